From an optimization exercise on the open Yosys and OpenROAD flow, aimed at small area; shortcuts taken in it are not production practice.
At most, simulation tests tie the RTL to the original design; equivalence was not proved.
The runs stand in the order in which they began. Some may have run side by side, so a run need not build on the results above it, and the first need not be the original design.
Not every run is shown, and edits may drop behaviour that the tests do not exercise.
No functional check of the RTL was part of runs 3 and 4.

**design.v**
```verilog
`timescale 1ns / 1ps
module UART_BAUDRATE_GEN #(parameter BAUD_RATE = 9600)
(
    input I_sys_clk,  
    input I_rst,
    input I_enable,
    output reg O_BaudRate_generator_tick
);
localparam BAUD_RATE_DELIMITER = ((125_000_000/(BAUD_RATE*16))-1);
reg [$clog2(BAUD_RATE_DELIMITER) - 1:0] baud_counter_reg, baud_counter_reg_next;
reg                                     O_BaudRate_generator_tick_next;
always@(posedge I_sys_clk, posedge I_rst)
begin
    if(I_rst == 1)
    begin
    baud_counter_reg          <= 0;
    O_BaudRate_generator_tick <= 0;
    end
    else
    begin
    baud_counter_reg          <= baud_counter_reg_next;
    O_BaudRate_generator_tick <= O_BaudRate_generator_tick_next;
    end
end
always@(*)
begin
    baud_counter_reg_next          = baud_counter_reg;
    O_BaudRate_generator_tick_next = 0;
    if(I_enable == 1)
    begin
          if(baud_counter_reg >= BAUD_RATE_DELIMITER) 
          begin
            baud_counter_reg_next          = 0;
            O_BaudRate_generator_tick_next = 1;
            end
          else
          begin
            baud_counter_reg_next = baud_counter_reg+1;
          end
    end
end
endmodule
`timescale 1ns / 1ps
module UART_RX 
(
    input I_sys_clk,
    input I_rst,
    input I_rx_serial_data,
    input I_baud_tick,
    output [7:0] o_read_data,
    output o_read_data_valid
);
parameter STATE_IDLE             = 3'b001;
parameter STATE_DATA             = 3'b010;
parameter STATE_STOP             = 3'b100;
parameter SAMPLING_COUNTER_LIMIT = 16;
parameter DATA_WIDTH             = 8;
reg [2:0] bit_counter,bit_counter_next;
reg [3:0] sampling_counter,sampling_counter_next;
reg [7:0] recieved_byte,recieved_byte_next;
reg [2:0] current_state,current_state_next;
reg [1:0] I_rx_serial_data_sync2;
reg       read_data_valid,read_data_valid_next;
wire I_rx_serial_data_synced;
assign I_rx_serial_data_synced  = I_rx_serial_data_sync2[1];
assign o_read_data              = recieved_byte;
assign o_read_data_valid        = read_data_valid;
always@(posedge I_sys_clk, posedge I_rst)
begin
        if(I_rst == 1)
        begin
        bit_counter            <= 0;
        sampling_counter       <= 0;
        recieved_byte          <= 0;
        I_rx_serial_data_sync2 <= 0;
        read_data_valid        <= 0;
        current_state          <= STATE_IDLE;
        end
        else 
        begin
        bit_counter            <= bit_counter_next;
        sampling_counter       <= sampling_counter_next;
        recieved_byte          <= recieved_byte_next;
        current_state          <= current_state_next;
        read_data_valid        <= read_data_valid_next;
        I_rx_serial_data_sync2 <= {I_rx_serial_data_sync2[0],I_rx_serial_data};
        end
end
always@(*)
begin
    bit_counter_next      = bit_counter;
    sampling_counter_next = sampling_counter;
    recieved_byte_next    = recieved_byte;
    current_state_next    = current_state;
    read_data_valid_next  = 0;
    case(current_state)
    STATE_IDLE:  
    begin
        if(I_rx_serial_data_synced == 0)
        begin
            if(I_baud_tick == 1)
            begin
                if(sampling_counter <(SAMPLING_COUNTER_LIMIT/2))  
                begin
                    sampling_counter_next = sampling_counter+1;
                end
                if(sampling_counter ==(SAMPLING_COUNTER_LIMIT/2)-1)
                begin
                    sampling_counter_next = 0;
                    current_state_next    = STATE_DATA;
                end
                end
        end
    end 
    STATE_DATA:  
    begin
        if(I_baud_tick == 1)
        begin
             if(sampling_counter <SAMPLING_COUNTER_LIMIT)  
             begin
                sampling_counter_next = sampling_counter+1;  
             end
             if(sampling_counter == (SAMPLING_COUNTER_LIMIT)-1)
             begin
             sampling_counter_next = 0;
             recieved_byte_next    = {I_rx_serial_data_synced,recieved_byte[DATA_WIDTH-1:1]};
                if(bit_counter == DATA_WIDTH-1)
                begin
                    current_state_next      = STATE_STOP;  
                    read_data_valid_next    = 1;
                    bit_counter_next        = 0;
                end
                else
                begin
                    bit_counter_next = bit_counter+1;  
                end
             end
         end
    end   
    STATE_STOP:  
    begin
        if(I_baud_tick == 1)
        begin
             if(sampling_counter <SAMPLING_COUNTER_LIMIT)
             begin
                sampling_counter_next = sampling_counter+1;  
             end
             if(sampling_counter == (SAMPLING_COUNTER_LIMIT)-1)
             begin
                sampling_counter_next = 0;
                current_state_next    = STATE_IDLE;
             end
        end
    end
    default:
    begin 
        current_state_next = STATE_IDLE;
    end
    endcase
end   
endmodule
`timescale 1ns / 1ps
module Wrapper_UART #(parameter BAUD_RATE = 9600)
(
input        I_sys_clk,
input        I_rst,
input        I_enable,
input        I_rx_serial_data,
output [7:0] o_read_data,
output       o_read_data_valid
);
wire wire_tick;
wire baud_rate_gen_I_sys_clk;
wire baud_rate_gen_I_rst;
wire baud_rate_gen_I_enable;
wire baud_rate_gen_O_BaudRate_generator_tick;
UART_BAUDRATE_GEN  #(.BAUD_RATE(BAUD_RATE))
M1 (
    .I_sys_clk                (baud_rate_gen_I_sys_clk),
    .I_rst                    (baud_rate_gen_I_rst),
    .I_enable                 (baud_rate_gen_I_enable),
    .O_BaudRate_generator_tick(baud_rate_gen_O_BaudRate_generator_tick)
);
wire       rx_I_sys_clk;
wire       rx_I_rst;
wire       rx_I_rx_serial_data;
wire       rx_I_baud_tick;
wire [7:0] rx_o_read_data;
wire       rx_o_read_data_valid;
UART_RX M2
(
    .I_sys_clk        (rx_I_sys_clk),
    .I_rst            (rx_I_rst),
    .I_rx_serial_data (rx_I_rx_serial_data),
    .I_baud_tick      (rx_I_baud_tick),
    .o_read_data      (rx_o_read_data),
    .o_read_data_valid(rx_o_read_data_valid)
);
assign baud_rate_gen_I_sys_clk = I_sys_clk;
assign baud_rate_gen_I_rst     = I_rst;
assign baud_rate_gen_I_enable  = 1;
assign rx_I_sys_clk            = I_sys_clk;
assign rx_I_rst                = I_rst;
assign rx_I_rx_serial_data     = I_rx_serial_data;
assign rx_I_baud_tick          = baud_rate_gen_O_BaudRate_generator_tick;
assign o_read_data             = rx_o_read_data;
assign o_read_data_valid       = rx_o_read_data_valid;
endmodule
`timescale 1ns / 1ps
module UART_Check_data
(
    input            I_sys_clk,
    input            I_rst,
    input      [7:0] I_write_data,  
    input            I_read_data_valid,
    output reg [6:0] o_write_enable
);
parameter STATE_IDLE            = 8'b00000001;
parameter STATE_LEFT_MOVEMENT   = 8'b00000010;
parameter STATE_TOP_MOVEMENT    = 8'b00000100;
parameter STATE_BOTTOM_MOVEMENT = 8'b00001000;
parameter STATE_RIGHT_MOVEMENT  = 8'b00010000;
parameter STATE_SCANNER_START   = 8'b00100000;
parameter STATE_SCANNER_RST     = 8'b01000000;
parameter STATE_USER_RST        = 8'b10000000;
reg [6:0] o_write_enable_next;
reg [7:0] current_state,current_state_next;
always@(posedge I_sys_clk, posedge I_rst)
begin
        if(I_rst == 1)
        begin
        o_write_enable[0] <=0;  
        o_write_enable[1] <=0;  
        o_write_enable[2] <=0;  
        o_write_enable[3] <=0;  
        o_write_enable[4] <=0;  
        o_write_enable[5] <=0;  
        o_write_enable[6] <=0;  
        current_state     <= STATE_IDLE;
        end
        else
        begin
        o_write_enable[0] <= o_write_enable_next[0];
        o_write_enable[1] <= o_write_enable_next[1];
        o_write_enable[2] <= o_write_enable_next[2];
        o_write_enable[3] <= o_write_enable_next[3];
        o_write_enable[4] <= o_write_enable_next[4];
        o_write_enable[5] <= o_write_enable_next[5];
        o_write_enable[6] <= o_write_enable_next[6];
        current_state     <= current_state_next;
        end
end
always@(*)
begin
    o_write_enable_next[0]  = o_write_enable[0];
    o_write_enable_next[1]  = o_write_enable[1];
    o_write_enable_next[2]  = o_write_enable[2];
    o_write_enable_next[3]  = o_write_enable[3];
    o_write_enable_next[4]  = o_write_enable[4];
    o_write_enable_next[5]  = o_write_enable[5];
    o_write_enable_next[6]  = o_write_enable[6];
    current_state_next      = current_state;
    case (current_state)
    STATE_IDLE:  
    begin
        o_write_enable_next[0] =    0;
        o_write_enable_next[1] =    0;
        o_write_enable_next[2] =    0;
        o_write_enable_next[3] =    0;
        o_write_enable_next[4] =    0;
        o_write_enable_next[5] =    0;
        o_write_enable_next[6] =    0;
        if(I_read_data_valid == 1)
        begin
            if(I_write_data == 8'b01100001)
            begin
                current_state_next = STATE_LEFT_MOVEMENT;
            end
            else if (I_write_data == 8'b01110111)
            begin
                current_state_next = STATE_TOP_MOVEMENT;
            end
            else if (I_write_data == 8'b01110011)
            begin
                current_state_next = STATE_BOTTOM_MOVEMENT;
            end
            else if (I_write_data == 8'b01100100)
            begin
                current_state_next = STATE_RIGHT_MOVEMENT;
            end
            else if (I_write_data == 8'b01100010)
            begin
                current_state_next = STATE_SCANNER_START;
            end
            else if (I_write_data == 8'b01101110)
            begin
                current_state_next = STATE_SCANNER_RST;
            end
            else if (I_write_data == 8'b01101101)
            begin
                current_state_next = STATE_USER_RST;
            end
            else
            begin
                current_state_next = STATE_IDLE;
            end
        end
    end
    STATE_LEFT_MOVEMENT:  
    begin
        o_write_enable_next[0] = 1;
        current_state_next     = STATE_IDLE;
    end
    STATE_TOP_MOVEMENT:  
    begin
        o_write_enable_next[1] = 1;
        current_state_next     = STATE_IDLE;
    end
    STATE_BOTTOM_MOVEMENT:  
    begin
        o_write_enable_next[2] = 1;
        current_state_next     = STATE_IDLE;
    end
    STATE_RIGHT_MOVEMENT:  
    begin
        o_write_enable_next[3] = 1;
        current_state_next     = STATE_IDLE;
    end
    STATE_SCANNER_START:  
    begin
        o_write_enable_next[4] = 1;
        current_state_next     = STATE_IDLE;
    end
    STATE_SCANNER_RST:  
    begin
        o_write_enable_next[5] = 1;
        current_state_next     = STATE_IDLE;
    end
    STATE_USER_RST:  
    begin
        o_write_enable_next[6] = 1;
        current_state_next     = STATE_IDLE;
    end
    default:
    begin
       current_state_next = STATE_IDLE;
    end
    endcase
end
endmodule
`timescale 1ns / 1ps
module motor_logic #(parameter count_limit = 0)
(
    input       I_servo_pwm_EN,
    input [2:0] I_duty_cycle_selected,
    input       I_clk,
    input       I_rst,
    input       I_motor_tick,
    output reg  o_servo_output,
    output      movement_done
);
reg [8:0]  counter_pwm;
reg [13:0] counter_continous_signal;
reg        movement_done_reg;
wire       counter_trigger;
assign counter_trigger = (I_servo_pwm_EN)? 1 : 0;
assign movement_done   = movement_done_reg;
always@(posedge I_clk or posedge I_rst)
begin
  if(I_rst)
  begin
    counter_pwm              <= 0;
    counter_continous_signal <= 0;
    movement_done_reg        <= 0;
    o_servo_output           <= 0;
  end
  else if(I_motor_tick)
  begin
    if(counter_pwm >= I_duty_cycle_selected)
    begin
      counter_pwm          <= 0;
      o_servo_output       <= 0;
           if(counter_continous_signal >= count_limit)
           begin
                movement_done_reg         <= 1;
                counter_continous_signal  <= 0;
           end
      end
    else if (counter_trigger == 1 || counter_pwm > 0 )
    begin
      movement_done_reg    <= 0;
      counter_pwm          <= counter_pwm+1;
      o_servo_output       <= 1;
      end
    if(counter_continous_signal < count_limit)
    begin
    counter_continous_signal <= counter_continous_signal+1;
    end
  end
end
endmodule
`timescale 1ns / 1ps
module scanner #(parameter MOTOR_CLOCK_FREQUENCY = 2000)
(
    input       I_sys_clk, 
    input       I_rst,
    input       I_rst_button,
    input       I_start_button,
    input       direction1_movement_done,
    input       direction2_movement_done,
    input       direction3_movement_done,
    input       gripping1_movement_done,
    input       gripping2_movement_done,
    input       gripping3_movement_done,
    output      o_motor_clk,
    output      o_motor_tick,
    output reg  clk_posedge_detector,
    output reg  scanner_done,
    output reg  gripper1_orientation_indicator,
    output reg  gripper2_orientation_indicator,
    output reg  gripper3_orientation_indicator,
    output reg  directional1_orientation_indicator,
    output reg  directional2_orientation_indicator,
    output reg  directional3_orientation_indicator,
    output reg  o_servo1_directional,
    output reg  o_servo2_directional,
    output reg  o_servo3_directional,
    output reg  o_servo1_gripping,
    output reg  o_servo2_gripping,
    output reg  o_servo3_gripping
);
parameter COUNT_LIMIT                   = (125_000_000/(2*MOTOR_CLOCK_FREQUENCY))-1;
parameter SCANNING_IDLE                 = 8'b00000001;
parameter SCANNING_CUBE_1ST_FACE        = 8'b00000010;
parameter SCANNING_CUBE_2ND_FACE        = 8'b00000100;
parameter SCANNING_CUBE_3RD_FACE        = 8'b00001000;
parameter SCANNING_CUBE_4TH_FACE        = 8'b00010000;
parameter SCANNING_CUBE_5TH_FACE        = 8'b00100000;
parameter SCANNING_CUBE_6TH_FACE        = 8'b01000000;
parameter SCANNING_DONE                 = 8'b10000000;
reg [$clog2(COUNT_LIMIT) - 1:0] counter;
reg                             clk_divider;
reg [12:0] key;
reg [12:0] key_next;
reg [7:0]  cube_current_position;
reg [7:0]  cube_new_position;
reg        I_scanner_clk_sync;
reg        direction1_movement_done_reg;
reg        scanner_done_combinational;
reg       o_servo1_gripping_next;
reg       o_servo2_gripping_next;
reg       o_servo3_gripping_next;
reg       o_servo1_directional_next;
reg       o_servo2_directional_next;
reg       o_servo3_directional_next;
reg       gripper1_orientation_indicator_next;
reg       gripper2_orientation_indicator_next;
reg       gripper3_orientation_indicator_next;
reg       directional1_orientation_indicator_next;
reg       directional2_orientation_indicator_next;
reg       directional3_orientation_indicator_next;
always@(posedge I_sys_clk or posedge I_rst)  
begin
  if(I_rst)
  begin
    counter                 <= 0;
    clk_divider             <= 0;
    I_scanner_clk_sync      <= 0;
    clk_posedge_detector    <= 0;
  end
  else
  begin
    counter                 <= counter + 1;
    I_scanner_clk_sync      <= clk_divider;
    clk_posedge_detector    <= (clk_divider == 1 && I_scanner_clk_sync == 0);
        if(counter == COUNT_LIMIT)
        begin
            clk_divider     <=  ~clk_divider;
            counter         <=  0;
        end
  end
end
assign  o_motor_clk = clk_divider;
assign  o_motor_tick = (counter == COUNT_LIMIT) && (clk_divider == 0);  
always@(posedge I_sys_clk or posedge I_rst)
begin
    if(I_rst)
    begin
        cube_current_position              <= SCANNING_IDLE;
        o_servo1_gripping                  <= 0;
        o_servo2_gripping                  <= 0;
        o_servo3_gripping                  <= 0;
        o_servo1_directional               <= 0;
        o_servo2_directional               <= 0;
        o_servo3_directional               <= 0;
        gripper1_orientation_indicator     <= 0; 
        gripper2_orientation_indicator     <= 0; 
        gripper3_orientation_indicator     <= 0; 
        directional1_orientation_indicator <= 0;
        directional2_orientation_indicator <= 0;
        directional3_orientation_indicator <= 0;
        key[0]                             <= 0;
        key[1]                             <= 0;
        key[2]                             <= 0;
        key[3]                             <= 0;
        key[4]                             <= 0;
        key[5]                             <= 0;
        key[6]                             <= 0;
        key[7]                             <= 0;
        key[8]                             <= 0;
        key[9]                             <= 0;
        key[10]                            <= 0;
        key[11]                            <= 0;
        key[12]                            <= 0;
        scanner_done                       <= 1;
    end
    else if(I_rst_button)
    begin
        cube_current_position              <= SCANNING_IDLE;
        o_servo1_gripping                  <= 0;
        o_servo2_gripping                  <= 0;
        o_servo3_gripping                  <= 0;
        o_servo1_directional               <= 0;
        o_servo2_directional               <= 0;
        o_servo3_directional               <= 0;
        gripper1_orientation_indicator     <= 0; 
        gripper2_orientation_indicator     <= 0; 
        gripper3_orientation_indicator     <= 0; 
        directional1_orientation_indicator <= 0;
        directional2_orientation_indicator <= 0;
        directional3_orientation_indicator <= 0;
        key[0]                             <= 0;
        key[1]                             <= 0;
        key[2]                             <= 0;
        key[3]                             <= 0;
        key[4]                             <= 0;
        key[5]                             <= 0;
        key[6]                             <= 0;
        key[7]                             <= 0;
        key[8]                             <= 0;
        key[9]                             <= 0;
        key[10]                            <= 0;
        key[11]                            <= 0;
        key[12]                            <= 0;
        scanner_done                       <= 1;
    end
    else
    begin
        cube_current_position              <= cube_new_position;
        o_servo1_gripping                  <= o_servo1_gripping_next;
        o_servo2_gripping                  <= o_servo2_gripping_next;
        o_servo3_gripping                  <= o_servo3_gripping_next;
        o_servo1_directional               <= o_servo1_directional_next;
        o_servo2_directional               <= o_servo2_directional_next;
        o_servo3_directional               <= o_servo3_directional_next;
        gripper1_orientation_indicator     <= gripper1_orientation_indicator_next;
        gripper2_orientation_indicator     <= gripper2_orientation_indicator_next;
        gripper3_orientation_indicator     <= gripper3_orientation_indicator_next;
        directional1_orientation_indicator <= directional1_orientation_indicator_next;
        directional2_orientation_indicator <= directional2_orientation_indicator_next;
        directional3_orientation_indicator <= directional3_orientation_indicator_next;
        key[0]                             <= key_next[0];
        key[1]                             <= key_next[1];
        key[2]                             <= key_next[2];
        key[3]                             <= key_next[3];
        key[4]                             <= key_next[4];
        key[5]                             <= key_next[5];
        key[6]                             <= key_next[6];
        key[7]                             <= key_next[7];
        key[8]                             <= key_next[8];
        key[9]                             <= key_next[9];
        key[10]                            <= key_next[10];
        key[11]                            <= key_next[11];
        key[12]                            <= key_next[12];
        scanner_done                       <= scanner_done_combinational;
    end
end
always@(*)
begin
    cube_new_position                       = cube_current_position;
    o_servo1_gripping_next                  = o_servo1_gripping;
    o_servo2_gripping_next                  = o_servo2_gripping;
    o_servo3_gripping_next                  = o_servo3_gripping;
    o_servo1_directional_next               = o_servo1_directional;
    o_servo2_directional_next               = o_servo2_directional;
    o_servo3_directional_next               = o_servo3_directional;
    gripper1_orientation_indicator_next     = gripper1_orientation_indicator;
    gripper2_orientation_indicator_next     = gripper2_orientation_indicator;
    gripper3_orientation_indicator_next     = gripper3_orientation_indicator;
    directional1_orientation_indicator_next = directional1_orientation_indicator;
    directional2_orientation_indicator_next = directional2_orientation_indicator;
    directional3_orientation_indicator_next = directional3_orientation_indicator;
    scanner_done_combinational              = scanner_done;
    key_next[0]                             = key[0];
    key_next[1]                             = key[1];
    key_next[2]                             = key[2];
    key_next[3]                             = key[3];
    key_next[4]                             = key[4];
    key_next[5]                             = key[5];
    key_next[6]                             = key[6];
    key_next[7]                             = key[7];
    key_next[8]                             = key[8];
    key_next[9]                             = key[9];
    key_next[10]                            = key[10];
    key_next[11]                            = key[11];
    key_next[12]                            = key[12];
    case(cube_current_position)
    SCANNING_IDLE:  
    begin
           if(I_start_button == 1)
           begin
               cube_new_position          = SCANNING_CUBE_1ST_FACE;
               scanner_done_combinational = 0;
           end
           else
           begin
               cube_new_position          = SCANNING_IDLE;
               scanner_done_combinational = 1;
           end
    end
    SCANNING_CUBE_1ST_FACE:  
    begin
        if(clk_posedge_detector == 1)
        begin
             o_servo1_gripping_next                  = 0;  
             o_servo2_gripping_next                  = 0;  
             o_servo3_gripping_next                  = 0;  
             cube_new_position                       = SCANNING_CUBE_2ND_FACE;
             key_next[0]                             = 1;
             o_servo1_directional_next               = 1;  
             o_servo2_directional_next               = 1;  
             directional1_orientation_indicator_next = 1;
             directional2_orientation_indicator_next = 1;
        end
    end
    SCANNING_CUBE_2ND_FACE:  
    begin
        if(clk_posedge_detector == 1)
        begin
            if(direction1_movement_done == 1 & key[0] == 1)
            begin
                key_next[0]                         = 0;
                key_next[1]                         = 1;
                o_servo1_directional_next           = 0;
                o_servo2_directional_next           = 0;
                o_servo3_gripping_next              = 1; 
                gripper3_orientation_indicator_next = 1;
            end
            if(gripping3_movement_done == 1 & key[1] == 1)
            begin
                key_next[1]                         = 0;
                key_next[2]                         = 1;
                o_servo1_gripping_next              = 1;  
                gripper1_orientation_indicator_next = 1;
                o_servo2_gripping_next              = 1;  
                gripper2_orientation_indicator_next = 1;
                o_servo3_gripping_next              = 0;
            end
            if(gripping1_movement_done == 1 && gripping2_movement_done == 1 && key[2] == 1)
            begin
                key_next[2]                             = 0;
                o_servo1_gripping_next                  = 0;
                o_servo2_gripping_next                  = 0;
                o_servo1_directional_next               = 1;  
                directional1_orientation_indicator_next = 0;
                o_servo2_directional_next               = 1;  
                directional2_orientation_indicator_next = 0;
                key_next[3]                             = 1;
            end
            if(direction1_movement_done == 1 && gripping3_movement_done == 1 && key[3] == 1 )
            begin
                key_next[3]                         = 0;
                o_servo1_directional_next           = 0;
                o_servo2_directional_next           = 0;
                o_servo3_gripping_next              = 0;
                cube_new_position                   = SCANNING_CUBE_3RD_FACE;
                o_servo1_gripping_next              = 1;  
                gripper1_orientation_indicator_next = 0;
                o_servo2_gripping_next              = 1;  
                gripper2_orientation_indicator_next = 0;
                key_next[12]                        = 1;
            end
        end
    end
    SCANNING_CUBE_3RD_FACE:  
    begin
        if(clk_posedge_detector == 1)
        begin
            if(key[12] == 1)
            begin
                key_next[12]           = 0;
                key_next[2]            = 1;
            end
             if(gripping1_movement_done == 1 && key[2] == 1)
             begin
                key_next[2]                         = 0;
                o_servo1_gripping_next              = 0;
                o_servo2_gripping_next              = 0;
                o_servo3_gripping_next              = 1; 
                gripper3_orientation_indicator_next = 0;
                key_next[1]                         = 1;
             end
             if(key[1] == 1)
             begin
                key_next[1] = 0;
                key_next[0] = 1;
             end
             if(gripping3_movement_done == 1 && key[0] == 1)
             begin
                o_servo3_gripping_next                  = 0;
                o_servo1_directional_next               = 1;  
                directional1_orientation_indicator_next = 1;
                o_servo2_directional_next               = 1;  
                directional2_orientation_indicator_next = 1;
                key_next[10]                            = 1;
                key_next[0]                             = 0;
             end
             if(key[10] == 1)
             begin
                key_next[10] = 0;
                key_next[11] = 1;
             end
             if(direction1_movement_done == 1 && key[11] == 1)
             begin
                o_servo3_gripping_next              = 1; 
                gripper3_orientation_indicator_next = 1;
                o_servo1_directional_next           = 0;
                o_servo2_directional_next           = 0;
                key_next[11]                        = 0;
                key_next[3]                         = 1;
             end
             if(key[3] == 1)
             begin
                key_next[3] = 0;
                key_next[4] = 1;
             end
             if(gripping3_movement_done == 1 && key[4] == 1)
             begin
                o_servo1_gripping_next              = 1;  
                gripper1_orientation_indicator_next = 1;
                o_servo2_gripping_next              = 1;  
                gripper2_orientation_indicator_next = 1;
                o_servo3_gripping_next              = 0;
                key_next[4]                         = 0;
                key_next[5]                         = 1;
             end
            if(key[5] == 1)
             begin
                key_next[5] = 0;
                key_next[6] = 1;
             end
             if(gripping1_movement_done == 1 && key[6] == 1)
             begin
                o_servo1_gripping_next                  = 0;
                o_servo2_gripping_next                  = 0;
                o_servo1_directional_next               = 1;
                directional1_orientation_indicator_next = 0;
                o_servo2_directional_next               = 1;
                directional2_orientation_indicator_next = 0;
                key_next[6]                             = 0;
                key_next[7]                             = 1;
             end
             if(key[7] == 1)
             begin
                key_next[7] = 0;
                key_next[8] = 1;
             end
             if(direction1_movement_done == 1 && key[8] == 1)
             begin
                key_next[8]                         = 0;
                o_servo1_directional_next           = 0;
                o_servo2_directional_next           = 0;
                cube_new_position                   = SCANNING_CUBE_4TH_FACE;
                o_servo1_gripping_next              = 1;  
                gripper1_orientation_indicator_next = 0;
                o_servo2_gripping_next              = 1;  
                gripper2_orientation_indicator_next = 0;
                key_next[9]                         = 1;
             end
        end
    end
    SCANNING_CUBE_4TH_FACE:  
    begin
        if(clk_posedge_detector == 1)
        begin
            if(key[9] == 1)
            begin
                key_next[9] = 0;
                key_next[2] = 1;
            end
             if(gripping1_movement_done == 1 && key[2] == 1)
             begin
                key_next[2]                         = 0;
                o_servo1_gripping_next              = 0;
                o_servo2_gripping_next              = 0;
                o_servo3_gripping_next              = 1; 
                gripper3_orientation_indicator_next = 0;
                key_next[1]                         = 1;
             end
             if(key[1] == 1)
             begin
                key_next[1] = 0;
                key_next[0] = 1;
             end
             if(gripping3_movement_done == 1 && key[0] == 1)
             begin
                o_servo3_gripping_next                  = 0;
                o_servo1_directional_next               = 1;  
                directional1_orientation_indicator_next = 1;
                o_servo2_directional_next               = 1;  
                directional2_orientation_indicator_next = 1;
                key_next[12]                            = 1;
                key_next[0]                             = 0;
             end
             if(key[12] == 1)
             begin
                key_next[12]  = 0;
                key_next[11]  = 1;
             end
             if(direction1_movement_done == 1 && key[11] == 1)
             begin
                o_servo3_gripping_next              = 1; 
                gripper3_orientation_indicator_next = 1;
                o_servo1_directional_next           = 0;
                o_servo2_directional_next           = 0;
                key_next[11]                        = 0;
                key_next[3]                         = 1;
             end
             if(key[3] == 1)
             begin
                key_next[3] = 0;
                key_next[4] = 1;
             end
             if(gripping3_movement_done == 1 && key[4] == 1)
             begin
                o_servo1_gripping_next              = 1;  
                gripper1_orientation_indicator_next = 1;
                o_servo2_gripping_next              = 1;  
                gripper2_orientation_indicator_next = 1;
                o_servo3_gripping_next              = 0;
                key_next[4]                         = 0;
                key_next[5]                         = 1;
             end
            if(key[5] == 1)
             begin
                key_next[5] = 0;
                key_next[6] = 1;
             end
             if(gripping1_movement_done == 1 && key[6] == 1)
             begin
                o_servo1_gripping_next                  = 0;
                o_servo2_gripping_next                  = 0;
                o_servo1_directional_next               = 1;
                directional1_orientation_indicator_next = 0;
                o_servo2_directional_next               = 1;
                directional2_orientation_indicator_next = 0;
                key_next[6]                             = 0;
                key_next[7]                             = 1;
             end
             if(key[7] == 1)
             begin
                key_next[7] = 0;
                key_next[8] = 1;
             end
             if(direction1_movement_done == 1 && key[8] == 1)
             begin
                key_next[8]                             = 0;
                o_servo1_directional_next               = 0;
                o_servo2_directional_next               = 0;
                cube_new_position                       = SCANNING_CUBE_5TH_FACE;
                key_next[1]                             = 1;
                o_servo3_directional_next               = 1;  
                directional3_orientation_indicator_next = 1;
             end
        end
    end
    SCANNING_CUBE_5TH_FACE:  
    begin
        if(clk_posedge_detector == 1)
        begin
            if(key[1] == 1)
            begin
                key_next[0] = 1;
                key_next[1] = 0;
            end
            if(key[0] == 1)
            begin
                key_next[0]  = 0;
                key_next[11] = 1;
            end
            if(key[11] == 1)
            begin
                key_next[11] = 0;
                key_next[8]  = 1;
            end
            if(direction3_movement_done == 1 && key[8] == 1)
            begin
                key_next[8]                         = 0;
                o_servo3_directional_next           = 0;
                o_servo1_gripping_next              = 1;  
                gripper1_orientation_indicator_next = 0;
                o_servo2_gripping_next              = 1;  
                gripper2_orientation_indicator_next = 0;
                key_next[7]                         = 1;
            end
            if(key[7] == 1)
            begin
                key_next[7] = 0;
                key_next[6] = 1;
            end
            if(gripping1_movement_done == 1 && key[6] == 1)
            begin
                o_servo1_gripping_next              = 0;
                o_servo2_gripping_next              = 0;
                o_servo3_gripping_next              = 1;  
                gripper3_orientation_indicator_next = 0;
                key_next[6]                         = 0;
                key_next[5]                         = 1;
            end
            if(key[5] == 1)
            begin
                key_next[5] = 0;
                key_next[4] = 1;
            end
            if(gripping3_movement_done == 1 && key[4] == 1)
            begin
                o_servo3_gripping_next                  = 0;
                o_servo3_directional_next               = 1;  
                directional3_orientation_indicator_next = 0;
                key_next[4]                             = 0;
                key_next[3]                             = 1;
            end
            if(key[3] == 1)
            begin
                key_next[3] = 0;
                key_next[9] = 1;
            end
            if(key[9] == 1)
            begin
                key_next[9]  = 0;
                key_next[10] = 1;
            end
            if(key[10] == 1)
            begin
                key_next[10] = 0;
                key_next[2]  = 1;
            end
            if(direction3_movement_done == 1 && key[2] == 1)
            begin
                key_next[2]                         = 0;
                o_servo3_directional_next           = 0;
                cube_new_position                   = SCANNING_CUBE_6TH_FACE;
                key_next[1]                         = 1;
                o_servo3_gripping_next              = 1;  
                gripper3_orientation_indicator_next = 1;
            end
        end
    end
    SCANNING_CUBE_6TH_FACE:  
    begin
        if(clk_posedge_detector == 1)
        begin
            if(gripping3_movement_done == 1 && key[1] == 1)
            begin
                key_next[1]                         = 0;
                o_servo3_gripping_next              = 0;
                o_servo1_gripping_next              = 1;  
                gripper1_orientation_indicator_next = 1;
                o_servo2_gripping_next              = 1;  
                gripper2_orientation_indicator_next = 1;
                key_next[8]                         = 1;
            end
            if(key[8] == 1)
            begin
                key_next[8] = 0;
                key_next[7] = 1;
            end
            if(gripping1_movement_done == 1 && key[7] == 1)
            begin
                key_next[7]                             = 0;
                o_servo1_gripping_next                  = 0;
                o_servo2_gripping_next                  = 0;
                o_servo3_directional_next               = 1;  
                directional3_orientation_indicator_next = 1;
                key_next[6]                             = 1;
            end
            if(key[6] == 1)
            begin
                key_next[6] = 0;
                key_next[9] = 1;
            end
            if(key[9] == 1)
            begin
                key_next[9]  = 0;
                key_next[10] = 1;
            end
            if(key[10] == 1)
            begin
                key_next[10] = 0;
                key_next[5]  = 1;
            end
            if(direction3_movement_done == 1 && key[5] == 1)
            begin
                o_servo3_directional_next           = 0;
                key_next[5]                         = 0;
                cube_new_position                   = SCANNING_DONE;
                key_next[6]                         = 1;
                o_servo1_gripping_next              = 1;  
                gripper1_orientation_indicator_next = 0;
                o_servo2_gripping_next              = 1;  
                gripper2_orientation_indicator_next = 0;
            end
        end
    end
    SCANNING_DONE:  
    begin
        if(clk_posedge_detector == 1)
        begin
            if(gripping1_movement_done == 1 && key[6] == 1)
            begin
                o_servo1_gripping_next              = 0;
                o_servo2_gripping_next              = 0;
                o_servo3_gripping_next              = 1;
                gripper3_orientation_indicator_next = 0;
                key_next[6]                         = 0;
                key_next[8]                         = 1;
            end
            if(key[8] == 1)
            begin
                key_next[8] = 0;
                key_next[9] = 1;
            end
            if(key[9] == 1)
            begin
                key_next[9]  = 0;
                key_next[10] = 1;
            end
            if(key[10] == 1)
            begin
                key_next[10]             = 0;
                key_next[7]              = 1;
                o_servo3_gripping_next   = 0;
            end
            if(key[7] == 1)
            begin
                key_next[7]         = 0;
                cube_new_position   = SCANNING_IDLE;
            end
        end
    end
        default:
        begin
            cube_new_position = SCANNING_IDLE;
        end
        endcase
end   
endmodule
`timescale 1ns / 1ps
module user_controller
(
    input I_sys_clk,
    input I_rst,
    input I_motor_clk,
    input motor_clk_posedge,
    input I_scanner_done,
    input I_rst_user_button,
    input I_user_movement_leftRow,
    input I_user_movement_rightRow,
    input I_user_movement_topRow,
    input I_user_movement_bottomRow,
    input direction1_movement_done_controller,
    input direction2_movement_done_controller,
    input direction3_movement_done_controller,
    input direction4_movement_done_controller,
    input gripping1_movement_done_controller,
    input gripping2_movement_done_controller,
    input gripping3_movement_done_controller,
    input gripping4_movement_done_controller,
    output reg o_write_ready,
    output reg gripper1_orientation_indicator,
    output reg gripper2_orientation_indicator,
    output reg gripper3_orientation_indicator,
    output reg gripper4_orientation_indicator,
    output reg directional1_orientation_indicator,
    output reg directional2_orientation_indicator,
    output reg directional3_orientation_indicator,
    output reg directional4_orientation_indicator,
    output reg o_servo1_directional_controller,
    output reg o_servo2_directional_controller,
    output reg o_servo3_directional_controller,
    output reg o_servo4_directional_controller,
    output reg o_servo1_gripping_controller,
    output reg o_servo2_gripping_controller,
    output reg o_servo3_gripping_controller,
    output reg o_servo4_gripping_controller
);
parameter STATE_IDLE            = 5'b00001;
parameter STATE_LEFT_MOVEMENT   = 5'b00010;
parameter STATE_TOP_MOVEMENT    = 5'b00100;
parameter STATE_BOTTOM_MOVEMENT = 5'b01000;
parameter STATE_RIGHT_MOVEMENT  = 5'b10000;
wire leftRow;
wire rightRow;
wire topRow;
wire bottomRow;
wire mtr_clk;
wire scanner_done;
assign leftRow      = (I_user_movement_leftRow)   ? 1 : 0;
assign rightRow     = (I_user_movement_rightRow)  ? 1 : 0;
assign topRow       = (I_user_movement_topRow)    ? 1 : 0;
assign bottomRow    = (I_user_movement_bottomRow) ? 1 : 0;
assign mtr_clk      = I_motor_clk;
assign scanner_done = I_scanner_done;
reg [8:0] key;
reg [8:0] key_next;
reg [4:0] current_state,current_state_next;
reg       o_write_ready_next;
reg       gripper1_orientation_indicator_next;
reg       gripper2_orientation_indicator_next;
reg       gripper3_orientation_indicator_next;
reg       gripper4_orientation_indicator_next;
reg       directional1_orientation_indicator_next;
reg       directional2_orientation_indicator_next;
reg       directional3_orientation_indicator_next;
reg       directional4_orientation_indicator_next;
reg       o_servo1_gripping_controller_next;
reg       o_servo2_gripping_controller_next;
reg       o_servo3_gripping_controller_next;
reg       o_servo4_gripping_controller_next;
reg       o_servo1_directional_controller_next;
reg       o_servo2_directional_controller_next;
reg       o_servo3_directional_controller_next;
reg       o_servo4_directional_controller_next;
always@(posedge I_sys_clk or posedge I_rst)
begin
    if(I_rst)
    begin
        o_servo1_gripping_controller       <= 0;
        o_servo2_gripping_controller       <= 0;
        o_servo3_gripping_controller       <= 0;
        o_servo4_gripping_controller       <= 0;
        o_servo1_directional_controller    <= 0;
        o_servo2_directional_controller    <= 0;
        o_servo3_directional_controller    <= 0;
        o_servo4_directional_controller    <= 0;
        gripper1_orientation_indicator     <= 0;  
        gripper2_orientation_indicator     <= 0;  
        gripper3_orientation_indicator     <= 0;  
        gripper4_orientation_indicator     <= 0;  
        directional1_orientation_indicator <= 0;
        directional2_orientation_indicator <= 0;
        directional3_orientation_indicator <= 0;
        directional4_orientation_indicator <= 0;
        key[0]                             <= 0;
        key[1]                             <= 0;
        key[2]                             <= 0;
        key[3]                             <= 0;
        key[4]                             <= 0;
        key[5]                             <= 0;
        key[6]                             <= 0;
        key[7]                             <= 0;
        key[8]                             <= 0;
        o_write_ready                      <= 1;
        current_state                      <= STATE_IDLE;
    end
    else if(I_rst_user_button)
    begin
        o_servo1_gripping_controller       <= 0;
        o_servo2_gripping_controller       <= 0;
        o_servo3_gripping_controller       <= 0;
        o_servo4_gripping_controller       <= 0;
        o_servo1_directional_controller    <= 0;
        o_servo2_directional_controller    <= 0;
        o_servo3_directional_controller    <= 0;
        o_servo4_directional_controller    <= 0;
        gripper1_orientation_indicator     <= 0;  
        gripper2_orientation_indicator     <= 0;  
        gripper3_orientation_indicator     <= 0;  
        gripper4_orientation_indicator     <= 0;  
        directional1_orientation_indicator <= 0;
        directional2_orientation_indicator <= 0;
        directional3_orientation_indicator <= 0;
        directional4_orientation_indicator <= 0;
        key[0]                             <= 0;
        key[1]                             <= 0;
        key[2]                             <= 0;
        key[3]                             <= 0;
        key[4]                             <= 0;
        key[5]                             <= 0;
        key[6]                             <= 0;
        key[7]                             <= 0;
        key[8]                             <= 0;
        o_write_ready                      <= 1;
        current_state                      <= STATE_IDLE;
    end
    else
    begin
        o_servo1_gripping_controller           <= o_servo1_gripping_controller_next;
        o_servo2_gripping_controller           <= o_servo2_gripping_controller_next;
        o_servo3_gripping_controller           <= o_servo3_gripping_controller_next;
        o_servo4_gripping_controller           <= o_servo4_gripping_controller_next;
        o_servo1_directional_controller        <= o_servo1_directional_controller_next;
        o_servo2_directional_controller        <= o_servo2_directional_controller_next;
        o_servo3_directional_controller        <= o_servo3_directional_controller_next;
        o_servo4_directional_controller        <= o_servo4_directional_controller_next;
        gripper1_orientation_indicator         <= gripper1_orientation_indicator_next;
        gripper2_orientation_indicator         <= gripper2_orientation_indicator_next;
        gripper3_orientation_indicator         <= gripper3_orientation_indicator_next;
        gripper4_orientation_indicator         <= gripper4_orientation_indicator_next;
        directional1_orientation_indicator     <= directional1_orientation_indicator_next;
        directional2_orientation_indicator     <= directional2_orientation_indicator_next;
        directional3_orientation_indicator     <= directional3_orientation_indicator_next;
        directional4_orientation_indicator     <= directional4_orientation_indicator_next;
        key[0]                                 <= key_next[0];
        key[1]                                 <= key_next[1];
        key[2]                                 <= key_next[2];
        key[3]                                 <= key_next[3];
        key[4]                                 <= key_next[4];
        key[5]                                 <= key_next[5];
        key[6]                                 <= key_next[6];
        key[7]                                 <= key_next[7];
        key[8]                                 <= key_next[8];
        o_write_ready                          <= o_write_ready_next;
        current_state                          <= current_state_next;
    end
end
always@(*)
begin
    o_servo1_gripping_controller_next          = o_servo1_gripping_controller;
    o_servo2_gripping_controller_next          = o_servo2_gripping_controller;
    o_servo3_gripping_controller_next          = o_servo3_gripping_controller;
    o_servo4_gripping_controller_next          = o_servo4_gripping_controller;
    o_servo1_directional_controller_next       = o_servo1_directional_controller;
    o_servo2_directional_controller_next       = o_servo2_directional_controller;
    o_servo3_directional_controller_next       = o_servo3_directional_controller;
    o_servo4_directional_controller_next       = o_servo4_directional_controller;
    gripper1_orientation_indicator_next        = gripper1_orientation_indicator;
    gripper2_orientation_indicator_next        = gripper2_orientation_indicator;
    gripper3_orientation_indicator_next        = gripper3_orientation_indicator;
    gripper4_orientation_indicator_next        = gripper4_orientation_indicator;
    directional1_orientation_indicator_next    = directional1_orientation_indicator;
    directional2_orientation_indicator_next    = directional2_orientation_indicator;
    directional3_orientation_indicator_next    = directional3_orientation_indicator;
    directional4_orientation_indicator_next    = directional4_orientation_indicator;
    key_next[0]                                = key[0];
    key_next[1]                                = key[1];
    key_next[2]                                = key[2];
    key_next[3]                                = key[3];
    key_next[4]                                = key[4];
    key_next[5]                                = key[5];
    key_next[6]                                = key[6];
    key_next[7]                                = key[7];
    key_next[8]                                = key[8];
    o_write_ready_next                         = o_write_ready;
    current_state_next                         = current_state;
    case(current_state)
    STATE_IDLE:  
    begin
        if(scanner_done == 1)
        begin
            if(leftRow == 1)
            begin
                directional1_orientation_indicator_next    = 0;
                o_write_ready_next                         = 0;
                key_next[0]                                = 1;
                current_state_next                         = STATE_LEFT_MOVEMENT;
            end
            if(topRow == 1)
            begin
                directional3_orientation_indicator_next    = 0;
                o_write_ready_next                         = 0;
                key_next[0]                                = 1;
                current_state_next                         = STATE_TOP_MOVEMENT;
            end
            if(bottomRow == 1)
            begin
                directional4_orientation_indicator_next    = 0;
                o_write_ready_next                         = 0;
                key_next[0]                                = 1;
                current_state_next                         = STATE_BOTTOM_MOVEMENT;
            end
            if(rightRow == 1)
            begin
                directional2_orientation_indicator_next    = 0;
                o_write_ready_next                         = 0;
                key_next[0]                                = 1;
                current_state_next                         = STATE_RIGHT_MOVEMENT;
            end
        end
    end
    STATE_LEFT_MOVEMENT:  
    begin
        if(motor_clk_posedge == 1)
        begin
            if(key[0] == 1)
            begin
                o_write_ready_next                         = 0;
                o_servo1_gripping_controller_next          = 0;
                o_servo1_directional_controller_next       = 1;  
                directional1_orientation_indicator_next    = 1;
                key_next[0]                                = 0;
                key_next[1]                                = 1;
            end
            if(key[1] == 1)
            begin
                key_next[1] = 0;
                key_next[2] = 1;
            end
            if(direction1_movement_done_controller == 1 && key[2] == 1)
            begin
                o_servo1_directional_controller_next   = 0;
                o_servo1_gripping_controller_next      = 1;  
                gripper1_orientation_indicator_next    = 1;
                key_next[2]                            = 0;
                key_next[3]                            = 1;
            end
            if(key[3] == 1)
            begin
                key_next[3] = 0;
                key_next[4] = 1;
            end
            if(gripping1_movement_done_controller == 1 && key[4] == 1)
            begin
                o_servo1_gripping_controller_next         = 0;
                o_servo1_directional_controller_next      = 1; 
                directional1_orientation_indicator_next   = 0;
                key_next[4]                               = 0;
                key_next[5]                               = 1;
            end
            if(key[5] == 1)
            begin
                key_next[5] = 0;
                key_next[6] = 1;
            end
            if(direction1_movement_done_controller == 1 && key[6] == 1)
            begin
                o_servo1_directional_controller_next   = 0;
                o_servo1_gripping_controller_next      = 1;  
                gripper1_orientation_indicator_next    = 0;
                key_next[6]                            = 0;
                key_next[7]                            = 1;
            end
            if(key[7] == 1)
            begin
                key_next[7]   = 0;
                key_next[8] = 1;
            end
            if(gripping1_movement_done_controller == 1 && key[8] == 1)
            begin
                o_servo1_gripping_controller_next   = 0;
                key_next[8]                         = 0;
                o_write_ready_next                  = 1;
                current_state_next                  = STATE_IDLE;
            end
       end
      end
    STATE_TOP_MOVEMENT:  
    begin
        if(motor_clk_posedge == 1)
        begin
            if(key[0] == 1)
            begin
                o_write_ready_next                      = 0;
                o_servo3_gripping_controller_next       = 1;  
                gripper3_orientation_indicator_next     = 1;
                o_servo3_directional_controller_next    = 0;
                key_next[0]                             = 0;
                key_next[1]                             = 1;
            end
            if(key[1] == 1)
            begin
                key_next[1] = 0;
                key_next[2] = 1;
            end
            if(gripping3_movement_done_controller == 1 && key[2] == 1)
            begin
                o_servo3_directional_controller_next      = 1; 
                directional3_orientation_indicator_next   = 1;
                o_servo3_gripping_controller_next         = 0;
                key_next[2]                               = 0;
                key_next[3]                               = 1;
            end
            if(key[3] == 1)
            begin
                key_next[3] = 0;
                key_next[4] = 1;
            end
            if(direction3_movement_done_controller == 1 && key[4] == 1)
            begin
                o_servo3_directional_controller_next   = 0;
                o_servo3_gripping_controller_next      = 1; 
                gripper3_orientation_indicator_next    = 0;
                key_next[4]                            = 0;
                key_next[5]                            = 1;
            end
            if(key[5] == 1)
            begin
                key_next[5] = 0;
                key_next[6] = 1;
            end
            if(gripping3_movement_done_controller == 1 && key[6] == 1)
            begin
                o_servo3_directional_controller_next      = 1;  
                directional3_orientation_indicator_next   = 0;
                o_servo3_gripping_controller_next         = 0;
                key_next[6]                               = 0;
                key_next[7]                               = 1;
            end
            if(key[7] == 1)
            begin
                key_next[7] = 0;
                key_next[8] = 1;
            end
            if(direction3_movement_done_controller == 1 && key[8] == 1)
            begin
                o_servo3_directional_controller_next   = 0;
                key_next[8]                            = 0;
                o_write_ready_next                     = 1;
                current_state_next                     = STATE_IDLE;
            end
        end
    end
    STATE_BOTTOM_MOVEMENT:  
    begin
        if(motor_clk_posedge == 1)
        begin
            if(key[0] == 1)
            begin
                o_write_ready_next                         = 0;
                o_servo4_gripping_controller_next          = 0;
                o_servo4_directional_controller_next       = 1;  
                directional4_orientation_indicator_next    = 1;
                key_next[0]                                = 0;
                key_next[1]                                = 1;
            end
            if(key[1] == 1)
            begin
                key_next[1] = 0;
                key_next[2] = 1;
            end
            if(direction4_movement_done_controller == 1 && key[2] == 1)
            begin
                o_servo4_directional_controller_next   = 0;
                o_servo4_gripping_controller_next      = 1;  
                gripper4_orientation_indicator_next    = 1;
                key_next[2]                            = 0;
                key_next[3]                            = 1;
            end
            if(key[3] == 1)
            begin
                key_next[3] = 0;
                key_next[4] = 1;
            end
            if(gripping4_movement_done_controller == 1 && key[4] == 1)
            begin
                o_servo4_gripping_controller_next         = 0;
                o_servo4_directional_controller_next      = 1; 
                directional4_orientation_indicator_next   = 0;
                key_next[4]                               = 0;
                key_next[5]                               = 1;
            end
            if(key[5] == 1)
            begin
                key_next[5] = 0;
                key_next[6] = 1;
            end
            if(direction4_movement_done_controller == 1 && key[6] == 1)
            begin
                o_servo4_directional_controller_next   = 0;
                o_servo4_gripping_controller_next      = 1;  
                gripper4_orientation_indicator_next    = 0;
                key_next[6]                            = 0;
                key_next[7]                            = 1;
            end
            if(key[7] == 1)
            begin
                key_next[7] = 0;
                key_next[8] = 1;
            end
            if(gripping4_movement_done_controller == 1 && key[8] == 1)
            begin
                o_servo4_gripping_controller_next      = 0;
                key_next[8]                            = 0;
                o_write_ready_next                     = 1;
                current_state_next                     = STATE_IDLE;
            end
        end
    end
    STATE_RIGHT_MOVEMENT:  
    begin
        if(motor_clk_posedge == 1)
        begin
            if(key[0] == 1)
            begin
                o_write_ready_next                         = 0;
                o_servo2_gripping_controller_next          = 0;
                o_servo2_directional_controller_next       = 1;  
                directional2_orientation_indicator_next    = 1;
                key_next[0]                                = 0;
                key_next[1]                                = 1;
            end
            if(key[1] == 1)
            begin
                key_next[1] = 0;
                key_next[2] = 1;
            end
            if(direction2_movement_done_controller == 1 && key[2] == 1)
            begin
                o_servo2_directional_controller_next   = 0;
                o_servo2_gripping_controller_next      = 1;  
                gripper2_orientation_indicator_next    = 1;
                key_next[2]                            = 0;
                key_next[3]                            = 1;
            end
            if(key[3] == 1)
            begin
                key_next[3] = 0;
                key_next[4] = 1;
            end
            if(gripping2_movement_done_controller == 1 && key[4] == 1)
            begin
                o_servo2_gripping_controller_next         = 0;
                o_servo2_directional_controller_next      = 1; 
                directional2_orientation_indicator_next   = 0;
                key_next[4]                               = 0;
                key_next[5]                               = 1;
            end
            if(key[5] == 1)
            begin
                key_next[5] = 0;
                key_next[6] = 1;
            end
            if(direction2_movement_done_controller == 1 && key[6] == 1)
            begin
                o_servo2_directional_controller_next   = 0;
                o_servo2_gripping_controller_next      = 1;  
                gripper2_orientation_indicator_next    = 0;
                key_next[6]                            = 0;
                key_next[7]                            = 1;
            end
            if(key[7] == 1)
            begin
                key_next[7] = 0;
                key_next[8] = 1;
            end
            if(gripping2_movement_done_controller == 1 && key[8] == 1)
            begin
                o_servo2_gripping_controller_next      = 0;
                key_next[8]                            = 0;
                o_write_ready_next                     = 1;
                current_state_next                     = STATE_IDLE;
            end
        end
    end
    default:
    begin
        current_state_next = STATE_IDLE;
    end
    endcase
end
endmodule
`timescale 1ns / 1ps
module Top_level
#(
    parameter BAUD_RATE             = 781250,   
    parameter MOTOR_CLOCK_FREQUENCY = 3906250,  
    parameter SERVO_COUNT_LIMIT     = 40        
)
(
    input           I_sys_clk_top,
    input           I_on_board_reset_n,
    input           I_rx_serial_data,
    output          o_servo1_directional_output_top,
    output          o_servo2_directional_output_top,
    output          o_servo3_directional_output_top,
    output          o_servo4_directional_output_top,
    output          o_servo1_gripping_output_top,
    output          o_servo2_gripping_output_top,
    output          o_servo3_gripping_output_top,
    output          o_servo4_gripping_output_top
);
wire        uart_sys_clk;
wire        uart_rst;
wire        uart_enable;
wire        uart_rx_serial_data;
wire [7:0]  uart_read_data;
wire        uart_read_data_valid;
Wrapper_UART #(.BAUD_RATE(BAUD_RATE))
uart
(
    .I_sys_clk        (uart_sys_clk),
    .I_rst            (uart_rst),
    .I_enable         (uart_enable),
    .I_rx_serial_data (uart_rx_serial_data),
    .o_read_data      (uart_read_data),
    .o_read_data_valid(uart_read_data_valid)
);
wire        uart_check_sys_clk;
wire        uart_check_rst;
wire [7:0]  uart_check_write_data;
wire        uart_check_read_valid;
wire [6:0]  uart_check_write_enable;
UART_Check_data uart_check
(
    .I_sys_clk        (uart_check_sys_clk),
    .I_rst            (uart_check_rst),
    .I_write_data     (uart_check_write_data),
    .I_read_data_valid(uart_check_read_valid),
    .o_write_enable   (uart_check_write_enable)
);
wire    cube_scanner_sys_clk;
wire    cube_scanner_rst_button;
wire    cube_scanner_start_button;
wire    cube_scanner_direction1_movement_done;
wire    cube_scanner_direction2_movement_done;
wire    cube_scanner_direction3_movement_done;
wire    cube_scanner_direction4_movement_done;
wire    cube_scanner_gripping1_movement_done;
wire    cube_scanner_gripping2_movement_done;
wire    cube_scanner_gripping3_movement_done;
wire    cube_scanner_gripping4_movement_done;
wire    cube_scanner_gripper1_orientation_indicator;
wire    cube_scanner_gripper2_orientation_indicator;
wire    cube_scanner_gripper3_orientation_indicator;
wire    cube_scanner_directional1_orientation_indicator;
wire    cube_scanner_directional2_orientation_indicator;
wire    cube_scanner_directional3_orientation_indicator;
wire    cube_scanner_servo1_directional;
wire    cube_scanner_servo2_directional;
wire    cube_scanner_servo3_directional;
wire    cube_scanner_servo1_gripping;
wire    cube_scanner_servo2_gripping;
wire    cube_scanner_servo3_gripping;
wire    cube_scanner_motor_clk;
wire    cube_scanner_motor_tick;
wire    cube_scanner_clk_posedge_detector;
wire    cube_scanner_scanner_done;
scanner #(.MOTOR_CLOCK_FREQUENCY(MOTOR_CLOCK_FREQUENCY))
cube_scanner
(
    .I_sys_clk                         (cube_scanner_sys_clk),
    .I_rst                             (I_on_board_reset_n),
    .I_rst_button                      (cube_scanner_rst_button),
    .I_start_button                    (cube_scanner_start_button),
    .direction1_movement_done          (cube_scanner_direction1_movement_done),
    .direction2_movement_done          (cube_scanner_direction2_movement_done),
    .direction3_movement_done          (cube_scanner_direction3_movement_done),
    .gripping1_movement_done           (cube_scanner_gripping1_movement_done),
    .gripping2_movement_done           (cube_scanner_gripping2_movement_done),
    .gripping3_movement_done           (cube_scanner_gripping3_movement_done),
    .gripper1_orientation_indicator    (cube_scanner_gripper1_orientation_indicator),
    .gripper2_orientation_indicator    (cube_scanner_gripper2_orientation_indicator),
    .gripper3_orientation_indicator    (cube_scanner_gripper3_orientation_indicator),
    .directional1_orientation_indicator(cube_scanner_directional1_orientation_indicator),
    .directional2_orientation_indicator(cube_scanner_directional2_orientation_indicator),
    .directional3_orientation_indicator(cube_scanner_directional3_orientation_indicator),
    .o_servo1_directional              (cube_scanner_servo1_directional),
    .o_servo2_directional              (cube_scanner_servo2_directional),
    .o_servo3_directional              (cube_scanner_servo3_directional),
    .o_servo1_gripping                 (cube_scanner_servo1_gripping),
    .o_servo2_gripping                 (cube_scanner_servo2_gripping),
    .o_servo3_gripping                 (cube_scanner_servo3_gripping),
    .o_motor_clk                       (cube_scanner_motor_clk),
    .o_motor_tick                      (cube_scanner_motor_tick),
    .clk_posedge_detector              (cube_scanner_clk_posedge_detector),
    .scanner_done                      (cube_scanner_scanner_done)
);
wire user_controller_I_sys_clk;
wire user_controller_cube_scanner_motor_clk;
wire user_controller_cube_scanner_clk_posedge_detector;
wire user_controller_scanner_done;
wire user_controller_I_rst_user_button;
wire user_controller_I_user_movement_leftRow;
wire user_controller_I_user_movement_rightRow;
wire user_controller_I_user_movement_topRow;
wire user_controller_I_user_movement_bottomRow;
wire user_controller_direction1_movement_done;
wire user_controller_direction2_movement_done;
wire user_controller_direction3_movement_done;
wire user_controller_direction4_movement_done;
wire user_controller_gripping1_movement_done;
wire user_controller_gripping2_movement_done;
wire user_controller_gripping3_movement_done;
wire user_controller_gripping4_movement_done;
wire user_controller_write_ready;
wire user_controller_gripper1_orientation_indicator;
wire user_controller_gripper2_orientation_indicator;
wire user_controller_gripper3_orientation_indicator;
wire user_controller_gripper4_orientation_indicator;
wire user_controller_directional1_orientation_indicator;
wire user_controller_directional2_orientation_indicator;
wire user_controller_directional3_orientation_indicator;
wire user_controller_directional4_orientation_indicator;
wire user_controller_o_servo1_directional;
wire user_controller_o_servo2_directional;
wire user_controller_o_servo3_directional;
wire user_controller_o_servo4_directional;
wire user_controller_o_servo1_gripping;
wire user_controller_o_servo2_gripping;
wire user_controller_o_servo3_gripping;
wire user_controller_o_servo4_gripping;
user_controller user_controller
(
    .I_sys_clk                          (user_controller_I_sys_clk),
    .I_rst                              (I_on_board_reset_n),
    .I_motor_clk                        (user_controller_cube_scanner_motor_clk),
    .motor_clk_posedge                  (user_controller_cube_scanner_clk_posedge_detector),
    .I_scanner_done                     (user_controller_scanner_done),
    .I_rst_user_button                  (user_controller_I_rst_user_button),
    .I_user_movement_leftRow            (user_controller_I_user_movement_leftRow),
    .I_user_movement_rightRow           (user_controller_I_user_movement_rightRow),
    .I_user_movement_topRow             (user_controller_I_user_movement_topRow),
    .I_user_movement_bottomRow          (user_controller_I_user_movement_bottomRow),
    .direction1_movement_done_controller(user_controller_direction1_movement_done),
    .direction2_movement_done_controller(user_controller_direction2_movement_done),
    .direction3_movement_done_controller(user_controller_direction3_movement_done),
    .direction4_movement_done_controller(user_controller_direction4_movement_done),
    .gripping1_movement_done_controller (user_controller_gripping1_movement_done),
    .gripping2_movement_done_controller (user_controller_gripping2_movement_done),
    .gripping3_movement_done_controller (user_controller_gripping3_movement_done),
    .gripping4_movement_done_controller (user_controller_gripping4_movement_done),
    .o_write_ready                      (user_controller_write_ready),
    .gripper1_orientation_indicator     (user_controller_gripper1_orientation_indicator),
    .gripper2_orientation_indicator     (user_controller_gripper2_orientation_indicator),
    .gripper3_orientation_indicator     (user_controller_gripper3_orientation_indicator),
    .gripper4_orientation_indicator     (user_controller_gripper4_orientation_indicator),
    .directional1_orientation_indicator (user_controller_directional1_orientation_indicator),
    .directional2_orientation_indicator (user_controller_directional2_orientation_indicator),
    .directional3_orientation_indicator (user_controller_directional3_orientation_indicator),
    .directional4_orientation_indicator (user_controller_directional4_orientation_indicator),
    .o_servo1_directional_controller    (user_controller_o_servo1_directional),
    .o_servo2_directional_controller    (user_controller_o_servo2_directional),
    .o_servo3_directional_controller    (user_controller_o_servo3_directional),
    .o_servo4_directional_controller    (user_controller_o_servo4_directional),
    .o_servo1_gripping_controller       (user_controller_o_servo1_gripping),
    .o_servo2_gripping_controller       (user_controller_o_servo2_gripping),
    .o_servo3_gripping_controller       (user_controller_o_servo3_gripping),
    .o_servo4_gripping_controller       (user_controller_o_servo4_gripping)
);
wire       motor_logic_direction1_movement_done;
wire       motor_logic_direction2_movement_done;
wire       motor_logic_direction3_movement_done;
wire       motor_logic_direction4_movement_done;
wire       motor_logic_gripping1_movement_done;
wire       motor_logic_gripping2_movement_done;
wire       motor_logic_gripping3_movement_done;
wire       motor_logic_gripping4_movement_done;
wire       motor_logic_directional1_duty_select;
wire       motor_logic_directional2_duty_select;
wire       motor_logic_directional3_duty_select;
wire       motor_logic_directional4_duty_select;
wire       motor_logic_grip1_duty_select;
wire       motor_logic_grip2_duty_select;
wire       motor_logic_grip3_duty_select;
wire       motor_logic_grip4_duty_select;
wire [2:0] motor_logic_directional1_duty_cycle_selected;
wire [2:0] motor_logic_directional2_duty_cycle_selected;
wire [2:0] motor_logic_directional3_duty_cycle_selected;
wire [2:0] motor_logic_directional4_duty_cycle_selected;
wire [2:0] motor_logic_grip1_duty_cycle_selected;
wire [2:0] motor_logic_grip2_duty_cycle_selected;
wire [2:0] motor_logic_grip3_duty_cycle_selected;
wire [2:0] motor_logic_grip4_duty_cycle_selected;
wire       motor_logic_o_servo1_directional_top;
wire       motor_logic_o_servo2_directional_top;
wire       motor_logic_o_servo3_directional_top;
wire       motor_logic_o_servo4_directional_top;
wire       motor_logic_o_servo1_gripping_top;
wire       motor_logic_o_servo2_gripping_top;
wire       motor_logic_o_servo3_gripping_top;
wire       motor_logic_o_servo4_gripping_top;
motor_logic #(.count_limit(SERVO_COUNT_LIMIT))
S_directional_1
(
    .I_servo_pwm_EN         (motor_logic_o_servo1_directional_top),
    .I_clk                  (I_sys_clk_top),
    .I_rst                  (I_on_board_reset_n),
    .I_motor_tick           (cube_scanner_motor_tick),
    .I_duty_cycle_selected  (motor_logic_directional1_duty_cycle_selected),
    .o_servo_output         (o_servo1_directional_output_top),
    .movement_done          (motor_logic_direction1_movement_done)
);
motor_logic #(.count_limit(SERVO_COUNT_LIMIT))
S_directional_2
(
    .I_servo_pwm_EN         (motor_logic_o_servo2_directional_top),
    .I_clk                  (I_sys_clk_top),
    .I_rst                  (I_on_board_reset_n),
    .I_motor_tick           (cube_scanner_motor_tick),
    .I_duty_cycle_selected  (motor_logic_directional2_duty_cycle_selected),
    .o_servo_output         (o_servo2_directional_output_top),
    .movement_done          (motor_logic_direction2_movement_done)
);
motor_logic #(.count_limit(SERVO_COUNT_LIMIT))
S_directional_3
(
    .I_servo_pwm_EN         (motor_logic_o_servo3_directional_top),
    .I_clk                  (I_sys_clk_top),
    .I_rst                  (I_on_board_reset_n),
    .I_motor_tick           (cube_scanner_motor_tick),
    .I_duty_cycle_selected  (motor_logic_directional3_duty_cycle_selected),
    .o_servo_output         (o_servo3_directional_output_top),
    .movement_done          (motor_logic_direction3_movement_done)
);
motor_logic #(.count_limit(SERVO_COUNT_LIMIT))
S_directional_4
(
    .I_servo_pwm_EN         (motor_logic_o_servo4_directional_top),
    .I_clk                  (I_sys_clk_top),
    .I_rst                  (I_on_board_reset_n),
    .I_motor_tick           (cube_scanner_motor_tick),
    .I_duty_cycle_selected  (motor_logic_directional4_duty_cycle_selected),
    .o_servo_output         (o_servo4_directional_output_top),
    .movement_done          (motor_logic_direction4_movement_done)
);
motor_logic #(.count_limit(SERVO_COUNT_LIMIT))
S_gripping_1
(
    .I_servo_pwm_EN         (motor_logic_o_servo1_gripping_top),
    .I_clk                  (I_sys_clk_top),
    .I_rst                  (I_on_board_reset_n),
    .I_motor_tick           (cube_scanner_motor_tick),
    .I_duty_cycle_selected  (motor_logic_grip1_duty_cycle_selected),
    .o_servo_output         (o_servo1_gripping_output_top),
    .movement_done          (motor_logic_gripping1_movement_done)
);
motor_logic #(.count_limit(SERVO_COUNT_LIMIT))
S_gripping_2
(
    .I_servo_pwm_EN         (motor_logic_o_servo2_gripping_top),
    .I_clk                  (I_sys_clk_top),
    .I_rst                  (I_on_board_reset_n),
    .I_motor_tick           (cube_scanner_motor_tick),
    .I_duty_cycle_selected  (motor_logic_grip2_duty_cycle_selected),
    .o_servo_output         (o_servo2_gripping_output_top),
    .movement_done          (motor_logic_gripping2_movement_done)
);
motor_logic #(.count_limit(SERVO_COUNT_LIMIT))
S_gripping_3
(
    .I_servo_pwm_EN         (motor_logic_o_servo3_gripping_top),
    .I_clk                  (I_sys_clk_top),
    .I_rst                  (I_on_board_reset_n),
    .I_motor_tick           (cube_scanner_motor_tick),
    .I_duty_cycle_selected  (motor_logic_grip3_duty_cycle_selected),
    .o_servo_output         (o_servo3_gripping_output_top),
    .movement_done          (motor_logic_gripping3_movement_done)
);
motor_logic #(.count_limit(SERVO_COUNT_LIMIT))
S_gripping_4
(
    .I_servo_pwm_EN         (motor_logic_o_servo4_gripping_top),
    .I_clk                  (I_sys_clk_top),
    .I_rst                  (I_on_board_reset_n),
    .I_motor_tick           (cube_scanner_motor_tick),
    .I_duty_cycle_selected  (motor_logic_grip4_duty_cycle_selected),
    .o_servo_output         (o_servo4_gripping_output_top),
    .movement_done          (motor_logic_gripping4_movement_done)
);
assign uart_sys_clk                             = I_sys_clk_top;
assign uart_rst                                 = I_on_board_reset_n;
assign uart_enable                              = user_controller_write_ready;
assign uart_rx_serial_data                      = I_rx_serial_data;
assign uart_check_sys_clk                       = I_sys_clk_top;
assign uart_check_rst                           = I_on_board_reset_n;
assign uart_check_write_data                    = uart_read_data;
assign uart_check_read_valid                    = uart_read_data_valid;
assign I_user_movement_leftRow_top              = uart_check_write_enable[0];
assign I_user_movement_topRow_top               = uart_check_write_enable[1];
assign I_user_movement_bottomRow_top            = uart_check_write_enable[2];
assign I_user_movement_rightRow_top             = uart_check_write_enable[3];
assign I_start_button_top                       = uart_check_write_enable[4];
assign I_rst_button_top                         = uart_check_write_enable[5];
assign I_rst_user_button_top                    = uart_check_write_enable[6];
wire I_user_movement_leftRow_top;
wire I_user_movement_topRow_top;
wire I_user_movement_bottomRow_top;
wire I_user_movement_rightRow_top;
wire I_start_button_top;
wire I_rst_button_top;
wire I_rst_user_button_top;
wire mux_select;
assign mux_select                = cube_scanner_scanner_done;
assign cube_scanner_sys_clk      = I_sys_clk_top;
assign cube_scanner_rst_button   = I_rst_button_top;
assign cube_scanner_start_button = I_start_button_top;
assign user_controller_I_sys_clk                         = I_sys_clk_top;
assign user_controller_cube_scanner_motor_clk            = cube_scanner_motor_clk;
assign user_controller_cube_scanner_clk_posedge_detector = cube_scanner_clk_posedge_detector;
assign user_controller_scanner_done                      = cube_scanner_scanner_done;
assign user_controller_I_rst_user_button                 = I_rst_user_button_top;
assign user_controller_I_user_movement_leftRow           = I_user_movement_leftRow_top;
assign user_controller_I_user_movement_rightRow          = I_user_movement_rightRow_top;
assign user_controller_I_user_movement_topRow            = I_user_movement_topRow_top;
assign user_controller_I_user_movement_bottomRow         = I_user_movement_bottomRow_top;
assign motor_logic_o_servo1_directional_top              = (mux_select) ? user_controller_o_servo1_directional                  : cube_scanner_servo1_directional;
assign motor_logic_o_servo2_directional_top              = (mux_select) ? user_controller_o_servo2_directional                  : cube_scanner_servo2_directional;
assign motor_logic_o_servo3_directional_top              = (mux_select) ? user_controller_o_servo3_directional                  : cube_scanner_servo3_directional;
assign motor_logic_o_servo4_directional_top              = (mux_select) ? user_controller_o_servo4_directional                  : 0;
assign motor_logic_o_servo1_gripping_top                 = (mux_select) ? user_controller_o_servo1_gripping                     : cube_scanner_servo1_gripping;
assign motor_logic_o_servo2_gripping_top                 = (mux_select) ? user_controller_o_servo2_gripping                     : cube_scanner_servo2_gripping;
assign motor_logic_o_servo3_gripping_top                 = (mux_select) ? user_controller_o_servo3_gripping                     : cube_scanner_servo3_gripping;
assign motor_logic_o_servo4_gripping_top                 = (mux_select) ? user_controller_o_servo4_gripping                     : 0;
assign motor_logic_directional1_duty_select              = (mux_select) ? user_controller_directional1_orientation_indicator    : cube_scanner_directional1_orientation_indicator;
assign motor_logic_directional2_duty_select              = (mux_select) ? user_controller_directional2_orientation_indicator    : cube_scanner_directional2_orientation_indicator;
assign motor_logic_directional3_duty_select              = (mux_select) ? user_controller_directional3_orientation_indicator    : cube_scanner_directional3_orientation_indicator;
assign motor_logic_directional4_duty_select              = (mux_select) ? user_controller_directional4_orientation_indicator    : 0;
assign motor_logic_grip1_duty_select                     = (mux_select) ? user_controller_gripper1_orientation_indicator        : cube_scanner_gripper1_orientation_indicator;
assign motor_logic_grip2_duty_select                     = (mux_select) ? user_controller_gripper2_orientation_indicator        : cube_scanner_gripper2_orientation_indicator;
assign motor_logic_grip3_duty_select                     = (mux_select) ? user_controller_gripper3_orientation_indicator        : cube_scanner_gripper3_orientation_indicator;
assign motor_logic_grip4_duty_select                     = (mux_select) ? user_controller_gripper4_orientation_indicator        : 0;
assign motor_logic_directional1_duty_cycle_selected      = (motor_logic_directional1_duty_select == 0) ? 'd3   : 'd1;
assign motor_logic_directional2_duty_cycle_selected      = (motor_logic_directional2_duty_select == 0) ? 'd3   : 'd1;
assign motor_logic_directional3_duty_cycle_selected      = (motor_logic_directional3_duty_select == 0) ? 'd3   : 'd1;
assign motor_logic_directional4_duty_cycle_selected      = (motor_logic_directional4_duty_select == 0) ? 'd3   : 'd1;
assign motor_logic_grip1_duty_cycle_selected             = (motor_logic_grip1_duty_select == 0)        ? 'd1   : 'd2;
assign motor_logic_grip2_duty_cycle_selected             = (motor_logic_grip2_duty_select == 0)        ? 'd1   : 'd2;
assign motor_logic_grip3_duty_cycle_selected             = (motor_logic_grip3_duty_select == 0)        ? 'd2   : 'd1;
assign motor_logic_grip4_duty_cycle_selected             = (motor_logic_grip4_duty_select == 0)        ? 'd1   : 'd2;
assign cube_scanner_direction1_movement_done            = (mux_select==0) ? motor_logic_direction1_movement_done : 0;
assign cube_scanner_direction2_movement_done            = (mux_select==0) ? motor_logic_direction2_movement_done : 0;
assign cube_scanner_direction3_movement_done            = (mux_select==0) ? motor_logic_direction3_movement_done : 0;
assign cube_scanner_direction4_movement_done            = (mux_select==0) ? motor_logic_direction4_movement_done : 0;
assign user_controller_direction1_movement_done         = (mux_select==1) ? motor_logic_direction1_movement_done : 0;
assign user_controller_direction2_movement_done         = (mux_select==1) ? motor_logic_direction2_movement_done : 0;
assign user_controller_direction3_movement_done         = (mux_select==1) ? motor_logic_direction3_movement_done : 0;
assign user_controller_direction4_movement_done         = (mux_select==1) ? motor_logic_direction4_movement_done : 0;
assign cube_scanner_gripping1_movement_done             = (mux_select==0) ? motor_logic_gripping1_movement_done  : 0;
assign cube_scanner_gripping2_movement_done             = (mux_select==0) ? motor_logic_gripping2_movement_done  : 0;
assign cube_scanner_gripping3_movement_done             = (mux_select==0) ? motor_logic_gripping3_movement_done  : 0;
assign cube_scanner_gripping4_movement_done             = (mux_select==0) ? motor_logic_gripping4_movement_done  : 0;
assign user_controller_gripping1_movement_done          = (mux_select==1) ? motor_logic_gripping1_movement_done  : 0;
assign user_controller_gripping2_movement_done          = (mux_select==1) ? motor_logic_gripping2_movement_done  : 0;
assign user_controller_gripping3_movement_done          = (mux_select==1) ? motor_logic_gripping3_movement_done  : 0;
assign user_controller_gripping4_movement_done          = (mux_select==1) ? motor_logic_gripping4_movement_done  : 0;
endmodule
```
**constraint.sdc**
```tcl
create_clock -name core_clock -period 8.0 [get_ports {I_sys_clk_top}]
set_input_delay 1.6000 -clock core_clock [delete_from_list [all_inputs] [get_ports {I_sys_clk_top}]]
set_output_delay 1.6000 -clock core_clock [all_outputs]
set_load 0.01 [all_outputs]
```
**config.mk**
```make
export PLATFORM = sky130hd
export DESIGN_NAME = Top_level
export DESIGN_NICKNAME = Top_level
export VERILOG_FILES = /design/flow/design.v
export SDC_FILE = /design/flow/constraint.sdc
export NUM_CORES = 4
export LEC_CHECK = 0
export CAP_MARGIN = 20
export CORE_MARGIN = 2
export CORE_UTILIZATION = 40
export SLEW_MARGIN = 20
```
**run.sh**
```bash
#!/bin/bash
# synth_recipe.tcl (not shown) runs the flow's synth.tcl, then flattens the netlist and writes it again
# the make line also repeats each setting of config.mk as NAME=value (left out here)
make -C /OpenROAD-flow-scripts/flow DESIGN_CONFIG=/design/flow/config.mk WORK_HOME=/design/flow/orfs CLKGATE_MAP_FILE= SYNTH_SCRIPT=/design/flow/synth_recipe.tcl finish
```
==> impl_metrics.ini, run 1 <==
[worst_setup_path]
r2r-start = cube_scanner.scanner_done$_DFFE_PP1P_
path_cells = buf_4 > nand2_1 > ha_1 > or4_1 > a211oi_1 > a211oi_1 > nand3_1 > xor2_1 > nor2_1
cp.arrival_ns = 3.82
start_kind = register
cp.required_ns = 8.42
crit_type = reg -> reg
end_kind = register
cp_num_buf_inv = 1
path_delay_family = compound AO/OA/AOI/OAI gates
max_stage_delay_ns = 0.67
slowest_stage = a211oi_1
cp_common_cell = a211oi_1
cp_num_cells = 9
critPathMaxFanout = 60
r2r-end = S_gripping_4.counter_continous_signal[4]$_DFFE_PP0P_
r2r_cells = 9
ff2ff_setup_slack_ns = 4.59

[logic_synthesis]
syn_inst = 1694
synth-seq-area-share = 0.4874
synth_top_cell_area_share = 0.4791
yosys-top-cells-area = dfrtp_1, nor2_1, ha_1
synth_top_area_cell = dfrtp_1
synth_edf_count = 0
synth.most_common_cell = dfrtp_1
ys_ff_latch = 310
avgSynthCellArea_um2 = 9.403
synthArstFlopShare = 1.000
yosys_warnings = 6
synth_ff_type = dfrtp_1
synth_commonest_cells = dfrtp_1, nor2_1, a21oi_1
syn_nets = 1748
synthesis.area_um2 = 15930
yosysUniqueCellTypes = 81

[global_route]
grt_pass1_wl_um = 63710
met1_usage = 0.2598
grt_use_total = 0.1865
grt_max_degree = 151
gr-total-overflow = 0
met2_usage = 0.2910
antenna_found_initial = 0
grt.met3_usage = 0.03899
grt_pass1_vias = 12360
top_usage_layer = met2

[route]
drt-total-wl_um = 37810
antenna_left = 0
first_pass_iters = 5
wire_per_inst_um = 16.90
drtIter0Drc = 901
vias_per_cell = 5.648
vias = 12640
remaining_drc_errors = 0

[final_layout]
syn2layout_area_growth_pct = 11.63
fillers = 3774
multiInputGateArea_um2 = 7579
num_antenna_cells = 0
drive_gt1_frac = 0.07239
finalNetCount = 1740
regArea_um2 = 7764
fin_util = 0.4496

[clock_tree]
cts-resized-gates = 0
cts_buffer_depth = 3
cts.sinks = 310
clock_latency_ns = 0.55
tritoncts = built
cts-root-buf = clkbuf_16
cts_buffers = 36
cts_setup_buffers = 0
cts_hold_buffers = 0
clkTransAtPathRegs_ns = 0.06
htree_num_levels = 2

[sta]
min_period_over_period = 0.4258
worst_slack_ns = 4.594
report.final.slew_viol_count = 0
max_freq_mhz = 293.6
setup_tns_ns = 0
slew_headroom = 0.3745
setup_viol = 0
tightest_slew_ns = 0.9284
period_needed_ns = 3.406
hold_viol_final = 0
holdWs_ns = 0.3514
rsz0062_at_grt = no
clock_skew_ns = 0.02161

[floorplan]
start_util = 0.4028
die_h_um = 203.6
num_rows = 73
coreArea_um2 = 39550
dieArea_um2 = 41430
fp.dieW_um = 203.6
io-pin-count = 11

[hold_path]
hold_path.class = reg -> reg
hold_start = uart.M2.I_rx_serial_data_sync2[0]$_DFF_PP0_
min_path_cells = 0
min_to = uart.M2.I_rx_serial_data_sync2[1]$_DFF_PP0_

[placement]
pre_cts_ws_ns = 4.617
hpwlAfterDp_um = 25320
portBuffers = 10
place_congestion = 0.8971

[job]
cap_violations = 0

[outcome]
outcome = complete, no violations
==> area by class of cell <==
type | instances | area share
Clock buffer | 53 | 0.06171
Clock inverter | 12 | 0.007811
Inverter | 79 | 0.01689
Multi-Input combinational cell | 1233 | 0.4262
Sequential cell | 310 | 0.4366
Tap cell | 525 | 0.03694
Timing Repair Buffer | 26 | 0.01379
==> layer usage <==
layer  routed length, µm  vias to the layer above  part of all wire
met2               16970                      323              0.45
li1                    -                     6120                 -
met4                 971                        0             0.026
met5                   0                        -                 0
met3                2228                       80             0.059
met1               17640                     6117              0.47
==> kinds of logic (layout without fill, tap and decap cells) <==
logic type / Yosys count / after routing / share of synthesized area
xor gates and xnor gates: 26 / 26 / 0.01430
DFF: 310 / 310 / 0.4874
buffers and inverters: 151 / 170 / 0.03731
AOI/OAI and AO/OA: 407 / 407 / 0.1656
adders and majority gates: 51 / 51 / 0.04006
muxes: 40 / 40 / 0.02851
and+or+nand+nor: 709 / 709 / 0.2268
==> metrics by stage <==
step / cell area [µm²] / std cells
6_report: 17780 / 2238
5_1_grt: 17780 / 2238
4_1_cts: 17770 / 2238
3_5_place_dp: 16540 / 2173
3_3_place_gp: 16540 / 2173
2_1_floorplan: 15930 / 1694
==> worst max path at each step <==
stage | endpoint | startpoint | slack (ns)
CTS | S_gripping_4.counter_continous_signal[4]$_DFFE_PP0P_ | cube_scanner.scanner_done$_DFFE_PP1P_ | 4.64
detailed placement | S_gripping_4.counter_continous_signal[4]$_DFFE_PP0P_ | cube_scanner.scanner_done$_DFFE_PP1P_ | 4.62
floorplan | S_directional_1.counter_continous_signal[0]$_DFFE_PP0P_ | I_on_board_reset_n | 2.28
finish | S_gripping_4.counter_continous_signal[4]$_DFFE_PP0P_ | cube_scanner.scanner_done$_DFFE_PP1P_ | 4.59
global placement | S_gripping_4.counter_continous_signal[4]$_DFFE_PP0P_ | cube_scanner.scanner_done$_DFFE_PP1P_ | 4.70
global route | S_directional_2.counter_pwm[8]$_DFFE_PP0P_ | cube_scanner.scanner_done$_DFFE_PP1P_ | 4.27
==> worst register-to-register path, cell delays in order, from the launching register on <==
cell and delay [ns]:
dfstp_2 0.51, buf_4 0.48, nand2_1 0.24, ha_1 0.23, or4_1 0.39, a211oi_1 0.67, a211oi_1 0.35, nand3_1 0.21
xor2_1 0.16, nor2_1 0.05
==> cells in the final DEF (no fill, tap or decap), types with 41 or more instances in the layout <==
master     n
a31oi_1   47
and3_1    41
inv_1     78
ha_1      51
nand3_1   58
nor3_1    53
nor2_1   229
o21ai_0   99
and2_1    52
nand2_1  102
dfrtp_1  305
a21oi_1  104
Power of run 1 is not shown: the default activity estimate is doubtful for this run.
==> run 2, diff against run 1 <==
==> design.v (replaced) <==
module UART_BAUDRATE_GEN
(
    input  I_sys_clk,
    input  I_rst,
    output O_tick,
    output O_phase3      
);
reg [3:0] b;
always @(posedge I_sys_clk or posedge I_rst)
begin
    if (I_rst)
        b <= 4'd10;
    else begin
        b[0] <= ~b[0];
        b[1] <= (b[1] ^ b[0]) & ~b[3];
        b[2] <= b[2] ^ (b[1] & b[0]);
        b[3] <= (b[2] & b[1] & b[0]) | (b[3] & ~b[1] & ~b[0]);
    end
end
assign O_tick   = (b == 4'd0);
assign O_phase3 = (b == 4'd3);
endmodule
module UART_RX
(
    input        I_sys_clk,
    input        I_rst,
    input        I_rx_serial_data,
    input        I_baud_tick,
    output [2:0] o_code,
    output       o_stop_start    
);
reg [1:0] sync;
reg [3:0] u;
reg [3:0] sp;
reg [2:0] S;
wire line = sync[1];
wire idle = u[3] & u[0];
always @(posedge I_sys_clk or posedge I_rst)
begin
    if (I_rst) begin
        sync <= 2'b00;
        u    <= 4'd9;
        sp   <= 4'd0;
        S    <= 3'd0;
    end else begin
        sync <= {sync[0], I_rx_serial_data};
        if (I_baud_tick) begin
            if (idle) begin
                if (!line) begin
                    if (sp[2:0] == 3'd7) begin
                        u  <= 4'd0;
                        sp <= 4'd0;
                    end else
                        sp <= sp + 4'd1;
                end
            end else begin
                {u, sp} <= {u, sp} + 8'd1;
                if (!u[3] && sp == 4'd15) begin
                    case (u[2:0])
                    3'd0, 3'd1, 3'd2: S <= {line, S[2:1]};
                    3'd3: if (line != (S[2] & (S[0] ^ S[1]))) S <= 3'd0;
                    3'd4: if (line != (S[0] & S[1]))           S <= 3'd0;
                    3'd5, 3'd6: if (!line)                     S <= 3'd0;
                    default:    if (line)                      S <= 3'd0;
                    endcase
                end
            end
        end
    end
end
assign o_code       = S;
assign o_stop_start = u[3] & ~u[0] & (sp == 4'd0);
endmodule
module Wrapper_UART
(
    input        I_sys_clk,
    input        I_rst,
    input        I_rx_serial_data,
    output [7:0] o_cmd
);
wire       tick, phase3, stop_start;
wire [2:0] code;
UART_BAUDRATE_GEN M1 (.I_sys_clk(I_sys_clk), .I_rst(I_rst), .O_tick(tick), .O_phase3(phase3));
UART_RX M2 (.I_sys_clk(I_sys_clk), .I_rst(I_rst), .I_rx_serial_data(I_rx_serial_data),
            .I_baud_tick(tick), .o_code(code), .o_stop_start(stop_start));
UART_Check_data M3 (.I_code(code), .I_valid2(stop_start & phase3), .o_write_enable(o_cmd[6:0]));
assign o_cmd[7] = 1'b0;
endmodule
module UART_Check_data
(
    input  [2:0] I_code,
    input        I_valid2,
    output [6:0] o_write_enable
);
assign o_write_enable[0] = I_valid2 & (I_code == 3'b001);  
assign o_write_enable[1] = I_valid2 & (I_code == 3'b111);  
assign o_write_enable[2] = I_valid2 & (I_code == 3'b011);  
assign o_write_enable[3] = I_valid2 & (I_code == 3'b100);  
assign o_write_enable[4] = I_valid2 & (I_code == 3'b010);  
assign o_write_enable[5] = I_valid2 & (I_code == 3'b110);  
assign o_write_enable[6] = I_valid2 & (I_code == 3'b101);  
endmodule
module motor_logic #(parameter count_limit = 40, parameter KIND = 0)
(
    input   I_clk,
    input   I_rst,
    input   I_motor_tick,
    input   I_servo_pwm_EN,
    input   I_ind,             
    output  o_servo_output,
    output  movement_done
);
localparam CW = $clog2(count_limit + 1);
reg [1:0]    pwm;
reg [CW-1:0] cnt;
reg          dn;
wire sat = ((cnt & count_limit) == count_limit);
wire hi  = |pwm;
wire pend = (KIND == 0) ? (I_ind ? hi      : &pwm)    :    
            (KIND == 1) ? (I_ind ? pwm[1]  : hi)      :    
                          (I_ind ? hi      : pwm[1]);      
always @(posedge I_clk or posedge I_rst)
begin
    if (I_rst) begin
        pwm <= 2'd0;
        cnt <= {CW{1'b0}};
        dn  <= 1'b0;
    end else if (I_motor_tick) begin
        if (pend) begin
            pwm <= 2'd0;
            if (sat) begin
                dn  <= 1'b1;
                cnt <= {CW{1'b0}};
            end
        end else if (I_servo_pwm_EN || hi) begin
            dn  <= 1'b0;
            pwm <= pwm + 2'd1;
        end
        if (!sat)
            cnt <= cnt + 1'b1;
    end
end
assign o_servo_output = hi;
assign movement_done  = dn;
endmodule
module scanner
(
    input        I_sys_clk,
    input        I_rst,
    input        I_rst_button,
    input        I_start_button,
    input        det,
    input        D1,
    input        D3,
    input        G1,
    input        G2,
    input        G3,
    output       scanner_done,
    output [7:0] outs           
);
reg  [5:0] s;
reg        di3;
wire       cond;
wire [6:0] tab;
wire       di3_set, di3_clr;
scanner_table table_i (.s(s), .D1(D1), .D3(D3), .G1(G1), .G2(G2), .G3(G3),
                       .cond(cond), .outs(tab), .di3_set(di3_set), .di3_clr(di3_clr));
wire idle  = (s == 6'd0) | (s == 6'd63);
wire adv   = det & cond;
always @(posedge I_sys_clk or posedge I_rst)
begin
    if (I_rst) begin
        s   <= 6'd0;
        di3 <= 1'b0;
    end else if (I_rst_button) begin
        s   <= 6'd0;
        di3 <= 1'b0;
    end else begin
        if (idle) begin
            if (I_start_button) s <= 6'd10;
            else                s <= 6'd0;
        end else if (adv) begin
            s <= s + 6'd1;
            if (di3_set) di3 <= 1'b1;
            if (di3_clr) di3 <= 1'b0;
        end
    end
end
assign scanner_done = (s == 6'd0);
assign outs = {di3, tab};
endmodule
module scanner_table(input [5:0] s, input D1, input D3, input G1, input G2, input G3,
    output reg cond, output reg [6:0] outs, output di3_set, output di3_clr);
always @(*) begin
    case (s)
    6'd10: begin cond = 1'b1; outs = 7'b0000000; end  
    6'd11: begin cond = D1; outs = 7'b0001100; end  
    6'd12: begin cond = G3; outs = 7'b0111000; end  
    6'd13: begin cond = G1 & G2; outs = 7'b0101011; end  
    6'd14: begin cond = D1 & G3; outs = 7'b0100110; end  
    6'd15: begin cond = 1'b1; outs = 7'b0100001; end  
    6'd16: begin cond = G1; outs = 7'b0100001; end  
    6'd17: begin cond = 1'b1; outs = 7'b0010000; end  
    6'd18: begin cond = G3; outs = 7'b0010000; end  
    6'd19: begin cond = 1'b1; outs = 7'b0001100; end  
    6'd20: begin cond = D1; outs = 7'b0001100; end  
    6'd21: begin cond = 1'b1; outs = 7'b0111000; end  
    6'd22: begin cond = G3; outs = 7'b0111000; end  
    6'd23: begin cond = 1'b1; outs = 7'b0101011; end  
    6'd24: begin cond = G1; outs = 7'b0101011; end  
    6'd25: begin cond = 1'b1; outs = 7'b0100110; end  
    6'd26: begin cond = D1; outs = 7'b0100110; end  
    6'd27: begin cond = 1'b1; outs = 7'b0100001; end  
    6'd28: begin cond = G1; outs = 7'b0100001; end  
    6'd29: begin cond = 1'b1; outs = 7'b0010000; end  
    6'd30: begin cond = G3; outs = 7'b0010000; end  
    6'd31: begin cond = 1'b1; outs = 7'b0001100; end  
    6'd32: begin cond = D1; outs = 7'b0001100; end  
    6'd33: begin cond = 1'b1; outs = 7'b0111000; end  
    6'd34: begin cond = G3; outs = 7'b0111000; end  
    6'd35: begin cond = 1'b1; outs = 7'b0101011; end  
    6'd36: begin cond = G1; outs = 7'b0101011; end  
    6'd37: begin cond = 1'b1; outs = 7'b0100110; end  
    6'd38: begin cond = D1; outs = 7'b0100110; end  
    6'd39: begin cond = 1'b1; outs = 7'b1100010; end  
    6'd40: begin cond = 1'b1; outs = 7'b1100010; end  
    6'd41: begin cond = 1'b1; outs = 7'b1100010; end  
    6'd42: begin cond = D3; outs = 7'b1100010; end  
    6'd43: begin cond = 1'b1; outs = 7'b0100001; end  
    6'd44: begin cond = G1; outs = 7'b0100001; end  
    6'd45: begin cond = 1'b1; outs = 7'b0010000; end  
    6'd46: begin cond = G3; outs = 7'b0010000; end  
    6'd47: begin cond = 1'b1; outs = 7'b1000000; end  
    6'd48: begin cond = 1'b1; outs = 7'b1000000; end  
    6'd49: begin cond = 1'b1; outs = 7'b1000000; end  
    6'd50: begin cond = D3; outs = 7'b1000000; end  
    6'd51: begin cond = G3; outs = 7'b0110000; end  
    6'd52: begin cond = 1'b1; outs = 7'b0100011; end  
    6'd53: begin cond = G1; outs = 7'b0100011; end  
    6'd54: begin cond = 1'b1; outs = 7'b1100010; end  
    6'd55: begin cond = 1'b1; outs = 7'b1100010; end  
    6'd56: begin cond = 1'b1; outs = 7'b1100010; end  
    6'd57: begin cond = D3; outs = 7'b1100010; end  
    6'd58: begin cond = G1; outs = 7'b0100001; end  
    6'd59: begin cond = 1'b1; outs = 7'b0010000; end  
    6'd60: begin cond = 1'b1; outs = 7'b0010000; end  
    6'd61: begin cond = 1'b1; outs = 7'b0010000; end  
    6'd62: begin cond = 1'b1; outs = 7'b0000000; end  
    default: begin cond = 1'b1; outs = 7'b0000000; end
    endcase
end
assign di3_set = (s == 6'd38) | (s == 6'd53);
assign di3_clr = (s == 6'd46);
endmodule
module user_controller
(
    input        I_sys_clk,
    input        I_rst,
    input        I_rst_user_button,
    input  [3:0] I_move,         
    input        det,
    input        scanner_done,
    input  [7:0] done,           
    output [3:0] o_d,
    output [3:0] o_g,
    output [3:0] o_di,
    output [3:0] o_gi
);
reg [3:0] st;
reg [1:0] arm;    
wire idle = (st == 4'd0);
wire top  = (arm == 2'd2);
wire dA   = scanner_done & done[arm];
wire gA   = scanner_done & done[{1'b1, arm}];
wire cond = (top ^ st[1]) ? gA : dA;
always @(posedge I_sys_clk or posedge I_rst)
begin
    if (I_rst) begin
        st  <= 4'd0;
        arm <= 2'd0;
    end else if (I_rst_user_button) begin
        st  <= 4'd0;
        arm <= 2'd0;
    end else if (idle) begin
        if (scanner_done & (|I_move)) begin
            st  <= 4'b0111;
            arm <= {I_move[1] | I_move[2], I_move[3] | I_move[2]};
        end
    end else if (det & (~st[3] | ~st[0] | cond)) begin
        st <= st + 4'd1;
    end
end
wire act = st[3];
wire p1  = st[2];
wire p0  = st[1];
wire gv  = top ? ~p0 : p0;
wire dv  = ~gv;
wire giv = top ? ~p1 : (p1 ^ p0);
wire div = top ? (p1 ^ p0) : ~p1;
genvar i;
generate
for (i = 0; i < 4; i = i + 1) begin : arms
    wire sel = act & (arm == i);
    assign o_g[i]  = sel & gv;
    assign o_d[i]  = sel & dv;
    assign o_gi[i] = sel & giv;
    assign o_di[i] = sel & div;
end
endgenerate
endmodule
module Top_level
#(
    parameter BAUD_RATE             = 781250,   
    parameter MOTOR_CLOCK_FREQUENCY = 3906250,  
    parameter SERVO_COUNT_LIMIT     = 40        
)
(
    input           I_sys_clk_top,
    input           I_on_board_reset_n,
    input           I_rx_serial_data,
    output          o_servo1_directional_output_top,
    output          o_servo2_directional_output_top,
    output          o_servo3_directional_output_top,
    output          o_servo4_directional_output_top,
    output          o_servo1_gripping_output_top,
    output          o_servo2_gripping_output_top,
    output          o_servo3_gripping_output_top,
    output          o_servo4_gripping_output_top
);
wire clk = I_sys_clk_top;
wire rst = I_on_board_reset_n;
reg  [4:0] mc;
always @(posedge clk or posedge rst)
    if (rst) mc <= 5'd0;
    else     mc <= mc + 5'd1;
wire motor_tick = (mc == 5'd15);
wire motor_det  = (mc == 5'd17);
wire [7:0] cmd;
Wrapper_UART uart
(
    .I_sys_clk        (clk),
    .I_rst            (rst),
    .I_rx_serial_data (I_rx_serial_data),
    .o_cmd            (cmd)
);
wire       sc_done;
wire [7:0] sc_outs;    
wire [7:0] done;       
scanner cube_scanner
(
    .I_sys_clk  (clk),
    .I_rst      (rst),
    .I_rst_button(cmd[5]),
    .I_start_button(cmd[4]),
    .det        (motor_det),
    .D1         (done[0]),
    .D3         (done[2]),
    .G1         (done[4]),
    .G2         (done[5]),
    .G3         (done[6]),
    .scanner_done(sc_done),
    .outs       (sc_outs)
);
wire [3:0] u_d, u_g, u_di, u_gi;
user_controller user_ctrl
(
    .I_sys_clk  (clk),
    .I_rst      (rst),
    .I_rst_user_button(cmd[6]),
    .I_move     (cmd[3:0]),
    .det        (motor_det),
    .scanner_done(sc_done),
    .done       (done),
    .o_d        (u_d),
    .o_g        (u_g),
    .o_di       (u_di),
    .o_gi       (u_gi)
);
wire [3:0] en_d  = sc_done ? u_d  : {1'b0, sc_outs[6], sc_outs[2], sc_outs[2]};
wire [3:0] en_g  = sc_done ? u_g  : {1'b0, sc_outs[4], sc_outs[0], sc_outs[0]};
wire [3:0] ind_d = sc_done ? u_di : {1'b0, sc_outs[7], sc_outs[3], sc_outs[3]};
wire [3:0] ind_g = sc_done ? u_gi : {1'b0, sc_outs[5], sc_outs[1], sc_outs[1]};
wire [7:0] pwm_out;
genvar i;
generate
for (i = 0; i < 4; i = i + 1) begin : servo
    motor_logic #(.count_limit(SERVO_COUNT_LIMIT), .KIND(0)) S_directional
    (
        .I_clk(clk), .I_rst(rst), .I_motor_tick(motor_tick),
        .I_servo_pwm_EN(en_d[i]), .I_ind(ind_d[i]),
        .o_servo_output(pwm_out[i]), .movement_done(done[i])
    );
    motor_logic #(.count_limit(SERVO_COUNT_LIMIT), .KIND(i == 2 ? 2 : 1)) S_gripping
    (
        .I_clk(clk), .I_rst(rst), .I_motor_tick(motor_tick),
        .I_servo_pwm_EN(en_g[i]), .I_ind(ind_g[i]),
        .o_servo_output(pwm_out[4+i]), .movement_done(done[4+i])
    );
end
endgenerate
assign o_servo1_directional_output_top = pwm_out[0];
assign o_servo2_directional_output_top = pwm_out[1];
assign o_servo3_directional_output_top = pwm_out[2];
assign o_servo4_directional_output_top = pwm_out[3];
assign o_servo1_gripping_output_top    = pwm_out[4];
assign o_servo2_gripping_output_top    = pwm_out[5];
assign o_servo3_gripping_output_top    = pwm_out[6];
assign o_servo4_gripping_output_top    = pwm_out[7];
endmodule
==> run 2 against run 1 <==
Against the previous run:
- worst setup slack got worse by 0.052 ns
- utilization fell by 1.7 points
- area after synthesis decreased by 55%
- design area fell by 57%
- synthesized cell count is 52% lower
- critical path depth is the same
- critical endpoint is now servo[2].S_gripping.cnt[4]$_DFFE_PP0P_
==> impl_metrics.ini, run 2 <==
[outcome]
outcome = complete, no violations

[placement]
portBuffers = 10
place_area_um2 = 7436
place_congestion = 0.8759
dp.cells = 1023
hpwlAfterDp_um = 11450

[floorplan]
dieArea_um2 = 19100
io-pin-count = 11
die_h_um = 138.2
fp.dieW_um = 138.2
coreArea_um2 = 17840
start_util = 0.4037
num_rows = 49

[sta]
slew_headroom = 0.3548
min_period_over_period = 0.4322
tightest_slew_ns = 0.9678
report.final.slew_viol_count = 0
setup_viol = 0
hold_viol_final = 0
rsz0062_at_grt = no
setup_tns_ns = 0
period_needed_ns = 3.458
clock_skew_ns = 0.006897
max_freq_mhz = 289.2

[logic_synthesis]
synthesis.area_um2 = 7203
yosys-top-cells-area = dfrtp_1, ha_1, nand2_1
synth_top_area_cell = dfrtp_1
yosysUniqueCellTypes = 86
ys_ff_latch = 107
synth_edf_count = 0
synth-seq-area-share = 0.3724
syn_nets = 861
avgSynthCellArea_um2 = 8.806
synth_commonest_cells = dfrtp_1, nand2_1, inv_1
synth_ff_type = dfrtp_1
synth.most_common_cell = dfrtp_1
syn_inst = 818
synthArstFlopShare = 1.000
yosys_warnings = 9
synth_top_cell_area_share = 0.3578

[route]
first_pass_iters = 5
remaining_drc_errors = 0
vias = 6009
vias_per_cell = 5.783
drtIter0Drc = 677
drt-total-wl_um = 16580
wire_per_inst_um = 15.96
antenna_left = 0

[global_route]
gr-total-overflow = 0
grt_max_degree = 83
grt_pass1_wl_um = 27940
grt_pass1_vias = 5508
grt_use_total = 0.1753
antenna_found_initial = 0

[job]
cap_violations = 0

[clock_tree]
cts-resized-gates = 0
cts_buffers = 9
cts_setup_buffers = 0
cts.sinks = 107
clock_latency_ns = 0.37
clkTransAtPathRegs_ns = 0.08
tritoncts = built
cts_buffer_depth = 2
cts-root-buf = clkbuf_16
htree_num_levels = 3
cts_hold_buffers = 0

[final_layout]
syn2layout_area_growth_pct = 7.191
largestRegisters = servo.S_directional.cnt: 24 flops, servo.S_gripping.cnt: 24 flops
finalNetCount = 848
num_antenna_cells = 0
multiInputGateArea_um2 = 4079
instances_no_fill = 1039
final_cell_mix = dfrtp_1, nand2_1, inv_1
fillers = 1747
drive_gt1_frac = 0.07778
layout_commonest_cell = dfrtp_1
design_area_um2 = 7721
regArea_um2 = 2683

[hold_path]
hold_start = uart.M2.sync[0]$_DFF_PP0_
hold_path.class = reg -> reg

[worst_setup_path]
end_kind = register
r2r-start = mc[0]$_DFF_PP0_
crit_type = reg -> reg
cp.arrival_ns = 3.74
cp.required_ns = 8.28
start_kind = register
critPathMaxFanout = 82
cp-startpoint = mc[0]$_DFF_PP0_
-- run 2: cells by family after synthesis --
logic type / after synthesis / synth area share
xor gates and xnor gates: 10 / 0.01216
adders and majority gates: 40 / 0.06948
DFF: 107 / 0.3724
muxes: 24 / 0.03387
and+or+nand+nor: 277 / 0.2001
AOI/OAI and AO/OA: 253 / 0.2503
buffers and inverters: 107 / 0.06166
-- run 2: per-stage QoR --
stage / utilization / setup WS (ns) / hold slack (ns)
after global placement: 0.4168 / 4.600 / 0.3365
after CTS: 0.4328 / 4.535 / 0.3571
after detailed placement: 0.4168 / 4.524 / 0.3394
after global routing: 0.4328 / 4.251 / 0.3659
after floorplan: - / 3.589 / 0.3312
final: 0.4328 / 4.542 / 0.3559
-- run 2: layout make-up --
cell class                 count  share of cell area
multi-input combinational    604              0.5283
sequential                   107              0.3474
tap                          229             0.03711
inverter                      70             0.03435
clock buffer                   9             0.02917
timing repair buffer          13             0.01588
clock inverter                 7            0.007778
-- run 2: worst paths after layout --
kind / slack (ns) / cells after the start / endpoint
max: 4.54 / 9 / servo[2].S_gripping.cnt[4]$_DFFE_PP0P_
min reg2reg: 0.36 / 0 / uart.M2.sync[1]$_DFF_PP0_
min: 0.36 / 0 / uart.M2.sync[1]$_DFF_PP0_
max in group asynchronous: 5.11 / 3 / servo[2].S_directional.dn$_DFFE_PP0P_
min in group asynchronous: 1.69 / 2 / uart.M2.sync[0]$_DFF_PP0_
max reg2reg: 4.54 / 9 / servo[2].S_gripping.cnt[4]$_DFFE_PP0P_
-- run 2: critical path, stage by stage (launching register included) --
cell,delay (ns)
dfrtp_1,0.39
ha_1,0.20
and3_1,0.16
ha_2,0.16
buf_4,0.60
clkinv_1,0.80
a21oi_1,0.53
nand4_1,0.16
xor2_1,0.16
a41oi_1,0.16
-- run 2: per-layer routing --
layer,GRT usage,up-vias,routed length (µm)
met5,0,-,0
met4,0.05478,0,286
met3,0.02979,21,671
met2,0.2637,139,7275
met1,0.2585,2860,8347
li1,-,2989,-
Power of run 2 is not shown: the default activity estimate is doubtful for this run.
==> run 3, diff against run 2 <==
--- a/design.v
+++ b/design.v
@@ -2,7 +2,7 @@
 (
     input  I_sys_clk,
     input  I_rst,
-    output O_tick,
+    output O_tick,       
     output O_phase3      
 );
 reg [3:0] b;
@@ -17,7 +17,7 @@
         b[3] <= (b[2] & b[1] & b[0]) | (b[3] & ~b[1] & ~b[0]);
     end
 end
-assign O_tick   = (b == 4'd0);
+assign O_tick   = b[3] & ~b[1] & ~b[0];    
 assign O_phase3 = (b == 4'd3);
 endmodule
 module UART_RX
@@ -29,21 +29,18 @@
     output [2:0] o_code,
     output       o_stop_start    
 );
-reg [1:0] sync;
 reg [3:0] u;
 reg [3:0] sp;
 reg [2:0] S;
-wire line = sync[1];
+wire line = I_rx_serial_data;    
 wire idle = u[3] & u[0];
 always @(posedge I_sys_clk or posedge I_rst)
 begin
     if (I_rst) begin
-        sync <= 2'b00;
         u    <= 4'd9;
         sp   <= 4'd0;
         S    <= 3'd0;
     end else begin
-        sync <= {sync[0], I_rx_serial_data};
         if (I_baud_tick) begin
             if (idle) begin
                 if (!line) begin
@@ -100,49 +97,78 @@
 assign o_write_enable[5] = I_valid2 & (I_code == 3'b110);  
 assign o_write_enable[6] = I_valid2 & (I_code == 3'b101);  
 endmodule
-module motor_logic #(parameter count_limit = 40, parameter KIND = 0)
+module motor_logic #(parameter count_limit = 40)
 (
     input   I_clk,
     input   I_rst,
     input   I_motor_tick,
     input   I_servo_pwm_EN,
-    input   I_ind,             
+    input   I_ind,
     output  o_servo_output,
     output  movement_done
 );
 localparam CW = $clog2(count_limit + 1);
 reg [1:0]    pwm;
-reg [CW-1:0] cnt;
 reg          dn;
-wire sat = ((cnt & count_limit) == count_limit);
-wire hi  = |pwm;
-wire pend = (KIND == 0) ? (I_ind ? hi      : &pwm)    :    
-            (KIND == 1) ? (I_ind ? pwm[1]  : hi)      :    
-                          (I_ind ? hi      : pwm[1]);      
+reg [CW-1:0] cnt;
+wire T    = I_motor_tick;
+wire sat  = ((cnt & count_limit) == count_limit);
+wire hi   = |pwm;
+wire pend = I_ind ? hi : &pwm;
+wire stop = T & pend;                     
+wire step = T & ~pend & (I_servo_pwm_EN | hi);
+wire clr  = stop & sat;
+wire [CW-1:0] cnt_inc = cnt + {{(CW-1){1'b0}}, T & ~sat};
 always @(posedge I_clk or posedge I_rst)
 begin
     if (I_rst) begin
         pwm <= 2'd0;
-        cnt <= {CW{1'b0}};
         dn  <= 1'b0;
-    end else if (I_motor_tick) begin
-        if (pend) begin
-            pwm <= 2'd0;
-            if (sat) begin
-                dn  <= 1'b1;
-                cnt <= {CW{1'b0}};
-            end
-        end else if (I_servo_pwm_EN || hi) begin
-            dn  <= 1'b0;
-            pwm <= pwm + 2'd1;
-        end
-        if (!sat)
-            cnt <= cnt + 1'b1;
+        cnt <= {CW{1'b0}};
+    end else begin
+        pwm <= stop ? 2'd0 : pwm + {1'b0, step};
+        dn  <= clr | (dn & ~step);
+        cnt <= cnt_inc & ~({CW{clr}} & count_limit);
     end
 end
 assign o_servo_output = hi;
 assign movement_done  = dn;
 endmodule
+module motor_logic_grip #(parameter count_limit = 40, parameter REV = 0)
+(
+    input   I_clk,
+    input   I_rst,
+    input   I_motor_tick,
+    input   I_servo_pwm_EN,
+    input   I_ind,
+    output  o_servo_output,
+    output  movement_done
+);
+localparam CW = $clog2(count_limit + 1);
+reg [1:0]    q;
+reg [CW-1:0] cnt;
+wire T    = I_motor_tick;
+wire sat  = ((cnt & count_limit) == count_limit);
+wire two  = REV ? ~I_ind : I_ind;         
+wire pend = q[1] & (q[0] | ~two);
+wire stop = T & pend;
+wire step = T & ~pend & (I_servo_pwm_EN | q[1]);
+wire clr  = stop & sat;
+wire [CW-1:0] cnt_inc = cnt + {{(CW-1){1'b0}}, T & ~sat};
+always @(posedge I_clk or posedge I_rst)
+begin
+    if (I_rst) begin
+        q   <= 2'b00;
+        cnt <= {CW{1'b0}};
+    end else begin
+        if (stop)      q <= {1'b0, sat};
+        else if (step) q <= {1'b1, q[1]};
+        cnt <= cnt_inc & ~({CW{clr}} & count_limit);
+    end
+end
+assign o_servo_output = q[1];
+assign movement_done  = ~q[1] & q[0];
+endmodule
 module scanner
 (
     input        I_sys_clk,
@@ -187,7 +213,7 @@
     end
 end
 assign scanner_done = (s == 6'd0);
-assign outs = {di3, tab};
+assign outs = {di3 & ~scanner_done, tab};    
 endmodule
 module scanner_table(input [5:0] s, input D1, input D3, input G1, input G2, input G3,
     output reg cond, output reg [6:0] outs, output di3_set, output di3_clr);
@@ -300,7 +326,7 @@
 genvar i;
 generate
 for (i = 0; i < 4; i = i + 1) begin : arms
-    wire sel = act & (arm == i);
+    wire sel = act & scanner_done & (arm == i);
     assign o_g[i]  = sel & gv;
     assign o_d[i]  = sel & dv;
     assign o_gi[i] = sel & giv;
@@ -376,21 +402,21 @@
     .o_di       (u_di),
     .o_gi       (u_gi)
 );
-wire [3:0] en_d  = sc_done ? u_d  : {1'b0, sc_outs[6], sc_outs[2], sc_outs[2]};
-wire [3:0] en_g  = sc_done ? u_g  : {1'b0, sc_outs[4], sc_outs[0], sc_outs[0]};
-wire [3:0] ind_d = sc_done ? u_di : {1'b0, sc_outs[7], sc_outs[3], sc_outs[3]};
-wire [3:0] ind_g = sc_done ? u_gi : {1'b0, sc_outs[5], sc_outs[1], sc_outs[1]};
+wire [3:0] en_d  = u_d  | {1'b0, sc_outs[6], sc_outs[2], sc_outs[2]};
+wire [3:0] en_g  = u_g  | {1'b0, sc_outs[4], sc_outs[0], sc_outs[0]};
+wire [3:0] ind_d = u_di | {1'b0, sc_outs[7], sc_outs[3], sc_outs[3]};
+wire [3:0] ind_g = u_gi | {1'b0, sc_outs[5], sc_outs[1], sc_outs[1]};
 wire [7:0] pwm_out;
 genvar i;
 generate
 for (i = 0; i < 4; i = i + 1) begin : servo
-    motor_logic #(.count_limit(SERVO_COUNT_LIMIT), .KIND(0)) S_directional
+    motor_logic #(.count_limit(SERVO_COUNT_LIMIT)) S_directional
     (
         .I_clk(clk), .I_rst(rst), .I_motor_tick(motor_tick),
         .I_servo_pwm_EN(en_d[i]), .I_ind(ind_d[i]),
         .o_servo_output(pwm_out[i]), .movement_done(done[i])
     );
-    motor_logic #(.count_limit(SERVO_COUNT_LIMIT), .KIND(i == 2 ? 2 : 1)) S_gripping
+    motor_logic_grip #(.count_limit(SERVO_COUNT_LIMIT), .REV(i == 2)) S_gripping
     (
         .I_clk(clk), .I_rst(rst), .I_motor_tick(motor_tick),
         .I_servo_pwm_EN(en_g[i]), .I_ind(ind_g[i]),
--- a/config.mk
+++ b/config.mk
@@ -5,7 +5,9 @@
 export SDC_FILE = /design/flow/constraint.sdc
 export NUM_CORES = 4
 export LEC_CHECK = 0
+export ABC_AREA = 1
 export CAP_MARGIN = 20
 export CORE_MARGIN = 2
-export CORE_UTILIZATION = 40
+export CORE_UTILIZATION = 70
+export PLACE_DENSITY = 0.85
 export SLEW_MARGIN = 20
==> run 3 against run 2 <==
Against the previous run:
- maximum frequency grew 10%
- via count shrank 15%
- non-clock buffer count shrank 2
- sequential share of layout area grew 4.8 points
- synthesized cell count shrank 6.0%
- register-to-register slack gained 0.39 ns
- utilization grew 34 points
- critical path type is now reg -> out
==> impl_metrics.ini, run 3 <==
[logic_synthesis]
synth.most_common_cell = nand2_1
yosys-top-cells-area = dfrtp_1, nand2_1, ha_1
synthArstFlopShare = 1.000
synthesis.area_um2 = 6012
synth_edf_count = 0
synth_commonest_cells = nand2_1, inv_1, dfrtp_1
synth_ff_type = dfrtp_1
syn_nets = 810
synth_top_cell_area_share = 0.4037
synth_top_area_cell = dfrtp_1
syn_inst = 769
ys_ff_latch = 101
avgSynthCellArea_um2 = 7.818
yosysUniqueCellTypes = 43
synth-seq-area-share = 0.4212
yosys_warnings = 9

[route]
vias = 5091
first_pass_iters = 5
drtIter0Drc = 347
drt-total-wl_um = 13130
remaining_drc_errors = 0
wire_per_inst_um = 14.76
antenna_left = 0
vias_per_cell = 5.720

[worst_setup_path]
start_kind = register
cp.required_ns = 6.40
critPathMaxFanout = 5
r2r_cells = 12
cp.arrival_ns = 1.53
crit_type = reg -> out
end_kind = output pin

[placement]
place_congestion = 0.8820
portBuffers = 10
hpwlAfterDp_um = 9872

[global_route]
grt_max_degree = 84
grt_use_total = 0.2940
gr-total-overflow = 0
grt_pass1_wl_um = 22850
grt_pass1_vias = 5159
antenna_found_initial = 0

[final_layout]
drive_gt1_frac = 0.05223
largestRegisters = servo.S_directional.cnt: 24 flops, servo.S_gripping.cnt: 24 flops
fillers = 598
regArea_um2 = 2532
syn2layout_area_growth_pct = 6.410
final_cell_mix = nand2_1, inv_1, dfrtp_1
num_antenna_cells = 0
multiInputGateArea_um2 = 2943
layout_commonest_cell = nand2_1
finalNetCount = 821

[floorplan]
fp.dieW_um = 96.68
start_util = 0.7280
num_rows = 33
coreArea_um2 = 8258
dieArea_um2 = 9346
io-pin-count = 11
die_h_um = 96.68

[clock_tree]
clkTransAtPathRegs_ns = 0.11
cts_buffer_depth = 2
clock_latency_ns = 0.38
cts_setup_buffers = 0
cts_hold_buffers = 0
cts_buffers = 9
tritoncts = built
cts.sinks = 101
cts-resized-gates = 0
cts-root-buf = clkbuf_8
htree_num_levels = 3

[sta]
period_needed_ns = 3.134
hold_viol_final = 0
report.final.slew_viol_count = 0
setup_tns_ns = 0
tightest_slew_ns = 0.7379
min_period_over_period = 0.3917
slew_headroom = 0.5080
clock_skew_ns = 0.01620
setup_viol = 0
max_freq_mhz = 319.1
rsz0062_at_grt = no

[hold_path]
min_path_cells = 1
hold_path.class = reg -> reg

[job]
cap_violations = 0

[outcome]
outcome = complete, no violations
[run 3: kinds of logic (layout without fill, tap and decap cells)]
| family | count (synthesis) | count (layout) | synth area share |
|---|---|---|---|
| AOI/OAI and AO/OA | 78 | 78 | 0.07763 |
| xor gates and xnor gates | 39 | 39 | 0.05682 |
| DFF | 101 | 101 | 0.4212 |
| and+or+nand+nor | 374 | 374 | 0.2760 |
| adders and majority gates | 38 | 38 | 0.07908 |
| buffers and inverters | 139 | 155 | 0.08928 |
[run 3: final cells by class]
class | count | share of cell area
clock buffer | 10 | 0.01995
clock inverter | 6 | 0.01076
inverter | 128 | 0.07549
multi-input combinational | 529 | 0.4600
sequential | 101 | 0.3959
tap | 105 | 0.02054
timing repair buffer | 11 | 0.01741
[run 3: worst paths after layout]
kind | from | end | slack, ns
max in group asynchronous | I_on_board_reset_n | servo[0].S_gripping.cnt[5]$_DFF_PP0_ | 5.51
min reg2reg | uart.M1.b[0]$_DFF_PP0_ | uart.M1.b[0]$_DFF_PP0_ | 0.47
max | servo[0].S_directional.pwm[1]$_DFF_PP0_ | o_servo1_directional_output_top | 4.87
min in group asynchronous | I_on_board_reset_n | uart.M1.b[0]$_DFF_PP0_ | 1.49
min | uart.M1.b[0]$_DFF_PP0_ | uart.M1.b[0]$_DFF_PP0_ | 0.47
max reg2reg | mc[0]$_DFF_PP0_ | servo[2].S_directional.cnt[5]$_DFF_PP0_ | 4.93
[run 3: worst max-delay path: stages, from the launching register on]
cell	delay (ns)
dfrtp_1	0.38
inv_1	0.06
nand2_1	0.16
clkdlybuf4s50_1	0.57
[run 3: through the flow]
step | util | instances | area (µm²) | hold slack, ns | worst slack [ns]
finish | 0.7747 | 890 | 6397 | 0.4725 | 4.866
global route | 0.7747 | 890 | 6397 | 0.4927 | 4.610
CTS | 0.7742 | 890 | 6394 | 0.4761 | 4.854
detailed placement | 0.7505 | 874 | 6197 | 0.4597 | 4.696
global placement | 0.7505 | 874 | 6197 | 0.4393 | 4.804
floorplan | - | 769 | 6012 | 0.4271 | 3.759
[run 3: metal layers]
layer	part of all wire	vias up	track usage
met4	0.019	0	0.09642
met1	0.42	2441	0.3583
met3	0.049	27	0.05853
met5	0	-	0
li1	-	2493	-
met2	0.51	130	0.5235
Power of run 3 is not shown: the default activity estimate is doubtful for this run.
==> run 4, diff against run 3 <==
--- a/config.mk
+++ b/config.mk
@@ -8,6 +8,5 @@
 export ABC_AREA = 1
 export CAP_MARGIN = 20
 export CORE_MARGIN = 2
-export CORE_UTILIZATION = 70
-export PLACE_DENSITY = 0.85
+export CORE_UTILIZATION = 55
 export SLEW_MARGIN = 20
==> run 4 against run 3 <==
Against the previous run:
- still clean on timing, DRC and antenna
- worst hold slack worse by 0.0043 ns
- global-route usage is 5.9 points lower
- clock skew decreased by 0.0039 ns
- utilization shrank 18 points
- register-to-register slack improved by 0.12 ns
- sequential share of layout area shrank 0.22 points
- critical path type unchanged
==> impl_metrics.ini, run 4 <==
[global_route]
grt_pass1_wl_um = 21720
grt_max_degree = 67
gr-total-overflow = 0
grt_use_total = 0.2353
grt_pass1_vias = 4752
antenna_found_initial = 0

[logic_synthesis]
synth_commonest_cells = nand2_1, inv_1, dfrtp_1
synthesis.area_um2 = 6012
syn_inst = 769
yosys_warnings = 9
synth.most_common_cell = nand2_1
synth_edf_count = 0
synthArstFlopShare = 1.000
synth_top_cell_area_share = 0.4037
avgSynthCellArea_um2 = 7.818
synth_ff_type = dfrtp_1
synth-seq-area-share = 0.4212
ys_ff_latch = 101
yosysUniqueCellTypes = 43
yosys-top-cells-area = dfrtp_1, nand2_1, ha_1
synth_top_area_cell = dfrtp_1
syn_nets = 810

[route]
drtIter0Drc = 374
vias_per_cell = 5.306
drt-total-wl_um = 12520
vias = 4908
remaining_drc_errors = 0
first_pass_iters = 5
antenna_left = 0
wire_per_inst_um = 13.54

[final_layout]
drive_gt1_frac = 0.05223
fillers = 993
syn2layout_area_growth_pct = 6.993
layout_commonest_cell = nand2_1
multiInputGateArea_um2 = 2943
finalNetCount = 821
final_cell_mix = nand2_1, inv_1, dfrtp_1
regArea_um2 = 2532
largestRegisters = servo.S_directional.cnt: 24 flops, servo.S_gripping.cnt: 24 flops
num_antenna_cells = 0

[placement]
place_congestion = 0.9310
hpwlAfterDp_um = 9267
portBuffers = 10

[floorplan]
fp.dieW_um = 108.6
coreArea_um2 = 10750
num_rows = 38
dieArea_um2 = 11780
start_util = 0.5595
io-pin-count = 11
die_h_um = 108.6

[clock_tree]
cts-root-buf = clkbuf_8
cts_buffers = 9
cts_setup_buffers = 0
htree_num_levels = 3
tritoncts = built
cts.sinks = 101
cts-resized-gates = 0
clkTransAtPathRegs_ns = 0.09
cts_buffer_depth = 2
clock_latency_ns = 0.38
cts_hold_buffers = 0

[sta]
setup_tns_ns = 0
rsz0062_at_grt = no
hold_viol_final = 0
slew_headroom = 0.4537
tightest_slew_ns = 0.8194
clock_skew_ns = 0.01230
period_needed_ns = 3.128
max_freq_mhz = 319.7
setup_viol = 0
min_period_over_period = 0.3910
report.final.slew_viol_count = 0

[hold_path]
hold_start = uart.M1.b[0]$_DFF_PP0_
min_path_cells = 1
min_to = uart.M1.b[0]$_DFF_PP0_
hold_path.class = reg -> reg

[worst_setup_path]
crit_type = reg -> out
start_kind = register
cp.arrival_ns = 1.53
r2r-start = mc[0]$_DFF_PP0_
critPathMaxFanout = 5
ff2ff_setup_slack_ns = 5.05
r2r-end = servo[2].S_directional.cnt[5]$_DFF_PP0_
cp.required_ns = 6.40
end_kind = output pin
r2r_cells = 12

[outcome]
outcome = complete, no violations

[job]
cap_violations = 0
## run 4: how the worst max path moves through the flow
stage                                                  startpoint                                       to  slack, ns  cells after the start
after floorplan                                I_on_board_reset_n             cube_scanner.di3$_DFFE_PP0P_       3.76                      1
after global placement                         I_on_board_reset_n     servo[0].S_gripping.cnt[1]$_DFF_PP0_       4.78                      3
after detailed placement                         I_rx_serial_data                 uart.M2.u[2]$_DFFE_PP0P_       4.66                      7
after CTS                 servo[1].S_directional.pwm[0]$_DFF_PP0_          o_servo2_directional_output_top       4.84                      3
after global routing                              mc[0]$_DFF_PP0_  servo[2].S_directional.cnt[5]$_DFF_PP0_       4.64                     12
final                     servo[1].S_directional.pwm[0]$_DFF_PP0_          o_servo2_directional_output_top       4.87                      3
## run 4: layer usage
metal  up-vias  GRT usage  share of wire
met4         0    0.08974          0.019
met1      2310     0.3216           0.48
met5         -          0              0
met3        22    0.03496          0.035
li1       2491          -              -
met2        85     0.3790           0.46
## run 4: cell families (layout without fill, tap and decap cells)
| family | Yosys count | after routing | synth area share |
|---|---|---|---|
| fa+ha+maj | 38 | 38 | 0.07908 |
| xor+xnor | 39 | 39 | 0.05682 |
| compound gates | 78 | 78 | 0.07763 |
| simple gates | 374 | 374 | 0.2760 |
| buf+inv | 139 | 155 | 0.08928 |
| flops | 101 | 101 | 0.4212 |
## run 4: worst max-delay path: stages, from the launching register on
cell and delay (ns):
dfrtp_1 0.36, inv_1 0.07, nand2_1 0.16, clkdlybuf4s50_1 0.56
## run 4: layout make-up
type / instances / share of cell area
Timing Repair Buffer: 11 / 0.01673
Tap cell: 140 / 0.02723
Inverter: 128 / 0.07508
Multi-Input combinational cell: 529 / 0.4575
Clock buffer: 10 / 0.01984
Sequential cell: 101 / 0.3937
Clock inverter: 6 / 0.009920
## run 4: metrics by stage
step | hold slack, ns | util | instance area, µm² | cells | worst slack, ns
6_report | 0.4682 | 0.5986 | 6432 | 925 | 4.872
5_1_grt | 0.4835 | 0.5986 | 6432 | 925 | 4.642
4_1_cts | 0.4690 | 0.5986 | 6432 | 925 | 4.843
3_5_place_dp | 0.4486 | 0.5808 | 6241 | 909 | 4.656
3_3_place_gp | 0.4390 | 0.5808 | 6241 | 909 | 4.776
2_1_floorplan | 0.4271 | - | 6012 | 769 | 3.759
Power of run 4 is not shown: the default activity estimate is doubtful for this run.
==> run 5, diff against run 4 <==
--- a/design.v
+++ b/design.v
@@ -184,6 +184,9 @@
     output       scanner_done,
     output [7:0] outs           
 );
+localparam [5:0] IDLE0 = 6'd8;
+localparam [5:0] IDLE1 = 6'd9;
+localparam [5:0] FIRST = 6'd19;
 reg  [5:0] s;
 reg        di3;
 wire       cond;
@@ -191,92 +194,89 @@
 wire       di3_set, di3_clr;
 scanner_table table_i (.s(s), .D1(D1), .D3(D3), .G1(G1), .G2(G2), .G3(G3),
                        .cond(cond), .outs(tab), .di3_set(di3_set), .di3_clr(di3_clr));
-wire idle  = (s == 6'd0) | (s == 6'd63);
-wire adv   = det & cond;
+wire i0   = (s == IDLE0);
+wire i1   = (s == IDLE1);
+wire adv  = i0 | (~i1 & det & cond);
 always @(posedge I_sys_clk or posedge I_rst)
 begin
     if (I_rst) begin
-        s   <= 6'd0;
+        s   <= IDLE1;
         di3 <= 1'b0;
     end else if (I_rst_button) begin
-        s   <= 6'd0;
+        s   <= IDLE1;
         di3 <= 1'b0;
     end else begin
-        if (idle) begin
-            if (I_start_button) s <= 6'd10;
-            else                s <= 6'd0;
-        end else if (adv) begin
-            s <= s + 6'd1;
-            if (di3_set) di3 <= 1'b1;
-            if (di3_clr) di3 <= 1'b0;
-        end
+        if ((i0 | i1) & I_start_button) s <= FIRST;
+        else                            s <= s + {5'd0, adv};
+        if (adv & di3_set) di3 <= 1'b1;
+        if (adv & di3_clr) di3 <= 1'b0;
     end
 end
-assign scanner_done = (s == 6'd0);
-assign outs = {di3 & ~scanner_done, tab};    
+assign scanner_done = i1;
+assign outs = {di3 & ~i1, tab};    
 endmodule
 module scanner_table(input [5:0] s, input D1, input D3, input G1, input G2, input G3,
     output reg cond, output reg [6:0] outs, output di3_set, output di3_clr);
 always @(*) begin
     case (s)
-    6'd10: begin cond = 1'b1; outs = 7'b0000000; end  
-    6'd11: begin cond = D1; outs = 7'b0001100; end  
-    6'd12: begin cond = G3; outs = 7'b0111000; end  
-    6'd13: begin cond = G1 & G2; outs = 7'b0101011; end  
-    6'd14: begin cond = D1 & G3; outs = 7'b0100110; end  
-    6'd15: begin cond = 1'b1; outs = 7'b0100001; end  
-    6'd16: begin cond = G1; outs = 7'b0100001; end  
-    6'd17: begin cond = 1'b1; outs = 7'b0010000; end  
-    6'd18: begin cond = G3; outs = 7'b0010000; end  
-    6'd19: begin cond = 1'b1; outs = 7'b0001100; end  
+    6'd19: begin cond = 1'b1; outs = 7'b0000000; end  
     6'd20: begin cond = D1; outs = 7'b0001100; end  
-    6'd21: begin cond = 1'b1; outs = 7'b0111000; end  
-    6'd22: begin cond = G3; outs = 7'b0111000; end  
-    6'd23: begin cond = 1'b1; outs = 7'b0101011; end  
-    6'd24: begin cond = G1; outs = 7'b0101011; end  
-    6'd25: begin cond = 1'b1; outs = 7'b0100110; end  
-    6'd26: begin cond = D1; outs = 7'b0100110; end  
-    6'd27: begin cond = 1'b1; outs = 7'b0100001; end  
-    6'd28: begin cond = G1; outs = 7'b0100001; end  
-    6'd29: begin cond = 1'b1; outs = 7'b0010000; end  
-    6'd30: begin cond = G3; outs = 7'b0010000; end  
-    6'd31: begin cond = 1'b1; outs = 7'b0001100; end  
-    6'd32: begin cond = D1; outs = 7'b0001100; end  
-    6'd33: begin cond = 1'b1; outs = 7'b0111000; end  
-    6'd34: begin cond = G3; outs = 7'b0111000; end  
-    6'd35: begin cond = 1'b1; outs = 7'b0101011; end  
-    6'd36: begin cond = G1; outs = 7'b0101011; end  
-    6'd37: begin cond = 1'b1; outs = 7'b0100110; end  
-    6'd38: begin cond = D1; outs = 7'b0100110; end  
-    6'd39: begin cond = 1'b1; outs = 7'b1100010; end  
-    6'd40: begin cond = 1'b1; outs = 7'b1100010; end  
-    6'd41: begin cond = 1'b1; outs = 7'b1100010; end  
-    6'd42: begin cond = D3; outs = 7'b1100010; end  
-    6'd43: begin cond = 1'b1; outs = 7'b0100001; end  
-    6'd44: begin cond = G1; outs = 7'b0100001; end  
-    6'd45: begin cond = 1'b1; outs = 7'b0010000; end  
-    6'd46: begin cond = G3; outs = 7'b0010000; end  
-    6'd47: begin cond = 1'b1; outs = 7'b1000000; end  
-    6'd48: begin cond = 1'b1; outs = 7'b1000000; end  
-    6'd49: begin cond = 1'b1; outs = 7'b1000000; end  
-    6'd50: begin cond = D3; outs = 7'b1000000; end  
-    6'd51: begin cond = G3; outs = 7'b0110000; end  
-    6'd52: begin cond = 1'b1; outs = 7'b0100011; end  
-    6'd53: begin cond = G1; outs = 7'b0100011; end  
-    6'd54: begin cond = 1'b1; outs = 7'b1100010; end  
-    6'd55: begin cond = 1'b1; outs = 7'b1100010; end  
-    6'd56: begin cond = 1'b1; outs = 7'b1100010; end  
-    6'd57: begin cond = D3; outs = 7'b1100010; end  
-    6'd58: begin cond = G1; outs = 7'b0100001; end  
-    6'd59: begin cond = 1'b1; outs = 7'b0010000; end  
-    6'd60: begin cond = 1'b1; outs = 7'b0010000; end  
-    6'd61: begin cond = 1'b1; outs = 7'b0010000; end  
-    6'd62: begin cond = 1'b1; outs = 7'b0000000; end  
+    6'd21: begin cond = G3; outs = 7'b0111000; end  
+    6'd22: begin cond = G1 & G2; outs = 7'b0101011; end  
+    6'd23: begin cond = D1 & G3; outs = 7'b0100110; end  
+    6'd24: begin cond = 1'b1; outs = 7'b0100001; end  
+    6'd25: begin cond = G1; outs = 7'b0100001; end  
+    6'd26: begin cond = 1'b1; outs = 7'b0010000; end  
+    6'd27: begin cond = G3; outs = 7'b0010000; end  
+    6'd28: begin cond = 1'b1; outs = 7'b0001100; end  
+    6'd29: begin cond = D1; outs = 7'b0001100; end  
+    6'd30: begin cond = 1'b1; outs = 7'b0111000; end  
+    6'd31: begin cond = G3; outs = 7'b0111000; end  
+    6'd32: begin cond = 1'b1; outs = 7'b0101011; end  
+    6'd33: begin cond = G1; outs = 7'b0101011; end  
+    6'd34: begin cond = 1'b1; outs = 7'b0100110; end  
+    6'd35: begin cond = D1; outs = 7'b0100110; end  
+    6'd36: begin cond = 1'b1; outs = 7'b0100001; end  
+    6'd37: begin cond = G1; outs = 7'b0100001; end  
+    6'd38: begin cond = 1'b1; outs = 7'b0010000; end  
+    6'd39: begin cond = G3; outs = 7'b0010000; end  
+    6'd40: begin cond = 1'b1; outs = 7'b0001100; end  
+    6'd41: begin cond = D1; outs = 7'b0001100; end  
+    6'd42: begin cond = 1'b1; outs = 7'b0111000; end  
+    6'd43: begin cond = G3; outs = 7'b0111000; end  
+    6'd44: begin cond = 1'b1; outs = 7'b0101011; end  
+    6'd45: begin cond = G1; outs = 7'b0101011; end  
+    6'd46: begin cond = 1'b1; outs = 7'b0100110; end  
+    6'd47: begin cond = D1; outs = 7'b0100110; end  
+    6'd48: begin cond = 1'b1; outs = 7'b1100010; end  
+    6'd49: begin cond = 1'b1; outs = 7'b1100010; end  
+    6'd50: begin cond = 1'b1; outs = 7'b1100010; end  
+    6'd51: begin cond = D3; outs = 7'b1100010; end  
+    6'd52: begin cond = 1'b1; outs = 7'b0100001; end  
+    6'd53: begin cond = G1; outs = 7'b0100001; end  
+    6'd54: begin cond = 1'b1; outs = 7'b0010000; end  
+    6'd55: begin cond = G3; outs = 7'b0010000; end  
+    6'd56: begin cond = 1'b1; outs = 7'b1000000; end  
+    6'd57: begin cond = 1'b1; outs = 7'b1000000; end  
+    6'd58: begin cond = 1'b1; outs = 7'b1000000; end  
+    6'd59: begin cond = D3; outs = 7'b1000000; end  
+    6'd60: begin cond = G3; outs = 7'b0110000; end  
+    6'd61: begin cond = 1'b1; outs = 7'b0100011; end  
+    6'd62: begin cond = G1; outs = 7'b0100011; end  
+    6'd63: begin cond = 1'b1; outs = 7'b1100010; end  
+    6'd0: begin cond = 1'b1; outs = 7'b1100010; end  
+    6'd1: begin cond = 1'b1; outs = 7'b1100010; end  
+    6'd2: begin cond = D3; outs = 7'b1100010; end  
+    6'd3: begin cond = G1; outs = 7'b0100001; end  
+    6'd4: begin cond = 1'b1; outs = 7'b0010000; end  
+    6'd5: begin cond = 1'b1; outs = 7'b0010000; end  
+    6'd6: begin cond = 1'b1; outs = 7'b0010000; end  
+    6'd7: begin cond = 1'b1; outs = 7'b0000000; end  
     default: begin cond = 1'b1; outs = 7'b0000000; end
     endcase
 end
-assign di3_set = (s == 6'd38) | (s == 6'd53);
-assign di3_clr = (s == 6'd46);
+assign di3_set = (s == 6'd47) | (s == 6'd62);
+assign di3_clr = (s == 6'd55);
 endmodule
 module user_controller
 (
==> flow/run.sh (new file) <==
#!/bin/bash
# Layout flow: the standard flow (standard.sh), with the synthesis's final
# technology mapping done by an area-oriented abc script (flow/area.script)
# instead of ORFS's, and without ORFS's adder extraction. Everything before the
# mapping, and so every register, is as in the standard synthesis.
set -euo pipefail
HERE=$(pwd)
sed "s|^  log_cmd abc {\*}\$abc_args|  log_cmd abc -script $HERE/flow/area.script {*}[lrange \$abc_args 2 end]|" \
    "$FLOW_HOME/scripts/synth.tcl" > "$HERE/synth_area.tcl"
grep -q "flow/area.script" "$HERE/synth_area.tcl"
sed "s|^source \$::env(SCRIPTS_DIR)/synth.tcl|source $HERE/synth_area.tcl|" \
    "$HERE/synth_recipe.tcl" > "$HERE/synth_top.tcl"
grep -q "synth_area.tcl" "$HERE/synth_top.tcl"
bash "$HERE/standard.sh" SYNTH_SCRIPT="$HERE/synth_top.tcl" ADDER_MAP_FILE= finish > "$HERE/flow_make.log" 2>&1
==> flow/area.script (new file) <==
strash
&get -n
&st
&synch2
&dch -f
&nf -a
&put
mfs2
strash
dch -f
amap
==> standard.sh (new file) <==
#!/bin/bash
# synth_recipe.tcl (not shown) runs the flow's synth.tcl, then flattens the netlist and writes it again
# the make line also repeats each setting of config.mk as NAME=value (left out here)
make -C /OpenROAD-flow-scripts/flow DESIGN_CONFIG=/design/flow/config.mk WORK_HOME=/design/flow/orfs CLKGATE_MAP_FILE= SYNTH_SCRIPT=/design/flow/synth_recipe.tcl "${@:-finish}"
--- a/config.mk
+++ b/config.mk
@@ -8,5 +8,6 @@
 export ABC_AREA = 1
 export CAP_MARGIN = 20
 export CORE_MARGIN = 2
-export CORE_UTILIZATION = 55
+export CORE_UTILIZATION = 65
+export PLACE_DENSITY = 0.8
 export SLEW_MARGIN = 20
removed: run.sh
==> run 5 against run 4 <==
Against the previous run:
- flip-flop and latch count is the same
- worst setup slack got worse by 0.44 ns
- die area is 28% lower
- critical path depth grew 6
- wire length shrank 14%
==> impl_metrics.ini, run 5 <==
[worst_setup_path]
cp.arrival_ns = 3.85
cp.required_ns = 8.29
crit_type = in -> reg
end_kind = register
start_kind = input pin
critPathMaxFanout = 6

[final_layout]
layout_commonest_cell = nor2_1
num_antenna_cells = 0
final_cell_mix = nor2_1, dfrtp_1, clkinv_1
largestRegisters = servo.S_directional.cnt: 24 flops, servo.S_gripping.cnt: 24 flops
drive_gt1_frac = 0.03692
finalNetCount = 648
syn2layout_area_growth_pct = 9.230

[logic_synthesis]
synth_edf_count = 0
ys_ff_latch = 101
synth.most_common_cell = nor2_1
yosys-top-cells-area = dfrtp_1, nor2_1, clkinv_1
synth_commonest_cells = nor2_1, dfrtp_1, clkinv_1
syn_nets = 625
syn_inst = 622
yosys_warnings = 9
yosysUniqueCellTypes = 36
synth_ff_type = dfrtp_1
synthArstFlopShare = 1.000
synth-seq-area-share = 0.5014
synth_top_cell_area_share = 0.4702
synthesis.area_um2 = 5056
avgSynthCellArea_um2 = 8.129
synth_top_area_cell = dfrtp_1

[global_route]
gr-total-overflow = 0
grt_max_degree = 66
grt_pass1_vias = 4256
grt_pass1_wl_um = 18770
antenna_found_initial = 0
grt_use_total = 0.2771

[sta]
max_freq_mhz = 280.5
period_needed_ns = 3.565
clock_skew_ns = 0.009810
tightest_slew_ns = 0.9792
hold_viol_final = 0
rsz0062_at_grt = no
setup_tns_ns = 0
worst_slack_ns = 4.435
setup_viol = 0
min_period_over_period = 0.4457
report.final.slew_viol_count = 0
slew_headroom = 0.3303

[placement]
pre_cts_ws_ns = 4.087
hpwlAfterDp_um = 7897
portBuffers = 10
place_congestion = 0.9419

[route]
drtIter0Drc = 333
drt-total-wl_um = 10820
first_pass_iters = 5
wire_per_inst_um = 14.39
vias_per_cell = 5.891
remaining_drc_errors = 0
vias = 4430
antenna_left = 0

[floorplan]
coreArea_um2 = 7647
die_h_um = 92.20
start_util = 0.6612
num_rows = 32
fp.dieW_um = 92.20
dieArea_um2 = 8500
io-pin-count = 11

[clock_tree]
tritoncts = built
cts_buffers = 9
cts_buffer_depth = 2
htree_num_levels = 3
cts_setup_buffers = 0
cts-root-buf = clkbuf_8
clock_latency_ns = 0.36
cts-resized-gates = 0
clkTransAtPathRegs_ns = 0.10
cts_hold_buffers = 0
cts.sinks = 101

[job]
cap_violations = 0

[hold_path]
hold_path.class = reg -> reg

[outcome]
outcome = complete, no violations
[run 5: changes by cell type in the layout (fill, tap and decap cells not counted), moves of 25 or more]
cell      before  now
nand2_1      166   46
nor2_1        73  158
nand3_1       74   13
clkinv_1       0   89
inv_1        122    0
xor2_1        25    0
ha_1          38    0
[run 5: stage by stage]
stage                     std cells  hold slack (ns)  area (µm²)  utilization
final                           752           0.4797        5523       0.7222
after global routing            752           0.5000        5523       0.7222
after CTS                       752           0.4791        5523       0.7222
after detailed placement        736           0.4577        5301       0.6932
after global placement          736           0.4548        5301       0.6932
after floorplan                 622           0.4399        5056            -
[run 5: critical path: stages]
cell,delay [ns]
clkdlybuf4s50_1,0.46
a31oi_1,0.25
and3_1,0.24
nand2_1,0.08
nor3_1,0.34
o21ai_0,0.17
a221oi_1,0.50
nand3_1,0.12
o21ai_0,0.09
[run 5: final cells by class]
type | count | area [µm²]
flip-flops and latches | 101 | 2535
multi-input cells | 431 | 2183
fillers | 587 | 2125
inverters | 90 | 340.3
clock buffers | 10 | 127.6
well taps | 102 | 127.6
repair buffers | 12 | 115.1
clock inverters | 6 | 93.84
[run 5: kinds of logic after synthesis]
family	after synthesis	synth area share
flip-flops	101	0.5014
AO/OA/AOI/OAI	151	0.1943
buffers and inverters	90	0.06681
AND/OR/NAND/NOR	280	0.2376
[run 5: path summary, 6_finish.rpt]
check | depth (start not counted) | slack (ns) | to | from
worst min-delay path | 1 | 0.48 | servo[0].S_gripping.cnt[4]$_DFF_PP0_ | servo[0].S_gripping.cnt[4]$_DFF_PP0_
max in group asynchronous | 3 | 5.27 | cube_scanner.s[2]$_DFF_PP0_ | I_on_board_reset_n
worst max-delay path | 9 | 4.43 | uart.M2.S[1]$_DFFE_PP0P_ | I_rx_serial_data
worst min register to register | 1 | 0.48 | servo[0].S_gripping.cnt[4]$_DFF_PP0_ | servo[0].S_gripping.cnt[4]$_DFF_PP0_
min in group asynchronous | 2 | 1.59 | uart.M2.u[2]$_DFFE_PP0P_ | I_on_board_reset_n
worst max register to register | 12 | 4.44 | servo[3].S_directional.cnt[5]$_DFF_PP0_ | cube_scanner.s[3]$_DFF_PP1_
[run 5: routing by layer]
metal	GRT usage	wire [µm]
met3	0.03780	522
met1	0.3583	4802
met4	0.1132	257
met5	0	0
met2	0.4737	5237
Power of run 5 is not shown: the default activity estimate is doubtful for this run.
==> run 6, diff against run 5 <==
==> flow/area.script (replaced) <==
strash
&get -n
&st
&deepsyn -T 60
&st
&dch -f
&nf -a
&put
mfs2
strash
&get -n
&st
&deepsyn -T 60
&st
&dch -f
&nf -a
&put
mfs2
strash
dch -f
amap
==> run 6 against run 5 <==
Against the previous run:
- critical endpoint is now cube_scanner.s[5]$_DFF_PP0_
- critical path depth is 11 higher
- non-clock buffer count unchanged
- first-iteration DRC count is 9.0% lower
- flip-flop and latch count is the same
- synthesized cell count decreased by 11%
- still clean on timing, DRC and antenna
- register-to-register slack got worse by 0.20 ns
- clock-buffer cell count rose by 1
- area after synthesis down 6.0%
- worst setup slack worse by 0.20 ns
- via count decreased by 12%
- utilization about the same
==> impl_metrics.ini, run 6 <==
[sta]
min_period_over_period = 0.4702
max_freq_mhz = 265.9
tightest_slew_ns = 0.9213
setup_tns_ns = 0
period_needed_ns = 3.761
setup_viol = 0
slew_headroom = 0.3843
clock_skew_ns = 0.009057
report.final.slew_viol_count = 0
hold_viol_final = 0
rsz0062_at_grt = no
worst_slack_ns = 4.239

[final_layout]
num_antenna_cells = 0
fillers = 560
finalNetCount = 581
largestRegisters = servo.S_directional.cnt: 24 flops, servo.S_gripping.cnt: 24 flops
regArea_um2 = 2535
drive_gt1_frac = 0.03945
multiInputGateArea_um2 = 1941
final_cell_mix = nor2_1, dfrtp_1, clkinv_1
syn2layout_area_growth_pct = 9.110
fin_util = 0.7226
instances_no_fill = 682
layout_commonest_cell = nor2_1

[logic_synthesis]
avgSynthCellArea_um2 = 8.562
synth_top_area_cell = dfrtp_1
muxShareOfSynthArea = 0
yosys_warnings = 9
synth_commonest_cells = nor2_1, dfrtp_1, clkinv_1
synth_fa_ha_area_frac = 0
synth_compound_area_frac = 0.1893
synthSimpleGateAreaFrac = 0.2188
synth_ff_type = dfrtp_1
yosys-top-cells-area = dfrtp_1, nor2_1, clkinv_1
synth-seq-area-share = 0.5334
synthesis.area_um2 = 4752
synth_top_family_by_area = simple AND/OR/NAND/NOR gates
yosysUniqueCellTypes = 39
synth.most_common_cell = nor2_1
syn_nets = 558
synth_edf_count = 0
synth-xor-area-share = 0
syn_inst = 555
synth_top_cell_area_share = 0.5003
ys_ff_latch = 101
synthArstFlopShare = 1.000

[clock_tree]
cts.sinks = 101
cts_buffers = 9
clock_latency_ns = 0.37
cts_setup_buffers = 0
clkTransAtPathRegs_ns = 0.09
tritoncts = built
cts-resized-gates = 0
cts_hold_buffers = 0
htree_num_levels = 3
cts-root-buf = clkbuf_8
cts_buffer_depth = 2

[worst_setup_path]
crit_type = reg -> reg
start_kind = register
slowest_stage = dfrtp_1
max_stage_delay_ns = 0.44
cp-startpoint = cube_scanner.s[2]$_DFF_PP0_
path_cells = clkinv_1 > nor2_1 > clkinv_1 > nor2_1 > nand2_1 > nand3_1 > o32ai_1 > a41o_1 > nor2_1 > o21ai_0 > nor3_1 > a2111oi_0 > nor2_1 > clkinv_1 > nor2_1 > clkinv_1 > o32ai_1 > clkinv_1 > o22ai_1 > o22ai_1
r2r_cells = 20
end_kind = register
cp.arrival_ns = 4.00
critPathMaxFanout = 5
r2r-end = cube_scanner.s[5]$_DFF_PP0_
r2r-start = cube_scanner.s[2]$_DFF_PP0_
ff2ff_setup_slack_ns = 4.24
cp.required_ns = 8.24

[placement]
hpwlAfterDp_um = 7096
pre_cts_ws_ns = 4.370
place_congestion = 0.8840
portBuffers = 10
dp.cells = 666

[hold_path]
min_to = servo[1].S_directional.cnt[4]$_DFF_PP0_
min_path_cells = 1
hold_start = servo[1].S_directional.cnt[4]$_DFF_PP0_
hold_path.class = reg -> reg

[floorplan]
fp.dieW_um = 89.51
dieArea_um2 = 8011
io-pin-count = 11
coreArea_um2 = 7176
start_util = 0.6622
num_rows = 31
die_h_um = 89.51

[job]
cap_violations = 0

[route]
first_pass_iters = 5
remaining_drc_errors = 0
vias_per_cell = 5.710
wire_per_inst_um = 14.02
vias = 3894
drt-total-wl_um = 9560
drtIter0Drc = 303
antenna_left = 0

[global_route]
grt_pass1_vias = 3585
grt_use_total = 0.2572
gr-total-overflow = 0
grt_max_degree = 75
antenna_found_initial = 0
grt_pass1_wl_um = 15740

[outcome]
outcome = complete, no violations
[run 6: changes by cell type after synthesis, sizes merged, moves of 3 or more]
cell / previous run / this run
and2: 6 / 9
a221oi: 5 / 1
clkinv: 90 / 74
o32ai: 8 / 5
or3: 5 / 8
nand2: 46 / 42
nor4: 5 / 2
o22ai: 16 / 13
or2: 6 / 3
nand3: 13 / 6
nor2: 158 / 130
[run 6: cells by family (layout without fill, tap and decap cells)]
kind of cell / count (synthesis) / in the layout
and+or+nand+nor: 240 / 240
AOI/OAI and AO/OA: 140 / 140
DFF: 101 / 101
buffers and inverters: 74 / 102
[run 6: worst max path at each step]
stage,cells past startpoint,slack [ns],end
after floorplan,1,4.69,cube_scanner.di3$_DFFE_PP0P_
after global placement,20,4.47,cube_scanner.s[5]$_DFF_PP0_
final,20,4.24,cube_scanner.s[5]$_DFF_PP0_
after detailed placement,20,4.37,cube_scanner.s[5]$_DFF_PP0_
after global routing,20,3.76,cube_scanner.s[5]$_DFF_PP0_
after CTS,20,4.29,cube_scanner.s[5]$_DFF_PP0_
[run 6: area by class of cell]
class | instances | area share
flip-flops and latches | 101 | 0.4889
multi-input cells | 380 | 0.3743
inverters | 74 | 0.05405
clock buffers | 11 | 0.02534
well taps | 99 | 0.02389
repair buffers | 12 | 0.02220
clock inverters | 5 | 0.01134
[run 6: stage by stage]
| stage | cell area (µm²) | hold slack, ns |
|---|---|---|
| after floorplan | 4752 | 0.4399 |
| after global placement | 4994 | 0.4505 |
| after detailed placement | 4995 | 0.4575 |
| after CTS | 5185 | 0.4739 |
| after global routing | 5185 | 0.4928 |
| final | 5185 | 0.4713 |
[run 6: worst max-delay path: cells and delay by family, from the launching register on]
family,cells,cell delay (ns)
flip-flops,1,0.44
buffers and inverters,5,0.68
AND/OR/NAND/NOR,8,1.26
AO/OA/AOI/OAI,7,1.25
[run 6: layer usage]
| metal | track usage | vias to the layer above | wire length (µm) |
|---|---|---|---|
| met3 | 0.05355 | 19 | 415 |
| met4 | 0.09634 | 0 | 191 |
| met5 | 0 | - | 0 |
| met1 | 0.3263 | 1813 | 4182 |
| met2 | 0.4357 | 104 | 4770 |
| li1 | - | 1958 | - |
Power of run 6 is not shown: the default activity estimate is doubtful for this run.
==> run 7, diff against run 6 <==
--- a/design.v
+++ b/design.v
@@ -184,9 +184,9 @@
     output       scanner_done,
     output [7:0] outs           
 );
-localparam [5:0] IDLE0 = 6'd8;
-localparam [5:0] IDLE1 = 6'd9;
-localparam [5:0] FIRST = 6'd19;
+localparam [5:0] IDLE0 = 6'd24;
+localparam [5:0] IDLE1 = 6'd25;
+localparam [5:0] FIRST = 6'd27;
 reg  [5:0] s;
 reg        di3;
 wire       cond;
@@ -197,6 +197,7 @@
 wire i0   = (s == IDLE0);
 wire i1   = (s == IDLE1);
 wire adv  = i0 | (~i1 & det & cond);
+wire wrap = s[5] & (s[3:0] == 4'd11);    
 always @(posedge I_sys_clk or posedge I_rst)
 begin
     if (I_rst) begin
@@ -207,6 +208,7 @@
         di3 <= 1'b0;
     end else begin
         if ((i0 | i1) & I_start_button) s <= FIRST;
+        else if (adv & wrap)            s <= {~s[4], ~s[4], 4'd0};
         else                            s <= s + {5'd0, adv};
         if (adv & di3_set) di3 <= 1'b1;
         if (adv & di3_clr) di3 <= 1'b0;
@@ -219,64 +221,64 @@
     output reg cond, output reg [6:0] outs, output di3_set, output di3_clr);
 always @(*) begin
     case (s)
-    6'd19: begin cond = 1'b1; outs = 7'b0000000; end  
-    6'd20: begin cond = D1; outs = 7'b0001100; end  
-    6'd21: begin cond = G3; outs = 7'b0111000; end  
-    6'd22: begin cond = G1 & G2; outs = 7'b0101011; end  
-    6'd23: begin cond = D1 & G3; outs = 7'b0100110; end  
-    6'd24: begin cond = 1'b1; outs = 7'b0100001; end  
-    6'd25: begin cond = G1; outs = 7'b0100001; end  
-    6'd26: begin cond = 1'b1; outs = 7'b0010000; end  
-    6'd27: begin cond = G3; outs = 7'b0010000; end  
-    6'd28: begin cond = 1'b1; outs = 7'b0001100; end  
-    6'd29: begin cond = D1; outs = 7'b0001100; end  
-    6'd30: begin cond = 1'b1; outs = 7'b0111000; end  
-    6'd31: begin cond = G3; outs = 7'b0111000; end  
-    6'd32: begin cond = 1'b1; outs = 7'b0101011; end  
-    6'd33: begin cond = G1; outs = 7'b0101011; end  
-    6'd34: begin cond = 1'b1; outs = 7'b0100110; end  
-    6'd35: begin cond = D1; outs = 7'b0100110; end  
-    6'd36: begin cond = 1'b1; outs = 7'b0100001; end  
-    6'd37: begin cond = G1; outs = 7'b0100001; end  
-    6'd38: begin cond = 1'b1; outs = 7'b0010000; end  
-    6'd39: begin cond = G3; outs = 7'b0010000; end  
-    6'd40: begin cond = 1'b1; outs = 7'b0001100; end  
-    6'd41: begin cond = D1; outs = 7'b0001100; end  
-    6'd42: begin cond = 1'b1; outs = 7'b0111000; end  
-    6'd43: begin cond = G3; outs = 7'b0111000; end  
-    6'd44: begin cond = 1'b1; outs = 7'b0101011; end  
-    6'd45: begin cond = G1; outs = 7'b0101011; end  
-    6'd46: begin cond = 1'b1; outs = 7'b0100110; end  
-    6'd47: begin cond = D1; outs = 7'b0100110; end  
-    6'd48: begin cond = 1'b1; outs = 7'b1100010; end  
-    6'd49: begin cond = 1'b1; outs = 7'b1100010; end  
-    6'd50: begin cond = 1'b1; outs = 7'b1100010; end  
-    6'd51: begin cond = D3; outs = 7'b1100010; end  
-    6'd52: begin cond = 1'b1; outs = 7'b0100001; end  
-    6'd53: begin cond = G1; outs = 7'b0100001; end  
-    6'd54: begin cond = 1'b1; outs = 7'b0010000; end  
-    6'd55: begin cond = G3; outs = 7'b0010000; end  
-    6'd56: begin cond = 1'b1; outs = 7'b1000000; end  
-    6'd57: begin cond = 1'b1; outs = 7'b1000000; end  
-    6'd58: begin cond = 1'b1; outs = 7'b1000000; end  
-    6'd59: begin cond = D3; outs = 7'b1000000; end  
-    6'd60: begin cond = G3; outs = 7'b0110000; end  
-    6'd61: begin cond = 1'b1; outs = 7'b0100011; end  
-    6'd62: begin cond = G1; outs = 7'b0100011; end  
-    6'd63: begin cond = 1'b1; outs = 7'b1100010; end  
+    6'd27: begin cond = 1'b1; outs = 7'b0000000; end  
+    6'd28: begin cond = D1; outs = 7'b0001100; end  
+    6'd29: begin cond = G3; outs = 7'b0111000; end  
+    6'd30: begin cond = G1 & G2; outs = 7'b0101011; end  
+    6'd31: begin cond = D1 & G3; outs = 7'b0100110; end  
+    6'd32: begin cond = 1'b1; outs = 7'b0100001; end  
+    6'd33: begin cond = G1; outs = 7'b0100001; end  
+    6'd34: begin cond = 1'b1; outs = 7'b0010000; end  
+    6'd35: begin cond = G3; outs = 7'b0010000; end  
+    6'd36: begin cond = 1'b1; outs = 7'b0001100; end  
+    6'd37: begin cond = D1; outs = 7'b0001100; end  
+    6'd38: begin cond = 1'b1; outs = 7'b0111000; end  
+    6'd39: begin cond = G3; outs = 7'b0111000; end  
+    6'd40: begin cond = 1'b1; outs = 7'b0101011; end  
+    6'd41: begin cond = G1; outs = 7'b0101011; end  
+    6'd42: begin cond = 1'b1; outs = 7'b0100110; end  
+    6'd43: begin cond = D1; outs = 7'b0100110; end  
+    6'd48: begin cond = 1'b1; outs = 7'b0100001; end  
+    6'd49: begin cond = G1; outs = 7'b0100001; end  
+    6'd50: begin cond = 1'b1; outs = 7'b0010000; end  
+    6'd51: begin cond = G3; outs = 7'b0010000; end  
+    6'd52: begin cond = 1'b1; outs = 7'b0001100; end  
+    6'd53: begin cond = D1; outs = 7'b0001100; end  
+    6'd54: begin cond = 1'b1; outs = 7'b0111000; end  
+    6'd55: begin cond = G3; outs = 7'b0111000; end  
+    6'd56: begin cond = 1'b1; outs = 7'b0101011; end  
+    6'd57: begin cond = G1; outs = 7'b0101011; end  
+    6'd58: begin cond = 1'b1; outs = 7'b0100110; end  
+    6'd59: begin cond = D1; outs = 7'b0100110; end  
     6'd0: begin cond = 1'b1; outs = 7'b1100010; end  
     6'd1: begin cond = 1'b1; outs = 7'b1100010; end  
-    6'd2: begin cond = D3; outs = 7'b1100010; end  
-    6'd3: begin cond = G1; outs = 7'b0100001; end  
-    6'd4: begin cond = 1'b1; outs = 7'b0010000; end  
-    6'd5: begin cond = 1'b1; outs = 7'b0010000; end  
+    6'd2: begin cond = 1'b1; outs = 7'b1100010; end  
+    6'd3: begin cond = D3; outs = 7'b1100010; end  
+    6'd4: begin cond = 1'b1; outs = 7'b0100001; end  
+    6'd5: begin cond = G1; outs = 7'b0100001; end  
     6'd6: begin cond = 1'b1; outs = 7'b0010000; end  
-    6'd7: begin cond = 1'b1; outs = 7'b0000000; end  
+    6'd7: begin cond = G3; outs = 7'b0010000; end  
+    6'd8: begin cond = 1'b1; outs = 7'b1000000; end  
+    6'd9: begin cond = 1'b1; outs = 7'b1000000; end  
+    6'd10: begin cond = 1'b1; outs = 7'b1000000; end  
+    6'd11: begin cond = D3; outs = 7'b1000000; end  
+    6'd12: begin cond = G3; outs = 7'b0110000; end  
+    6'd13: begin cond = 1'b1; outs = 7'b0100011; end  
+    6'd14: begin cond = G1; outs = 7'b0100011; end  
+    6'd15: begin cond = 1'b1; outs = 7'b1100010; end  
+    6'd16: begin cond = 1'b1; outs = 7'b1100010; end  
+    6'd17: begin cond = 1'b1; outs = 7'b1100010; end  
+    6'd18: begin cond = D3; outs = 7'b1100010; end  
+    6'd19: begin cond = G1; outs = 7'b0100001; end  
+    6'd20: begin cond = 1'b1; outs = 7'b0010000; end  
+    6'd21: begin cond = 1'b1; outs = 7'b0010000; end  
+    6'd22: begin cond = 1'b1; outs = 7'b0010000; end  
+    6'd23: begin cond = 1'b1; outs = 7'b0000000; end  
     default: begin cond = 1'b1; outs = 7'b0000000; end
     endcase
 end
-assign di3_set = (s == 6'd47) | (s == 6'd62);
-assign di3_clr = (s == 6'd55);
+assign di3_set = (s == 6'd59) | (s == 6'd14);
+assign di3_clr = (s == 6'd7);
 endmodule
 module user_controller
 (
--- a/flow/run.sh
+++ b/flow/run.sh
@@ -11,4 +11,4 @@
 sed "s|^source \$::env(SCRIPTS_DIR)/synth.tcl|source $HERE/synth_area.tcl|" \
     "$HERE/synth_recipe.tcl" > "$HERE/synth_top.tcl"
 grep -q "synth_area.tcl" "$HERE/synth_top.tcl"
-bash "$HERE/standard.sh" SYNTH_SCRIPT="$HERE/synth_top.tcl" ADDER_MAP_FILE= finish > "$HERE/flow_make.log" 2>&1
+bash "$HERE/standard.sh" SYNTH_SCRIPT="$HERE/synth_top.tcl" ADDER_MAP_FILE= BUFFER_PORTS_ARGS="-buffer_cell sky130_fd_sc_hd__buf_1" finish > "$HERE/flow_make.log" 2>&1
--- a/config.mk
+++ b/config.mk
@@ -8,6 +8,8 @@
 export ABC_AREA = 1
 export CAP_MARGIN = 20
 export CORE_MARGIN = 2
-export CORE_UTILIZATION = 65
-export PLACE_DENSITY = 0.8
+export CORE_UTILIZATION = 75
+export CTS_CLUSTER_DIAMETER = 100
+export CTS_CLUSTER_SIZE = 40
+export PLACE_DENSITY = 0.85
 export SLEW_MARGIN = 20
==> run 7 against run 6 <==
Against the previous run:
- clock-buffer cell count is 1 lower
- area after synthesis grew 0.61%
- worst setup slack improved by 0.28 ns
- die area shrank 12%
- critical endpoint is now servo[3].S_gripping.cnt[3]$_DFF_PP0_
- largest cell class unchanged
==> impl_metrics.ini, run 7 <==
[outcome]
outcome = complete, no violations

[hold_path]
hold_start = servo[0].S_gripping.cnt[4]$_DFF_PP0_
hold_path.class = reg -> reg

[logic_synthesis]
synth_top_cell_area_share = 0.4920
synthArstFlopShare = 1.000
avgSynthCellArea_um2 = 8.417
yosys-top-cells-area = dfrtp_1, nor2_1, clkinv_1
synth_ff_type = dfrtp_1
synth_commonest_cells = nor2_1, dfrtp_1, clkinv_1
syn_nets = 571
synth-seq-area-share = 0.5305
synthesis.area_um2 = 4781
yosys_warnings = 9
syn_inst = 568
yosysUniqueCellTypes = 36
ys_ff_latch = 101
synth_top_area_cell = dfrtp_1
synth.most_common_cell = nor2_1
synth_edf_count = 0

[global_route]
grt_pass1_wl_um = 18310
antenna_found_initial = 0
grt_pass1_vias = 4079
grt_use_total = 0.3255
grt_max_degree = 63
gr-total-overflow = 0

[worst_setup_path]
r2r-start = cube_scanner.s[3]$_DFF_PP1_
cp-startpoint = cube_scanner.s[3]$_DFF_PP1_
r2r-end = servo[3].S_gripping.cnt[3]$_DFF_PP0_
cp.arrival_ns = 3.77
critPathMaxFanout = 8
cp.required_ns = 8.29
end_kind = register
ff2ff_setup_slack_ns = 4.52
start_kind = register
crit_type = reg -> reg
r2r_cells = 10
endpoint = servo[3].S_gripping.cnt[3]$_DFF_PP0_

[sta]
max_freq_mhz = 287.2
slew_headroom = 0.4597
tightest_slew_ns = 0.8003
rsz0062_at_grt = no
report.final.slew_viol_count = 0
setup_tns_ns = 0
hold_viol_final = 0
clock_skew_ns = 0.007506
worst_slack_ns = 4.518
min_period_over_period = 0.4352
period_needed_ns = 3.482
holdWs_ns = 0.4772
setup_viol = 0

[route]
vias_per_cell = 6.159
wire_per_inst_um = 15.61
drt-met1-wl_um = 4476
vias = 4151
drt-total-wl_um = 10520
remaining_drc_errors = 0
dr_wl_met3_um = 610
first_pass_iters = 5
met2_wirelength_um = 5174
drtIter0Drc = 378
top_layer = met4
antenna_left = 0

[floorplan]
die_h_um = 83.84
coreArea_um2 = 6241
dieArea_um2 = 7029
start_util = 0.7660
num_rows = 29
fp.dieW_um = 83.84
io-pin-count = 11

[clock_tree]
cts_setup_buffers = 0
cts-root-buf = clkbuf_8
clock_latency_ns = 0.37
cts_buffers = 9
htree_num_levels = 3
clkTransAtPathRegs_ns = 0.10
cts.sinks = 101
cts-resized-gates = 0
tritoncts = built
cts_buffer_depth = 2
cts_hold_buffers = 0

[final_layout]
syn2layout_area_growth_pct = 7.825
drive_gt1_frac = 0.04523
finalNetCount = 595
layout_commonest_cell = nor2_1
num_antenna_cells = 0
instances_no_fill = 674
largestRegisters = servo.S_directional.cnt: 24 flops, servo.S_gripping.cnt: 24 flops
final_cell_mix = nor2_1, dfrtp_1, clkinv_1

[job]
cap_violations = 0

[placement]
dp.cells = 658
portBuffers = 10
hpwlAfterDp_um = 7768
pre_cts_ws_ns = 4.696
place_congestion = 0.9764
## run 7: layout make-up
class / count / area (µm²)
Sequential cell: 101 / 2536
Multi-Input combinational cell: 383 / 1929
Fill cell: 372 / 1086
Inverter: 84 / 317.8
Clock buffer: 10 / 137.6
Tap cell: 77 / 96.34
Clock inverter: 6 / 77.57
Timing Repair Buffer: 13 / 60.06
## run 7: how the worst min path moves through the flow
stage                                               to  depth (start not counted)
2_1_floorplan  servo[1].S_directional.cnt[4]$_DFF_PP0_                          1
3_3_place_gp                    uart.M1.b[0]$_DFF_PP0_                          1
3_5_place_dp                    uart.M1.b[0]$_DFF_PP0_                          1
4_1_cts           servo[0].S_gripping.cnt[4]$_DFF_PP0_                          1
5_1_grt           servo[0].S_gripping.cnt[4]$_DFF_PP0_                          1
6_report          servo[0].S_gripping.cnt[4]$_DFF_PP0_                          1
## run 7: cells by family after synthesis
logic type             synth area share
flip-flops                       0.5305
AO/OA/AOI/OAI                    0.1782
buffers and inverters           0.06595
AND/OR/NAND/NOR                  0.2253
## run 7: metal layers
metal / up-vias / track usage
met5: - / 0
met4: 0 / 0.1202
met3: 36 / 0.07517
met2: 154 / 0.5389
met1: 1976 / 0.4238
li1: 1985 / -
## run 7: through the flow
stage	area, µm²	util
2_1_floorplan	4781	-
3_3_place_gp	4940	0.7915
3_5_place_dp	4940	0.7915
4_1_cts	5155	0.8260
5_1_grt	5155	0.8260
6_report	5155	0.8260
## run 7: critical path: stages (launching register included)
cell	delay, ns
dfstp_2	0.63
clkinv_1	0.16
nor3_1	0.24
nand2_1	0.18
nor2_1	0.33
clkinv_1	0.20
nor3_1	0.43
clkinv_1	0.16
o311ai_0	0.70
nor2_1	0.08
o32ai_1	0.28
Power of run 7 is not shown: the default activity estimate is doubtful for this run.
==> run 8, diff against run 7 <==
--- a/config.mk
+++ b/config.mk
@@ -9,7 +9,5 @@
 export CAP_MARGIN = 20
 export CORE_MARGIN = 2
 export CORE_UTILIZATION = 75
-export CTS_CLUSTER_DIAMETER = 100
-export CTS_CLUSTER_SIZE = 40
 export PLACE_DENSITY = 0.85
 export SLEW_MARGIN = 20
==> run 8 against run 7 <==
Against the previous run:
- largest cell class unchanged
- still clean
- first-iteration DRC count is the same
- flip-flop and latch count is the same
- worst hold slack is the same
- critical endpoint unchanged
==> impl_metrics.ini, run 8 <==
[worst_setup_path]
end_kind = register
cp.arrival_ns = 3.77
start_kind = register
cp.required_ns = 8.29
crit_type = reg -> reg
critPathMaxFanout = 8

[floorplan]
num_rows = 29
die_h_um = 83.84
io-pin-count = 11
start_util = 0.7660
fp.dieW_um = 83.84
coreArea_um2 = 6241
dieArea_um2 = 7029

[final_layout]
final_cell_mix = nor2_1, dfrtp_1, clkinv_1
num_antenna_cells = 0
drive_gt1_frac = 0.04523
largestRegisters = servo.S_directional.cnt: 24 flops, servo.S_gripping.cnt: 24 flops
syn2layout_area_growth_pct = 7.825
layout_commonest_cell = nor2_1
finalNetCount = 595

[route]
remaining_drc_errors = 0
wire_per_inst_um = 15.61
vias_per_cell = 6.159
first_pass_iters = 5
antenna_left = 0
vias = 4151
drt-total-wl_um = 10520
drtIter0Drc = 378

[sta]
report.final.slew_viol_count = 0
slew_headroom = 0.4597
setup_tns_ns = 0
setup_viol = 0
period_needed_ns = 3.482
max_freq_mhz = 287.2
rsz0062_at_grt = no
min_period_over_period = 0.4352
clock_skew_ns = 0.007506
hold_viol_final = 0
tightest_slew_ns = 0.8003

[global_route]
gr-total-overflow = 0
grt_pass1_vias = 4079
grt_use_total = 0.3255
grt_max_degree = 63
antenna_found_initial = 0
grt_pass1_wl_um = 18310

[logic_synthesis]
synth_ff_type = dfrtp_1
yosysUniqueCellTypes = 36
syn_inst = 568
synth.most_common_cell = nor2_1
synth-seq-area-share = 0.5305
yosys_warnings = 9
synthesis.area_um2 = 4781
syn_nets = 571
synth_commonest_cells = nor2_1, dfrtp_1, clkinv_1
avgSynthCellArea_um2 = 8.417
yosys-top-cells-area = dfrtp_1, nor2_1, clkinv_1
synth_edf_count = 0
synth_top_cell_area_share = 0.4920
synthArstFlopShare = 1.000
ys_ff_latch = 101
synth_top_area_cell = dfrtp_1

[clock_tree]
cts_hold_buffers = 0
cts_setup_buffers = 0
cts-resized-gates = 0
tritoncts = built
cts-root-buf = clkbuf_8
cts_buffer_depth = 2
cts.sinks = 101
htree_num_levels = 3
clkTransAtPathRegs_ns = 0.10
clock_latency_ns = 0.37
cts_buffers = 9

[placement]
portBuffers = 10
place_congestion = 0.9764
hpwlAfterDp_um = 7768

[job]
cap_violations = 0

[hold_path]
hold_path.class = reg -> reg

[outcome]
outcome = complete, no violations
[run 8: cell counts in the layout (fill, tap and decap cells not counted)]
Identical to the previous run, type by type.
[run 8: worst paths after layout]
kind	endpoint	depth (start not counted)	slack, ns	start
worst max register to register	servo[3].S_gripping.cnt[3]$_DFF_PP0_	10	4.52	cube_scanner.s[3]$_DFF_PP1_
worst min-delay path	servo[0].S_gripping.cnt[4]$_DFF_PP0_	1	0.48	servo[0].S_gripping.cnt[4]$_DFF_PP0_
worst min register to register	servo[0].S_gripping.cnt[4]$_DFF_PP0_	1	0.48	servo[0].S_gripping.cnt[4]$_DFF_PP0_
worst max-delay path	servo[3].S_gripping.cnt[3]$_DFF_PP0_	10	4.52	cube_scanner.s[3]$_DFF_PP1_
min in group asynchronous	servo[1].S_gripping.cnt[4]$_DFF_PP0_	2	1.23	I_on_board_reset_n
max in group asynchronous	servo[0].S_gripping.cnt[3]$_DFF_PP0_	3	5.62	I_on_board_reset_n
[run 8: metrics by stage]
step	area (µm²)	hold WS [ns]	cells	setup slack [ns]	util
global placement	4940	0.4528	658	4.787	0.7915
CTS	5155	0.4801	674	4.605	0.8260
detailed placement	4940	0.4638	658	4.696	0.7915
finish	5155	0.4772	674	4.518	0.8260
global route	5155	0.5003	674	4.112	0.8260
floorplan	4781	0.4399	568	4.690	-
[run 8: kinds of logic after synthesis]
group / Yosys count / synth area share
buffers and inverters: 84 / 0.06595
AND/OR/NAND/NOR: 252 / 0.2253
flip-flops: 101 / 0.5305
AO/OA/AOI/OAI: 131 / 0.1782
[run 8: layout make-up]
class	count	area, µm²
flip-flops and latches	101	2536
multi-input cells	383	1929
fillers	372	1086
inverters	84	317.8
clock buffers	10	137.6
well taps	77	96.34
clock inverters	6	77.57
repair buffers	13	60.06
[run 8: critical path, cell delays in order, from the launching register on]
cell      delay, ns
dfstp_2        0.63
clkinv_1       0.16
nor3_1         0.24
nand2_1        0.18
nor2_1         0.33
clkinv_1       0.20
nor3_1         0.43
clkinv_1       0.16
o311ai_0       0.70
nor2_1         0.08
o32ai_1        0.28
[run 8: per-layer routing]
metal / vias to the layer above / track usage / wire [µm]
li1: 1985 / - / -
met1: 1976 / 0.4238 / 4476
met2: 154 / 0.5389 / 5174
met3: 36 / 0.07517 / 610
met4: 0 / 0.1202 / 262
met5: - / 0 / 0
Power of run 8 is not shown: the default activity estimate is doubtful for this run.
==> run 9, diff against run 8 <==
==> flow/run.sh (replaced) <==
#!/bin/bash
# Layout flow: the standard flow (standard.sh), with the synthesis's final
# technology mapping done by an area-oriented abc script (flow/area.script)
# instead of ORFS's, and without ORFS's adder extraction. Everything before the
# mapping, and so every register, is as in the standard synthesis.
set -euo pipefail
CTS_ARGS_OVERRIDE="-sink_clustering_enable -repair_clock_nets -dont_use_dummy_load -buf_list {sky130_fd_sc_hd__clkbuf_4 sky130_fd_sc_hd__clkbuf_8}"
HERE=$(pwd)
sed "s|^  log_cmd abc {\*}\$abc_args|  log_cmd abc -script $HERE/flow/area.script {*}[lrange \$abc_args 2 end]|" \
    "$FLOW_HOME/scripts/synth.tcl" > "$HERE/synth_area.tcl"
grep -q "flow/area.script" "$HERE/synth_area.tcl"
sed "s|^source \$::env(SCRIPTS_DIR)/synth.tcl|source $HERE/synth_area.tcl|" \
    "$HERE/synth_recipe.tcl" > "$HERE/synth_top.tcl"
grep -q "synth_area.tcl" "$HERE/synth_top.tcl"
bash "$HERE/standard.sh" SYNTH_SCRIPT="$HERE/synth_top.tcl" ADDER_MAP_FILE= BUFFER_PORTS_ARGS="-buffer_cell sky130_fd_sc_hd__buf_1" CTS_ARGS="${CTS_ARGS_OVERRIDE:--sink_clustering_enable -repair_clock_nets -dont_use_dummy_load}" finish > "$HERE/flow_make.log" 2>&1
==> run 9 against run 8 <==
Against the previous run:
- synthesized cell count shrank 1.4%
- clock-buffer cell count fell by 1
- clock skew rose by 0.026 ns
- highest routed layer unchanged
- non-clock buffer count unchanged
- first-iteration DRC count is 9.8% lower
- area after synthesis is 0.29% higher
- largest cell class unchanged
- worst setup slack worse by 0.27 ns
- global-route usage is 0.49 points lower
- flip-flop and latch count stayed put
==> impl_metrics.ini, run 9 <==
[route]
vias = 4012
vias_per_cell = 6.088
first_pass_iters = 8
remaining_drc_errors = 0
drtIter0Drc = 341
drt-total-wl_um = 10610
antenna_left = 0
wire_per_inst_um = 16.10

[logic_synthesis]
yosysUniqueCellTypes = 36
syn_nets = 563
avgSynthCellArea_um2 = 8.562
synth_edf_count = 0
yosys-top-cells-area = dfrtp_1, nor2_1, clkinv_1
synth_top_area_cell = dfrtp_1
synth-seq-area-share = 0.5290
syn_inst = 560
yosys_warnings = 9
ys_ff_latch = 101
synth.most_common_cell = nor2_1
synth_commonest_cells = nor2_1, dfrtp_1, clkinv_1
synth_ff_type = dfrtp_1
synthArstFlopShare = 1.000
synthesis.area_um2 = 4795
synth_top_cell_area_share = 0.4906

[floorplan]
io-pin-count = 11
die_h_um = 83.96
start_util = 0.7638
coreArea_um2 = 6277
dieArea_um2 = 7048
num_rows = 29
fp.dieW_um = 83.96

[worst_setup_path]
critPathMaxFanout = 7
crit_type = reg -> reg
start_kind = register
r2r-end = cube_scanner.s[5]$_DFF_PP0_
r2r-start = cube_scanner.s[0]$_DFF_PP1_
cp.required_ns = 8.25
end_kind = register
cp.arrival_ns = 4.00
ff2ff_setup_slack_ns = 4.25
r2r_cells = 18

[placement]
portBuffers = 10
hpwlAfterDp_um = 7786
place_congestion = 0.8452

[sta]
tightest_slew_ns = 0.7419
clock_skew_ns = 0.03391
slew_headroom = 0.4991
setup_tns_ns = 0
min_period_over_period = 0.4686
report.final.slew_viol_count = 0
max_freq_mhz = 266.8
setup_viol = 0
period_needed_ns = 3.749
hold_viol_final = 0
rsz0062_at_grt = no

[clock_tree]
cts.sinks = 101
clock_latency_ns = 0.37
cts_hold_buffers = 0
cts_setup_buffers = 0
htree_num_levels = 3
cts-resized-gates = 0
cts_buffers = 9
tritoncts = built
cts-root-buf = clkbuf_8
cts_buffer_depth = 2
clkTransAtPathRegs_ns = 0.08

[global_route]
antenna_found_initial = 0
gr-total-overflow = 0
grt_max_degree = 54
grt_use_total = 0.3206
grt_pass1_wl_um = 18070
grt_pass1_vias = 3991

[final_layout]
finalNetCount = 587
layout_commonest_cell = nor2_1
drive_gt1_frac = 0.03436
final_cell_mix = nor2_1, dfrtp_1, clkinv_1
num_antenna_cells = 0
largestRegisters = servo.S_directional.cnt: 24 flops, servo.S_gripping.cnt: 24 flops
syn2layout_area_growth_pct = 5.898

[hold_path]
hold_start = servo[1].S_directional.cnt[4]$_DFF_PP0_
hold_path.class = reg -> reg
min_path_cells = 1
min_to = servo[1].S_directional.cnt[4]$_DFF_PP0_

[outcome]
outcome = complete, no violations

[job]
cap_violations = 0
## run 9: per-stage QoR
| stage | hold WS, ns | instances | area, µm² | util | setup WS (ns) |
|---|---|---|---|---|---|
| finish | 0.4723 | 659 | 5077 | 0.8089 | 4.251 |
| global route | 0.4909 | 659 | 5077 | 0.8089 | 3.904 |
| CTS | 0.4708 | 659 | 5077 | 0.8089 | 4.345 |
| detailed placement | 0.4602 | 650 | 4954 | 0.7891 | 4.384 |
| global placement | 0.4539 | 650 | 4954 | 0.7891 | 4.390 |
| floorplan | 0.4399 | 560 | 4795 | - | 4.690 |
## run 9: layout make-up
type	instances	area, µm²
clock buffers	9	123.9
fillers	417	1200
inverters	70	265.3
multi-input cells	389	1996
flip-flops and latches	101	2536
well taps	77	96.34
repair buffers	13	60.06
## run 9: worst max path at each step
stage | endpoint | depth (start not counted) | start | slack (ns)
6_report | cube_scanner.s[5]$_DFF_PP0_ | 18 | cube_scanner.s[0]$_DFF_PP1_ | 4.25
3_5_place_dp | cube_scanner.s[5]$_DFF_PP0_ | 18 | cube_scanner.s[0]$_DFF_PP1_ | 4.38
4_1_cts | cube_scanner.s[5]$_DFF_PP0_ | 18 | cube_scanner.s[0]$_DFF_PP1_ | 4.34
5_1_grt | cube_scanner.s[5]$_DFF_PP0_ | 18 | cube_scanner.s[0]$_DFF_PP1_ | 3.90
3_3_place_gp | cube_scanner.s[5]$_DFF_PP0_ | 18 | cube_scanner.s[0]$_DFF_PP1_ | 4.39
2_1_floorplan | cube_scanner.di3$_DFFE_PP0P_ | 1 | I_on_board_reset_n | 4.69
## run 9: kinds of logic after synthesis
family | after synthesis | share of synthesized area
AND/OR/NAND/NOR | 258 | 0.2377
buffers and inverters | 70 | 0.05480
flip-flops | 101 | 0.5290
AO/OA/AOI/OAI | 131 | 0.1785
## run 9: worst max-delay path, cell delays in order (launching register included)
cell and delay, ns:
dfstp_2 0.61, clkinv_1 0.21, o21a_1 0.25, nor2_1 0.14, nor2_1 0.07, o22ai_1 0.15
a21oi_1 0.11, o211ai_1 0.16, a21oi_1 0.06, a2111oi_0 0.64, o31ai_1 0.16, a21oi_1 0.22
nor2_1 0.10, nand2_1 0.12, clkinv_1 0.08, o21ai_0 0.18, nor2_1 0.14, a21oi_1 0.17
nor2_1 0.05
## run 9: routing by layer
metal	track usage	vias to the layer above	routed length, µm	share of wire
met1	0.3874	1901	4438	0.42
met5	0	-	0	0
li1	-	1951	-	-
met2	0.5709	126	5469	0.52
met4	0.1085	0	249	0.023
met3	0.06825	34	454	0.043
Power of run 9 is not shown: the default activity estimate is doubtful for this run.
==> run 10, diff against run 9 <==
--- a/flow/run.sh
+++ b/flow/run.sh
@@ -4,7 +4,6 @@
 # instead of ORFS's, and without ORFS's adder extraction. Everything before the
 # mapping, and so every register, is as in the standard synthesis.
 set -euo pipefail
-CTS_ARGS_OVERRIDE="-sink_clustering_enable -repair_clock_nets -dont_use_dummy_load -buf_list {sky130_fd_sc_hd__clkbuf_4 sky130_fd_sc_hd__clkbuf_8}"
 HERE=$(pwd)
 sed "s|^  log_cmd abc {\*}\$abc_args|  log_cmd abc -script $HERE/flow/area.script {*}[lrange \$abc_args 2 end]|" \
     "$FLOW_HOME/scripts/synth.tcl" > "$HERE/synth_area.tcl"
==> run 10 against run 9 <==
Against the previous run:
- still clean
- die area shrank 0.27%
- first-iteration DRC count up 10%
- maximum frequency grew 9.7%
- sequential share of layout area up 0.14 points
- largest cell class unchanged
==> impl_metrics.ini, run 10 <==
[outcome]
outcome = complete, no violations

[hold_path]
hold_start = servo[0].S_gripping.cnt[4]$_DFF_PP0_
min_to = servo[0].S_gripping.cnt[4]$_DFF_PP0_
hold_path.class = reg -> reg
min_path_cells = 1

[sta]
rsz0062_at_grt = no
slew_headroom = 0.4857
hold_viol_final = 0
setup_tns_ns = 0
tightest_slew_ns = 0.7649
period_needed_ns = 3.418
min_period_over_period = 0.4273
setup_viol = 0
max_freq_mhz = 292.5
clock_skew_ns = 0.03466
report.final.slew_viol_count = 0

[floorplan]
dieArea_um2 = 7029
coreArea_um2 = 6241
die_h_um = 83.84
io-pin-count = 11
num_rows = 29
fp.dieW_um = 83.84
start_util = 0.7660

[logic_synthesis]
yosys-top-cells-area = dfrtp_1, nor2_1, clkinv_1
synthArstFlopShare = 1.000
synth_top_area_cell = dfrtp_1
synth.most_common_cell = nor2_1
synth-seq-area-share = 0.5305
synthesis.area_um2 = 4781
yosys_warnings = 9
avgSynthCellArea_um2 = 8.417
ys_ff_latch = 101
syn_nets = 571
synth_top_cell_area_share = 0.4920
synth_commonest_cells = nor2_1, dfrtp_1, clkinv_1
synth_edf_count = 0
yosysUniqueCellTypes = 36
synth_ff_type = dfrtp_1
syn_inst = 568

[clock_tree]
cts-root-buf = clkbuf_8
cts.sinks = 101
cts_buffer_depth = 2
tritoncts = built
cts_hold_buffers = 0
clock_latency_ns = 0.38
cts_setup_buffers = 0
htree_num_levels = 3
cts_buffers = 9
clkTransAtPathRegs_ns = 0.10
cts-resized-gates = 0

[worst_setup_path]
cp_common_cell = clkinv_1
path_delay_family = simple AND/OR/NAND/NOR gates
cp_num_buf_inv = 3
r2r_cells = 10
path_cells = clkinv_1 > nor3_1 > nand2_1 > nor2_1 > clkinv_1 > nor3_1 > clkinv_1 > o311ai_0 > nor2_1 > o32ai_1
cp.arrival_ns = 3.71
critPathMaxFanout = 8
start_kind = register
ff2ff_setup_slack_ns = 4.58
r2r-start = cube_scanner.s[3]$_DFF_PP1_
slowest_stage = o311ai_0
end_kind = register
max_stage_delay_ns = 0.64
crit_type = reg -> reg
r2r-end = servo[3].S_gripping.cnt[3]$_DFF_PP0_
cp.required_ns = 8.29

[final_layout]
largestRegisters = servo.S_directional.cnt: 24 flops, servo.S_gripping.cnt: 24 flops
num_antenna_cells = 0
layout_commonest_cell = nor2_1
fin_util = 0.8113
regArea_um2 = 2536
syn2layout_area_growth_pct = 5.915
final_cell_mix = nor2_1, dfrtp_1, clkinv_1
multiInputGateArea_um2 = 1929
finalNetCount = 595
fillers = 385
drive_gt1_frac = 0.03390

[placement]
hpwlAfterDp_um = 7768
portBuffers = 10
place_congestion = 0.9764

[global_route]
gr-total-overflow = 0
grt_pass1_wl_um = 18080
grt_max_degree = 63
grt_use_total = 0.3219
grt_pass1_vias = 4059
antenna_found_initial = 0

[route]
vias = 4120
first_pass_iters = 6
drtIter0Drc = 375
remaining_drc_errors = 0
vias_per_cell = 6.177
drt-total-wl_um = 10360
wire_per_inst_um = 15.54
antenna_left = 0

[job]
cap_violations = 0
==> run 10: changes by cell type in the layout (fill, tap and decap cells not counted), moves of 4 or more <==
cell	delta
nor2b_1	-4
and3_1	+4
clkinv_1	+14
o22a_1	-4
and2_0	-5
nand2_1	+13
or2_0	-4
==> run 10: worst max path at each step <==
stage	slack [ns]	startpoint	cells past startpoint	end
3_3_place_gp	4.79	cube_scanner.s[3]$_DFF_PP1_	10	servo[3].S_gripping.cnt[3]$_DFF_PP0_
4_1_cts	4.68	cube_scanner.s[3]$_DFF_PP1_	10	servo[3].S_gripping.cnt[3]$_DFF_PP0_
3_5_place_dp	4.70	cube_scanner.s[3]$_DFF_PP1_	10	servo[3].S_gripping.cnt[3]$_DFF_PP0_
6_report	4.58	cube_scanner.s[3]$_DFF_PP1_	10	servo[3].S_gripping.cnt[3]$_DFF_PP0_
5_1_grt	4.16	cube_scanner.s[3]$_DFF_PP1_	10	servo[3].S_gripping.cnt[3]$_DFF_PP0_
2_1_floorplan	4.69	I_on_board_reset_n	1	cube_scanner.di3$_DFFE_PP0P_
==> run 10: metal layers <==
metal  vias to the layer above  GRT usage  wire length, µm
met1                      1964     0.4159             4425
met5                         -          0                0
met4                         0     0.1290              297
li1                       1980          -                -
met2                       139     0.5280             5060
met3                        37    0.07913              581
==> run 10: cell families after synthesis <==
logic type	synth area share
AO/OA/AOI/OAI	0.1782
flip-flops	0.5305
buffers and inverters	0.06595
AND/OR/NAND/NOR	0.2253
==> run 10: worst reg2reg max path, delay by kind of cell (launching register included) <==
| family | cells | cell delay (ns) |
|---|---|---|
| AO/OA/AOI/OAI | 2 | 0.91 |
| buffers and inverters | 3 | 0.52 |
| flip-flops | 1 | 0.62 |
| AND/OR/NAND/NOR | 5 | 1.27 |
==> run 10: cell type report <==
cell class,count,area share
Clock buffer,9,0.02446
Inverter,84,0.06276
Multi-Input combinational cell,383,0.3810
Sequential cell,101,0.5009
Tap cell,77,0.01903
Timing Repair Buffer,13,0.01186
==> run 10: metrics by stage <==
step / setup WS, ns / hold slack [ns] / instance area, µm² / instances
3_5_place_dp: 4.696 / 0.4638 / 4940 / 658
2_1_floorplan: 4.690 / 0.4399 / 4781 / 568
5_1_grt: 4.158 / 0.4971 / 5064 / 667
6_report: 4.582 / 0.4728 / 5064 / 667
4_1_cts: 4.676 / 0.4772 / 5064 / 667
3_3_place_gp: 4.787 / 0.4528 / 4940 / 658
Power of run 10 is not shown: the default activity estimate is doubtful for this run.
==> run 11, diff against run 10 <==
--- a/flow/run.sh
+++ b/flow/run.sh
@@ -4,6 +4,7 @@
 # instead of ORFS's, and without ORFS's adder extraction. Everything before the
 # mapping, and so every register, is as in the standard synthesis.
 set -euo pipefail
+CTS_ARGS_OVERRIDE="-sink_clustering_enable -repair_clock_nets -dont_use_dummy_load -buf_list sky130_fd_sc_hd__clkbuf_8 -sink_clustering_size 18 -sink_clustering_max_diameter 60"
 HERE=$(pwd)
 sed "s|^  log_cmd abc {\*}\$abc_args|  log_cmd abc -script $HERE/flow/area.script {*}[lrange \$abc_args 2 end]|" \
     "$FLOW_HOME/scripts/synth.tcl" > "$HERE/synth_area.tcl"
==> run 11 against run 10 <==
Against the previous run:
- utilization stayed put
- flip-flop and latch count is the same
- highest routed layer unchanged
- design area unchanged
- register-to-register slack about the same
==> impl_metrics.ini, run 11 <==
[placement]
portBuffers = 10
pre_cts_ws_ns = 4.696
place_congestion = 0.9764
dp.cells = 658
hpwlAfterDp_um = 7768

[route]
wire_per_inst_um = 15.54
drt-total-wl_um = 10360
antenna_left = 0
vias_per_cell = 6.177
remaining_drc_errors = 0
vias = 4120
drtIter0Drc = 375
first_pass_iters = 6

[global_route]
gr-total-overflow = 0
grt_pass1_vias = 4059
top_usage_layer = met2
met1_usage = 0.4159
grt_use_total = 0.3219
grt_pass1_wl_um = 18080
grt.met3_usage = 0.07913
met2_usage = 0.5280
grt_max_degree = 63
antenna_found_initial = 0

[sta]
setup_viol = 0
hold_viol_final = 0
slew_headroom = 0.4857
clock_skew_ns = 0.03466
report.final.slew_viol_count = 0
tightest_slew_ns = 0.7649
max_freq_mhz = 292.5
holdWs_ns = 0.4728
period_needed_ns = 3.418
worst_slack_ns = 4.582
rsz0062_at_grt = no
min_period_over_period = 0.4273
setup_tns_ns = 0

[clock_tree]
htree_num_levels = 3
cts_hold_buffers = 0
cts_setup_buffers = 0
tritoncts = built
cts_buffers = 9
clock_latency_ns = 0.38
cts-resized-gates = 0
cts-root-buf = clkbuf_8
cts.sinks = 101
cts_buffer_depth = 2
clkTransAtPathRegs_ns = 0.10

[floorplan]
die_h_um = 83.84
io-pin-count = 11
coreArea_um2 = 6241
fp.dieW_um = 83.84
num_rows = 29
start_util = 0.7660
dieArea_um2 = 7029

[final_layout]
multiInputGateArea_um2 = 1929
final_cell_mix = nor2_1, dfrtp_1, clkinv_1
layout_commonest_cell = nor2_1
finalNetCount = 595
instances_no_fill = 667
drive_gt1_frac = 0.03390
largestRegisters = servo.S_directional.cnt: 24 flops, servo.S_gripping.cnt: 24 flops
num_antenna_cells = 0
syn2layout_area_growth_pct = 5.915
regArea_um2 = 2536
fillers = 385

[worst_setup_path]
cp.required_ns = 8.29
max_stage_delay_ns = 0.64
r2r-start = cube_scanner.s[3]$_DFF_PP1_
r2r-end = servo[3].S_gripping.cnt[3]$_DFF_PP0_
slowest_stage = o311ai_0
cp_common_cell = clkinv_1
ff2ff_setup_slack_ns = 4.58
cp.arrival_ns = 3.71
r2r_cells = 10
path_cells = clkinv_1 > nor3_1 > nand2_1 > nor2_1 > clkinv_1 > nor3_1 > clkinv_1 > o311ai_0 > nor2_1 > o32ai_1
end_kind = register
start_kind = register
critPathMaxFanout = 8
crit_type = reg -> reg

[logic_synthesis]
syn_nets = 571
ys_ff_latch = 101
syn_inst = 568
avgSynthCellArea_um2 = 8.417
synth_top_area_cell = dfrtp_1
yosys_warnings = 9
synthesis.area_um2 = 4781
synth.most_common_cell = nor2_1
synthArstFlopShare = 1.000
yosysUniqueCellTypes = 36
synth_top_cell_area_share = 0.4920
synth_edf_count = 0
synth_commonest_cells = nor2_1, dfrtp_1, clkinv_1
synth-seq-area-share = 0.5305
synth_ff_type = dfrtp_1
yosys-top-cells-area = dfrtp_1, nor2_1, clkinv_1

[outcome]
outcome = complete, no violations

[hold_path]
min_path_cells = 1
hold_path.class = reg -> reg
min_to = servo[0].S_gripping.cnt[4]$_DFF_PP0_
hold_start = servo[0].S_gripping.cnt[4]$_DFF_PP0_

[job]
cap_violations = 0
==> run 11: cell counts after synthesis <==
No cell type changed its count.
==> run 11: through the flow <==
step / instance area [µm²] / util
floorplan: 4781 / -
global placement: 4940 / 0.7915
detailed placement: 4940 / 0.7915
CTS: 5064 / 0.8113
global route: 5064 / 0.8113
finish: 5064 / 0.8113
==> run 11: worst max-delay path: cells and delay by family (launching register included) <==
| kind | cells | cell delay [ns] |
|---|---|---|
| flip-flops | 1 | 0.62 |
| buffers and inverters | 3 | 0.52 |
| AO/OA/AOI/OAI | 2 | 0.91 |
| AND/OR/NAND/NOR | 5 | 1.27 |
==> run 11: cells by family after synthesis <==
| family | after synthesis | share of synthesized area |
|---|---|---|
| and+or+nand+nor | 252 | 0.2253 |
| AOI/OAI and AO/OA | 131 | 0.1782 |
| DFF | 101 | 0.5305 |
| buffers and inverters | 84 | 0.06595 |
==> run 11: final cells by class <==
class                   instances  area share
flip-flops and latches        101      0.5009
multi-input cells             383      0.3810
inverters                      84     0.06276
clock buffers                   9     0.02446
well taps                      77     0.01903
repair buffers                 13     0.01186
==> run 11: worst max-delay path by stage <==
stage | from | to | slack [ns] | cells past startpoint
floorplan | I_on_board_reset_n | cube_scanner.di3$_DFFE_PP0P_ | 4.69 | 1
global placement | cube_scanner.s[3]$_DFF_PP1_ | servo[3].S_gripping.cnt[3]$_DFF_PP0_ | 4.79 | 10
detailed placement | cube_scanner.s[3]$_DFF_PP1_ | servo[3].S_gripping.cnt[3]$_DFF_PP0_ | 4.70 | 10
CTS | cube_scanner.s[3]$_DFF_PP1_ | servo[3].S_gripping.cnt[3]$_DFF_PP0_ | 4.68 | 10
global route | cube_scanner.s[3]$_DFF_PP1_ | servo[3].S_gripping.cnt[3]$_DFF_PP0_ | 4.16 | 10
finish | cube_scanner.s[3]$_DFF_PP1_ | servo[3].S_gripping.cnt[3]$_DFF_PP0_ | 4.58 | 10
==> run 11: per-layer routing <==
layer / vias to the layer above / part of all wire / wire (µm)
met1: 1964 / 0.43 / 4425
li1: 1980 / - / -
met3: 37 / 0.056 / 581
met2: 139 / 0.49 / 5060
met5: - / 0 / 0
met4: 0 / 0.029 / 297
Power of run 11 is not shown: the default activity estimate is doubtful for this run.
==> run 12, diff against run 11 <==
--- a/flow/run.sh
+++ b/flow/run.sh
@@ -4,7 +4,7 @@
 # instead of ORFS's, and without ORFS's adder extraction. Everything before the
 # mapping, and so every register, is as in the standard synthesis.
 set -euo pipefail
-CTS_ARGS_OVERRIDE="-sink_clustering_enable -repair_clock_nets -dont_use_dummy_load -buf_list sky130_fd_sc_hd__clkbuf_8 -sink_clustering_size 18 -sink_clustering_max_diameter 60"
+CTS_ARGS_OVERRIDE="-sink_clustering_enable -repair_clock_nets -dont_use_dummy_load -buf_list sky130_fd_sc_hd__clkbuf_16 -sink_clustering_size 30 -sink_clustering_max_diameter 80"
 HERE=$(pwd)
 sed "s|^  log_cmd abc {\*}\$abc_args|  log_cmd abc -script $HERE/flow/area.script {*}[lrange \$abc_args 2 end]|" \
     "$FLOW_HOME/scripts/synth.tcl" > "$HERE/synth_area.tcl"
==> run 12 against run 11 <==
Against the previous run:
- via count rose by 1.3%
- utilization is 1.6 points higher
- wire length rose by 3.9%
- design area up 2.0%
- clock skew shrank 0.014 ns
- clock-buffer cell count is the same
- maximum frequency down 4.0%
- register-to-register slack worse by 0.14 ns
- final cell count did not move
- area after synthesis unchanged
- still clean
==> impl_metrics.ini, run 12 <==
[logic_synthesis]
avgSynthCellArea_um2 = 8.417
ys_ff_latch = 101
synth.most_common_cell = nor2_1
yosys_warnings = 9
synth_top_cell_area_share = 0.4920
synthesis.area_um2 = 4781
syn_inst = 568
synthArstFlopShare = 1.000
syn_nets = 571
synth_edf_count = 0
yosys-top-cells-area = dfrtp_1, nor2_1, clkinv_1
yosysUniqueCellTypes = 36
synth_commonest_cells = nor2_1, dfrtp_1, clkinv_1
synth_top_area_cell = dfrtp_1
synth-seq-area-share = 0.5305
synth_ff_type = dfrtp_1

[worst_setup_path]
path_delay_family = simple AND/OR/NAND/NOR gates
slowest_stage = o311ai_0
endpoint = servo[3].S_gripping.cnt[3]$_DFF_PP0_
crit_type = reg -> reg
r2r_cells = 10
cp_num_cells = 10
cp_num_buf_inv = 3
cp.required_ns = 8.25
cp.arrival_ns = 3.81
cp-startpoint = cube_scanner.s[3]$_DFF_PP1_
end_kind = register
path_cells = clkinv_1 > nor3_1 > nand2_1 > nor2_1 > clkinv_1 > nor3_1 > clkinv_1 > o311ai_0 > nor2_1 > o32ai_1
ff2ff_setup_slack_ns = 4.44
r2r-end = servo[3].S_gripping.cnt[3]$_DFF_PP0_
max_stage_delay_ns = 0.74
critPathMaxFanout = 8
cp_common_cell = clkinv_1
r2r-start = cube_scanner.s[3]$_DFF_PP1_
start_kind = register

[hold_path]
hold_path.class = reg -> reg

[floorplan]
fp.dieW_um = 83.84
num_rows = 29
io-pin-count = 11
dieArea_um2 = 7029
coreArea_um2 = 6241
die_h_um = 83.84
start_util = 0.7660

[sta]
min_period_over_period = 0.4450
setup_viol = 0
max_freq_mhz = 280.9
report.final.slew_viol_count = 0
rsz0062_at_grt = no
clock_skew_ns = 0.02074
tightest_slew_ns = 0.8452
slew_headroom = 0.4294
period_needed_ns = 3.560
hold_viol_final = 0
setup_tns_ns = 0

[clock_tree]
clock_latency_ns = 0.34
cts-resized-gates = 0
cts_setup_buffers = 0
cts_buffers = 9
clkTransAtPathRegs_ns = 0.07
htree_num_levels = 3
tritoncts = built
cts_buffer_depth = 2
cts-root-buf = clkbuf_16
cts_hold_buffers = 0
cts.sinks = 101

[final_layout]
multiInputGateArea_um2 = 1929
drive_gt1_frac = 0.03390
regArea_um2 = 2536
num_antenna_cells = 0
largestRegisters = servo.S_directional.cnt: 24 flops, servo.S_gripping.cnt: 24 flops
syn2layout_area_growth_pct = 8.034
fillers = 374
finalNetCount = 595
final_cell_mix = nor2_1, dfrtp_1, clkinv_1
layout_commonest_cell = nor2_1

[job]
cap_violations = 0

[route]
antenna_left = 0
drt-total-wl_um = 10770
remaining_drc_errors = 0
first_pass_iters = 4
drtIter0Drc = 358
wire_per_inst_um = 16.15
vias_per_cell = 6.255
vias = 4172

[global_route]
grt_pass1_vias = 4114
grt_pass1_wl_um = 18680
gr-total-overflow = 0
grt_max_degree = 63
antenna_found_initial = 0
grt_use_total = 0.3348

[outcome]
outcome = complete, no violations

[placement]
place_congestion = 0.9764
hpwlAfterDp_um = 7768
portBuffers = 10
run 12: final cells by class:
cell class / count / area share
clock buffer: 9 / 0.04360
inverter: 84 / 0.06153
multi-input combinational: 383 / 0.3735
sequential: 101 / 0.4910
tap: 77 / 0.01865
timing repair buffer: 13 / 0.01163
run 12: metrics by stage:
stage	cell area [µm²]	hold WS, ns	worst slack [ns]	std cells	utilization
5_1_grt	5165	0.4906	4.070	667	0.8276
3_5_place_dp	4940	0.4638	4.696	658	0.7915
2_1_floorplan	4781	0.4399	4.690	568	-
3_3_place_gp	4940	0.4528	4.787	658	0.7915
4_1_cts	5165	0.4741	4.545	667	0.8276
6_report	5165	0.4706	4.440	667	0.8276
run 12: worst reg2reg max path, stage by stage (launching register included):
cell and delay [ns]:
dfstp_2 0.61, clkinv_1 0.16, nor3_1 0.24, nand2_1 0.18, nor2_1 0.33, clkinv_1 0.20
nor3_1 0.44, clkinv_1 0.17, o311ai_0 0.74, nor2_1 0.10, o32ai_1 0.29
run 12: worst min path at each step:
stage / from / endpoint / slack [ns] / cells past startpoint
after global placement: uart.M1.b[0]$_DFF_PP0_ / uart.M1.b[0]$_DFF_PP0_ / 0.45 / 1
after global routing: servo[1].S_directional.cnt[4]$_DFF_PP0_ / servo[1].S_directional.cnt[4]$_DFF_PP0_ / 0.49 / 1
after CTS: servo[1].S_directional.cnt[4]$_DFF_PP0_ / servo[1].S_directional.cnt[4]$_DFF_PP0_ / 0.47 / 1
final: servo[0].S_gripping.cnt[4]$_DFF_PP0_ / servo[0].S_gripping.cnt[4]$_DFF_PP0_ / 0.47 / 1
after detailed placement: uart.M1.b[0]$_DFF_PP0_ / uart.M1.b[0]$_DFF_PP0_ / 0.46 / 1
after floorplan: servo[1].S_directional.cnt[4]$_DFF_PP0_ / servo[1].S_directional.cnt[4]$_DFF_PP0_ / 0.44 / 1
run 12: per-layer routing:
metal | up-vias | wire [µm] | global-route usage | share of wire
li1 | 1987 | - | - | -
met1 | 2025 | 4587 | 0.4317 | 0.43
met2 | 131 | 5399 | 0.5556 | 0.50
met3 | 29 | 530 | 0.07814 | 0.049
met4 | 0 | 253 | 0.1290 | 0.023
met5 | - | 0 | 0 | 0
run 12: logic make-up (layout without fill, tap and decap cells):
logic type             Yosys count  count (layout)  synth area share
and+or+nand+nor                252             252            0.2253
AOI/OAI and AO/OA              131             131            0.1782
DFF                            101             101            0.5305
buffers and inverters           84             106           0.06595
Power of run 12 is not shown: the default activity estimate is doubtful for this run.
==> run 13, diff against run 12 <==
--- a/flow/run.sh
+++ b/flow/run.sh
@@ -4,7 +4,6 @@
 # instead of ORFS's, and without ORFS's adder extraction. Everything before the
 # mapping, and so every register, is as in the standard synthesis.
 set -euo pipefail
-CTS_ARGS_OVERRIDE="-sink_clustering_enable -repair_clock_nets -dont_use_dummy_load -buf_list sky130_fd_sc_hd__clkbuf_16 -sink_clustering_size 30 -sink_clustering_max_diameter 80"
 HERE=$(pwd)
 sed "s|^  log_cmd abc {\*}\$abc_args|  log_cmd abc -script $HERE/flow/area.script {*}[lrange \$abc_args 2 end]|" \
     "$FLOW_HOME/scripts/synth.tcl" > "$HERE/synth_area.tcl"
--- a/config.mk
+++ b/config.mk
@@ -8,6 +8,6 @@
 export ABC_AREA = 1
 export CAP_MARGIN = 20
 export CORE_MARGIN = 2
-export CORE_UTILIZATION = 75
-export PLACE_DENSITY = 0.85
+export CORE_UTILIZATION = 85
+export PLACE_DENSITY = 0.93
 export SLEW_MARGIN = 20
==> run 13 against run 12 <==
Against the previous run:
- utilization increased by 9.1 points
- worst setup slack got worse by 0.18 ns
- wire length increased by 3.8%
- global-route usage increased by 5.2 points
- register-to-register slack got worse by 0.18 ns
- die area decreased by 12%
- first-iteration DRC count increased by 41%
- flip-flop and latch count unchanged
- area after synthesis decreased by 0.47%
- critical path depth increased by 7
- design area decreased by 2.7%
- clock skew increased by 0.0032 ns
- largest cell class unchanged
==> impl_metrics.ini, run 13 <==
[sta]
tightest_slew_ns = 0.9319
setup_tns_ns = 0
holdWs_ns = 0.4755
max_freq_mhz = 267.1
min_period_over_period = 0.4680
slew_headroom = 0.3772
report.final.slew_viol_count = 0
clock_skew_ns = 0.02392
setup_viol = 0
period_needed_ns = 3.744
hold_viol_final = 0
rsz0062_at_grt = no

[logic_synthesis]
synth_top_family_by_area = simple AND/OR/NAND/NOR gates
synth_edf_count = 0
syn_inst = 560
syn_nets = 563
yosys-top-cells-area = dfrtp_1, nor2_1, clkinv_1
synthesis.area_um2 = 4758
synth_compound_area_frac = 0.1788
ys_ff_latch = 101
synth-xor-area-share = 0
synth_ff_type = dfrtp_1
synth_top_area_cell = dfrtp_1
muxShareOfSynthArea = 0
yosys_warnings = 9
synth.most_common_cell = nor2_1
synth_fa_ha_area_frac = 0
synthArstFlopShare = 1.000
synth_commonest_cells = nor2_1, dfrtp_1, clkinv_1
synth_top_cell_area_share = 0.4943
avgSynthCellArea_um2 = 8.497
synth-seq-area-share = 0.5330
synthSimpleGateAreaFrac = 0.2298
yosysUniqueCellTypes = 37

[final_layout]
fillers = 221
multiInputGateArea_um2 = 1944
largestRegisters = servo.S_directional.cnt: 24 flops, servo.S_gripping.cnt: 24 flops
finalNetCount = 586
final_cell_mix = nor2_1, dfrtp_1, clkinv_1
layout_commonest_cell = nor2_1
syn2layout_area_growth_pct = 5.653
num_antenna_cells = 0
regArea_um2 = 2536
drive_gt1_frac = 0.03270

[worst_setup_path]
crit_type = reg -> reg
cp_num_buf_inv = 4
slowest_stage = dfstp_2
cp.arrival_ns = 3.99
start_kind = register
critPathMaxFanout = 12
cp_common_cell = clkinv_1
path_delay_family = compound AO/OA/AOI/OAI gates
max_stage_delay_ns = 0.58
path_cells = clkinv_1 > nor2_1 > nand2_1 > o221ai_1 > clkinv_1 > o31ai_1 > o21ai_0 > nor4_1 > a211oi_1 > o21a_1 > nor2_1 > clkinv_1 > nor2_1 > o21ai_0 > clkinv_1 > nand2_1 > a222oi_1
end_kind = register
cp.required_ns = 8.24

[route]
first_pass_iters = 8
vias = 4307
drt-total-wl_um = 11170
drtIter0Drc = 506
wire_per_inst_um = 17.11
antenna_left = 0
remaining_drc_errors = 0
vias_per_cell = 6.596

[floorplan]
coreArea_um2 = 5473
io-pin-count = 11
start_util = 0.8695
fp.dieW_um = 78.82
die_h_um = 78.82
num_rows = 27
dieArea_um2 = 6213

[placement]
hpwlAfterDp_um = 7807
portBuffers = 10
place_congestion = 0.9597

[global_route]
grt_use_total = 0.3873
grt_pass1_vias = 4185
gr-total-overflow = 0
grt_max_degree = 57
antenna_found_initial = 0
grt_pass1_wl_um = 18550

[clock_tree]
tritoncts = built
cts.sinks = 101
cts-root-buf = clkbuf_8
clock_latency_ns = 0.36
cts_hold_buffers = 0
clkTransAtPathRegs_ns = 0.09
cts-resized-gates = 0
cts_setup_buffers = 0
cts_buffer_depth = 2
cts_buffers = 9
htree_num_levels = 3

[outcome]
outcome = complete, no violations

[job]
cap_violations = 0

[hold_path]
hold_path.class = reg -> reg
-- run 13: kinds of logic (layout without fill, tap and decap cells) --
family | count (synthesis) | in the layout
and+or+nand+nor | 253 | 253
AOI/OAI and AO/OA | 132 | 132
DFF | 101 | 101
buffers and inverters | 74 | 95
-- run 13: path summary, 6_finish.rpt --
path	from	end	slack [ns]	cells after the start
worst max-delay path	cube_scanner.s[3]$_DFF_PP1_	cube_scanner.s[5]$_DFF_PP0_	4.26	17
worst min-delay path	servo[3].S_gripping.cnt[4]$_DFF_PP0_	servo[3].S_gripping.cnt[4]$_DFF_PP0_	0.48	1
worst max register to register	cube_scanner.s[3]$_DFF_PP1_	cube_scanner.s[5]$_DFF_PP0_	4.26	17
worst min register to register	servo[3].S_gripping.cnt[4]$_DFF_PP0_	servo[3].S_gripping.cnt[4]$_DFF_PP0_	0.48	1
max in group asynchronous	I_on_board_reset_n	servo[0].S_directional.cnt[0]$_DFF_PP0_	5.62	3
min in group asynchronous	I_on_board_reset_n	servo[1].S_gripping.cnt[2]$_DFF_PP0_	1.26	2
-- run 13: area by class of cell --
class | count | area share
tap | 72 | 0.01792
timing repair buffer | 12 | 0.01045
inverter | 74 | 0.05575
sequential | 101 | 0.5045
multi-input combinational | 385 | 0.3868
clock buffer | 9 | 0.02464
-- run 13: worst reg2reg max path, delay by kind of cell (launching register included) --
family / cells / cell delay [ns]
compound gates: 7 / 1.29
buf+inv: 4 / 0.66
flops: 1 / 0.58
simple gates: 6 / 1.09
-- run 13: layer usage --
metal,vias to the layer above,routed length [µm],global-route usage
met1,2018,4252,0.4816
met5,-,0,0
met3,67,961,0.08523
met2,281,5472,0.6573
met4,0,487,0.1759
li1,1941,-,-
-- run 13: per-stage QoR --
stage	worst slack (ns)	std cells	area, µm²	util
floorplan	4.690	560	4758	-
global placement	4.698	644	4903	0.8960
detailed placement	4.412	644	4903	0.8960
CTS	4.358	653	5027	0.9186
global route	3.763	653	5027	0.9186
finish	4.256	653	5027	0.9186
Power of run 13 is not shown: the default activity estimate is doubtful for this run.
==> run 14, diff against run 13 <==
--- a/flow/area.script
+++ b/flow/area.script
@@ -1,3 +1,12 @@
+strash
+&get -n
+&st
+&deepsyn -T 60
+&st
+&dch -f
+&nf -a
+&put
+mfs2
 strash
 &get -n
 &st
--- a/config.mk
+++ b/config.mk
@@ -6,8 +6,8 @@
 export NUM_CORES = 4
 export LEC_CHECK = 0
 export ABC_AREA = 1
-export CAP_MARGIN = 20
+export CAP_MARGIN = 0
 export CORE_MARGIN = 2
-export CORE_UTILIZATION = 85
-export PLACE_DENSITY = 0.93
-export SLEW_MARGIN = 20
+export CORE_UTILIZATION = 75
+export PLACE_DENSITY = 0.85
+export SLEW_MARGIN = 0
==> run 14 against run 13 <==
Against the previous run:
- still clean
- register-to-register slack barely moved
- non-clock buffer count did not move
- worst hold slack barely moved
- largest cell class unchanged
==> impl_metrics.ini, run 14 <==
[logic_synthesis]
synth_ff_type = dfrtp_1
avgSynthCellArea_um2 = 8.465
synthArstFlopShare = 1.000
synth.most_common_cell = nor2_1
synth_top_cell_area_share = 0.4980
yosysUniqueCellTypes = 34
synthesis.area_um2 = 4723
synth_edf_count = 0
yosys-top-cells-area = dfrtp_1, nor2_1, clkinv_1
ys_ff_latch = 101
synth_commonest_cells = nor2_1, dfrtp_1, clkinv_1
syn_inst = 558
yosys_warnings = 9
synth-seq-area-share = 0.5370
syn_nets = 561
synth_top_area_cell = dfrtp_1

[global_route]
grt_use_total = 0.3110
antenna_found_initial = 0
gr-total-overflow = 0
grt_max_degree = 66
grt_pass1_vias = 3952
grt_pass1_wl_um = 17410

[sta]
min_period_over_period = 0.4681
slew_headroom = 0.3990
hold_viol_final = 0
setup_tns_ns = 0
rsz0062_at_grt = no
tightest_slew_ns = 0.8933
max_freq_mhz = 267.0
period_needed_ns = 3.745
clock_skew_ns = 0.03020
holdWs_ns = 0.4756
setup_viol = 0
report.final.slew_viol_count = 0

[placement]
hpwlAfterDp_um = 7372
portBuffers = 10
dp.cells = 645
place_area_um2 = 4872
place_congestion = 1.006

[clock_tree]
clock_latency_ns = 0.36
cts.sinks = 101
cts_buffer_depth = 2
clkTransAtPathRegs_ns = 0.07
cts-root-buf = clkbuf_8
cts_hold_buffers = 0
cts_setup_buffers = 0
cts-resized-gates = 0
cts_buffers = 9
tritoncts = built
htree_num_levels = 3

[floorplan]
num_rows = 28
coreArea_um2 = 5991
start_util = 0.7884
dieArea_um2 = 6949
io-pin-count = 11
die_h_um = 83.36
fp.dieW_um = 83.36

[job]
cap_violations = 0

[final_layout]
finalNetCount = 584
largestRegisters = servo.S_directional.cnt: 24 flops, servo.S_gripping.cnt: 24 flops
final_cell_mix = nor2_1, dfrtp_1, clkinv_1
syn2layout_area_growth_pct = 5.775
instances_no_fill = 654
num_antenna_cells = 0
design_area_um2 = 4996
drive_gt1_frac = 0.03282
layout_commonest_cell = nor2_1

[worst_setup_path]
end_kind = register
endpoint = cube_scanner.s[5]$_DFF_PP0_
critPathMaxFanout = 9
cp.arrival_ns = 3.99
r2r-start = cube_scanner.s[3]$_DFF_PP1_
cp.required_ns = 8.25
crit_type = reg -> reg
path_cells = clkinv_1 > nor3_1 > nand2_1 > clkinv_1 > nor4_1 > a311oi_1 > clkinv_1 > nor2_1 > nand3_1 > o21ai_0 > a32o_1 > o21ai_0 > a21oi_1 > nand2_1 > clkinv_1 > o21ai_0 > nor2_1 > a21oi_1 > a311oi_1
ff2ff_setup_slack_ns = 4.25
r2r_cells = 19
slowest_stage = dfstp_2
start_kind = register
cp_common_cell = clkinv_1
r2r-end = cube_scanner.s[5]$_DFF_PP0_
cp-startpoint = cube_scanner.s[3]$_DFF_PP1_
max_stage_delay_ns = 0.63

[route]
antenna_left = 0
first_pass_iters = 5
remaining_drc_errors = 0
drt-total-wl_um = 10160
vias_per_cell = 6.144
drtIter0Drc = 280
vias = 4018
wire_per_inst_um = 15.54

[hold_path]
hold_path.class = reg -> reg
min_path_cells = 1

[outcome]
outcome = complete, no violations
[run 14: changes by cell type in the layout (fill, tap and decap cells not counted), moves of 4 or more]
cell	change
nor2_1	-5
a21oi_1	+12
o211ai_1	+4
o21a_1	-7
nor3_1	-4
and2_0	-5
and3_1	+4
o21ai_0	-6
clkinv_1	+4
a211oi_1	-5
[run 14: layer usage]
metal / vias to the layer above / GRT usage / share of wire
met5: - / 0 / 0
met1: 1900 / 0.3977 / 0.42
met2: 139 / 0.5359 / 0.51
met3: 33 / 0.05765 / 0.045
met4: 0 / 0.1073 / 0.018
li1: 1946 / - / -
[run 14: logic make-up (layout without fill, tap and decap cells)]
group	Yosys count	in the layout	synth area share
AND/OR/NAND/NOR	250	250	0.2291
AO/OA/AOI/OAI	129	129	0.1719
flip-flops	101	101	0.5370
buffers and inverters	78	99	0.06199
[run 14: worst max-delay path, delay by kind of cell, from the launching register on]
family / cells / cell delay, ns
AO/OA/AOI/OAI: 8 / 1.45
AND/OR/NAND/NOR: 7 / 1.01
flip-flops: 1 / 0.63
buffers and inverters: 4 / 0.56
[run 14: how the worst min path moves through the flow]
| stage | startpoint | endpoint | slack [ns] |
|---|---|---|---|
| floorplan | uart.M1.b[0]$_DFF_PP0_ | uart.M1.b[0]$_DFF_PP0_ | 0.44 |
| global placement | uart.M1.b[0]$_DFF_PP0_ | uart.M1.b[0]$_DFF_PP0_ | 0.46 |
| detailed placement | uart.M1.b[0]$_DFF_PP0_ | uart.M1.b[0]$_DFF_PP0_ | 0.46 |
| CTS | uart.M1.b[0]$_DFF_PP0_ | uart.M1.b[0]$_DFF_PP0_ | 0.48 |
| global route | uart.M1.b[0]$_DFF_PP0_ | uart.M1.b[0]$_DFF_PP0_ | 0.49 |
| finish | servo[3].S_gripping.cnt[4]$_DFF_PP0_ | servo[3].S_gripping.cnt[4]$_DFF_PP0_ | 0.48 |
[run 14: area by class of cell]
| class | instances | area [µm²] |
|---|---|---|
| multi-input cells | 379 | 1894 |
| repair buffers | 12 | 52.55 |
| well taps | 75 | 93.84 |
| fillers | 357 | 994.7 |
| inverters | 78 | 295.3 |
| flip-flops and latches | 101 | 2536 |
| clock buffers | 9 | 123.9 |
[run 14: stage by stage]
stage | util | setup slack, ns
6_report | 0.8340 | 4.255
5_1_grt | 0.8340 | 3.913
4_1_cts | 0.8340 | 4.299
3_5_place_dp | 0.8133 | 4.350
3_3_place_gp | 0.8133 | 4.466
2_1_floorplan | - | 4.690
Power of run 14 is not shown: the default activity estimate is doubtful for this run.
==> run 15, diff against run 14 <==
==> flow/area.script (replaced) <==
strash
&get -n
&st
&deepsyn -T 60
&st
&dch -f
&nf -a
&put
mfs2
strash
&get -n
&st
&deepsyn -T 60
&st
&dch -f
&nf -a
&put
mfs2
strash
dch -f
amap
==> run 15 against run 14 <==
Against the previous run:
- wire length rose by 4.4%
- area after synthesis rose by 1.5%
- register-to-register slack barely moved
- flip-flop and latch count did not move
- first-iteration DRC count rose by 22%
- global-route usage rose by 0.96 points
==> impl_metrics.ini, run 15 <==
[sta]
holdWs_ns = 0.4723
max_freq_mhz = 266.8
period_needed_ns = 3.749
tightest_slew_ns = 0.7419
slew_headroom = 0.4991
setup_viol = 0
setup_tns_ns = 0
hold_viol_final = 0
report.final.slew_viol_count = 0
min_period_over_period = 0.4686
clock_skew_ns = 0.03391
rsz0062_at_grt = no

[clock_tree]
cts.sinks = 101
cts_buffers = 9
cts_hold_buffers = 0
cts_buffer_depth = 2
clkTransAtPathRegs_ns = 0.08
clock_latency_ns = 0.37
htree_num_levels = 3
tritoncts = built
cts-root-buf = clkbuf_8
cts_setup_buffers = 0
cts-resized-gates = 0

[logic_synthesis]
syn_nets = 563
synth_top_cell_area_share = 0.4906
avgSynthCellArea_um2 = 8.562
synthSimpleGateAreaFrac = 0.2377
syn_inst = 560
synthArstFlopShare = 1.000
synth_compound_area_frac = 0.1785
synth.most_common_cell = nor2_1
synth_commonest_cells = nor2_1, dfrtp_1, clkinv_1
yosys_warnings = 9
yosysUniqueCellTypes = 36
synth-seq-area-share = 0.5290
synth_fa_ha_area_frac = 0
synth_top_area_cell = dfrtp_1
muxShareOfSynthArea = 0
synth-xor-area-share = 0
ys_ff_latch = 101
synth_top_family_by_area = simple AND/OR/NAND/NOR gates
synth_ff_type = dfrtp_1
synthesis.area_um2 = 4795
synth_edf_count = 0
yosys-top-cells-area = dfrtp_1, nor2_1, clkinv_1

[final_layout]
syn2layout_area_growth_pct = 5.898
largestRegisters = servo.S_directional.cnt: 24 flops, servo.S_gripping.cnt: 24 flops
multiInputGateArea_um2 = 1996
final_cell_mix = nor2_1, dfrtp_1, clkinv_1
num_antenna_cells = 0
regArea_um2 = 2536
fillers = 417
drive_gt1_frac = 0.03436
layout_commonest_cell = nor2_1
finalNetCount = 587

[worst_setup_path]
r2r_cells = 18
cp.required_ns = 8.25
slowest_stage = a2111oi_0
crit_type = reg -> reg
r2r-end = cube_scanner.s[5]$_DFF_PP0_
cp_num_buf_inv = 2
r2r-start = cube_scanner.s[0]$_DFF_PP1_
cp_num_cells = 18
end_kind = register
cp-startpoint = cube_scanner.s[0]$_DFF_PP1_
endpoint = cube_scanner.s[5]$_DFF_PP0_
cp.arrival_ns = 4.00
cp_common_cell = nor2_1
start_kind = register
max_stage_delay_ns = 0.64
ff2ff_setup_slack_ns = 4.25
critPathMaxFanout = 7
path_delay_family = compound AO/OA/AOI/OAI gates
path_cells = clkinv_1 > o21a_1 > nor2_1 > nor2_1 > o22ai_1 > a21oi_1 > o211ai_1 > a21oi_1 > a2111oi_0 > o31ai_1 > a21oi_1 > nor2_1 > nand2_1 > clkinv_1 > o21ai_0 > nor2_1 > a21oi_1 > nor2_1

[route]
vias = 4012
remaining_drc_errors = 0
first_pass_iters = 8
antenna_left = 0
drt-total-wl_um = 10610
drtIter0Drc = 341
wire_per_inst_um = 16.10
vias_per_cell = 6.088

[placement]
hpwlAfterDp_um = 7786
place_congestion = 0.8452
portBuffers = 10

[global_route]
grt_max_degree = 54
grt_use_total = 0.3206
antenna_found_initial = 0
grt_pass1_vias = 3991
gr-total-overflow = 0
grt_pass1_wl_um = 18070

[floorplan]
dieArea_um2 = 7048
start_util = 0.7638
num_rows = 29
die_h_um = 83.96
coreArea_um2 = 6277
fp.dieW_um = 83.96
io-pin-count = 11

[outcome]
outcome = complete, no violations

[hold_path]
hold_path.class = reg -> reg

[job]
cap_violations = 0
-- run 15: metal layers --
metal	up-vias	wire length, µm	share of wire	global-route usage
met2	126	5469	0.52	0.5709
met3	34	454	0.043	0.06825
met4	0	249	0.023	0.1085
met1	1901	4438	0.42	0.3874
met5	-	0	0	0
li1	1951	-	-	-
-- run 15: kinds of logic (layout without fill, tap and decap cells) --
group,count (synthesis),in the layout
DFF,101,101
and+or+nand+nor,258,258
buffers and inverters,70,92
AOI/OAI and AO/OA,131,131
-- run 15: worst min path at each step --
stage	slack [ns]	to	depth (start not counted)	from
after detailed placement	0.46	servo[1].S_directional.cnt[4]$_DFF_PP0_	1	servo[1].S_directional.cnt[4]$_DFF_PP0_
after floorplan	0.44	servo[1].S_directional.cnt[4]$_DFF_PP0_	1	servo[1].S_directional.cnt[4]$_DFF_PP0_
after CTS	0.47	servo[1].S_directional.cnt[4]$_DFF_PP0_	1	servo[1].S_directional.cnt[4]$_DFF_PP0_
final	0.47	servo[1].S_directional.cnt[4]$_DFF_PP0_	1	servo[1].S_directional.cnt[4]$_DFF_PP0_
after global routing	0.49	servo[0].S_gripping.cnt[4]$_DFF_PP0_	1	servo[0].S_gripping.cnt[4]$_DFF_PP0_
after global placement	0.45	uart.M1.b[0]$_DFF_PP0_	1	uart.M1.b[0]$_DFF_PP0_
-- run 15: per-stage QoR --
| step | setup slack [ns] | instances | util | area [µm²] |
|---|---|---|---|---|
| after global routing | 3.904 | 659 | 0.8089 | 5077 |
| after detailed placement | 4.384 | 650 | 0.7891 | 4954 |
| after global placement | 4.390 | 650 | 0.7891 | 4954 |
| after floorplan | 4.690 | 560 | - | 4795 |
| final | 4.251 | 659 | 0.8089 | 5077 |
| after CTS | 4.345 | 659 | 0.8089 | 5077 |
-- run 15: area by class of cell --
class | count | area share
Timing Repair Buffer | 13 | 0.01183
Sequential cell | 101 | 0.4995
Multi-Input combinational cell | 389 | 0.3930
Inverter | 70 | 0.05224
Clock buffer | 9 | 0.02440
Tap cell | 77 | 0.01897
-- run 15: worst register-to-register path, delay by kind of cell, from the launching register on --
family | cells | cell delay (ns)
buffers and inverters | 2 | 0.29
flip-flops | 1 | 0.61
AND/OR/NAND/NOR | 6 | 0.62
AO/OA/AOI/OAI | 10 | 2.11
Power of run 15 is not shown: the default activity estimate is doubtful for this run.
==> run 16, diff against run 15 <==
==> flow/run.sh (replaced) <==
#!/bin/bash
# Layout flow: the standard flow (standard.sh), with these changes:
# - synthesis: the final technology mapping is done by area-oriented abc
#   scripts (flow/area*.script, tried in turn by flow/abc_multi.tcl, smallest
#   kept) instead of ORFS's, and without ORFS's adder extraction; everything
#   before the mapping, and so every register, is as in the standard synthesis;
# - port buffers are buf_1 cells;
# - clock tree synthesis without dummy loads.
set -euo pipefail
HERE=$(pwd)
sed "s|^  log_cmd abc {\*}\$abc_args|  source $HERE/flow/abc_multi.tcl|" \
    "$FLOW_HOME/scripts/synth.tcl" > "$HERE/synth_area.tcl"
grep -q "flow/abc_multi.tcl" "$HERE/synth_area.tcl"
sed "s|^source \$::env(SCRIPTS_DIR)/synth.tcl|source $HERE/synth_area.tcl|" \
    "$HERE/synth_recipe.tcl" > "$HERE/synth_top.tcl"
grep -q "synth_area.tcl" "$HERE/synth_top.tcl"
bash "$HERE/standard.sh" SYNTH_SCRIPT="$HERE/synth_top.tcl" ADDER_MAP_FILE= \
    BUFFER_PORTS_ARGS="-buffer_cell sky130_fd_sc_hd__buf_1" \
    CTS_ARGS="-sink_clustering_enable -repair_clock_nets -dont_use_dummy_load" \
    finish > "$HERE/flow_make.log" 2>&1
==> flow/abc_multi.tcl (new file) <==
# Technology mapping, multi-start: map the design with each area script
# (deepsyn with different seeds) and keep the smallest result. Only the
# combinational logic changes; the registers are those of the standard synthesis.
set abc_dir [file dirname [file normalize [info script]]]
design -save pre_abc
set best_area 1e18
foreach scr [lsort [glob $abc_dir/area*.script]] {
  design -load pre_abc
  log_cmd abc -script $scr {*}[lrange $abc_args 2 end]
  set st [tee -q -s result.string stat {*}$lib_args]
  if { ![regexp {Chip area for module [^:]*: ([0-9.]+)} $st -> area] } {
    error "no area from stat"
  }
  puts "abc_multi: $scr area $area"
  if { $area < $best_area } {
    set best_area $area
    design -save best_abc
  }
}
design -load best_abc
puts "abc_multi: kept area $best_area"
==> flow/area1.script (new file) <==
strash
&get -n
&st
&deepsyn -T 45 -S 11
&st
&dch -f
&nf -a
&put
mfs2
strash
&get -n
&st
&deepsyn -T 45 -S 11
&st
&dch -f
&nf -a
&put
mfs2
strash
&get -n
&st
&deepsyn -T 45 -S 11
&st
&dch -f
&nf -a
&put
mfs2
strash
dch -f
amap
==> flow/area2.script (new file) <==
strash
&get -n
&st
&deepsyn -T 45 -S 22
&st
&dch -f
&nf -a
&put
mfs2
strash
&get -n
&st
&deepsyn -T 45 -S 22
&st
&dch -f
&nf -a
&put
mfs2
strash
&get -n
&st
&deepsyn -T 45 -S 22
&st
&dch -f
&nf -a
&put
mfs2
strash
dch -f
amap
==> flow/area3.script (new file) <==
strash
&get -n
&st
&deepsyn -T 45 -S 33
&st
&dch -f
&nf -a
&put
mfs2
strash
&get -n
&st
&deepsyn -T 45 -S 33
&st
&dch -f
&nf -a
&put
mfs2
strash
&get -n
&st
&deepsyn -T 45 -S 33
&st
&dch -f
&nf -a
&put
mfs2
strash
dch -f
amap
==> flow/area4.script (new file) <==
strash
&get -n
&st
&deepsyn -T 45 -S 44
&st
&dch -f
&nf -a
&put
mfs2
strash
&get -n
&st
&deepsyn -T 45 -S 44
&st
&dch -f
&nf -a
&put
mfs2
strash
&get -n
&st
&deepsyn -T 45 -S 44
&st
&dch -f
&nf -a
&put
mfs2
strash
dch -f
amap
--- a/config.mk
+++ b/config.mk
@@ -6,8 +6,8 @@
 export NUM_CORES = 4
 export LEC_CHECK = 0
 export ABC_AREA = 1
-export CAP_MARGIN = 0
+export CAP_MARGIN = 20
 export CORE_MARGIN = 2
 export CORE_UTILIZATION = 75
 export PLACE_DENSITY = 0.85
-export SLEW_MARGIN = 0
+export SLEW_MARGIN = 20
removed: flow/area.script
==> run 16 against run 15 <==
Against the previous run:
- worst hold slack better by 0.0013 ns
- synthesized cell count down 0.54%
- via count up 2.9%
- utilization up 2.2 points
- critical path type unchanged
- largest cell class unchanged
==> impl_metrics.ini, run 16 <==
[logic_synthesis]
ys_ff_latch = 101
yosys_warnings = 9
yosys-top-cells-area = dfrtp_1, nor2_1, clkinv_1
synth_top_cell_area_share = 0.4967
synthArstFlopShare = 1.000
yosysUniqueCellTypes = 37
synth_commonest_cells = nor2_1, dfrtp_1, clkinv_1
synth.most_common_cell = nor2_1
syn_nets = 560
avgSynthCellArea_um2 = 8.502
synth_top_area_cell = dfrtp_1
synth-seq-area-share = 0.5355
synth_edf_count = 0
syn_inst = 557
synth_ff_type = dfrtp_1
synthesis.area_um2 = 4736

[sta]
slew_headroom = 0.4051
clock_skew_ns = 0.02899
period_needed_ns = 3.453
tightest_slew_ns = 0.8841
min_period_over_period = 0.4316
max_freq_mhz = 289.6
rsz0062_at_grt = no
report.final.slew_viol_count = 0
hold_viol_final = 0
setup_viol = 0
setup_tns_ns = 0

[final_layout]
layout_commonest_cell = nor2_1
syn2layout_area_growth_pct = 5.760
drive_gt1_frac = 0.03287
finalNetCount = 583
fin_util = 0.8312
largestRegisters = servo.S_directional.cnt: 24 flops, servo.S_gripping.cnt: 24 flops
num_antenna_cells = 0
final_cell_mix = nor2_1, dfrtp_1, clkinv_1

[global_route]
grt_pass1_vias = 4035
grt_max_degree = 67
gr-total-overflow = 0
antenna_found_initial = 0
grt_pass1_wl_um = 18150
grt_use_total = 0.3271

[floorplan]
start_util = 0.7859
fp.dieW_um = 83.47
coreArea_um2 = 6026
io-pin-count = 11
num_rows = 28
dieArea_um2 = 6966
die_h_um = 83.47

[route]
vias_per_cell = 6.322
drtIter0Drc = 404
drt-total-wl_um = 10390
remaining_drc_errors = 0
vias = 4128
first_pass_iters = 5
antenna_left = 0
wire_per_inst_um = 15.92

[outcome]
outcome = complete, no violations

[clock_tree]
cts_buffer_depth = 2
htree_num_levels = 3
cts.sinks = 101
cts-root-buf = clkbuf_8
cts_setup_buffers = 0
cts_buffers = 9
cts-resized-gates = 0
clock_latency_ns = 0.38
clkTransAtPathRegs_ns = 0.09
cts_hold_buffers = 0
tritoncts = built

[worst_setup_path]
cp.arrival_ns = 3.72
critPathMaxFanout = 9
end_kind = register
start_kind = register
cp.required_ns = 8.27
ff2ff_setup_slack_ns = 4.55
crit_type = reg -> reg

[placement]
place_congestion = 0.9525
portBuffers = 10
hpwlAfterDp_um = 7458

[hold_path]
hold_path.class = reg -> reg

[job]
cap_violations = 0
run 16: changes by cell type in the layout (fill, tap and decap cells not counted), moves of 4 or more:
cell,previous run,this run
o211ai_1,5,1
and3_1,9,15
o21a_1,19,14
nor2b_1,10,4
nand2_1,27,38
o22a_1,5,1
and2_0,13,8
nor2_1,146,139
nor3_1,28,24
run 16: final timing paths:
kind / from / end / cells past startpoint
min in group asynchronous: I_on_board_reset_n / servo[0].S_gripping.cnt[2]$_DFF_PP0_ / 2
worst min register to register: servo[2].S_gripping.cnt[4]$_DFF_PP0_ / servo[2].S_gripping.cnt[4]$_DFF_PP0_ / 1
max in group asynchronous: I_on_board_reset_n / mc[1]$_DFF_PP0_ / 3
worst max-delay path: cube_scanner.s[3]$_DFF_PP1_ / user_ctrl.st[3]$_DFFE_PP0P_ / 11
worst min-delay path: servo[2].S_gripping.cnt[4]$_DFF_PP0_ / servo[2].S_gripping.cnt[4]$_DFF_PP0_ / 1
worst max register to register: cube_scanner.s[3]$_DFF_PP1_ / user_ctrl.st[3]$_DFFE_PP0P_ / 11
run 16: per-layer routing:
metal	part of all wire	wire length, µm	vias to the layer above	track usage
met5	0	0	-	0
met3	0.056	580	43	0.06924
met2	0.50	5165	180	0.5543
li1	-	-	1944	-
met1	0.42	4318	1961	0.4215
met4	0.032	329	0	0.1188
run 16: cells by family after synthesis:
kind of cell,synth area share
flops,0.5355
buf+inv,0.05786
simple gates,0.2431
compound gates,0.1635
run 16: worst max-delay path: stages (launching register included):
cell	delay, ns
dfstp_2	0.64
clkinv_1	0.20
nor2_1	0.26
nand3_1	0.17
nor2_1	0.32
clkinv_1	0.23
o311a_1	0.39
o31ai_1	0.28
nand2_1	0.16
nor3_1	0.36
nor2_1	0.11
a211oi_1	0.23
run 16: area by class of cell:
cell class / count / area, µm²
Sequential cell: 101 / 2536
Inverter: 73 / 276.5
Clock buffer: 9 / 123.9
Multi-Input combinational cell: 383 / 1926
Tap cell: 75 / 93.84
Fill cell: 375 / 1017
Timing Repair Buffer: 12 / 52.55
run 16: through the flow:
step	instance area, µm²	std cells	setup WS [ns]	hold slack, ns
after floorplan	4736	557	4.690	0.4399
after global placement	4885	644	4.720	0.4516
after detailed placement	4885	644	4.716	0.4627
after CTS	5009	653	4.648	0.4762
after global routing	5009	653	4.241	0.4913
final	5009	653	4.547	0.4735
Power of run 16 is not shown: the default activity estimate is doubtful for this run.
==> run 17, diff against run 16 <==
==> flow/area1.script (replaced) <==
strash
&get -n
&st
&deepsyn -T 60
&st
&dch -f
&nf -a
&put
mfs2
strash
&get -n
&st
&deepsyn -T 60
&st
&dch -f
&nf -a
&put
mfs2
strash
&get -n
&st
&deepsyn -T 60
&st
&dch -f
&nf -a
&put
mfs2
strash
dch -f
amap
==> flow/area2.script (replaced) <==
strash
&get -n
&st
&deepsyn -T 60 -S 11
&st
&dch -f
&nf -a
&put
mfs2
strash
&get -n
&st
&deepsyn -T 60 -S 11
&st
&dch -f
&nf -a
&put
mfs2
strash
&get -n
&st
&deepsyn -T 60 -S 11
&st
&dch -f
&nf -a
&put
mfs2
strash
dch -f
amap
==> flow/area3.script (replaced) <==
strash
&get -n
&st
&deepsyn -T 60 -S 22
&st
&dch -f
&nf -a
&put
mfs2
strash
&get -n
&st
&deepsyn -T 60 -S 22
&st
&dch -f
&nf -a
&put
mfs2
strash
&get -n
&st
&deepsyn -T 60 -S 22
&st
&dch -f
&nf -a
&put
mfs2
strash
dch -f
amap
removed: flow/area4.script
==> run 17 against run 16 <==
Against the previous run:
- die area grew 0.37%
- via count is 2.8% lower
- utilization decreased by 2.6 points
- sequential share of layout area fell by 0.14 points
- worst hold slack better by 0.0014 ns
- non-clock buffer count shrank 1
- clock skew about the same
- highest routed layer unchanged
- critical endpoint is now cube_scanner.s[4]$_DFF_PP1_
- largest cell class unchanged
- clock-buffer cell count did not move
==> impl_metrics.ini, run 17 <==
[sta]
min_period_over_period = 0.5074
tightest_slew_ns = 0.9587
setup_tns_ns = 0
report.final.slew_viol_count = 0
clock_skew_ns = 0.02872
hold_viol_final = 0
period_needed_ns = 4.059
setup_viol = 0
slew_headroom = 0.3593
rsz0062_at_grt = no
worst_slack_ns = 3.941
max_freq_mhz = 246.4

[final_layout]
layout_commonest_cell = nor2_1
instances_no_fill = 661
largestRegisters = servo.S_directional.cnt: 24 flops, servo.S_gripping.cnt: 24 flops
num_antenna_cells = 0
final_cell_mix = nor2_1, dfrtp_1, clkinv_1
finalNetCount = 589
drive_gt1_frac = 0.03082
syn2layout_area_growth_pct = 5.632

[logic_synthesis]
syn_nets = 567
synth_ff_type = dfrtp_1
synth_edf_count = 0
yosysUniqueCellTypes = 37
synth-seq-area-share = 0.5334
muxShareOfSynthArea = 0
yosys_warnings = 9
syn_inst = 564
synthArstFlopShare = 1.000
avgSynthCellArea_um2 = 8.430
synth.most_common_cell = nor2_1
ys_ff_latch = 101
synth_top_cell_area_share = 0.4947
synth_fa_ha_area_frac = 0
synth_top_area_cell = dfrtp_1
synth_commonest_cells = nor2_1, dfrtp_1, clkinv_1
synthSimpleGateAreaFrac = 0.2400
synth_top_family_by_area = simple AND/OR/NAND/NOR gates
synthesis.area_um2 = 4755
yosys-top-cells-area = dfrtp_1, nor2_1, clkinv_1
synth-xor-area-share = 0
synth_compound_area_frac = 0.1674

[route]
vias = 4012
drtIter0Drc = 343
first_pass_iters = 6
drt-total-wl_um = 10020
wire_per_inst_um = 15.15
vias_per_cell = 6.070
remaining_drc_errors = 0
antenna_left = 0

[placement]
place_congestion = 0.8846
pre_cts_ws_ns = 4.101
hpwlAfterDp_um = 7406
portBuffers = 10
dp.cells = 652

[hold_path]
hold_path.class = reg -> reg

[global_route]
grt_pass1_wl_um = 17460
grt_use_total = 0.3120
gr-total-overflow = 0
grt_pass1_vias = 3909
antenna_found_initial = 0
grt_max_degree = 53

[worst_setup_path]
cp.required_ns = 8.26
r2r-start = cube_scanner.s[3]$_DFF_PP1_
start_kind = register
cp-startpoint = cube_scanner.s[3]$_DFF_PP1_
end_kind = register
slowest_stage = dfstp_2
r2r_cells = 16
path_cells = clkinv_1 > nor2_1 > nand2_1 > o211ai_1 > clkinv_1 > nand2_1 > o221ai_1 > nor4_1 > clkinv_1 > a2111oi_0 > o41ai_1 > nor2_1 > nand2_1 > nor3_1 > clkinv_1 > o221ai_1
max_stage_delay_ns = 0.57
critPathMaxFanout = 9
cp_num_cells = 16
cp.arrival_ns = 4.32
r2r-end = cube_scanner.s[4]$_DFF_PP1_
cp_common_cell = clkinv_1
cp_num_buf_inv = 4
endpoint = cube_scanner.s[4]$_DFF_PP1_
crit_type = reg -> reg
ff2ff_setup_slack_ns = 3.94
path_delay_family = simple AND/OR/NAND/NOR gates

[floorplan]
coreArea_um2 = 6241
fp.dieW_um = 83.62
die_h_um = 83.62
dieArea_um2 = 6992
start_util = 0.7618
io-pin-count = 11
num_rows = 29

[clock_tree]
cts_buffers = 9
cts_hold_buffers = 0
cts_setup_buffers = 0
clock_latency_ns = 0.37
clkTransAtPathRegs_ns = 0.07
cts-resized-gates = 0
cts-root-buf = clkbuf_8
htree_num_levels = 3
tritoncts = built
cts.sinks = 101
cts_buffer_depth = 2

[job]
cap_violations = 0

[outcome]
outcome = complete, no violations
run 17: cell types whose count changed in the layout (fill, tap and decap cells not counted), sizes merged, moves of 4 or more:
| cell | delta |
|---|---|
| nor4 | -4 |
| nand4 | -5 |
| o22ai | -5 |
| nand2 | -4 |
| a31oi | +4 |
| and3 | -6 |
| nor2b | +5 |
| and2 | +5 |
| nor2 | +11 |
run 17: metrics by stage:
step	utilization	area (µm²)	hold slack, ns
after global placement	0.7849	4898	0.4532
after CTS	0.8047	5022	0.4772
after global routing	0.8047	5022	0.4962
after floorplan	-	4755	0.4434
final	0.8047	5022	0.4749
after detailed placement	0.7849	4898	0.4575
run 17: kinds of logic (layout without fill, tap and decap cells):
| kind of cell | after synthesis | in the layout |
|---|---|---|
| buffers and inverters | 75 | 95 |
| DFF | 101 | 101 |
| and+or+nand+nor | 263 | 263 |
| AOI/OAI and AO/OA | 125 | 125 |
run 17: worst min path at each step:
stage	depth (start not counted)	from	to	slack (ns)
final	1	uart.M1.b[0]$_DFF_PP0_	uart.M1.b[0]$_DFF_PP0_	0.47
after global routing	1	servo[3].S_gripping.cnt[4]$_DFF_PP0_	servo[3].S_gripping.cnt[4]$_DFF_PP0_	0.50
after CTS	1	uart.M1.b[0]$_DFF_PP0_	uart.M1.b[0]$_DFF_PP0_	0.48
after detailed placement	1	uart.M1.b[0]$_DFF_PP0_	uart.M1.b[0]$_DFF_PP0_	0.46
after global placement	1	uart.M1.b[0]$_DFF_PP0_	uart.M1.b[0]$_DFF_PP0_	0.45
after floorplan	1	uart.M1.b[0]$_DFF_PP0_	uart.M1.b[0]$_DFF_PP0_	0.44
run 17: layout make-up:
cell class                      instances  area (µm²)
Sequential cell                       101        2536
Multi-Input combinational cell        388        1937
Fill cell                             393        1219
Inverter                               75       284.0
Clock buffer                            9       123.9
Tap cell                               77       96.34
Timing Repair Buffer                   11       45.04
run 17: layer usage:
layer | up-vias | share of wire | GRT usage
li1 | 1950 | - | -
met1 | 1854 | 0.42 | 0.4178
met2 | 166 | 0.48 | 0.4953
met3 | 42 | 0.063 | 0.06528
met4 | 0 | 0.035 | 0.1452
met5 | - | 0 | 0
run 17: worst reg2reg max path: stages, from the launching register on:
cell and delay (ns):
dfstp_2 0.57, clkinv_1 0.23, nor2_1 0.20, nand2_1 0.09
o211ai_1 0.15, clkinv_1 0.18, nand2_1 0.10, o221ai_1 0.16
nor4_1 0.53, clkinv_1 0.18, a2111oi_0 0.34, o41ai_1 0.20
nor2_1 0.28, nand2_1 0.17, nor3_1 0.33, clkinv_1 0.11
o221ai_1 0.18
Power of run 17 is not shown: the default activity estimate is doubtful for this run.

-- separate check: timing with driven ports --
The results above use ideal ports. As a check the final layouts listed here were re-extracted and re-timed, cells and wires unchanged. Step 1: set_driving_cell puts a clkbuf_16 on I_sys_clk_top and a buf_2 on each other input, an assumption about the parent block. Step 2 adds t to the input delays and takes it off the output delays; t is the mean of the earliest and latest rising clock arrival at the registers after step 1. Input paths then give back, and output paths get back, about the clock's delay inside the block. a / b / c = no drivers / after step 1 / after step 2; a / b = the first two.
run | shift t [ns] | setup WS [ns] | pins driven straight from the clock port
run 1 | 0.586 | 4.594 / 4.594 / 4.594 | 1
run 2 | 0.409 | 4.542 / 4.542 / 4.542 | 1
run 3 | 0.402 | 4.866 / 4.831 / 4.692 | 1
run 4 | 0.405 | 4.872 / 4.838 / 4.627 | 1
run 5 | 0.392 | 4.435 / 4.445 / 4.054 | 1
run 6 | 0.398 | 4.239 / 4.239 / 4.239 | 1
run 7 | 0.399 | 4.518 / 4.518 / 4.518 | 1
run 8 | 0.399 | 4.518 / 4.518 / 4.518 | 1
run 9 | 0.382 | 4.251 / 4.251 / 4.251 | 1
run 10 | 0.389 | 4.582 / 4.582 / 4.582 | 1
run 11 | 0.389 | 4.582 / 4.582 / 4.582 | 1
run 12 | 0.371 | 4.440 / 4.440 / 4.440 | 1
run 13 | 0.386 | 4.256 / 4.256 / 4.256 | 1
run 14 | 0.378 | 4.255 / 4.255 / 4.255 | 1
run 15 | 0.382 | 4.251 / 4.251 / 4.251 | 1
run 16 | 0.392 | 4.547 / 4.547 / 4.547 | 1
run 17 | 0.386 | 3.941 / 3.941 / 3.941 | 1
After both steps setup and hold are still met in every run listed. For run 5, which loses most, drivers alone change the setup slack by +0.010 ns; drivers and shift together by -0.381 ns.
